From an optimization exercise on the open Yosys and OpenROAD flow, aimed at small area; shortcuts taken in it are not production practice. In this exercise RTL edits were held to simulation tests only and were not proved equivalent to the original. Order is by start time. A run may have started before the one above it ended, and the first run may already hold edits. Not every run is shown, and edits may drop behaviour that the tests do not exercise. No driver is modelled on the clock port, so clocking that relies on it looks cheaper here than on a real chip.

===== run.sh =====
#!/bin/bash
# synth_recipe.tcl (not shown) runs the flow's synth.tcl, then flattens the netlist and writes it again
# the make line also repeats each setting of config.mk as NAME=value (left out here)
make -C /OpenROAD-flow-scripts/flow DESIGN_CONFIG=/design/flow/config.mk WORK_HOME=/design/flow/orfs CLKGATE_MAP_FILE= SYNTH_SCRIPT=/design/flow/synth_recipe.tcl finish

===== config.mk =====
export PLATFORM = sky130hd
export DESIGN_NAME = VGAController2
export DESIGN_NICKNAME = VGAController2
export VERILOG_FILES = /design/flow/design.v
export SDC_FILE = /design/flow/constraint.sdc
export NUM_CORES = 4
export LEC_CHECK = 0
export CAP_MARGIN = 20
export CORE_MARGIN = 2
export CORE_UTILIZATION = 40
export SLEW_MARGIN = 20

===== constraint.sdc =====
create_clock -name core_clock -period 10.0 [get_ports {CLK}]
set_input_delay 2.0000 -clock core_clock [delete_from_list [all_inputs] [get_ports {CLK}]]
set_output_delay 2.0000 -clock core_clock [all_outputs]
set_load 0.01 [all_outputs]

===== design.v =====
`timescale 1ns / 1ps
module VGAController2(CLK, KBCODE, HCOORD, VCOORD, KBSTROBE, CSEL, ARST_L);
input CLK, ARST_L, KBSTROBE;
input [7:0] KBCODE;
input [9:0] HCOORD;
input [9:0] VCOORD;
output [11:0] CSEL;
reg refresh;
reg refreshSlow;
reg [31:0] count_i;
reg [31:0] count2_i;
reg [11:0] CSEL;
reg [10:0] XPos;
reg [10:0] xspeed_i;
reg [10:0] YPos;
reg [10:0] yspeed_i;
reg [10:0] laserPos1X; 
reg [10:0] laserPos1Y;
reg [10:0] laserPos2X; 
reg [10:0] laserPos2Y; 
reg [10:0] laserPos3X; 
reg [10:0] laserPos3Y;  
wire col_S;
wire col_N;
wire col_W;
wire col_E;
wire floor;
reg laser1Wait;
reg laser2Wait;
reg laser3Wait;
reg moveright;
reg moveleft;
reg [6:0] jumpcount;
reg [6:0] laserCount;
reg jump;
reg [2:0] laser;
reg shield;
reg laserEN;
wire shieldCol;
wire col_Elaser1;
wire col_Elaser2;
wire col_Elaser3;
assign col_S = (YPos >= 471) ? 1'b1 : 1'b0;
assign col_N = (YPos <= 10) ? 1'b1 : 1'b0;
assign col_W = (XPos <= 10) ? 1'b1 : 1'b0;
assign col_E = (XPos >= 630) ? 1'b1 : 1'b0;
assign floor = (YPos >= 420) ? 1'b1 : 1'b0;
assign col_Elaser1 = (laserPos1X >= 630) ? 1'b1 : 1'b0;
assign col_Elaser2 = (laserPos2X >= 630) ? 1'b1 : 1'b0;
assign col_Elaser3 = (laserPos3X >= 630) ? 1'b1 : 1'b0;
always@(posedge CLK)
    begin
        if((HCOORD >= XPos) && (HCOORD < (XPos + 10))&&(VCOORD >= YPos)&&(VCOORD < (YPos + 2)))
            CSEL <= 12'h000;
        else if((HCOORD >= XPos + 2) && (HCOORD < (XPos + 10)) && (VCOORD >= YPos+2) && (VCOORD < (YPos + 4)))
            CSEL <= 12'hFA5;
        else if((HCOORD >= XPos) && (HCOORD < (XPos + 2)) && (VCOORD >= YPos+2) && (VCOORD < (YPos + 5)))
            CSEL <= 12'h000; 
        else if((HCOORD >= XPos + 2) && (HCOORD < (XPos + 6)) && (VCOORD >= YPos+4) && (VCOORD < (YPos + 5)))
             CSEL <= 12'hFA5;
        else if((HCOORD >= XPos + 6) && (HCOORD < (XPos + 7)) && (VCOORD >= YPos+4) && (VCOORD < (YPos + 5)))
             CSEL <= 12'hFFF; 
        else if((HCOORD >= XPos+7) && (HCOORD < (XPos + 8)) && (VCOORD >= YPos+4) && (VCOORD < (YPos + 5)))
                CSEL <= 12'h00F; 
        else if((HCOORD >= XPos + 8) && (HCOORD < (XPos + 10)) && (VCOORD >= YPos+4) && (VCOORD < (YPos + 5)))
                CSEL <= 12'hFA5;  
        else if((HCOORD >= XPos) && (HCOORD < (XPos + 10)) && (VCOORD >= YPos+5) && (VCOORD < (YPos + 8)))
                CSEL <= 12'hFA5;  
        else if((HCOORD >= XPos) && (HCOORD < (XPos + 6)) && (VCOORD >= YPos+9) && (VCOORD < (YPos + 10)))
                CSEL <= 12'hFA5;  
        else if((HCOORD >= XPos + 6) && (HCOORD < (XPos + 10)) && (VCOORD >= YPos+8) && (VCOORD < (YPos + 9)))
                CSEL <= 12'h000;
        else if((HCOORD >= XPos) && (HCOORD < (XPos + 10)) && (VCOORD >= YPos+8) && (VCOORD < (YPos + 10)))
                CSEL <= 12'hFA5; 
        else if((HCOORD >= XPos + 3) && (HCOORD < (XPos + 7)) && (VCOORD >= YPos+10) && (VCOORD < (YPos + 12)))
                CSEL <= 12'hFA5;  
        else if((HCOORD >= XPos + 1) && (HCOORD < (XPos + 10)) && (VCOORD >= YPos+12) && (VCOORD < (YPos + 14)))
                CSEL <= 12'h00F;          
        else if((HCOORD >= XPos + 1) && (HCOORD < (XPos + 4)) && (VCOORD >= YPos+14) && (VCOORD < (YPos + 16)))
                CSEL <= 12'h00F;  
        else if((HCOORD >= XPos + 1) && (HCOORD < (XPos + 10)) && (VCOORD >= YPos+16) && (VCOORD < (YPos + 23)))
                CSEL <= 12'h00F;
        else if((HCOORD >= XPos + 4) && (HCOORD < (XPos + 15)) && (VCOORD >= YPos+14) && (VCOORD < (YPos + 16)))
                CSEL <= 12'hFA5;
        else if((HCOORD >= XPos + 3) && (HCOORD < (XPos + 5)) && (VCOORD >= YPos+23) && (VCOORD < (YPos + 27)))
                CSEL <= 12'h000;  
        else if((HCOORD >= XPos + 6) && (HCOORD < (XPos + 8)) && (VCOORD >= YPos+23) && (VCOORD < (YPos + 27)))
                CSEL <= 12'h000;
        else if((HCOORD >= XPos + 13) && (HCOORD < (XPos + 22)) && (VCOORD >= YPos + 11) && (VCOORD < (YPos + 13)))
                CSEL <= 12'h000; 
        else if((HCOORD >= XPos + 13) && (HCOORD < (XPos + 15)) && (VCOORD >= YPos + 13) && (VCOORD < (YPos + 14)))
                CSEL <= 12'h000;
        else if((HCOORD >= XPos + 13) && (HCOORD < (XPos + 15)) && (VCOORD >= YPos + 16) && (VCOORD < (YPos + 17)))
                CSEL <= 12'h000; 
        else if((HCOORD >= laserPos1X) && (HCOORD < (laserPos1X + 7)) && (VCOORD >= laserPos1Y) && (VCOORD <(laserPos1Y + 2)))
                CSEL <= 12'hF00;
        else if((HCOORD >= laserPos2X) && (HCOORD < (laserPos2X + 7)) && (VCOORD >= laserPos2Y) && (VCOORD <(laserPos2Y + 2)))
                CSEL <= 12'hF00;   
        else if((HCOORD >= laserPos3X) && (HCOORD < (laserPos3X + 7)) && (VCOORD >= laserPos3Y) && (VCOORD <(laserPos3Y + 2)))
                CSEL <= 12'hF00; 
        else
            CSEL <= 12'hFFF;
    end
always@(posedge CLK or negedge ARST_L)
    begin
        if(ARST_L == 1'b0)
        begin
            jump <= 1'b1;
        end
        else if(jumpcount == 3)
        begin
            jump <= 1'b0;
        end
        else
        begin
            jump <= 1'b1;
        end
    end
always@(posedge CLK or negedge ARST_L)
    begin
        if(ARST_L == 1'b0)
        begin
            laserEN <= 1'b1;
        end
        else if(laserCount == 4)
        begin
            laserEN <= 1'b0;
        end
        else
        begin
            laserEN <= 1'b1;
        end
    end
always@(posedge CLK or negedge ARST_L)
    begin
        if(ARST_L == 1'b0)
        begin
            yspeed_i <= 0;
            xspeed_i <= 0;
            jumpcount <= 0;
            laserCount <= 0;
            moveleft <= 1'b0;
            moveright <= 1'b0;
            laser <= 3'd0;
            laser2Wait <= 1'b0;
            laser3Wait <= 1'b0;
        end
        else if((KBCODE == 8'h1D) && (KBSTROBE == 1'b1) && (col_N == 1'b0) && (col_S == 1'b0) && (col_W == 1'b0) && (col_E == 1'b0) && (jump == 1'b1))
            begin
                yspeed_i <= yspeed_i - 10;
                jumpcount <= jumpcount + 1;
            end
        else if((YPos <= 418)&&(refreshSlow == 1'b1)&& (KBSTROBE == 1'b0) )
            begin 
                yspeed_i <= yspeed_i + 1;
            end
        else if((YPos >= 419)&& (refreshSlow == 1'b1)&&(KBSTROBE == 1'b0))
            begin
                yspeed_i <= 0;
                jumpcount <= 0;
            end
        else if((col_Elaser1 == 1'b1) && (KBSTROBE == 1'b0))
            begin
                laserCount <= 0;
            end
        else if((KBCODE == 8'h23) && (KBSTROBE == 1'b1) && (moveleft == 1'b1 ))  
            begin
                xspeed_i <= 0;
                moveleft <= 1'b0;
            end
        else if((KBCODE == 8'h1C) && (KBSTROBE == 1'b1) && (moveright == 1'b1) )  
            begin
                xspeed_i <= 0;
                moveright <= 1'b0;
            end
        else if((KBCODE == 8'h23) && (KBSTROBE == 1'b1))  
            begin
                xspeed_i <= 3;
                moveright <= 1'b1;
            end
        else if((KBCODE == 8'h1C) && (KBSTROBE == 1'b1))  
            begin
                xspeed_i <= -3;
                moveleft <= 1'b1;
            end
        else if((KBCODE == 8'h29) && (KBSTROBE == 1'b1) && (laserCount == 0) && (laserEN == 1'b1))
            begin
                laser <= 1;
                laserCount <= laserCount + 1;
            end
        else if((KBCODE == 8'h29) && (KBSTROBE == 1'b1) && (laserCount == 1) && (laserEN ==1'b1))
            begin
                laserCount <= laserCount + 1;
                laser <= 2;
                laser2Wait <= 1'b1;
            end
        else if((KBCODE == 8'h29) && (KBSTROBE == 1'b1) && (laserCount == 2)&& (laserEN == 1'b1))
            begin
                laserCount <= laserCount + 1;
                laser <= 3;
                laser3Wait <= 1'b1;
            end 
        else if((refresh == 1'b1))
            begin
                laser <= 0;
            end
        else
        ;
    end        
always@(posedge CLK)
    begin 
        if(ARST_L == 1'b0)
        begin
            count_i <= 0;
            refresh <= 1'b0;
        end
        else if(count_i == 250000)
        begin
            count_i <= 0;
            refresh <= 1'b1;
        end
        else
        begin
            count_i <= count_i + 1;
            refresh <= 1'b0;
        end
    end
always @(posedge CLK or negedge ARST_L)
    begin
        if(ARST_L == 1'b0)
            begin
                laserPos1X <= 0;
                laserPos1Y <= 0; 
                laserPos2X <= 0;
                laserPos2Y <= 0;
                laserPos3X <= 0;
                laserPos3Y <= 0;
            end
        else if(laser == 1)
            begin
                laserPos1X <= (XPos + 22);  
                laserPos1Y <= (YPos + 11);
            end
        else if(laser == 2)
            begin
                laserPos2X <= (XPos + 22);  
                laserPos2Y <= (YPos + 11);
            end
        else if(laser == 3)
            begin
                laserPos3X <= (XPos + 22);  
                laserPos3Y <= (YPos + 11);
            end   
        else if((refresh == 1'b1)&&(col_Elaser1 == 1'b0)&&(col_Elaser2 == 1'b0) && (col_Elaser3 == 1'b0)) 
            begin
                laserPos1X <= laserPos1X + 5;
                laserPos1Y <= laserPos1Y;
                laserPos2X <= laserPos2X + 5;
                laserPos2Y <= laserPos2Y;
                laserPos3X <= laserPos3X + 5;
                laserPos3Y <= laserPos3Y;
            end
        else if((col_Elaser1 == 1'b1))
            begin
                laserPos1X <= 0;
                laserPos1Y <= 0;
            end     
        else if((col_Elaser2 == 1'b1))
            begin
                laserPos2X <= 0;
                laserPos2Y <= 0;
            end
        else if((col_Elaser3 == 1'b1))
            begin
                laserPos3X <= 0;
                laserPos3Y <= 0;       
            end   
        else 
            ;
     end       
always@(posedge CLK)
        begin
            if(ARST_L == 1'b0)
            begin
                count2_i <= 0;
                refreshSlow <= 1'b0;
            end
            else if(count2_i == 1000000)
            begin
                count2_i <= 0;
                refreshSlow <= 1'b1;
            end
            else
            begin
                count2_i <= count2_i + 1;
                refreshSlow <= 1'b0;
            end
        end          
always @(posedge CLK or negedge ARST_L)
    begin
        if(ARST_L == 1'b0)
        begin
            YPos <= 239;
            XPos <= 319;
        end
        else if((refresh == 1'b1) && (col_N == 0) && (col_S == 0) && (col_W == 0) && (col_E == 0) && (floor == 0))
        begin
            YPos <= YPos + yspeed_i;
            XPos <= XPos + xspeed_i;
        end
        else if((col_N == 1) && (refresh == 1'b1))
        begin
            YPos <= 11;
        end
        else if((col_S == 1) && (refresh == 1'b1))
        begin
            YPos <= 420;
        end
        else if((col_W == 1) && (refresh == 1'b1))
        begin
            XPos <= 11;
        end
        else if((col_E == 1) && (refresh == 1'b1))
        begin
            XPos <= 629;
        end
        else if((floor == 1) && (refresh == 1'b1))
        begin
            YPos <= 419;
        end
        else ;
    end
endmodule

==> results of run 1 <==
==> layout make-up <==
cell class / count / share of cell area, %
multi-input cells: 2374 / 70.4
flip-flops and latches: 193 / 18.4
well taps: 756 / 3.86
repair buffers: 69 / 2.55
inverters: 163 / 2.52
clock buffers: 18 / 1.79
clock inverters: 14 / 0.547
==> registers in the layout, summed over array words and instances, names as in the netlist, 2 cells and up <==
| signal | cells |
|---|---|
| count2_i | 32 |
| count_i | 32 |
| XPos | 11 |
| YPos | 11 |
| laserPos1X | 11 |
| laserPos1Y | 11 |
| laserPos2X | 11 |
| laserPos2Y | 11 |
| laserPos3X | 11 |
| laserPos3Y | 11 |
| yspeed_i | 11 |
| jumpcount | 7 |
| laserCount | 7 |
| CSEL | 5 |
| xspeed_i | 3 |
| laser | 2 |
==> logic make-up after synthesis <==
| family | count (synthesis) |
|---|---|
| AOI/OAI and AO/OA | 717 |
| adders and majority gates | 426 |
| buffers and inverters | 264 |
| xor gates and xnor gates | 289 |
| and+or+nand+nor | 932 |
| muxes | 10 |
| DFF | 193 |
==> per-layer routing <==
layer | global-route usage (%) | wire length [um] | share of wire (%)
met1 | 33.2 | 33700 | 45
met2 | 41.1 | 34000 | 46
met3 | 2.75 | 4340 | 5.8
met4 | 9.73 | 2520 | 3.4
met5 | 0 | 0 | 0
==> metrics by stage <==
step                      instances  setup slack, ps  hold WS (ps)  instance area (sq um)  util [%]
after floorplan                2831             5750           415                  22800         -
after global placement         3555             4220           441                  23900      42.4
after detailed placement       3555             4170           448                  23900      42.4
after CTS                      3587             4610           457                  24500      43.4
after global routing           3587             4260           489                  24500      43.4
final                          3587             4550           455                  24500      43.4
==> cells in the mapped netlist, types with 27 or more instances <==
library cell	count
a211oi_1	31
a21o_1	37
a21oi_1	166
buf_2	36
clkbuf_1	38
dfrtp_1	106
dfxtp_1	71
ha_1	424
inv_1	151
nand2_1	232
nand3_1	97
nand4_1	66
nor2_1	266
nor3_1	53
o211ai_1	29
o21a_1	27
o21ai_0	184
o22ai_1	32
xnor2_1	237
xor2_1	52
==> worst paths after layout <==
| kind | slack [ps] | endpoint | cells past startpoint |
|---|---|---|---|
| worst max-delay path | 4550 | CSEL[3] | 14 |
| worst min-delay path | 460 | laserEN | 1 |
| worst max register to register | 4550 | CSEL[3] | 14 |
| worst min register to register | 460 | laserEN | 1 |
| max in group asynchronous | 7170 | XPos[6] | 2 |
| min in group asynchronous | 1520 | YPos[10] | 1 |
==> impl_metrics.env, run 1 <==
export IMPL_crit_type="reg2reg"
export IMPL_hpwl_um=55100
export IMPL_synth_compound_area_share_pct=20.3
export IMPL_fin_crit_sh_pct=54.5
export IMPL_synth_top_cell_by_area="ha_1"
export IMPL_drt_wirelength_per_cell_um=20.8
export IMPL_synthXorXnorAreaFrac_pct=11.1
export IMPL_crit_required_ps=10390
export IMPL_holdCritStartpoint="laserCount[2]"
export IMPL_grt_ovfl_total=0
export IMPL_synth_avg_cell_area_sq_um=8.07
export IMPL_io_buffers=42
export IMPL_drtPass1Iterations=5
export IMPL_arrival_ps=5840
export IMPL_setup_viol=0
export IMPL_area_growth_syn_to_layout_pct=7.25
export IMPL_synth_area_mux_share_pct=0.455
export IMPL_syn_instance_count=2831
export IMPL_grtUsageTotal_pct=24.9
export IMPL_seq_area_frac_synth_pct=19.7
export IMPL_finalHoldViolations=0
export IMPL_coreArea_sq_um=56400
export IMPL_initial_core_util_pct=40.5
export IMPL_cts_hold_buf=0
export IMPL_synth_area_top_cells="ha_1, dfrtp_1, xnor2_1"
export IMPL_fin_skew_ps=16.9
export IMPL_synth_distinct_cells=102
export IMPL_synthArstFlopShare_pct=63.2
export IMPL_grt_pass1_vias=21000
export IMPL_reg2reg_from="YPos[3]"
export IMPL_syn_cell_area_sq_um=22800
export IMPL_grt_antenna_before_repair=0
export IMPL_critPathBufInv=1
export IMPL_max_slew_margin_pct=28.5
export IMPL_synth_edf_count=0
export IMPL_cts_buffers=17
export IMPL_layout_common_cells="ha_1, nor2_1, xnor2_1, nand2_1, o21ai_0"
export IMPL_ys_flop_type="dfrtp_1"
export IMPL_die_w_um=243
export IMPL_ys_seq_elements=193
export IMPL_start_kind="register"
export IMPL_grt_max_degree=69
export IMPL_crit_start="YPos[3]"
export IMPL_drc=0
export IMPL_synth_top_area_share_pct=23.2
export IMPL_final_nets=3275
export IMPL_period_minus_slack_ps=5450
export IMPL_rows=87
export IMPL_globalplace_congestion=0.965
export IMPL_setup_tns_final_ps=0
export IMPL_synth_top_family_by_area="adder cells"
export IMPL_drive_gt1_share_pct=4.77
export IMPL_h_tree_depth=4
export IMPL_max_clock_path_buffers=2
export IMPL_post_cts_resized=0
export IMPL_path_max_fanout=16
export IMPL_num_fill_cells=5777
export IMPL_ff_latch_area_sq_um=4490
export IMPL_die_area_sq_um=59000
export IMPL_tritoncts="done"
export IMPL_slowest_stage="dfstp_2"
export IMPL_end_kind="register"
export IMPL_cp_cell_sequence="inv_1 > ha_1 > a21oi_1 > and2_1 > nor2_1 > xnor2_1 > ha_1 > a2111oi_0 > o211ai_1 > o2111ai_1 > o32ai_1 > a21oi_1 > nand3b_1 > a311oi_1"
export IMPL_status="finished clean"
export IMPL_rsz0062_at_grt="no"
export IMPL_clock_root_buffer="clkbuf_16"
export IMPL_route_vias_total=21600
export IMPL_viasPerCell=6.02
export IMPL_drv_slew=0
export IMPL_final_common_cell="ha_1"
export IMPL_io_pins=43
export IMPL_die_h_um=243
export IMPL_maxCapViolations=0
export IMPL_antenna_cells=0
export IMPL_critPathTopFamily="compound AO/OA/AOI/OAI gates"
export IMPL_max_slew_worst_pin_slew_ps=1070
export IMPL_synth_simple_area_share_pct=20.2
export IMPL_clock_latency_ps=480
export IMPL_grt_pass1_wl_um=117000
export IMPL_initialDrtViolationCount=1679
export IMPL_synth_warning_count=1
export IMPL_multi_input_area_sq_um=17200
export IMPL_critPathMaxStageDelay_ps=850
export IMPL_cts_sinks=193
export IMPL_hold_path_class="reg2reg"
export IMPL_yosys_area_share_adder_pct=23.4
export IMPL_fmax_ghz=0.183
export IMPL_postCtsSetupRepairBufs=0
export IMPL_ant_nets=0
export IMPL_wl_um=74600
export IMPL_clk_pin_slew_ps=80
Power of run 1 is not shown: the default activity estimate is doubtful for this run.
==> run 2: changes to the inputs <==
==> design.v (replaced) <==
module VGAController2(CLK, KBCODE, HCOORD, VCOORD, KBSTROBE, CSEL, ARST_L);
input CLK, ARST_L, KBSTROBE;
input [7:0] KBCODE;
input [9:0] HCOORD;
input [9:0] VCOORD;
output [11:0] CSEL;
reg [17:0] count_i;
reg [19:0] count2_i;
reg refresh;
reg refreshSlow;
wire hit1 = count_i[17] & count_i[16] & count_i[15] & count_i[14] &
            count_i[12] & count_i[7] & count_i[4];                  
wire hit2 = count2_i[19] & count2_i[18] & count2_i[17] & count2_i[16] &
            count2_i[14] & count2_i[9] & count2_i[6];               
always @(posedge CLK) begin
    if (!ARST_L || hit1) count_i <= 18'd0;
    else                 count_i <= count_i + 18'd1;
    refresh <= ARST_L & hit1;
    if (!ARST_L || hit2) count2_i <= 20'd0;
    else                 count2_i <= count2_i + 20'd1;
    refreshSlow <= ARST_L & hit2;
end
reg [9:0]  XPos;
reg [10:0] YPos;
reg [10:0] yspeed_i;
reg        moveleft, moveright;
reg [6:0]  jumpcount;
reg        jump;
reg [1:0]  laserCount;
reg [1:0]  laser;
reg [9:0]  laserPos1X, laserPos2X, laserPos3X;
reg [10:0] laserPos1Y, laserPos2Y, laserPos3Y;
wire col_S = (YPos >= 11'd471);
wire col_N = (YPos <= 11'd10);
wire col_W = (XPos <= 10'd10);
wire col_E = (XPos >= 10'd630);
wire floor = (YPos >= 11'd420);
wire col_Elaser1 = (laserPos1X >= 10'd630);
wire col_Elaser2 = (laserPos2X >= 10'd630);
wire col_Elaser3 = (laserPos3X >= 10'd630);
wire kW  = KBSTROBE & (KBCODE == 8'h1D);
wire kD  = KBSTROBE & (KBCODE == 8'h23);
wire kA  = KBSTROBE & (KBCODE == 8'h1C);
wire kSp = KBSTROBE & (KBCODE == 8'h29);
wire p_jump = kW & ~col_N & ~col_S & ~col_W & ~col_E & jump;
wire p_grav = ~KBSTROBE & refreshSlow;
wire [10:0] ys_add = yspeed_i + (p_jump ? 11'h7F6 : 11'h001);
always @(posedge CLK or negedge ARST_L) begin
    if (!ARST_L) jump <= 1'b1;
    else         jump <= (jumpcount != 7'd3);
end
always @(posedge CLK or negedge ARST_L) begin
    if (!ARST_L) begin
        yspeed_i   <= 11'd0;
        jumpcount  <= 7'd0;
        laserCount <= 2'd0;
        moveleft   <= 1'b0;
        moveright  <= 1'b0;
        laser      <= 2'd0;
    end else if (p_jump) begin
        yspeed_i  <= ys_add;
        jumpcount <= jumpcount + 7'd1;
    end else if (p_grav) begin
        if (YPos <= 11'd418) yspeed_i <= ys_add;
        else begin
            yspeed_i  <= 11'd0;
            jumpcount <= 7'd0;
        end
    end else if (~KBSTROBE & col_Elaser1) begin
        laserCount <= 2'd0;
    end else if (kD & moveleft) begin
        moveleft <= 1'b0;
    end else if (kA & moveright) begin
        moveright <= 1'b0;
    end else if (kD) begin
        moveright <= 1'b1;
    end else if (kA) begin
        moveleft <= 1'b1;
    end else if (kSp & (laserCount != 2'd3)) begin
        laserCount <= laserCount + 2'd1;
        laser      <= laserCount + 2'd1;
    end else if (refresh) begin
        laser <= 2'd0;
    end
end
wire [9:0]  shotX = XPos + 10'd22;
wire [10:0] shotY = YPos + 11'd11;
always @(posedge CLK or negedge ARST_L) begin
    if (!ARST_L) begin
        laserPos1X <= 10'd0; laserPos1Y <= 11'd0;
        laserPos2X <= 10'd0; laserPos2Y <= 11'd0;
        laserPos3X <= 10'd0; laserPos3Y <= 11'd0;
    end else if (laser == 2'd1) begin
        laserPos1X <= shotX; laserPos1Y <= shotY;
    end else if (laser == 2'd2) begin
        laserPos2X <= shotX; laserPos2Y <= shotY;
    end else if (laser == 2'd3) begin
        laserPos3X <= shotX; laserPos3Y <= shotY;
    end else if (refresh & ~col_Elaser1 & ~col_Elaser2 & ~col_Elaser3) begin
        laserPos1X <= laserPos1X + 10'd5;
        laserPos2X <= laserPos2X + 10'd5;
        laserPos3X <= laserPos3X + 10'd5;
    end else if (col_Elaser1) begin
        laserPos1X <= 10'd0; laserPos1Y <= 11'd0;
    end else if (col_Elaser2) begin
        laserPos2X <= 10'd0; laserPos2Y <= 11'd0;
    end else if (col_Elaser3) begin
        laserPos3X <= 10'd0; laserPos3Y <= 11'd0;
    end
end
wire [9:0] xs = moveright ? 10'd3 : moveleft ? 10'h3FD : 10'd0;
always @(posedge CLK or negedge ARST_L) begin
    if (!ARST_L) begin
        YPos <= 11'd239;
        XPos <= 10'd319;
    end else if (refresh) begin
        if (col_N)      YPos <= 11'd11;
        else if (col_S) YPos <= 11'd420;
        else if (col_W) XPos <= 10'd11;
        else if (col_E) XPos <= 10'd629;
        else if (floor) YPos <= 11'd419;
        else begin
            YPos <= YPos + yspeed_i;
            XPos <= XPos + xs;
        end
    end
end
wire [10:0] dx = {1'b0, HCOORD} - {1'b0, XPos};
wire [11:0] dy = {2'b0, VCOORD} - {1'b0, YPos};
wire sx = (dx[10:5] == 6'd0);
wire sy = (dy[11:5] == 7'd0);
reg [3:0] spr;    
always @* begin
    spr = 4'b0000;
    if      (dx[4:0] < 10 && dy[4:0] < 2)                      spr = 4'b1000;
    else if (dx[4:0] >= 2 && dx[4:0] < 10 && dy[4:0] >= 2 && dy[4:0] < 4)  spr = 4'b1101;
    else if (dx[4:0] < 2 && dy[4:0] >= 2 && dy[4:0] < 5)       spr = 4'b1000;
    else if (dx[4:0] >= 2 && dx[4:0] < 6 && dy[4:0] == 4)      spr = 4'b1101;
    else if (dx[4:0] == 6 && dy[4:0] == 4)                     spr = 4'b1111;
    else if (dx[4:0] == 7 && dy[4:0] == 4)                     spr = 4'b1011;
    else if (dx[4:0] >= 8 && dx[4:0] < 10 && dy[4:0] == 4)     spr = 4'b1101;
    else if (dx[4:0] < 10 && dy[4:0] >= 5 && dy[4:0] < 8)      spr = 4'b1101;
    else if (dx[4:0] < 6 && dy[4:0] == 9)                      spr = 4'b1101;
    else if (dx[4:0] >= 6 && dx[4:0] < 10 && dy[4:0] == 8)     spr = 4'b1000;
    else if (dx[4:0] < 10 && dy[4:0] >= 8 && dy[4:0] < 10)     spr = 4'b1101;
    else if (dx[4:0] >= 3 && dx[4:0] < 7 && dy[4:0] >= 10 && dy[4:0] < 12) spr = 4'b1101;
    else if (dx[4:0] >= 1 && dx[4:0] < 10 && dy[4:0] >= 12 && dy[4:0] < 14) spr = 4'b1011;
    else if (dx[4:0] >= 1 && dx[4:0] < 4 && dy[4:0] >= 14 && dy[4:0] < 16)  spr = 4'b1011;
    else if (dx[4:0] >= 1 && dx[4:0] < 10 && dy[4:0] >= 16 && dy[4:0] < 23) spr = 4'b1011;
    else if (dx[4:0] >= 4 && dx[4:0] < 15 && dy[4:0] >= 14 && dy[4:0] < 16) spr = 4'b1101;
    else if (dx[4:0] >= 3 && dx[4:0] < 5 && dy[4:0] >= 23 && dy[4:0] < 27)  spr = 4'b1000;
    else if (dx[4:0] >= 6 && dx[4:0] < 8 && dy[4:0] >= 23 && dy[4:0] < 27)  spr = 4'b1000;
    else if (dx[4:0] >= 13 && dx[4:0] < 22 && dy[4:0] >= 11 && dy[4:0] < 13) spr = 4'b1000;
    else if (dx[4:0] >= 13 && dx[4:0] < 15 && dy[4:0] == 13)   spr = 4'b1000;
    else if (dx[4:0] >= 13 && dx[4:0] < 15 && dy[4:0] == 16)   spr = 4'b1000;
end
wire [10:0] lx1 = {1'b0, HCOORD} - {1'b0, laserPos1X};
wire [10:0] lx2 = {1'b0, HCOORD} - {1'b0, laserPos2X};
wire [10:0] lx3 = {1'b0, HCOORD} - {1'b0, laserPos3X};
wire [11:0] ly1 = {2'b0, VCOORD} - {1'b0, laserPos1Y};
wire [11:0] ly2 = {2'b0, VCOORD} - {1'b0, laserPos2Y};
wire [11:0] ly3 = {2'b0, VCOORD} - {1'b0, laserPos3Y};
wire l1 = (lx1[10:3] == 8'd0) & (lx1[2:0] != 3'd7) & (ly1[11:1] == 11'd0);
wire l2 = (lx2[10:3] == 8'd0) & (lx2[2:0] != 3'd7) & (ly2[11:1] == 11'd0);
wire l3 = (lx3[10:3] == 8'd0) & (lx3[2:0] != 3'd7) & (ly3[11:1] == 11'd0);
wire       sp = sx & sy & spr[3];
reg  [2:0] code;
always @(posedge CLK)
    code <= sp ? spr[2:0] : (l1 | l2 | l3) ? 3'b100 : 3'b111;
assign CSEL = {{4{code[2]}},
               code[2] & code[0], code[2] & code[1], code[2] & code[0], code[2] & code[1],
               code[1], code[0], code[1], code[0]};
endmodule
==> run 2 against run 1 <==
Net effect:
- still clean
- synthesized area is 45% lower
- global-route usage is 4.1 points lower
- worst setup slack better by 0.76 ps
- final cell count is 45% lower
- sequential cell count is 41 lower
- core utilization is 1.7 points higher
- synthesized cell count is 46% lower
- clock skew is 5.4 ps lower
- sequential share of layout area is 7.7 points higher
- worst hold slack better by 17 ps
- first-iteration DRC count is 63% lower
- clock-buffer cell count stayed put
- critical path type is now in2reg
- critical endpoint is now yspeed_i[10]
==> impl_metrics.env, run 2 <==
export IMPL_initial_core_util_pct=40.7
export IMPL_seq_area_frac_synth_pct=28.9
export IMPL_globalplace_congestion=0.897
export IMPL_synth_edf_count=0
export IMPL_reg2reg_depth=17
export IMPL_grt_ovfl_total=0
export IMPL_setup_viol=0
export IMPL_synth_commonest_cells="o21ai_0, nor2_1, ha_1, inv_1, nand2_1"
export IMPL_max_slew_margin_pct=33.5
export IMPL_fin_util_pct=45.1
export IMPL_synth_warning_count=1
export IMPL_crit_type="in2reg"
export IMPL_reg2reg_from="YPos[0]"
export IMPL_grt_max_degree=49
export IMPL_layout_common_cells="o21ai_0, nor2_1, inv_1, ha_1, nand2_1"
export IMPL_initialDrtViolationCount=625
export IMPL_final_nets=1712
export IMPL_top_register="count2_i"
export IMPL_maxCapViolations=0
export IMPL_path_max_fanout=10
export IMPL_fin_crit_sh_pct=54.5
export IMPL_drc=0
export IMPL_clock_root_buffer="clkbuf_16"
export IMPL_coreArea_sq_um=30700
export IMPL_synth_distinct_cells=92
export IMPL_synthArstFlopShare_pct=71.7
export IMPL_hold_path_class="reg2reg"
export IMPL_ant_nets=0
export IMPL_drtPass1Iterations=5
export IMPL_synth_top_area_share_pct=18.8
export IMPL_clk_pin_slew_ps=70
export IMPL_syn_instance_count=1526
export IMPL_rsz0062_at_grt="no"
export IMPL_drt_wirelength_per_cell_um=17.2
export IMPL_die_w_um=181
export IMPL_viasPerCell=5.72
export IMPL_hold_path_depth=1
export IMPL_area_growth_syn_to_layout_pct=10.9
export IMPL_synth_top_cell_by_area="dfrtp_1"
export IMPL_route_vias_total=11200
export IMPL_r2r_end="yspeed_i[10]"
export IMPL_synth_most_common_cell="o21ai_0"
export IMPL_period_minus_slack_ps=5450
export IMPL_io_pins=43
export IMPL_tritoncts="done"
export IMPL_h_tree_depth=4
export IMPL_cts_buffers=17
export IMPL_setup_tns_final_ps=0
export IMPL_grt_pass1_vias=10900
export IMPL_end_kind="register"
export IMPL_max_clock_path_buffers=2
export IMPL_clock_latency_ps=440
export IMPL_die_area_sq_um=32600
export IMPL_wl_um=33800
export IMPL_grt_pass1_wl_um=55000
export IMPL_fin_skew_ps=11.5
export IMPL_io_buffers=42
export IMPL_drv_slew=0
export IMPL_holdCritStartpoint="count2_i[0]"
export IMPL_final_common_cell="o21ai_0"
export IMPL_largest_reg_flops=20
export IMPL_rows=64
export IMPL_status="finished clean"
export IMPL_drive_gt1_share_pct=5.69
export IMPL_start_kind="primary input"
export IMPL_synth_avg_cell_area_sq_um=8.18
export IMPL_reg_top3="count2_i x20, count_i x18"
export IMPL_rrSetupSlack_ps=5240
export IMPL_hpwl_um=26400
export IMPL_grtUsageTotal_pct=20.8
export IMPL_syn_cell_area_sq_um=12500
export IMPL_post_cts_resized=0
export IMPL_holdPathEnd="count2_i[0]"
export IMPL_arrival_ps=5760
export IMPL_grt_antenna_before_repair=0
export IMPL_fmax_ghz=0.183
export IMPL_synth_area_top_cells="dfrtp_1, ha_1, dfxtp_1"
export IMPL_cts_sinks=152
export IMPL_finalHoldViolations=0
export IMPL_ys_seq_elements=152
export IMPL_ys_flop_type="dfrtp_1"
export IMPL_antenna_cells=0
export IMPL_postCtsSetupRepairBufs=0
export IMPL_cts_hold_buf=0
export IMPL_crit_required_ps=10310
export IMPL_die_h_um=181
export IMPL_max_slew_worst_pin_slew_ps=995
run 2: cell count changes after synthesis, sizes merged, moves of 47 or more:
cell   previous run  this run
ha              424       120
xnor2           237        63
nor2            269       134
nand2           232       114
a21oi           170        95
nand4            69        16
buf              63        16
run 2: worst max path at each step:
stage | start | endpoint | cells after the start
floorplan | KBCODE[1] | yspeed_i[10] | 15
global placement | KBCODE[1] | yspeed_i[10] | 15
detailed placement | KBCODE[1] | yspeed_i[10] | 15
CTS | KBCODE[1] | yspeed_i[10] | 15
global route | KBCODE[1] | yspeed_i[10] | 15
finish | KBCODE[1] | yspeed_i[10] | 15
run 2: logic make-up (layout without fill, tap and decap cells):
kind of cell / count (synthesis) / in the layout / synth area share (%)
compound gates: 452 / 452 / 23.1
mux: 9 / 9 / 0.742
xor+xnor: 107 / 107 / 7.57
buf+inv: 167 / 204 / 5.40
simple gates: 508 / 508 / 20.5
fa+ha+maj: 131 / 131 / 13.8
flops: 152 / 152 / 28.9
run 2: stage by stage:
| step | cell area (sq um) | hold slack (ps) | cells | setup slack, ps |
|---|---|---|---|---|
| 2_1_floorplan | 12500 | 426 | 1526 | 4920 |
| 3_3_place_gp | 13200 | 439 | 1927 | 4120 |
| 3_5_place_dp | 13200 | 454 | 1927 | 4090 |
| 4_1_cts | 13800 | 468 | 1959 | 4560 |
| 5_1_grt | 13800 | 490 | 1959 | 4170 |
| 6_report | 13800 | 472 | 1959 | 4550 |
run 2: metal layers:
metal / GRT usage [%] / wire length, um / share of wire, %
met3: 3.46 / 1620 / 4.8
met1: 26.8 / 15300 / 45
met5: 0 / 0 / 0
met4: 5.48 / 559 / 1.7
met2: 36.1 / 16300 / 48
run 2: area by class of cell:
| class | instances | area, sq um |
|---|---|---|
| clock buffers | 18 | 439 |
| multi-input cells | 1207 | 8210 |
| well taps | 396 | 495 |
| inverters | 123 | 462 |
| fillers | 3020 | 16800 |
| clock inverters | 14 | 155 |
| repair buffers | 49 | 470 |
| flip-flops and latches | 152 | 3610 |
run 2: critical path, stage by stage:
cell             delay, ps
clkdlybuf4s50_1        410
nand2b_1               170
nor3_1                 170
nand3_1                110
or4_1                  670
ha_1                   300
fa_1                   410
a21oi_1                220
o21bai_1               100
a21oi_1                220
o21ai_0                150
o41ai_1                500
nor2_1                  80
o21ai_1                130
o221ai_1               120
Power of run 2 is not shown: the default activity estimate is doubtful for this run.
==> run 3: changes to the inputs <==
==> design.v (replaced) <==
module VGAController2(CLK, KBCODE, HCOORD, VCOORD, KBSTROBE, CSEL, ARST_L);
input CLK, ARST_L, KBSTROBE;
input [7:0] KBCODE;
input [9:0] HCOORD;
input [9:0] VCOORD;
output [11:0] CSEL;
function [10:0] add11;
    input [10:0] a;
    input [10:0] b;
    input        cin;
    integer i;
    reg c;
    begin
        c = cin;
        for (i = 0; i < 11; i = i + 1) begin
            add11[i] = a[i] ^ b[i] ^ c;
            c = (a[i] & b[i]) | (c & (a[i] ^ b[i]));
        end
    end
endfunction
function [9:0] inc10;
    input [9:0] a;
    integer i;
    reg c;
    begin
        c = 1'b1;
        for (i = 0; i < 10; i = i + 1) begin
            inc10[i] = a[i] ^ c;
            c = a[i] & c;
        end
    end
endfunction
reg [17:0] count_i;
reg [19:0] count2_i;
reg refresh;
reg refreshSlow;
wire hit1 = (count_i  == 18'h150C9);
wire hit2 = (count2_i == 20'h1C4D6);
always @(posedge CLK or negedge ARST_L) begin
    if (!ARST_L) begin
        count_i     <= 18'h2A192;
        count2_i    <= 20'h389AD;
        refresh     <= 1'b0;
        refreshSlow <= 1'b0;
    end else begin
        count_i     <= {count_i[16:0],  ~(count_i[17]  ^ count_i[10]  ^ hit1)};
        count2_i    <= {count2_i[18:0], ~(count2_i[19] ^ count2_i[16] ^ hit2)};
        refresh     <= hit1;
        refreshSlow <= hit2;
    end
end
reg [9:0]  XP;
reg [10:0] YP;
reg [10:0] yspeed_i;
reg        moveleft, moveright;
reg [6:0]  jumpcount;
reg        jump;
reg [1:0]  laserCount;
reg [1:0]  laser;
reg [9:0]  laserPos1X, laserPos2X, laserPos3X;
reg [10:0] laserPos1Y, laserPos2Y, laserPos3Y;
wire ywrap = (YP <= 11'd10);                           
wire col_N = (YP >= 11'd11) & (YP <= 11'd21);          
wire col_S = (YP >= 11'd482) | ywrap;                  
wire floor = (YP >= 11'd431) | ywrap;                  
wire col_W = (XP <= 10'd32);                           
wire col_E = (XP >= 10'd652);                          
wire col_Elaser1 = (laserPos1X >= 10'd630);
wire col_Elaser2 = (laserPos2X >= 10'd630);
wire col_Elaser3 = (laserPos3X >= 10'd630);
wire kW  = KBSTROBE & (KBCODE == 8'h1D);
wire kD  = KBSTROBE & (KBCODE == 8'h23);
wire kA  = KBSTROBE & (KBCODE == 8'h1C);
wire kSp = KBSTROBE & (KBCODE == 8'h29);
wire p_jump = kW & ~col_N & ~col_S & ~col_W & ~col_E & jump;
wire p_grav = ~KBSTROBE & refreshSlow;
wire [10:0] ys_add = add11(yspeed_i, {{7{p_jump}}, 1'b0, p_jump, p_jump, ~p_jump}, 1'b0);
wire [6:0] jc_inc;
assign jc_inc[0] = ~jumpcount[0];
genvar g;
generate for (g = 1; g < 7; g = g + 1) begin : jci
    assign jc_inc[g] = jumpcount[g] ^ (&jumpcount[g-1:0]);
end endgenerate
always @(posedge CLK or negedge ARST_L) begin
    if (!ARST_L) jump <= 1'b1;
    else         jump <= (jumpcount != 7'd3);
end
always @(posedge CLK) begin
    if (!ARST_L) begin
        yspeed_i   <= 11'd0;
        jumpcount  <= 7'd0;
        laserCount <= 2'd0;
        moveleft   <= 1'b0;
        moveright  <= 1'b0;
        laser      <= 2'd0;
    end else if (p_jump) begin
        yspeed_i  <= ys_add;
        jumpcount <= jc_inc;
    end else if (p_grav) begin
        if (~floor & (YP != 11'd430)) yspeed_i <= ys_add;    
        else begin
            yspeed_i  <= 11'd0;
            jumpcount <= 7'd0;
        end
    end else if (~KBSTROBE & col_Elaser1) begin
        laserCount <= 2'd0;
    end else if (kD & moveleft) begin
        moveleft <= 1'b0;
    end else if (kA & moveright) begin
        moveright <= 1'b0;
    end else if (kD) begin
        moveright <= 1'b1;
    end else if (kA) begin
        moveleft <= 1'b1;
    end else if (kSp & (laserCount != 2'd3)) begin
        laserCount <= {laserCount[1] ^ laserCount[0], ~laserCount[0]};
        laser      <= {laserCount[1] ^ laserCount[0], ~laserCount[0]};
    end else if (refresh) begin
        laser <= 2'd0;
    end
end
function [9:0] plus5;
    input [9:0] a;
    reg [6:0] hi;
    begin
        hi = inc10({3'b000, a[9:3]}) ;
        plus5[0] = ~a[0];
        plus5[1] = a[1] ^ a[0];
        plus5[2] = ~(a[2] ^ (a[1] & a[0]));
        plus5[9:3] = (a[2] | (a[1] & a[0])) ? hi : a[9:3];
    end
endfunction
wire l_mv = refresh & ~col_Elaser1 & ~col_Elaser2 & ~col_Elaser3;
always @(posedge CLK) begin
    if (!ARST_L) begin
        laserPos1X <= 10'd0; laserPos1Y <= 11'd0;
        laserPos2X <= 10'd0; laserPos2Y <= 11'd0;
        laserPos3X <= 10'd0; laserPos3Y <= 11'd0;
    end else if (laser == 2'd1) begin
        laserPos1X <= XP; laserPos1Y <= YP;
    end else if (laser == 2'd2) begin
        laserPos2X <= XP; laserPos2Y <= YP;
    end else if (laser == 2'd3) begin
        laserPos3X <= XP; laserPos3Y <= YP;
    end else if (l_mv) begin
        laserPos1X <= plus5(laserPos1X);
        laserPos2X <= plus5(laserPos2X);
        laserPos3X <= plus5(laserPos3X);
    end else if (col_Elaser1) begin
        laserPos1X <= 10'd0; laserPos1Y <= 11'd0;
    end else if (col_Elaser2) begin
        laserPos2X <= 10'd0; laserPos2Y <= 11'd0;
    end else if (col_Elaser3) begin
        laserPos3X <= 10'd0; laserPos3Y <= 11'd0;
    end
end
wire [10:0] xp_add = add11({1'b0, XP}, {1'b0, {8{moveleft}}, moveright, moveright | moveleft}, 1'b0);
wire [10:0] yp_add = add11(YP, yspeed_i, 1'b0);
always @(posedge CLK or negedge ARST_L) begin
    if (!ARST_L) begin
        YP <= 11'd250;
        XP <= 10'd341;
    end else if (refresh) begin
        if (col_N)      YP <= 11'd22;
        else if (col_S) YP <= 11'd431;
        else if (col_W) XP <= 10'd33;
        else if (col_E) XP <= 10'd651;
        else if (floor) YP <= 11'd430;
        else begin
            YP <= yp_add;
            XP <= xp_add[9:0];
        end
    end
end
wire [10:0] slo  = add11({6'd0, HCOORD[4:0]}, {6'd0, ~XP[4:0]}, 1'b1);
wire [4:0]  ix   = slo[4:0];
wire        c5   = slo[5];
wire [4:0]  hh   = HCOORD[9:5];
wire [5:0]  hm;                       
assign hm[0] = 1'b1;
generate for (g = 1; g < 6; g = g + 1) begin : hmg
    assign hm[g] = &hh[g-1:0];
end endgenerate
wire [4:0]  xd   = XP[9:5] ^ hh;
wire        sx   = c5 ? ((xd == hm[4:0]) & ~hm[5]) : (xd == 5'd0);
wire [10:0] tlo  = add11({7'd0, VCOORD[3:0]}, {7'd0, ~YP[3:0]}, 1'b1);
wire        c4   = tlo[4];
wire [5:0]  vh   = VCOORD[9:4];
wire [6:0]  vp;                       
wire [6:0]  vm;                       
assign vp[0] = 1'b1;
assign vm[0] = 1'b1;
generate for (g = 1; g < 7; g = g + 1) begin : vmg
    assign vp[g] = &vh[g-1:0];
    assign vm[g] = ~|vh[g-1:0];
end endgenerate
wire [6:0]  yd   = YP[10:4] ^ {1'b0, vh};
wire        e0   = (yd == 7'd0);
wire        ep   = (yd == vp);
wire        em   = (yd == vm) & (|vh);
wire        sy   = (c4 ? (e0 | ep) : (em | e0)) & ~ywrap;
wire [4:0]  iy   = {c4 ? ep : e0, tlo[3:0]};
reg  [3:0] spr;    
always @* begin
    case ({iy, ix})
    10'd682: spr = 4'b1000;
    10'd683: spr = 4'b1000;
    10'd684: spr = 4'b1000;
    10'd685: spr = 4'b1000;
    10'd686: spr = 4'b1000;
    10'd687: spr = 4'b1000;
    10'd688: spr = 4'b1000;
    10'd689: spr = 4'b1000;
    10'd690: spr = 4'b1000;
    10'd691: spr = 4'b1000;
    10'd714: spr = 4'b1000;
    10'd715: spr = 4'b1000;
    10'd716: spr = 4'b1000;
    10'd717: spr = 4'b1000;
    10'd718: spr = 4'b1000;
    10'd719: spr = 4'b1000;
    10'd720: spr = 4'b1000;
    10'd721: spr = 4'b1000;
    10'd722: spr = 4'b1000;
    10'd723: spr = 4'b1000;
    10'd746: spr = 4'b1000;
    10'd747: spr = 4'b1000;
    10'd748: spr = 4'b1101;
    10'd749: spr = 4'b1101;
    10'd750: spr = 4'b1101;
    10'd751: spr = 4'b1101;
    10'd752: spr = 4'b1101;
    10'd753: spr = 4'b1101;
    10'd754: spr = 4'b1101;
    10'd755: spr = 4'b1101;
    10'd778: spr = 4'b1000;
    10'd779: spr = 4'b1000;
    10'd780: spr = 4'b1101;
    10'd781: spr = 4'b1101;
    10'd782: spr = 4'b1101;
    10'd783: spr = 4'b1101;
    10'd784: spr = 4'b1101;
    10'd785: spr = 4'b1101;
    10'd786: spr = 4'b1101;
    10'd787: spr = 4'b1101;
    10'd810: spr = 4'b1000;
    10'd811: spr = 4'b1000;
    10'd812: spr = 4'b1101;
    10'd813: spr = 4'b1101;
    10'd814: spr = 4'b1101;
    10'd815: spr = 4'b1101;
    10'd816: spr = 4'b1111;
    10'd817: spr = 4'b1011;
    10'd818: spr = 4'b1101;
    10'd819: spr = 4'b1101;
    10'd842: spr = 4'b1101;
    10'd843: spr = 4'b1101;
    10'd844: spr = 4'b1101;
    10'd845: spr = 4'b1101;
    10'd846: spr = 4'b1101;
    10'd847: spr = 4'b1101;
    10'd848: spr = 4'b1101;
    10'd849: spr = 4'b1101;
    10'd850: spr = 4'b1101;
    10'd851: spr = 4'b1101;
    10'd874: spr = 4'b1101;
    10'd875: spr = 4'b1101;
    10'd876: spr = 4'b1101;
    10'd877: spr = 4'b1101;
    10'd878: spr = 4'b1101;
    10'd879: spr = 4'b1101;
    10'd880: spr = 4'b1101;
    10'd881: spr = 4'b1101;
    10'd882: spr = 4'b1101;
    10'd883: spr = 4'b1101;
    10'd906: spr = 4'b1101;
    10'd907: spr = 4'b1101;
    10'd908: spr = 4'b1101;
    10'd909: spr = 4'b1101;
    10'd910: spr = 4'b1101;
    10'd911: spr = 4'b1101;
    10'd912: spr = 4'b1101;
    10'd913: spr = 4'b1101;
    10'd914: spr = 4'b1101;
    10'd915: spr = 4'b1101;
    10'd938: spr = 4'b1101;
    10'd939: spr = 4'b1101;
    10'd940: spr = 4'b1101;
    10'd941: spr = 4'b1101;
    10'd942: spr = 4'b1101;
    10'd943: spr = 4'b1101;
    10'd944: spr = 4'b1000;
    10'd945: spr = 4'b1000;
    10'd946: spr = 4'b1000;
    10'd947: spr = 4'b1000;
    10'd970: spr = 4'b1101;
    10'd971: spr = 4'b1101;
    10'd972: spr = 4'b1101;
    10'd973: spr = 4'b1101;
    10'd974: spr = 4'b1101;
    10'd975: spr = 4'b1101;
    10'd976: spr = 4'b1101;
    10'd977: spr = 4'b1101;
    10'd978: spr = 4'b1101;
    10'd979: spr = 4'b1101;
    10'd1005: spr = 4'b1101;
    10'd1006: spr = 4'b1101;
    10'd1007: spr = 4'b1101;
    10'd1008: spr = 4'b1101;
    10'd13: spr = 4'b1101;
    10'd14: spr = 4'b1101;
    10'd15: spr = 4'b1101;
    10'd16: spr = 4'b1101;
    10'd23: spr = 4'b1000;
    10'd24: spr = 4'b1000;
    10'd25: spr = 4'b1000;
    10'd26: spr = 4'b1000;
    10'd27: spr = 4'b1000;
    10'd28: spr = 4'b1000;
    10'd29: spr = 4'b1000;
    10'd30: spr = 4'b1000;
    10'd31: spr = 4'b1000;
    10'd43: spr = 4'b1011;
    10'd44: spr = 4'b1011;
    10'd45: spr = 4'b1011;
    10'd46: spr = 4'b1011;
    10'd47: spr = 4'b1011;
    10'd48: spr = 4'b1011;
    10'd49: spr = 4'b1011;
    10'd50: spr = 4'b1011;
    10'd51: spr = 4'b1011;
    10'd55: spr = 4'b1000;
    10'd56: spr = 4'b1000;
    10'd57: spr = 4'b1000;
    10'd58: spr = 4'b1000;
    10'd59: spr = 4'b1000;
    10'd60: spr = 4'b1000;
    10'd61: spr = 4'b1000;
    10'd62: spr = 4'b1000;
    10'd63: spr = 4'b1000;
    10'd75: spr = 4'b1011;
    10'd76: spr = 4'b1011;
    10'd77: spr = 4'b1011;
    10'd78: spr = 4'b1011;
    10'd79: spr = 4'b1011;
    10'd80: spr = 4'b1011;
    10'd81: spr = 4'b1011;
    10'd82: spr = 4'b1011;
    10'd83: spr = 4'b1011;
    10'd87: spr = 4'b1000;
    10'd88: spr = 4'b1000;
    10'd107: spr = 4'b1011;
    10'd108: spr = 4'b1011;
    10'd109: spr = 4'b1011;
    10'd110: spr = 4'b1101;
    10'd111: spr = 4'b1101;
    10'd112: spr = 4'b1101;
    10'd113: spr = 4'b1101;
    10'd114: spr = 4'b1101;
    10'd115: spr = 4'b1101;
    10'd116: spr = 4'b1101;
    10'd117: spr = 4'b1101;
    10'd118: spr = 4'b1101;
    10'd119: spr = 4'b1101;
    10'd120: spr = 4'b1101;
    10'd139: spr = 4'b1011;
    10'd140: spr = 4'b1011;
    10'd141: spr = 4'b1011;
    10'd142: spr = 4'b1101;
    10'd143: spr = 4'b1101;
    10'd144: spr = 4'b1101;
    10'd145: spr = 4'b1101;
    10'd146: spr = 4'b1101;
    10'd147: spr = 4'b1101;
    10'd148: spr = 4'b1101;
    10'd149: spr = 4'b1101;
    10'd150: spr = 4'b1101;
    10'd151: spr = 4'b1101;
    10'd152: spr = 4'b1101;
    10'd171: spr = 4'b1011;
    10'd172: spr = 4'b1011;
    10'd173: spr = 4'b1011;
    10'd174: spr = 4'b1011;
    10'd175: spr = 4'b1011;
    10'd176: spr = 4'b1011;
    10'd177: spr = 4'b1011;
    10'd178: spr = 4'b1011;
    10'd179: spr = 4'b1011;
    10'd183: spr = 4'b1000;
    10'd184: spr = 4'b1000;
    10'd203: spr = 4'b1011;
    10'd204: spr = 4'b1011;
    10'd205: spr = 4'b1011;
    10'd206: spr = 4'b1011;
    10'd207: spr = 4'b1011;
    10'd208: spr = 4'b1011;
    10'd209: spr = 4'b1011;
    10'd210: spr = 4'b1011;
    10'd211: spr = 4'b1011;
    10'd235: spr = 4'b1011;
    10'd236: spr = 4'b1011;
    10'd237: spr = 4'b1011;
    10'd238: spr = 4'b1011;
    10'd239: spr = 4'b1011;
    10'd240: spr = 4'b1011;
    10'd241: spr = 4'b1011;
    10'd242: spr = 4'b1011;
    10'd243: spr = 4'b1011;
    10'd267: spr = 4'b1011;
    10'd268: spr = 4'b1011;
    10'd269: spr = 4'b1011;
    10'd270: spr = 4'b1011;
    10'd271: spr = 4'b1011;
    10'd272: spr = 4'b1011;
    10'd273: spr = 4'b1011;
    10'd274: spr = 4'b1011;
    10'd275: spr = 4'b1011;
    10'd299: spr = 4'b1011;
    10'd300: spr = 4'b1011;
    10'd301: spr = 4'b1011;
    10'd302: spr = 4'b1011;
    10'd303: spr = 4'b1011;
    10'd304: spr = 4'b1011;
    10'd305: spr = 4'b1011;
    10'd306: spr = 4'b1011;
    10'd307: spr = 4'b1011;
    10'd331: spr = 4'b1011;
    10'd332: spr = 4'b1011;
    10'd333: spr = 4'b1011;
    10'd334: spr = 4'b1011;
    10'd335: spr = 4'b1011;
    10'd336: spr = 4'b1011;
    10'd337: spr = 4'b1011;
    10'd338: spr = 4'b1011;
    10'd339: spr = 4'b1011;
    10'd363: spr = 4'b1011;
    10'd364: spr = 4'b1011;
    10'd365: spr = 4'b1011;
    10'd366: spr = 4'b1011;
    10'd367: spr = 4'b1011;
    10'd368: spr = 4'b1011;
    10'd369: spr = 4'b1011;
    10'd370: spr = 4'b1011;
    10'd371: spr = 4'b1011;
    10'd397: spr = 4'b1000;
    10'd398: spr = 4'b1000;
    10'd400: spr = 4'b1000;
    10'd401: spr = 4'b1000;
    10'd429: spr = 4'b1000;
    10'd430: spr = 4'b1000;
    10'd432: spr = 4'b1000;
    10'd433: spr = 4'b1000;
    10'd461: spr = 4'b1000;
    10'd462: spr = 4'b1000;
    10'd464: spr = 4'b1000;
    10'd465: spr = 4'b1000;
    10'd493: spr = 4'b1000;
    10'd494: spr = 4'b1000;
    10'd496: spr = 4'b1000;
    10'd497: spr = 4'b1000;
    default: spr = 4'b0000;
    endcase
end
wire [6:0] ha  = HCOORD[9:3];
wire [6:0] ham;                        
assign ham[0] = 1'b1;
generate for (g = 1; g < 7; g = g + 1) begin : hag
    assign ham[g] = ~|ha[g-1:0];
end endgenerate
wire       hnz = |ha;
wire [2:0] hl  = HCOORD[2:0];
wire [9:0] vw  = {1'b0, VCOORD[9:1]};
wire [9:0] vwm;                        
assign vwm[0] = 1'b1;
generate for (g = 1; g < 10; g = g + 1) begin : vwg
    assign vwm[g] = ~|vw[g-1:0];
end endgenerate
wire       vnz = |vw;
wire       v0  = VCOORD[0];
function lhit;
    input [9:0]  lx;
    input [10:0] ly;
    input [6:0]  ha;
    input [6:0]  ham;
    input        hnz;
    input [2:0]  hl;
    input [9:0]  vw;
    input [9:0]  vwm;
    input        vnz;
    input        v0;
    reg [6:0] dxh;
    reg [9:0] dyh;
    reg hx, hy;
    begin
        dxh = ha ^ lx[9:3];
        hx  = ((dxh == 7'd0) & (hl >= lx[2:0]) & ~((hl == 3'd7) & (lx[2:0] == 3'd0))) |
              ((dxh == ham) & hnz & ({1'b0, lx[2:0]} >= {1'b0, hl} + 4'd2));
        dyh = vw ^ ly[10:1];
        hy  = ((dyh == 10'd0) & (v0 | ~ly[0])) |
              ((dyh == vwm) & vnz & ~v0 & ly[0]);
        lhit = hx & hy;
    end
endfunction
wire l1 = lhit(laserPos1X, laserPos1Y, ha, ham, hnz, hl, vw, vwm, vnz, v0);
wire l2 = lhit(laserPos2X, laserPos2Y, ha, ham, hnz, hl, vw, vwm, vnz, v0);
wire l3 = lhit(laserPos3X, laserPos3Y, ha, ham, hnz, hl, vw, vwm, vnz, v0);
wire       sp = sx & sy & spr[3];
reg  [2:0] code;
always @(posedge CLK)
    code <= sp ? spr[2:0] : (l1 | l2 | l3) ? 3'b100 : 3'b111;
assign CSEL = {{4{code[2]}},
               code[2] & code[0], code[2] & code[1], code[2] & code[0], code[2] & code[1],
               code[1], code[0], code[1], code[0]};
endmodule
==> run 3 against run 2 <==
Net effect:
- still clean on timing, DRC and antenna
- first-iteration DRC count is 22% higher
- cell area shrank 15%
- routed wire length is 19% lower
- worst setup slack lost 1100 ps
- critical path type unchanged
==> impl_metrics.env, run 3 <==
export IMPL_fin_crit_sh_pct=65.7
export IMPL_drtPass1Iterations=18
export IMPL_grt_max_degree=67
export IMPL_worst_slack_ps=3430
export IMPL_rsz0062_at_grt="no"
export IMPL_synth_distinct_cells=90
export IMPL_synthXorXnorAreaFrac_pct=5.98
export IMPL_clk_pin_slew_ps=70
export IMPL_ys_flop_type="dfxtp_1"
export IMPL_rows=59
export IMPL_max_slew_margin_pct=41.5
export IMPL_max_clock_path_buffers=2
export IMPL_synth_top_area_share_pct=16.9
export IMPL_maxCapViolations=0
export IMPL_syn_instance_count=1207
export IMPL_globalplace_congestion=0.891
export IMPL_synth_area_mux_share_pct=0.857
export IMPL_grt_ovfl_total=0
export IMPL_route_vias_total=9097
export IMPL_critPathBufInv=6
export IMPL_synth_compound_area_share_pct=22.6
export IMPL_cts_buffers=17
export IMPL_synth_top_family_by_area="compound AO/OA/AOI/OAI gates"
export IMPL_die_area_sq_um=28000
export IMPL_layout_common_cells="dfxtp_1, nor2_1, inv_1, nand2_1, ha_1"
export IMPL_stdcell_count=1543
export IMPL_tritoncts="done"
export IMPL_crit_required_ps=10350
export IMPL_area_growth_syn_to_layout_pct=10.9
export IMPL_die_w_um=167
export IMPL_synthArstFlopShare_pct=40.8
export IMPL_io_buffers=42
export IMPL_largest_reg_flops=20
export IMPL_seq_area_frac_synth_pct=31.8
export IMPL_arrival_ps=6920
export IMPL_ys_seq_elements=152
export IMPL_start_kind="primary input"
export IMPL_num_fill_cells=2565
export IMPL_synth_avg_cell_area_sq_um=8.84
export IMPL_drv_slew=0
export IMPL_reg_top3="count2_i x20, count_i x18"
export IMPL_hold_path_class="reg2reg"
export IMPL_synth_most_common_cell="dfxtp_1"
export IMPL_slowest_stage="clkdlybuf4s50_1"
export IMPL_fin_skew_ps=11.8
export IMPL_fmax_ghz=0.152
export IMPL_final_nets=1321
export IMPL_setup_tns_final_ps=0
export IMPL_cts_sinks=152
export IMPL_path_max_fanout=15
export IMPL_synth_commonest_cells="dfxtp_1, nor2_1, inv_1, nand2_1, ha_1"
export IMPL_viasPerCell=5.90
export IMPL_setup_viol=0
export IMPL_syn_cell_area_sq_um=10700
export IMPL_top_register="count2_i"
export IMPL_post_cts_resized=0
export IMPL_dp_cells=1510
export IMPL_drt_wirelength_per_cell_um=17.7
export IMPL_critPathTopFamily="adder cells"
export IMPL_synth_edf_count=0
export IMPL_h_tree_depth=4
export IMPL_period_minus_slack_ps=6570
export IMPL_synth_top_cell_by_area="dfxtp_1"
export IMPL_postCtsSetupRepairBufs=0
export IMPL_post_dp_cell_area_sq_um=11200
export IMPL_grtUsageTotal_pct=19.7
export IMPL_clock_root_buffer="clkbuf_16"
export IMPL_cp_cell_sequence="clkdlybuf4s50_1 > nand3b_1 > or4_1 > nor2_1 > o211ai_1 > buf_4 > ha_1 > inv_1 > fa_1 > inv_1 > fa_1 > ha_1 > inv_1 > fa_1 > fa_1 > fa_1 > inv_1 > fa_1 > fa_1 > fa_1 > mux2i_1 > nor2_1 > a211oi_1"
export IMPL_end_kind="register"
export IMPL_clock_latency_ps=430
export IMPL_finalHoldViolations=0
export IMPL_io_pins=43
export IMPL_grt_antenna_before_repair=0
export IMPL_dpl_worst_slack_ps=3000
export IMPL_critPathMaxStageDelay_ps=550
export IMPL_fin_area_sq_um=11800
export IMPL_ant_nets=0
export IMPL_grt_pass1_wl_um=44800
export IMPL_drive_gt1_share_pct=8.94
export IMPL_cts_hold_buf=0
export IMPL_antenna_cells=0
export IMPL_coreArea_sq_um=26100
export IMPL_synth_simple_area_share_pct=18.8
export IMPL_initialDrtViolationCount=760
export IMPL_crit_type="in2reg"
export IMPL_grt_pass1_vias=8514
export IMPL_final_common_cell="dfxtp_1"
export IMPL_path_common_cell="fa_1"
export IMPL_die_h_um=167
export IMPL_synth_warning_count=1
export IMPL_hpwl_um=19900
export IMPL_drc=0
export IMPL_wl_um=27400
export IMPL_synth_area_top_cells="dfxtp_1, dfrtp_1, ha_1"
export IMPL_yosys_area_share_adder_pct=13.4
export IMPL_max_slew_worst_pin_slew_ps=878
export IMPL_status="finished clean"
export IMPL_initial_core_util_pct=40.8
## run 3: worst reg2reg max path: stages, from the launching register on
cell and delay, ps:
dfrtp_1 570, or2_2 450, o21bai_1 210, a21oi_1 440, o211ai_1 170, buf_4 230
ha_1 200, inv_1 60, fa_1 150, inv_1 50, fa_1 360, ha_1 180
inv_1 60, fa_1 180, fa_1 190, fa_1 160, inv_1 50, fa_1 380
fa_1 390, fa_1 430, mux2i_1 170, nor2_1 50, a211oi_1 190
## run 3: through the flow
| step | util [%] | hold slack (ps) |
|---|---|---|
| final | 45.3 | 365 |
| after global routing | 45.3 | 370 |
| after detailed placement | 42.8 | 357 |
| after floorplan | - | 347 |
| after global placement | 42.8 | 353 |
| after CTS | 45.2 | 367 |
## run 3: layer usage
metal / GRT usage, % / wire, um / vias up
li1: - / - / 4375
met1: 28.9 / 13200 / 4430
met2: 30.6 / 12400 / 267
met3: 2.60 / 1430 / 25
met4: 4.95 / 290 / 0
met5: 0 / 0 / -
## run 3: path summary, 6_finish.rpt
check / depth (start not counted) / slack [ps] / to / start
hold / removal: 0 / 370 / count2_i[16] / count2_i[15]
min in group asynchronous: 1 / 1510 / count2_i[14] / ARST_L
setup reg to reg: 22 / 4610 / yspeed_i[10] / YP[9]
hold reg to reg: 0 / 370 / count2_i[16] / count2_i[15]
max in group asynchronous: 2 / 7590 / XP[4] / ARST_L
setup / recovery: 23 / 3430 / yspeed_i[10] / KBSTROBE
## run 3: final cells by class
cell class	instances	area (sq um)	area share [%]
multi-input combinational	886	6580	55.6
inverter	86	323	2.73
clock buffer	17	425	3.60
sequential	152	3390	28.7
clock inverter	15	200	1.69
tap	335	419	3.54
timing repair buffer	52	493	4.17
## run 3: cell families after synthesis
family          Yosys count
compound gates          335
fa+ha+maj                95
flops                   152
buf+inv                 169
simple gates            375
xor+xnor                 72
mux                       9
Power of run 3 is not shown: the default activity estimate is doubtful for this run.
==> run 4: changes to the inputs <==
--- a/design.v
+++ b/design.v
@@ -30,21 +30,27 @@
         end
     end
 endfunction
-reg [17:0] count_i;
-reg [19:0] count2_i;
+localparam [17:0] P1 = 18'h2AAAA;
+localparam [19:0] P2 = 20'hAAAAA;
+reg [17:0] c1;
+reg [19:0] c2;
 reg refresh;
 reg refreshSlow;
+wire [17:0] count_i  = c1 ^ P1;
+wire [19:0] count2_i = c2 ^ P2;
 wire hit1 = (count_i  == 18'h150C9);
 wire hit2 = (count2_i == 20'h1C4D6);
-always @(posedge CLK or negedge ARST_L) begin
+wire [17:0] count_n  = {count_i[16:0],  ~(count_i[17]  ^ count_i[10]  ^ hit1)};
+wire [19:0] count2_n = {count2_i[18:0], ~(count2_i[19] ^ count2_i[16] ^ hit2)};
+always @(posedge CLK) begin
     if (!ARST_L) begin
-        count_i     <= 18'h2A192;
-        count2_i    <= 20'h389AD;
+        c1          <= 18'h2A192 ^ P1;
+        c2          <= 20'h389AD ^ P2;
         refresh     <= 1'b0;
         refreshSlow <= 1'b0;
     end else begin
-        count_i     <= {count_i[16:0],  ~(count_i[17]  ^ count_i[10]  ^ hit1)};
-        count2_i    <= {count2_i[18:0], ~(count2_i[19] ^ count2_i[16] ^ hit2)};
+        c1          <= count_n  ^ P1;
+        c2          <= count2_n ^ P2;
         refresh     <= hit1;
         refreshSlow <= hit2;
     end
@@ -85,23 +91,25 @@
     if (!ARST_L) jump <= 1'b1;
     else         jump <= (jumpcount != 7'd3);
 end
+wire ys_up  = ~p_jump & p_grav & ~floor & (YP != 11'd430);    
+wire ys_clr = ~p_jump & p_grav & ~(~floor & (YP != 11'd430));
+always @(posedge CLK) begin
+    if (!ARST_L | ys_clr)  yspeed_i[10:1] <= 10'd0;
+    else if (p_jump | ys_up) yspeed_i[10:1] <= ys_add[10:1];
+    if (!ARST_L | ys_clr)  yspeed_i[0] <= 1'b0;
+    else if (ys_up)        yspeed_i[0] <= ~yspeed_i[0];
+end
+always @(posedge CLK) begin
+    if (!ARST_L | ys_clr)  jumpcount <= 7'd0;
+    else if (p_jump)       jumpcount <= jc_inc;
+end
 always @(posedge CLK) begin
     if (!ARST_L) begin
-        yspeed_i   <= 11'd0;
-        jumpcount  <= 7'd0;
         laserCount <= 2'd0;
         moveleft   <= 1'b0;
         moveright  <= 1'b0;
         laser      <= 2'd0;
-    end else if (p_jump) begin
-        yspeed_i  <= ys_add;
-        jumpcount <= jc_inc;
-    end else if (p_grav) begin
-        if (~floor & (YP != 11'd430)) yspeed_i <= ys_add;    
-        else begin
-            yspeed_i  <= 11'd0;
-            jumpcount <= 7'd0;
-        end
+    end else if (p_jump | p_grav) begin
     end else if (~KBSTROBE & col_Elaser1) begin
         laserCount <= 2'd0;
     end else if (kD & moveleft) begin
@@ -156,7 +164,7 @@
 end
 wire [10:0] xp_add = add11({1'b0, XP}, {1'b0, {8{moveleft}}, moveright, moveright | moveleft}, 1'b0);
 wire [10:0] yp_add = add11(YP, yspeed_i, 1'b0);
-always @(posedge CLK or negedge ARST_L) begin
+always @(posedge CLK) begin
     if (!ARST_L) begin
         YP <= 11'd250;
         XP <= 10'd341;
@@ -172,7 +180,7 @@
         end
     end
 end
-wire [10:0] slo  = add11({6'd0, HCOORD[4:0]}, {6'd0, ~XP[4:0]}, 1'b1);
+wire [10:0] slo  = add11({6'd0, HCOORD[4:0]}, {6'd0, ~XP[4:0]}, 1'b0);
 wire [4:0]  ix   = slo[4:0];
 wire        c5   = slo[5];
 wire [4:0]  hh   = HCOORD[9:5];
@@ -183,7 +191,7 @@
 end endgenerate
 wire [4:0]  xd   = XP[9:5] ^ hh;
 wire        sx   = c5 ? ((xd == hm[4:0]) & ~hm[5]) : (xd == 5'd0);
-wire [10:0] tlo  = add11({7'd0, VCOORD[3:0]}, {7'd0, ~YP[3:0]}, 1'b1);
+wire [10:0] tlo  = add11({7'd0, VCOORD[3:0]}, {7'd0, ~YP[3:0]}, 1'b0);
 wire        c4   = tlo[4];
 wire [5:0]  vh   = VCOORD[9:4];
 wire [6:0]  vp;                       
@@ -203,6 +211,17 @@
 reg  [3:0] spr;    
 always @* begin
     case ({iy, ix})
+    10'd649: spr = 4'b1000;
+    10'd650: spr = 4'b1000;
+    10'd651: spr = 4'b1000;
+    10'd652: spr = 4'b1000;
+    10'd653: spr = 4'b1000;
+    10'd654: spr = 4'b1000;
+    10'd655: spr = 4'b1000;
+    10'd656: spr = 4'b1000;
+    10'd657: spr = 4'b1000;
+    10'd658: spr = 4'b1000;
+    10'd681: spr = 4'b1000;
     10'd682: spr = 4'b1000;
     10'd683: spr = 4'b1000;
     10'd684: spr = 4'b1000;
@@ -212,19 +231,19 @@
     10'd688: spr = 4'b1000;
     10'd689: spr = 4'b1000;
     10'd690: spr = 4'b1000;
-    10'd691: spr = 4'b1000;
+    10'd713: spr = 4'b1000;
     10'd714: spr = 4'b1000;
-    10'd715: spr = 4'b1000;
-    10'd716: spr = 4'b1000;
-    10'd717: spr = 4'b1000;
-    10'd718: spr = 4'b1000;
-    10'd719: spr = 4'b1000;
-    10'd720: spr = 4'b1000;
-    10'd721: spr = 4'b1000;
-    10'd722: spr = 4'b1000;
-    10'd723: spr = 4'b1000;
+    10'd715: spr = 4'b1101;
+    10'd716: spr = 4'b1101;
+    10'd717: spr = 4'b1101;
+    10'd718: spr = 4'b1101;
+    10'd719: spr = 4'b1101;
+    10'd720: spr = 4'b1101;
+    10'd721: spr = 4'b1101;
+    10'd722: spr = 4'b1101;
+    10'd745: spr = 4'b1000;
     10'd746: spr = 4'b1000;
-    10'd747: spr = 4'b1000;
+    10'd747: spr = 4'b1101;
     10'd748: spr = 4'b1101;
     10'd749: spr = 4'b1101;
     10'd750: spr = 4'b1101;
@@ -232,27 +251,27 @@
     10'd752: spr = 4'b1101;
     10'd753: spr = 4'b1101;
     10'd754: spr = 4'b1101;
-    10'd755: spr = 4'b1101;
+    10'd777: spr = 4'b1000;
     10'd778: spr = 4'b1000;
-    10'd779: spr = 4'b1000;
+    10'd779: spr = 4'b1101;
     10'd780: spr = 4'b1101;
     10'd781: spr = 4'b1101;
     10'd782: spr = 4'b1101;
-    10'd783: spr = 4'b1101;
-    10'd784: spr = 4'b1101;
+    10'd783: spr = 4'b1111;
+    10'd784: spr = 4'b1011;
     10'd785: spr = 4'b1101;
     10'd786: spr = 4'b1101;
-    10'd787: spr = 4'b1101;
-    10'd810: spr = 4'b1000;
-    10'd811: spr = 4'b1000;
+    10'd809: spr = 4'b1101;
+    10'd810: spr = 4'b1101;
+    10'd811: spr = 4'b1101;
     10'd812: spr = 4'b1101;
     10'd813: spr = 4'b1101;
     10'd814: spr = 4'b1101;
     10'd815: spr = 4'b1101;
-    10'd816: spr = 4'b1111;
-    10'd817: spr = 4'b1011;
+    10'd816: spr = 4'b1101;
+    10'd817: spr = 4'b1101;
     10'd818: spr = 4'b1101;
-    10'd819: spr = 4'b1101;
+    10'd841: spr = 4'b1101;
     10'd842: spr = 4'b1101;
     10'd843: spr = 4'b1101;
     10'd844: spr = 4'b1101;
@@ -262,7 +281,7 @@
     10'd848: spr = 4'b1101;
     10'd849: spr = 4'b1101;
     10'd850: spr = 4'b1101;
-    10'd851: spr = 4'b1101;
+    10'd873: spr = 4'b1101;
     10'd874: spr = 4'b1101;
     10'd875: spr = 4'b1101;
     10'd876: spr = 4'b1101;
@@ -272,45 +291,53 @@
     10'd880: spr = 4'b1101;
     10'd881: spr = 4'b1101;
     10'd882: spr = 4'b1101;
-    10'd883: spr = 4'b1101;
+    10'd905: spr = 4'b1101;
     10'd906: spr = 4'b1101;
     10'd907: spr = 4'b1101;
     10'd908: spr = 4'b1101;
     10'd909: spr = 4'b1101;
     10'd910: spr = 4'b1101;
-    10'd911: spr = 4'b1101;
-    10'd912: spr = 4'b1101;
-    10'd913: spr = 4'b1101;
-    10'd914: spr = 4'b1101;
-    10'd915: spr = 4'b1101;
+    10'd911: spr = 4'b1000;
+    10'd912: spr = 4'b1000;
+    10'd913: spr = 4'b1000;
+    10'd914: spr = 4'b1000;
+    10'd937: spr = 4'b1101;
     10'd938: spr = 4'b1101;
     10'd939: spr = 4'b1101;
     10'd940: spr = 4'b1101;
     10'd941: spr = 4'b1101;
     10'd942: spr = 4'b1101;
     10'd943: spr = 4'b1101;
-    10'd944: spr = 4'b1000;
-    10'd945: spr = 4'b1000;
-    10'd946: spr = 4'b1000;
-    10'd947: spr = 4'b1000;
-    10'd970: spr = 4'b1101;
-    10'd971: spr = 4'b1101;
+    10'd944: spr = 4'b1101;
+    10'd945: spr = 4'b1101;
+    10'd946: spr = 4'b1101;
     10'd972: spr = 4'b1101;
     10'd973: spr = 4'b1101;
     10'd974: spr = 4'b1101;
     10'd975: spr = 4'b1101;
-    10'd976: spr = 4'b1101;
-    10'd977: spr = 4'b1101;
-    10'd978: spr = 4'b1101;
-    10'd979: spr = 4'b1101;
+    10'd1004: spr = 4'b1101;
     10'd1005: spr = 4'b1101;
     10'd1006: spr = 4'b1101;
     10'd1007: spr = 4'b1101;
-    10'd1008: spr = 4'b1101;
-    10'd13: spr = 4'b1101;
-    10'd14: spr = 4'b1101;
-    10'd15: spr = 4'b1101;
-    10'd16: spr = 4'b1101;
+    10'd1014: spr = 4'b1000;
+    10'd1015: spr = 4'b1000;
+    10'd1016: spr = 4'b1000;
+    10'd1017: spr = 4'b1000;
+    10'd1018: spr = 4'b1000;
+    10'd1019: spr = 4'b1000;
+    10'd1020: spr = 4'b1000;
+    10'd1021: spr = 4'b1000;
+    10'd1022: spr = 4'b1000;
+    10'd10: spr = 4'b1011;
+    10'd11: spr = 4'b1011;
+    10'd12: spr = 4'b1011;
+    10'd13: spr = 4'b1011;
+    10'd14: spr = 4'b1011;
+    10'd15: spr = 4'b1011;
+    10'd16: spr = 4'b1011;
+    10'd17: spr = 4'b1011;
+    10'd18: spr = 4'b1011;
+    10'd22: spr = 4'b1000;
     10'd23: spr = 4'b1000;
     10'd24: spr = 4'b1000;
     10'd25: spr = 4'b1000;
@@ -319,7 +346,7 @@
     10'd28: spr = 4'b1000;
     10'd29: spr = 4'b1000;
     10'd30: spr = 4'b1000;
-    10'd31: spr = 4'b1000;
+    10'd42: spr = 4'b1011;
     10'd43: spr = 4'b1011;
     10'd44: spr = 4'b1011;
     10'd45: spr = 4'b1011;
@@ -328,30 +355,26 @@
     10'd48: spr = 4'b1011;
     10'd49: spr = 4'b1011;
     10'd50: spr = 4'b1011;
-    10'd51: spr = 4'b1011;
+    10'd54: spr = 4'b1000;
     10'd55: spr = 4'b1000;
-    10'd56: spr = 4'b1000;
-    10'd57: spr = 4'b1000;
-    10'd58: spr = 4'b1000;
-    10'd59: spr = 4'b1000;
-    10'd60: spr = 4'b1000;
-    10'd61: spr = 4'b1000;
-    10'd62: spr = 4'b1000;
-    10'd63: spr = 4'b1000;
+    10'd74: spr = 4'b1011;
     10'd75: spr = 4'b1011;
     10'd76: spr = 4'b1011;
-    10'd77: spr = 4'b1011;
-    10'd78: spr = 4'b1011;
-    10'd79: spr = 4'b1011;
-    10'd80: spr = 4'b1011;
-    10'd81: spr = 4'b1011;
-    10'd82: spr = 4'b1011;
-    10'd83: spr = 4'b1011;
-    10'd87: spr = 4'b1000;
-    10'd88: spr = 4'b1000;
+    10'd77: spr = 4'b1101;
+    10'd78: spr = 4'b1101;
+    10'd79: spr = 4'b1101;
+    10'd80: spr = 4'b1101;
+    10'd81: spr = 4'b1101;
+    10'd82: spr = 4'b1101;
+    10'd83: spr = 4'b1101;
+    10'd84: spr = 4'b1101;
+    10'd85: spr = 4'b1101;
+    10'd86: spr = 4'b1101;
+    10'd87: spr = 4'b1101;
+    10'd106: spr = 4'b1011;
     10'd107: spr = 4'b1011;
     10'd108: spr = 4'b1011;
-    10'd109: spr = 4'b1011;
+    10'd109: spr = 4'b1101;
     10'd110: spr = 4'b1101;
     10'd111: spr = 4'b1101;
     10'd112: spr = 4'b1101;
@@ -362,21 +385,18 @@
     10'd117: spr = 4'b1101;
     10'd118: spr = 4'b1101;
     10'd119: spr = 4'b1101;
-    10'd120: spr = 4'b1101;
+    10'd138: spr = 4'b1011;
     10'd139: spr = 4'b1011;
     10'd140: spr = 4'b1011;
     10'd141: spr = 4'b1011;
-    10'd142: spr = 4'b1101;
-    10'd143: spr = 4'b1101;
-    10'd144: spr = 4'b1101;
-    10'd145: spr = 4'b1101;
-    10'd146: spr = 4'b1101;
-    10'd147: spr = 4'b1101;
-    10'd148: spr = 4'b1101;
-    10'd149: spr = 4'b1101;
-    10'd150: spr = 4'b1101;
-    10'd151: spr = 4'b1101;
-    10'd152: spr = 4'b1101;
+    10'd142: spr = 4'b1011;
+    10'd143: spr = 4'b1011;
+    10'd144: spr = 4'b1011;
+    10'd145: spr = 4'b1011;
+    10'd146: spr = 4'b1011;
+    10'd150: spr = 4'b1000;
+    10'd151: spr = 4'b1000;
+    10'd170: spr = 4'b1011;
     10'd171: spr = 4'b1011;
     10'd172: spr = 4'b1011;
     10'd173: spr = 4'b1011;
@@ -385,9 +405,7 @@
     10'd176: spr = 4'b1011;
     10'd177: spr = 4'b1011;
     10'd178: spr = 4'b1011;
-    10'd179: spr = 4'b1011;
-    10'd183: spr = 4'b1000;
-    10'd184: spr = 4'b1000;
+    10'd202: spr = 4'b1011;
     10'd203: spr = 4'b1011;
     10'd204: spr = 4'b1011;
     10'd205: spr = 4'b1011;
@@ -396,7 +414,7 @@
     10'd208: spr = 4'b1011;
     10'd209: spr = 4'b1011;
     10'd210: spr = 4'b1011;
-    10'd211: spr = 4'b1011;
+    10'd234: spr = 4'b1011;
     10'd235: spr = 4'b1011;
     10'd236: spr = 4'b1011;
     10'd237: spr = 4'b1011;
@@ -405,7 +423,7 @@
     10'd240: spr = 4'b1011;
     10'd241: spr = 4'b1011;
     10'd242: spr = 4'b1011;
-    10'd243: spr = 4'b1011;
+    10'd266: spr = 4'b1011;
     10'd267: spr = 4'b1011;
     10'd268: spr = 4'b1011;
     10'd269: spr = 4'b1011;
@@ -414,7 +432,7 @@
     10'd272: spr = 4'b1011;
     10'd273: spr = 4'b1011;
     10'd274: spr = 4'b1011;
-    10'd275: spr = 4'b1011;
+    10'd298: spr = 4'b1011;
     10'd299: spr = 4'b1011;
     10'd300: spr = 4'b1011;
     10'd301: spr = 4'b1011;
@@ -423,7 +441,7 @@
     10'd304: spr = 4'b1011;
     10'd305: spr = 4'b1011;
     10'd306: spr = 4'b1011;
-    10'd307: spr = 4'b1011;
+    10'd330: spr = 4'b1011;
     10'd331: spr = 4'b1011;
     10'd332: spr = 4'b1011;
     10'd333: spr = 4'b1011;
@@ -432,32 +450,22 @@
     10'd336: spr = 4'b1011;
     10'd337: spr = 4'b1011;
     10'd338: spr = 4'b1011;
-    10'd339: spr = 4'b1011;
-    10'd363: spr = 4'b1011;
-    10'd364: spr = 4'b1011;
-    10'd365: spr = 4'b1011;
-    10'd366: spr = 4'b1011;
-    10'd367: spr = 4'b1011;
-    10'd368: spr = 4'b1011;
-    10'd369: spr = 4'b1011;
-    10'd370: spr = 4'b1011;
-    10'd371: spr = 4'b1011;
+    10'd364: spr = 4'b1000;
+    10'd365: spr = 4'b1000;
+    10'd367: spr = 4'b1000;
+    10'd368: spr = 4'b1000;
+    10'd396: spr = 4'b1000;
     10'd397: spr = 4'b1000;
-    10'd398: spr = 4'b1000;
+    10'd399: spr = 4'b1000;
     10'd400: spr = 4'b1000;
-    10'd401: spr = 4'b1000;
+    10'd428: spr = 4'b1000;
     10'd429: spr = 4'b1000;
-    10'd430: spr = 4'b1000;
+    10'd431: spr = 4'b1000;
     10'd432: spr = 4'b1000;
-    10'd433: spr = 4'b1000;
+    10'd460: spr = 4'b1000;
     10'd461: spr = 4'b1000;
-    10'd462: spr = 4'b1000;
+    10'd463: spr = 4'b1000;
     10'd464: spr = 4'b1000;
-    10'd465: spr = 4'b1000;
-    10'd493: spr = 4'b1000;
-    10'd494: spr = 4'b1000;
-    10'd496: spr = 4'b1000;
-    10'd497: spr = 4'b1000;
     default: spr = 4'b0000;
     endcase
 end
==> flow/run.sh (new file) <==
#!/bin/bash
# Layout flow: the standard ORFS flow (standard.sh) with
#  - the same synthesis script (synth_recipe.tcl), except that
#    * adders are not pre-mapped to full/half-adder cells (ADDER_MAP_FILE
#      empty), so ABC sees all the logic, and
#    * the final technology mapping uses an area-oriented ABC script
#      (flow/abc_area.script: &deepsyn for two minutes, then amap);
#    registers are mapped exactly as in the standard synthesis;
#  - the smallest buffer cell for pass-through outputs and port buffers
#    (every port still gets its own buffer);
#  - clock tree synthesis without dummy loads, with clkbuf_8 only.
# Each tool's output goes to its own log in this folder (and ORFS's logs).
set -euo pipefail
HERE=$(pwd)
{
  cat <<TCL
proc abc {args} {
  set i [lsearch \$args -script]
  if { \$i >= 0 } { lset args [expr {\$i + 1}] $HERE/flow/abc_area.script }
  yosys abc {*}\$args
}
TCL
  cat synth_recipe.tcl
} > synth_area.tcl

ARGS=(SYNTH_SCRIPT=$HERE/synth_area.tcl
      ADDER_MAP_FILE=
      "MIN_BUF_CELL_AND_PORTS=sky130_fd_sc_hd__buf_1 A X"
      "BUFFER_PORTS_ARGS=-buffer_cell sky130_fd_sc_hd__buf_1"
      "CTS_ARGS=-sink_clustering_enable -repair_clock_nets -dont_use_dummy_load -buf_list {sky130_fd_sc_hd__clkbuf_8}")
bash standard.sh "${ARGS[@]}" synth > synth.log 2>&1
bash standard.sh "${ARGS[@]}" finish > layout.log 2>&1
==> flow/abc_area.script (new file) <==
strash
dc2
&get -n
&st
&deepsyn -T 120
&put
dch -f
amap
==> standard.sh (new file) <==
#!/bin/bash
# synth_recipe.tcl (not shown) runs the flow's synth.tcl, then flattens the netlist and writes it again
# the make line also repeats each setting of config.mk as NAME=value (left out here)
make -C /OpenROAD-flow-scripts/flow DESIGN_CONFIG=/design/flow/config.mk WORK_HOME=/design/flow/orfs CLKGATE_MAP_FILE= SYNTH_SCRIPT=/design/flow/synth_recipe.tcl "${@:-finish}"
--- a/config.mk
+++ b/config.mk
@@ -7,5 +7,5 @@
 export LEC_CHECK = 0
 export CAP_MARGIN = 20
 export CORE_MARGIN = 2
-export CORE_UTILIZATION = 40
+export CORE_UTILIZATION = 65
 export SLEW_MARGIN = 20
removed: run.sh
==> run 4 against run 3 <==
Net effect:
- cell area decreased by 27%
- clock-buffer cell count unchanged
- highest routed layer unchanged
- synthesized cell count decreased by 4.9%
==> impl_metrics.env, run 4 <==
export IMPL_hold_path_class="reg2reg"
export IMPL_max_slew_margin_pct=42.6
export IMPL_arrival_ps=5480
export IMPL_io_buffers=42
export IMPL_crit_required_ps=10340
export IMPL_initial_core_util_pct=66.7
export IMPL_clock_root_buffer="clkbuf_8"
export IMPL_holdPathEnd="c2[2]"
export IMPL_synth_warning_count=1
export IMPL_rsz0062_at_grt="no"
export IMPL_crit_type="in2reg"
export IMPL_final_nets=1238
export IMPL_drv_slew=0
export IMPL_largest_reg_flops=20
export IMPL_rows=40
export IMPL_grt_pass1_vias=7678
export IMPL_path_common_cell="o21ai_0"
export IMPL_finalHoldViolations=0
export IMPL_top_register="c2"
export IMPL_num_fill_cells=1072
export IMPL_syn_cell_area_sq_um=8040
export IMPL_route_vias_total=8768
export IMPL_grt_ovfl_total=0
export IMPL_tritoncts="done"
export IMPL_fin_crit_sh_pct=51.4
export IMPL_critPathMaxStageDelay_ps=430
export IMPL_postCtsSetupRepairBufs=0
export IMPL_synth_distinct_cells=49
export IMPL_synthArstFlopShare_pct=0.658
export IMPL_start_kind="primary input"
export IMPL_seq_area_frac_synth_pct=37.9
export IMPL_stdcell_count=1373
export IMPL_dp_cells=1356
export IMPL_ys_flop_type="dfxtp_1"
export IMPL_antenna_cells=0
export IMPL_post_cts_resized=0
export IMPL_slowest_stage="o21ai_0"
export IMPL_grt_pass1_wl_um=38100
export IMPL_cp_cell_sequence="buf_1 > clkinv_1 > o22ai_1 > clkinv_1 > nand2_1 > o21ai_0 > nand2_1 > o21ai_0 > o21ai_0 > clkinv_1 > nand4_1 > o21ai_0 > a2111oi_0 > a31oi_1 > nor3_1 > o21ai_0 > or3_1 > a21o_1"
export IMPL_clock_latency_ps=480
export IMPL_cts_hold_buf=0
export IMPL_initialDrtViolationCount=1109
export IMPL_fmax_ghz=0.195
export IMPL_ff_latch_area_sq_um=3050
export IMPL_hpwl_um=17700
export IMPL_die_area_sq_um=13300
export IMPL_path_max_fanout=6
export IMPL_clk_pin_slew_ps=100
export IMPL_synth_top_area_share_pct=37.6
export IMPL_reg2reg_from="YP[3]"
export IMPL_die_w_um=115
export IMPL_synth_area_top_cells="dfxtp_1, nor2_1, clkinv_1"
export IMPL_fin_skew_ps=28.2
export IMPL_cts_buffers=17
export IMPL_setup_viol=0
export IMPL_max_slew_worst_pin_slew_ps=858
export IMPL_area_growth_syn_to_layout_pct=7.62
export IMPL_viasPerCell=6.39
export IMPL_drtPass1Iterations=7
export IMPL_status="finished clean"
export IMPL_drc=0
export IMPL_syn_instance_count=1148
export IMPL_layout_common_cells="nor2_1, clkinv_1, dfxtp_1, nand2_1, o21ai_0"
export IMPL_r2r_end="XP[9]"
export IMPL_hold_path_depth=1
export IMPL_holdCritStartpoint="c2[1]"
export IMPL_synth_commonest_cells="nor2_1, clkinv_1, dfxtp_1, nand2_1, o21ai_0"
export IMPL_coreArea_sq_um=12100
export IMPL_cts_sinks=152
export IMPL_reg2reg_depth=17
export IMPL_grt_antenna_before_repair=0
export IMPL_h_tree_depth=4
export IMPL_max_clock_path_buffers=2
export IMPL_end_kind="register"
export IMPL_drive_gt1_share_pct=1.91
export IMPL_final_common_cell="nor2_1"
export IMPL_die_h_um=115
export IMPL_grtUsageTotal_pct=36.5
export IMPL_synth_most_common_cell="nor2_1"
export IMPL_rrSetupSlack_ps=5770
export IMPL_io_pins=43
export IMPL_synth_edf_count=0
export IMPL_ys_seq_elements=152
export IMPL_grt_max_degree=42
export IMPL_hold_slack_ps=371
export IMPL_globalplace_congestion=1.04
export IMPL_reg_top3="c2 x20, c1 x18"
export IMPL_wl_um=23700
export IMPL_ant_nets=0
export IMPL_synth_avg_cell_area_sq_um=7.01
export IMPL_setup_tns_final_ps=0
export IMPL_drt_wirelength_per_cell_um=17.2
export IMPL_synth_top_cell_by_area="dfxtp_1"
export IMPL_multi_input_area_sq_um=4330
export IMPL_maxCapViolations=0
export IMPL_period_minus_slack_ps=5140
[run 4: worst max path at each step]
stage                    from  endpoint  slack [ps]  cells after the start
floorplan           HCOORD[1]   code[2]        5190                     17
global placement    HCOORD[1]   code[2]        4530                     18
detailed placement  HCOORD[1]   code[2]        4470                     18
CTS                 HCOORD[1]   code[2]        4930                     18
global route        HCOORD[1]   code[1]        4310                     18
finish              HCOORD[1]   code[2]        4860                     18
[run 4: through the flow]
stage	utilization (%)	area [sq um]	worst slack [ps]
2_1_floorplan	-	8040	5190
3_3_place_gp	69.8	8420	4530
3_5_place_dp	69.8	8420	4470
4_1_cts	71.8	8660	4930
5_1_grt	71.8	8660	4310
6_report	71.8	8660	4860
[run 4: kinds of logic (layout without fill, tap and decap cells)]
logic type             count (synthesis)  in the layout  share of synthesized area, %
AOI/OAI and AO/OA                    372            372                          30.0
and+or+nand+nor                      447            447                          23.8
DFF                                  152            152                          37.9
buffers and inverters                177            234                          8.26
[run 4: routing by layer]
metal | track usage (%) | part of all wire, %
met1 | 48.5 | 42
met2 | 57.1 | 45
met3 | 8.17 | 9.9
met4 | 16.4 | 3.5
met5 | 0 | 0
[run 4: area by class of cell]
type | count | share of cell area (%)
Clock buffer | 17 | 2.70
Inverter | 170 | 7.37
Multi-Input combinational cell | 819 | 50.0
Sequential cell | 152 | 35.2
Tap cell | 168 | 2.43
Timing Repair Buffer | 47 | 2.25
[run 4: critical path, delay by kind of cell]
kind | cells | cell delay, ps
buf+inv | 4 | 790
simple gates | 5 | 900
compound gates | 9 | 1790
Power of run 4 is not shown: the default activity estimate is doubtful for this run.
==> run 5: changes to the inputs <==
==> flow/run.sh (replaced) <==
#!/bin/bash
# Layout flow: the standard ORFS flow (standard.sh) with
#  - the same synthesis script (synth_recipe.tcl), except that
#    * adders are not pre-mapped to full/half-adder cells (ADDER_MAP_FILE
#      empty), so ABC sees all the logic, and
#    * the final technology mapping uses area-oriented ABC scripts
#      (flow/abc.script.in: &deepsyn, then amap or &nf); three such
#      syntheses run side by side (different seeds / mappers) and the one
#      with the smallest cell area is laid out;
#    registers are mapped exactly as in the standard synthesis;
#  - the smallest buffer cell for pass-through outputs and port buffers
#    (every port still gets its own buffer);
#  - clock tree synthesis without dummy loads, with clkbuf_8 only.
# Each tool's output goes to its own log in this folder (and ORFS's logs).
set -euo pipefail
HERE=$(pwd)

ARGS=(ADDER_MAP_FILE=
      "MIN_BUF_CELL_AND_PORTS=sky130_fd_sc_hd__buf_1 A X"
      "BUFFER_PORTS_ARGS=-buffer_cell sky130_fd_sc_hd__buf_1"
      "CTS_ARGS=-sink_clustering_enable -repair_clock_nets -dont_use_dummy_load -buf_list {sky130_fd_sc_hd__clkbuf_8}")

run_synth() {  # $1 = name, $2 = seed, $3 = mapper
  local n=$1
  sed -e "s/@SEED@/$2/" -e "s/@MAP@/$3/" flow/abc.script.in > abc_$n.script
  {
    cat <<TCL
proc abc {args} {
  set i [lsearch \$args -script]
  if { \$i >= 0 } { lset args [expr {\$i + 1}] $HERE/abc_$n.script }
  yosys abc {*}\$args
}
TCL
    cat synth_recipe.tcl
  } > synth_$n.tcl
  sed -E "s#WORK_HOME=[^ ]*/orfs #WORK_HOME=$HERE/syn_$n #" standard.sh > standard_$n.sh
  grep -q "WORK_HOME=$HERE/syn_$n " standard_$n.sh
  bash standard_$n.sh "${ARGS[@]}" SYNTH_SCRIPT=$HERE/synth_$n.tcl synth > synth_$n.log 2>&1
}

run_synth a 1 amap &
run_synth b 2 amap &
run_synth c 3 "\&nf -a" &
wait

best=""; best_area=""
for n in a b c; do
  rpt=syn_$n/reports/sky130hd/VGAController2/base/synth_stat.txt
  [[ -f $rpt ]] || continue
  a=$(awk '/Chip area for module/ {print $NF}' $rpt | tail -1)
  echo "synthesis $n: $a" >> synth_choice.log
  if [[ -z $best ]] || awk "BEGIN{exit !($a < $best_area)}"; then best=$n; best_area=$a; fi
done
echo "chosen: $best ($best_area)" >> synth_choice.log
mkdir -p orfs
cp -a syn_$best/. orfs/
bash standard.sh "${ARGS[@]}" SYNTH_SCRIPT=$HERE/synth_$best.tcl finish > layout.log 2>&1
==> flow/abc.script.in (new file) <==
strash
dc2
&get -n
&st
&deepsyn -T 100 -S @SEED@
&put
dch -f
@MAP@
--- a/config.mk
+++ b/config.mk
@@ -7,5 +7,5 @@
 export LEC_CHECK = 0
 export CAP_MARGIN = 20
 export CORE_MARGIN = 2
-export CORE_UTILIZATION = 65
+export CORE_UTILIZATION = 50
 export SLEW_MARGIN = 20
removed: flow/abc_area.script
==> run 5 against run 4 <==
Net effect:
- the flow now stops in synthesis (1_2_yosys)
==> impl_metrics.env, run 5 <==
export IMPL_tool_error="ERROR: Found 2373 problems in 'check -assert'."
export IMPL_synth_warning_count=1
export IMPL_lastStage="synthesis (1_2_yosys)"
export IMPL_status="aborted with a tool error"
==> run 6: changes to the inputs <==
--- a/design.v
+++ b/design.v
@@ -81,15 +81,11 @@
 wire p_jump = kW & ~col_N & ~col_S & ~col_W & ~col_E & jump;
 wire p_grav = ~KBSTROBE & refreshSlow;
 wire [10:0] ys_add = add11(yspeed_i, {{7{p_jump}}, 1'b0, p_jump, p_jump, ~p_jump}, 1'b0);
-wire [6:0] jc_inc;
-assign jc_inc[0] = ~jumpcount[0];
+wire [6:0] jc_inc = {jumpcount[5:0], jumpcount[6] ^ jumpcount[5] ^ (jumpcount[5:0] == 6'd0)};
 genvar g;
-generate for (g = 1; g < 7; g = g + 1) begin : jci
-    assign jc_inc[g] = jumpcount[g] ^ (&jumpcount[g-1:0]);
-end endgenerate
 always @(posedge CLK or negedge ARST_L) begin
     if (!ARST_L) jump <= 1'b1;
-    else         jump <= (jumpcount != 7'd3);
+    else         jump <= (jumpcount != 7'd4);    
 end
 wire ys_up  = ~p_jump & p_grav & ~floor & (YP != 11'd430);    
 wire ys_clr = ~p_jump & p_grav & ~(~floor & (YP != 11'd430));
@@ -258,7 +254,7 @@
     10'd781: spr = 4'b1101;
     10'd782: spr = 4'b1101;
     10'd783: spr = 4'b1111;
-    10'd784: spr = 4'b1011;
+    10'd784: spr = 4'b1010;
     10'd785: spr = 4'b1101;
     10'd786: spr = 4'b1101;
     10'd809: spr = 4'b1101;
@@ -328,15 +324,15 @@
     10'd1020: spr = 4'b1000;
     10'd1021: spr = 4'b1000;
     10'd1022: spr = 4'b1000;
-    10'd10: spr = 4'b1011;
-    10'd11: spr = 4'b1011;
-    10'd12: spr = 4'b1011;
-    10'd13: spr = 4'b1011;
-    10'd14: spr = 4'b1011;
-    10'd15: spr = 4'b1011;
-    10'd16: spr = 4'b1011;
-    10'd17: spr = 4'b1011;
-    10'd18: spr = 4'b1011;
+    10'd10: spr = 4'b1010;
+    10'd11: spr = 4'b1010;
+    10'd12: spr = 4'b1010;
+    10'd13: spr = 4'b1010;
+    10'd14: spr = 4'b1010;
+    10'd15: spr = 4'b1010;
+    10'd16: spr = 4'b1010;
+    10'd17: spr = 4'b1010;
+    10'd18: spr = 4'b1010;
     10'd22: spr = 4'b1000;
     10'd23: spr = 4'b1000;
     10'd24: spr = 4'b1000;
@@ -346,20 +342,20 @@
     10'd28: spr = 4'b1000;
     10'd29: spr = 4'b1000;
     10'd30: spr = 4'b1000;
-    10'd42: spr = 4'b1011;
-    10'd43: spr = 4'b1011;
-    10'd44: spr = 4'b1011;
-    10'd45: spr = 4'b1011;
-    10'd46: spr = 4'b1011;
-    10'd47: spr = 4'b1011;
-    10'd48: spr = 4'b1011;
-    10'd49: spr = 4'b1011;
-    10'd50: spr = 4'b1011;
+    10'd42: spr = 4'b1010;
+    10'd43: spr = 4'b1010;
+    10'd44: spr = 4'b1010;
+    10'd45: spr = 4'b1010;
+    10'd46: spr = 4'b1010;
+    10'd47: spr = 4'b1010;
+    10'd48: spr = 4'b1010;
+    10'd49: spr = 4'b1010;
+    10'd50: spr = 4'b1010;
     10'd54: spr = 4'b1000;
     10'd55: spr = 4'b1000;
-    10'd74: spr = 4'b1011;
-    10'd75: spr = 4'b1011;
-    10'd76: spr = 4'b1011;
+    10'd74: spr = 4'b1010;
+    10'd75: spr = 4'b1010;
+    10'd76: spr = 4'b1010;
     10'd77: spr = 4'b1101;
     10'd78: spr = 4'b1101;
     10'd79: spr = 4'b1101;
@@ -371,9 +367,9 @@
     10'd85: spr = 4'b1101;
     10'd86: spr = 4'b1101;
     10'd87: spr = 4'b1101;
-    10'd106: spr = 4'b1011;
-    10'd107: spr = 4'b1011;
-    10'd108: spr = 4'b1011;
+    10'd106: spr = 4'b1010;
+    10'd107: spr = 4'b1010;
+    10'd108: spr = 4'b1010;
     10'd109: spr = 4'b1101;
     10'd110: spr = 4'b1101;
     10'd111: spr = 4'b1101;
@@ -385,71 +381,71 @@
     10'd117: spr = 4'b1101;
     10'd118: spr = 4'b1101;
     10'd119: spr = 4'b1101;
-    10'd138: spr = 4'b1011;
-    10'd139: spr = 4'b1011;
-    10'd140: spr = 4'b1011;
-    10'd141: spr = 4'b1011;
-    10'd142: spr = 4'b1011;
-    10'd143: spr = 4'b1011;
-    10'd144: spr = 4'b1011;
-    10'd145: spr = 4'b1011;
-    10'd146: spr = 4'b1011;
+    10'd138: spr = 4'b1010;
+    10'd139: spr = 4'b1010;
+    10'd140: spr = 4'b1010;
+    10'd141: spr = 4'b1010;
+    10'd142: spr = 4'b1010;
+    10'd143: spr = 4'b1010;
+    10'd144: spr = 4'b1010;
+    10'd145: spr = 4'b1010;
+    10'd146: spr = 4'b1010;
     10'd150: spr = 4'b1000;
     10'd151: spr = 4'b1000;
-    10'd170: spr = 4'b1011;
-    10'd171: spr = 4'b1011;
-    10'd172: spr = 4'b1011;
-    10'd173: spr = 4'b1011;
-    10'd174: spr = 4'b1011;
-    10'd175: spr = 4'b1011;
-    10'd176: spr = 4'b1011;
-    10'd177: spr = 4'b1011;
-    10'd178: spr = 4'b1011;
-    10'd202: spr = 4'b1011;
-    10'd203: spr = 4'b1011;
-    10'd204: spr = 4'b1011;
-    10'd205: spr = 4'b1011;
-    10'd206: spr = 4'b1011;
-    10'd207: spr = 4'b1011;
-    10'd208: spr = 4'b1011;
-    10'd209: spr = 4'b1011;
-    10'd210: spr = 4'b1011;
-    10'd234: spr = 4'b1011;
-    10'd235: spr = 4'b1011;
-    10'd236: spr = 4'b1011;
-    10'd237: spr = 4'b1011;
-    10'd238: spr = 4'b1011;
-    10'd239: spr = 4'b1011;
-    10'd240: spr = 4'b1011;
-    10'd241: spr = 4'b1011;
-    10'd242: spr = 4'b1011;
-    10'd266: spr = 4'b1011;
-    10'd267: spr = 4'b1011;
-    10'd268: spr = 4'b1011;
-    10'd269: spr = 4'b1011;
-    10'd270: spr = 4'b1011;
-    10'd271: spr = 4'b1011;
-    10'd272: spr = 4'b1011;
-    10'd273: spr = 4'b1011;
-    10'd274: spr = 4'b1011;
-    10'd298: spr = 4'b1011;
-    10'd299: spr = 4'b1011;
-    10'd300: spr = 4'b1011;
-    10'd301: spr = 4'b1011;
-    10'd302: spr = 4'b1011;
-    10'd303: spr = 4'b1011;
-    10'd304: spr = 4'b1011;
-    10'd305: spr = 4'b1011;
-    10'd306: spr = 4'b1011;
-    10'd330: spr = 4'b1011;
-    10'd331: spr = 4'b1011;
-    10'd332: spr = 4'b1011;
-    10'd333: spr = 4'b1011;
-    10'd334: spr = 4'b1011;
-    10'd335: spr = 4'b1011;
-    10'd336: spr = 4'b1011;
-    10'd337: spr = 4'b1011;
-    10'd338: spr = 4'b1011;
+    10'd170: spr = 4'b1010;
+    10'd171: spr = 4'b1010;
+    10'd172: spr = 4'b1010;
+    10'd173: spr = 4'b1010;
+    10'd174: spr = 4'b1010;
+    10'd175: spr = 4'b1010;
+    10'd176: spr = 4'b1010;
+    10'd177: spr = 4'b1010;
+    10'd178: spr = 4'b1010;
+    10'd202: spr = 4'b1010;
+    10'd203: spr = 4'b1010;
+    10'd204: spr = 4'b1010;
+    10'd205: spr = 4'b1010;
+    10'd206: spr = 4'b1010;
+    10'd207: spr = 4'b1010;
+    10'd208: spr = 4'b1010;
+    10'd209: spr = 4'b1010;
+    10'd210: spr = 4'b1010;
+    10'd234: spr = 4'b1010;
+    10'd235: spr = 4'b1010;
+    10'd236: spr = 4'b1010;
+    10'd237: spr = 4'b1010;
+    10'd238: spr = 4'b1010;
+    10'd239: spr = 4'b1010;
+    10'd240: spr = 4'b1010;
+    10'd241: spr = 4'b1010;
+    10'd242: spr = 4'b1010;
+    10'd266: spr = 4'b1010;
+    10'd267: spr = 4'b1010;
+    10'd268: spr = 4'b1010;
+    10'd269: spr = 4'b1010;
+    10'd270: spr = 4'b1010;
+    10'd271: spr = 4'b1010;
+    10'd272: spr = 4'b1010;
+    10'd273: spr = 4'b1010;
+    10'd274: spr = 4'b1010;
+    10'd298: spr = 4'b1010;
+    10'd299: spr = 4'b1010;
+    10'd300: spr = 4'b1010;
+    10'd301: spr = 4'b1010;
+    10'd302: spr = 4'b1010;
+    10'd303: spr = 4'b1010;
+    10'd304: spr = 4'b1010;
+    10'd305: spr = 4'b1010;
+    10'd306: spr = 4'b1010;
+    10'd330: spr = 4'b1010;
+    10'd331: spr = 4'b1010;
+    10'd332: spr = 4'b1010;
+    10'd333: spr = 4'b1010;
+    10'd334: spr = 4'b1010;
+    10'd335: spr = 4'b1010;
+    10'd336: spr = 4'b1010;
+    10'd337: spr = 4'b1010;
+    10'd338: spr = 4'b1010;
     10'd364: spr = 4'b1000;
     10'd365: spr = 4'b1000;
     10'd367: spr = 4'b1000;
@@ -518,5 +514,5 @@
     code <= sp ? spr[2:0] : (l1 | l2 | l3) ? 3'b100 : 3'b111;
 assign CSEL = {{4{code[2]}},
                code[2] & code[0], code[2] & code[1], code[2] & code[0], code[2] & code[1],
-               code[1], code[0], code[1], code[0]};
+               code[1], code[1] | code[0], code[1], code[1] | code[0]};
 endmodule
--- a/flow/run.sh
+++ b/flow/run.sh
@@ -22,7 +22,7 @@
 
 run_synth() {  # $1 = name, $2 = seed, $3 = mapper
   local n=$1
-  sed -e "s/@SEED@/$2/" -e "s/@MAP@/$3/" flow/abc.script.in > abc_$n.script
+  sed -e "s/@SEED@/$2/" -e "s/@MAP@/$3/" flow/abc.script.in | tr '|' '\n' > abc_$n.script
   {
     cat <<TCL
 proc abc {args} {
@@ -38,15 +38,15 @@
   bash standard_$n.sh "${ARGS[@]}" SYNTH_SCRIPT=$HERE/synth_$n.tcl synth > synth_$n.log 2>&1
 }
 
-run_synth a 1 amap &
-run_synth b 2 amap &
-run_synth c 3 "\&nf -a" &
+run_synth a 1 "\&put|dch -f|amap" &
+run_synth b 2 "\&put|dch -f|amap" &
+run_synth c 3 "\&dch -f|\&nf -a|\&put" &
 wait
 
 best=""; best_area=""
 for n in a b c; do
   rpt=syn_$n/reports/sky130hd/VGAController2/base/synth_stat.txt
-  [[ -f $rpt ]] || continue
+  [[ -f $rpt && -f syn_$n/results/sky130hd/VGAController2/base/1_synth.odb ]] || continue
   a=$(awk '/Chip area for module/ {print $NF}' $rpt | tail -1)
   echo "synthesis $n: $a" >> synth_choice.log
   if [[ -z $best ]] || awk "BEGIN{exit !($a < $best_area)}"; then best=$n; best_area=$a; fi
==> flow/abc.script.in (replaced) <==
strash
dc2
&get -n
&st
&deepsyn -T 100 -S @SEED@
@MAP@
==> run 6 against run 5 <==
Net effect:
- the run now finishes clean
==> impl_metrics.env, run 6 <==
export IMPL_end_kind="register"
export IMPL_synth_edf_count=0
export IMPL_synth_warning_count=1
export IMPL_drtPass1Iterations=5
export IMPL_wl_um=24800
export IMPL_largest_reg_flops=20
export IMPL_rsz0062_at_grt="no"
export IMPL_clk_pin_slew_ps=80
export IMPL_ys_flop_type="dfxtp_1"
export IMPL_fin_skew_ps=42.0
export IMPL_top_register="c2"
export IMPL_post_dp_cell_area_sq_um=8460
export IMPL_grt_ovfl_total=0
export IMPL_die_area_sq_um=17100
export IMPL_grt_pass1_vias=7409
export IMPL_final_common_cell="nor2_1"
export IMPL_grtUsageTotal_pct=29.2
export IMPL_reg_top3="c2 x20, c1 x18"
export IMPL_cp_cell_sequence="buf_1 > clkinv_1 > nor2_1 > clkinv_1 > o22ai_1 > nand2_1 > o21ai_0 > nand2_1 > o21ai_0 > nor2_1 > a21oi_1 > nor3_1 > a31oi_1 > clkinv_1 > a31oi_1 > a21oi_1 > o21ai_0 > nor2b_1 > nor2_1"
export IMPL_critPathMaxStageDelay_ps=300
export IMPL_synth_top_family_by_area="compound AO/OA/AOI/OAI gates"
export IMPL_reg2reg_from="YP[3]"
export IMPL_route_vias_total=8460
export IMPL_syn_instance_count=1128
export IMPL_crit_cells=19
export IMPL_h_tree_depth=4
export IMPL_crit_type="in2reg"
export IMPL_synthArstFlopShare_pct=0.658
export IMPL_rows=46
export IMPL_synth_area_mux_share_pct=0
export IMPL_layout_common_cells="nor2_1, clkinv_1, dfxtp_1, o22ai_1, o21ai_0"
export IMPL_initial_core_util_pct=50.9
export IMPL_tritoncts="done"
export IMPL_seq_area_frac_synth_pct=38.0
export IMPL_multi_input_area_sq_um=4290
export IMPL_crit_start="HCOORD[0]"
export IMPL_cts_buffers=17
export IMPL_ff_latch_area_sq_um=3050
export IMPL_globalplace_congestion=1.04
export IMPL_clock_root_buffer="clkbuf_8"
export IMPL_drv_slew=0
export IMPL_yosys_area_share_adder_pct=0
export IMPL_synth_most_common_cell="nor2_1"
export IMPL_grt_max_degree=40
export IMPL_drt_wirelength_per_cell_um=17.7
export IMPL_period_minus_slack_ps=4670
export IMPL_drc=0
export IMPL_antenna_cells=0
export IMPL_cts_hold_buf=0
export IMPL_cts_sinks=152
export IMPL_syn_cell_area_sq_um=8020
export IMPL_max_slew_margin_pct=25.7
export IMPL_coreArea_sq_um=15800
export IMPL_finalHoldViolations=0
export IMPL_ant_nets=0
export IMPL_arrival_ps=4980
export IMPL_die_h_um=131
export IMPL_synth_distinct_cells=49
export IMPL_critPathBufInv=4
export IMPL_hold_path_depth=1
export IMPL_grt_antenna_before_repair=0
export IMPL_area_growth_syn_to_layout_pct=8.39
export IMPL_synth_compound_area_share_pct=30.6
export IMPL_status="finished clean"
export IMPL_post_cts_resized=0
export IMPL_fin_crit_sh_pct=46.7
export IMPL_synth_top_area_share_pct=37.7
export IMPL_synth_area_top_cells="dfxtp_1, nor2_1, clkinv_1"
export IMPL_synthXorXnorAreaFrac_pct=0
export IMPL_fin_util_pct=55.1
export IMPL_clock_latency_ps=460
export IMPL_setup_tns_final_ps=0
export IMPL_hold_slack_ps=381
export IMPL_drive_gt1_share_pct=2.03
export IMPL_postCtsSetupRepairBufs=0
export IMPL_hold_path_class="reg2reg"
export IMPL_maxCapViolations=0
export IMPL_reg2reg_depth=17
export IMPL_viasPerCell=6.04
export IMPL_path_max_fanout=7
export IMPL_num_fill_cells=1659
export IMPL_max_slew_worst_pin_slew_ps=1110
export IMPL_initialDrtViolationCount=756
export IMPL_io_pins=43
export IMPL_critPathTopFamily="compound AO/OA/AOI/OAI gates"
export IMPL_synth_avg_cell_area_sq_um=7.11
export IMPL_final_nets=1217
export IMPL_start_kind="primary input"
export IMPL_fmax_ghz=0.214
export IMPL_fin_area_sq_um=8690
export IMPL_setup_viol=0
export IMPL_synth_simple_area_share_pct=22.9
export IMPL_synth_top_cell_by_area="dfxtp_1"
export IMPL_io_buffers=42
export IMPL_max_clock_path_buffers=2
export IMPL_grt_pass1_wl_um=38400
export IMPL_hpwl_um=18700
export IMPL_holdCritStartpoint="c2[18]"
export IMPL_crit_required_ps=10310
export IMPL_slowest_stage="a31oi_1"
export IMPL_ys_seq_elements=152
export IMPL_die_w_um=131
export IMPL_synth_commonest_cells="nor2_1, clkinv_1, dfxtp_1, o22ai_1, o21ai_0"
==> run 6: metal layers <==
layer / track usage [%] / vias up / share of wire (%)
met2: 47.3 / 328 / 45
li1: - / 4198 / -
met4: 8.01 / 0 / 1.9
met1: 40.5 / 3894 / 46
met5: 0 / - / 0
met3: 4.93 / 40 / 6.4
==> run 6: through the flow <==
stage / instances / setup slack [ps]
after detailed placement: 1383 / 4990
after floorplan: 1128 / 5680
final: 1400 / 5330
after global routing: 1400 / 5000
after global placement: 1383 / 5090
after CTS: 1400 / 5440
==> run 6: cells by family after synthesis <==
logic type / after synthesis
compound gates: 375
simple gates: 419
buf+inv: 182
flops: 152
==> run 6: worst paths after layout <==
| path | end | slack, ps |
|---|---|---|
| min in group asynchronous | jump | 1890 |
| min reg2reg | c2[19] | 380 |
| min | c2[19] | 380 |
| max | code[0] | 5330 |
| max reg2reg | yspeed_i[10] | 6100 |
| max in group asynchronous | jump | 8080 |
==> run 6: area by class of cell <==
| cell class | count | area share (%) |
|---|---|---|
| sequential | 152 | 35.1 |
| tap | 216 | 3.11 |
| multi-input combinational | 794 | 49.3 |
| clock buffer | 17 | 2.69 |
| inverter | 173 | 7.47 |
| timing repair buffer | 48 | 2.33 |
==> run 6: worst register-to-register path: stages (launching register included) <==
cell and delay (ps):
dfxtp_1 510, clkinv_1 420, o21ai_0 330, nor2_1 110, nor3_1 210, o21ai_0 160
or2_0 320, nor4_1 230, buf_4 190, o21ai_0 140, nor2_1 160, nand2_1 110
nor2_1 150, nand2_1 120, o22ai_1 240, o221ai_1 200, a21oi_1 170, nor2_1 50
Power of run 6 is not shown: the default activity estimate is doubtful for this run.
==> run 7: changes to the inputs <==
==> flow/run.sh (replaced) <==
#!/bin/bash
# Layout flow: the standard ORFS flow (standard.sh) with
#  - the same synthesis script (synth_recipe.tcl), except that
#    * adders are not pre-mapped to full/half-adder cells (ADDER_MAP_FILE
#      empty), so ABC sees all the logic, and
#    * the final technology mapping uses area-oriented ABC scripts
#      (flow/abc.script.in: &deepsyn, then two rounds of choice-based area
#      mapping with amap); five such syntheses run side by side (different
#      seeds and amap options) and the one with the smallest cell area is
#      laid out;
#    registers are mapped exactly as in the standard synthesis;
#  - the smallest buffer cell for pass-through outputs and port buffers
#    (every port still gets its own buffer);
#  - clock tree synthesis without dummy loads, with clkbuf_4 buffers; after
#    it, each clock buffer whose flip-flop clock pins would see a slew over
#    85 ps is upsized to clkbuf_8 (flow/clock_buffers.tcl);
#  - buffers from synthesis removed at floorplan (REMOVE_ABC_BUFFERS).
# Each tool's output goes to its own log in this folder (and ORFS's logs).
set -euo pipefail
HERE=$(pwd)

ARGS=(ADDER_MAP_FILE=
      "MIN_BUF_CELL_AND_PORTS=sky130_fd_sc_hd__buf_1 A X"
      "BUFFER_PORTS_ARGS=-buffer_cell sky130_fd_sc_hd__buf_1"
      "CTS_ARGS=-sink_clustering_enable -repair_clock_nets -dont_use_dummy_load -buf_list {sky130_fd_sc_hd__clkbuf_4}"
      POST_CTS_TCL=$HERE/flow/clock_buffers.tcl
      REMOVE_ABC_BUFFERS=1)
export CLK_SLEW_TARGET=0.085

run_synth() {  # $1 = name, $2 = seed, $3 = extra amap option
  local n=$1
  sed -e "s/@SEED@/$2/" -e "s/@M@/$3/" flow/abc.script.in > abc_$n.script
  {
    cat <<TCL
proc abc {args} {
  set i [lsearch \$args -script]
  if { \$i >= 0 } { lset args [expr {\$i + 1}] $HERE/abc_$n.script }
  yosys abc {*}\$args
}
TCL
    cat synth_recipe.tcl
  } > synth_$n.tcl
  sed -E "s#WORK_HOME=[^ ]*/orfs #WORK_HOME=$HERE/syn_$n #" standard.sh > standard_$n.sh
  grep -q "WORK_HOME=$HERE/syn_$n " standard_$n.sh
  bash standard_$n.sh "${ARGS[@]}" SYNTH_SCRIPT=$HERE/synth_$n.tcl synth > synth_$n.log 2>&1
}

run_synth a 1 "" &
run_synth b 2 "" &
run_synth c 1 "-m" &
run_synth d 2 "-m" &
run_synth e 3 "-m" &
wait

best=""; best_area=""
for n in a b c d e; do
  rpt=syn_$n/reports/sky130hd/VGAController2/base/synth_stat.txt
  [[ -f $rpt && -f syn_$n/results/sky130hd/VGAController2/base/1_synth.odb ]] || continue
  a=$(awk '/Chip area for module/ {print $NF}' $rpt | tail -1)
  echo "synthesis $n: $a" >> synth_choice.log
  if [[ -z $best ]] || awk "BEGIN{exit !($a < $best_area)}"; then best=$n; best_area=$a; fi
done
echo "chosen: $best ($best_area)" >> synth_choice.log
mkdir -p orfs
cp -a syn_$best/. orfs/
bash standard.sh "${ARGS[@]}" SYNTH_SCRIPT=$HERE/synth_$best.tcl finish > layout.log 2>&1
==> flow/abc.script.in (replaced) <==
strash
dc2
&get -n
&st
&deepsyn -T 120 -S @SEED@
&put
dch -f
amap -F 20 -A 20 -C 5000 @M@
strash
dch -f
amap -F 20 -A 20 -C 5000 @M@
==> flow/clock_buffers.tcl (new file) <==
# Upsize the clock-tree buffers whose flip-flop clock pins see a high slew.
estimate_parasitics -placement
set lib_big [get_lib_cells sky130_fd_sc_hd__clkbuf_8]
set changed 0
foreach inst [get_cells -hierarchical *] {
  set m [get_property $inst ref_name]
  if { $m ne "sky130_fd_sc_hd__clkbuf_4" } { continue }
  set out [get_pins -of_objects $inst -filter "direction == output"]
  set net [get_nets -of_objects $out]
  set worst 0
  foreach p [get_pins -of_objects $net -filter "direction == input"] {
    set s [get_property $p slew_max]
    if { $s > $worst } { set worst $s }
  }
  if { $worst > $::env(CLK_SLEW_TARGET) } {
    replace_cell $inst $lib_big
    incr changed
  }
}
puts "clock buffers upsized: $changed"
if { $changed > 0 } {
  detailed_placement
  estimate_parasitics -placement
}
==> run 7 against run 6 <==
Net effect:
- worst hold slack got worse by 15 ps
- die area fell by 0.60%
- sequential share of layout area rose by 0.27 points
- fmax fell by 3.1%
- sequential cell count did not move
- critical path depth fell by 3
- clock-buffer cell count did not move
- largest cell class unchanged
==> impl_metrics.env, run 7 <==
export IMPL_syn_instance_count=1098
export IMPL_synth_distinct_cells=51
export IMPL_r2r_end="yspeed_i[10]"
export IMPL_finalHoldViolations=0
export IMPL_drv_slew=0
export IMPL_fin_util_pct=54.9
export IMPL_fmax_ghz=0.207
export IMPL_crit_type="in2reg"
export IMPL_die_h_um=130
export IMPL_drive_gt1_share_pct=1.99
export IMPL_period_minus_slack_ps=4820
export IMPL_hpwl_um=19300
export IMPL_fin_crit_sh_pct=48.2
export IMPL_rsz0062_at_grt="no"
export IMPL_initialDrtViolationCount=939
export IMPL_largest_reg_flops=20
export IMPL_io_pins=43
export IMPL_drtPass1Iterations=5
export IMPL_grt_pass1_wl_um=39900
export IMPL_cp_endpoint="code[1]"
export IMPL_arrival_ps=5200
export IMPL_grt_max_degree=37
export IMPL_layout_common_cells="clkinv_1, nor2_1, dfxtp_1, o22ai_1, o21ai_0"
export IMPL_grt_antenna_before_repair=1
export IMPL_clock_latency_ps=460
export IMPL_synth_top_cell_by_area="dfxtp_1"
export IMPL_ys_flop_type="dfxtp_1"
export IMPL_die_area_sq_um=17000
export IMPL_setup_viol=0
export IMPL_critPathMaxStageDelay_ps=460
export IMPL_drt_wirelength_per_cell_um=18.6
export IMPL_grtUsageTotal_pct=30.5
export IMPL_path_max_fanout=6
export IMPL_synth_area_top_cells="dfxtp_1, o22ai_1, clkinv_1"
export IMPL_die_w_um=130
export IMPL_synth_avg_cell_area_sq_um=7.26
export IMPL_viasPerCell=6.23
export IMPL_status="finished clean"
export IMPL_hold_path_class="reg2reg"
export IMPL_synth_top_area_share_pct=37.9
export IMPL_drc=0
export IMPL_final_nets=1186
export IMPL_syn_cell_area_sq_um=7970
export IMPL_ys_seq_elements=152
export IMPL_max_slew_margin_pct=25.1
export IMPL_io_buffers=42
export IMPL_reg2reg_from="YP[3]"
export IMPL_cp_cell_sequence="buf_1 > clkinv_1 > nor2_1 > nand2_1 > o21a_1 > o21ai_0 > nor2_1 > a21oi_1 > a21oi_1 > a2111oi_0 > o21ai_0 > a22oi_1 > nor2_1 > nor4_1 > a31oi_1 > a21oi_1"
export IMPL_coreArea_sq_um=15700
export IMPL_final_common_cell="clkinv_1"
export IMPL_multi_input_area_sq_um=4270
export IMPL_ff_latch_area_sq_um=3050
export IMPL_wl_um=25500
export IMPL_setup_tns_final_ps=0
export IMPL_globalplace_congestion=1.00
export IMPL_area_growth_syn_to_layout_pct=8.23
export IMPL_max_slew_worst_pin_slew_ps=1120
export IMPL_synth_most_common_cell="clkinv_1"
export IMPL_crit_start="HCOORD[0]"
export IMPL_synth_warning_count=1
export IMPL_reg2reg_depth=15
export IMPL_crit_required_ps=10380
export IMPL_synth_edf_count=0
export IMPL_maxCapViolations=0
export IMPL_end_kind="register"
export IMPL_clk_pin_slew_ps=100
export IMPL_rows=46
export IMPL_slowest_stage="o21ai_0"
export IMPL_rrSetupSlack_ps=6040
export IMPL_route_vias_total=8537
export IMPL_fin_skew_ps=31.8
export IMPL_start_kind="primary input"
export IMPL_initial_core_util_pct=50.7
export IMPL_cts_sinks=152
export IMPL_seq_area_frac_synth_pct=38.3
export IMPL_tritoncts="done"
export IMPL_synth_commonest_cells="clkinv_1, nor2_1, dfxtp_1, o22ai_1, o21ai_0"
export IMPL_reg_top3="c2 x20, c1 x18"
export IMPL_ant_nets=0
export IMPL_grt_pass1_vias=7528
export IMPL_num_fill_cells=1572
export IMPL_synthArstFlopShare_pct=0.658
export IMPL_grt_ovfl_total=0
export IMPL_top_register="c2"
-- run 7: cell types whose count changed in the layout (fill, tap and decap cells not counted), sizes merged, moves of 4 or more --
cell	change
clkinv	-8
o221ai	-4
o32ai	-8
nor2	-61
a22oi	+4
a21oi	+7
a221oi	-4
or3	-7
a21o	+5
o21ai	+26
a222oi	+8
o22ai	+28
-- run 7: through the flow --
step | hold slack (ps) | instances | setup slack [ps] | cell area (sq um)
detailed placement | 368 | 1352 | 4770 | 8400
global route | 375 | 1370 | 4860 | 8630
global placement | 363 | 1352 | 4910 | 8400
floorplan | 352 | 1089 | 5540 | 7940
finish | 365 | 1370 | 5180 | 8630
-- run 7: logic make-up after synthesis --
kind of cell,after synthesis,share of synthesized area (%)
and+or+nand+nor,339,18.7
DFF,152,38.3
AOI/OAI and AO/OA,433,34.9
buffers and inverters,174,8.19
-- run 7: final cells by class --
| cell class | instances | share of cell area, % |
|---|---|---|
| Multi-Input combinational cell | 772 | 49.5 |
| Sequential cell | 152 | 35.3 |
| Inverter | 165 | 7.18 |
| Tap cell | 216 | 3.13 |
| Clock buffer | 17 | 2.57 |
| Timing Repair Buffer | 47 | 2.26 |
| Antenna cell | 1 | 0.0290 |
-- run 7: metal layers --
metal | global-route usage [%] | routed length, um
met5 | 0 | 0
met4 | 13.3 | 968
met3 | 7.42 | 1980
met2 | 46.5 | 11200
met1 | 41.2 | 11400
-- run 7: critical path: cells and delay by family --
kind	cells	cell delay, ps
AO/OA/AOI/OAI	9	1870
buffers and inverters	2	460
AND/OR/NAND/NOR	5	860
-- run 7: worst min-delay path by stage --
stage	to	cells after the start	slack [ps]	startpoint
after detailed placement	c2[1]	1	370	c2[0]
after floorplan	c2[13]	1	350	c2[12]
after global routing	c1[3]	1	370	c1[2]
final	c2[1]	1	370	c2[0]
after global placement	c1[8]	1	360	c1[7]
Power of run 7 is not shown: the default activity estimate is doubtful for this run.
==> run 8: changes to the inputs <==
--- a/flow/run.sh
+++ b/flow/run.sh
@@ -4,10 +4,9 @@
 #    * adders are not pre-mapped to full/half-adder cells (ADDER_MAP_FILE
 #      empty), so ABC sees all the logic, and
 #    * the final technology mapping uses area-oriented ABC scripts
-#      (flow/abc.script.in: &deepsyn, then two rounds of choice-based area
-#      mapping with amap); five such syntheses run side by side (different
-#      seeds and amap options) and the one with the smallest cell area is
-#      laid out;
+#      (flow/abc.script.in: &deepsyn, then amap or &nf); three such
+#      syntheses run side by side (different seeds / mappers) and the one
+#      with the smallest cell area is laid out;
 #    registers are mapped exactly as in the standard synthesis;
 #  - the smallest buffer cell for pass-through outputs and port buffers
 #    (every port still gets its own buffer);
@@ -27,9 +26,9 @@
       REMOVE_ABC_BUFFERS=1)
 export CLK_SLEW_TARGET=0.085
 
-run_synth() {  # $1 = name, $2 = seed, $3 = extra amap option
+run_synth() {  # $1 = name, $2 = seed, $3 = mapper
   local n=$1
-  sed -e "s/@SEED@/$2/" -e "s/@M@/$3/" flow/abc.script.in > abc_$n.script
+  sed -e "s/@SEED@/$2/" -e "s/@MAP@/$3/" flow/abc.script.in | tr '|' '\n' > abc_$n.script
   {
     cat <<TCL
 proc abc {args} {
@@ -45,15 +44,13 @@
   bash standard_$n.sh "${ARGS[@]}" SYNTH_SCRIPT=$HERE/synth_$n.tcl synth > synth_$n.log 2>&1
 }
 
-run_synth a 1 "" &
-run_synth b 2 "" &
-run_synth c 1 "-m" &
-run_synth d 2 "-m" &
-run_synth e 3 "-m" &
+run_synth a 1 "\&put|dch -f|amap" &
+run_synth b 2 "\&put|dch -f|amap" &
+run_synth c 3 "\&dch -f|\&nf -a|\&put" &
 wait
 
 best=""; best_area=""
-for n in a b c d e; do
+for n in a b c; do
   rpt=syn_$n/reports/sky130hd/VGAController2/base/synth_stat.txt
   [[ -f $rpt && -f syn_$n/results/sky130hd/VGAController2/base/1_synth.odb ]] || continue
   a=$(awk '/Chip area for module/ {print $NF}' $rpt | tail -1)
==> flow/abc.script.in (replaced) <==
strash
dc2
&get -n
&st
&deepsyn -T 100 -S @SEED@
@MAP@
==> run 8 against run 7 <==
Net effect:
- sequential share of layout area down 0.28 points
- routed wire length down 4.3%
- cell area up 0.80%
- clock skew up 1.0 ps
- synthesized area up 0.97%
- non-clock buffer count unchanged
- register-to-register slack worse by 350 ps
- die area up 0.94%
- synthesized cell count up 4.5%
- still clean on timing, DRC and antenna
==> impl_metrics.env, run 8 <==
export IMPL_status="finished clean"
export IMPL_hpwl_um=18300
export IMPL_syn_cell_area_sq_um=8050
export IMPL_synth_commonest_cells="nor2_1, clkinv_1, dfxtp_1, nand2_1, o21ai_0"
export IMPL_path_max_fanout=9
export IMPL_fin_crit_sh_pct=47.5
export IMPL_synth_edf_count=0
export IMPL_max_slew_margin_pct=23.0
export IMPL_grt_pass1_wl_um=38600
export IMPL_period_minus_slack_ps=4750
export IMPL_seq_area_frac_synth_pct=37.9
export IMPL_grt_max_degree=45
export IMPL_end_kind="register"
export IMPL_top_register="c2"
export IMPL_io_buffers=42
export IMPL_die_w_um=131
export IMPL_reg_top3="c2 x20, c1 x18"
export IMPL_synth_top_cell_by_area="dfxtp_1"
export IMPL_wl_um=24500
export IMPL_die_h_um=131
export IMPL_setup_tns_final_ps=0
export IMPL_drc=0
export IMPL_grt_ovfl_total=0
export IMPL_clk_pin_slew_ps=100
export IMPL_synth_distinct_cells=46
export IMPL_cp_cell_sequence="buf_1 > clkinv_1 > o22ai_1 > clkinv_1 > nand2_1 > o21ai_0 > nand2_1 > o21ai_0 > o21ai_0 > clkinv_1 > a221oi_1 > nor3_1 > nor4_1 > o21ai_0 > nor3_1 > clkinv_1"
export IMPL_drtPass1Iterations=6
export IMPL_viasPerCell=5.99
export IMPL_rows=46
export IMPL_final_common_cell="nor2_1"
export IMPL_slowest_stage="o21ai_0"
export IMPL_synth_most_common_cell="nor2_1"
export IMPL_grtUsageTotal_pct=29.1
export IMPL_globalplace_congestion=0.973
export IMPL_route_vias_total=8492
export IMPL_critPathBufInv=5
export IMPL_synth_warning_count=1
export IMPL_io_pins=43
export IMPL_largest_reg_flops=20
export IMPL_worst_slack_ps=5250
export IMPL_synth_top_area_share_pct=37.6
export IMPL_finalHoldViolations=0
export IMPL_area_growth_syn_to_layout_pct=8.04
export IMPL_synth_avg_cell_area_sq_um=7.02
export IMPL_hold_path_class="reg2reg"
export IMPL_crit_required_ps=10320
export IMPL_fin_skew_ps=32.8
export IMPL_coreArea_sq_um=15800
export IMPL_synthArstFlopShare_pct=0.658
export IMPL_drive_gt1_share_pct=1.91
export IMPL_die_area_sq_um=17100
export IMPL_layout_common_cells="nor2_1, clkinv_1, dfxtp_1, nand2_1, o21ai_0"
export IMPL_ys_seq_elements=152
export IMPL_critPathTopFamily="compound AO/OA/AOI/OAI gates"
export IMPL_grt_pass1_vias=7573
export IMPL_clock_latency_ps=450
export IMPL_cts_sinks=152
export IMPL_final_nets=1235
export IMPL_arrival_ps=5070
export IMPL_initialDrtViolationCount=871
export IMPL_drt_wirelength_per_cell_um=17.2
export IMPL_initial_core_util_pct=50.8
export IMPL_crit_type="in2reg"
export IMPL_dpl_worst_slack_ps=4850
export IMPL_start_kind="primary input"
export IMPL_grt_antenna_before_repair=0
export IMPL_antenna_cells=0
export IMPL_max_slew_worst_pin_slew_ps=1150
export IMPL_critPathMaxStageDelay_ps=390
export IMPL_setup_viol=0
export IMPL_ys_flop_type="dfxtp_1"
export IMPL_ant_nets=0
export IMPL_synth_area_top_cells="dfxtp_1, nor2_1, clkinv_1"
export IMPL_maxCapViolations=0
export IMPL_rsz0062_at_grt="no"
export IMPL_fmax_ghz=0.210
export IMPL_syn_instance_count=1147
export IMPL_drv_slew=0
export IMPL_tritoncts="done"
==> run 8: cell types whose count changed after synthesis, sizes merged, moves of 6 or more <==
cell,previous run,this run
a222oi,9,1
clkinv,165,175
nor2,156,239
o21ai,105,83
a211oi,8,15
a21o,6,0
nor3,40,51
or3,3,11
o22ai,112,69
a21oi,72,58
o32ai,12,22
nand2,80,88
==> run 8: cell type report <==
cell class / instances / area (sq um)
Clock buffer: 17 / 215
Sequential cell: 152 / 3050
Multi-Input combinational cell: 811 / 4310
Timing Repair Buffer: 47 / 195
Tap cell: 216 / 270
Inverter: 175 / 657
Fill cell: 1589 / 7130
==> run 8: logic make-up (layout without fill, tap and decap cells) <==
group | Yosys count | after routing | share of synthesized area (%)
AND/OR/NAND/NOR | 448 | 448 | 23.9
AO/OA/AOI/OAI | 363 | 363 | 29.6
buffers and inverters | 184 | 239 | 8.58
flip-flops | 152 | 152 | 37.9
==> run 8: stage by stage <==
stage	area, sq um	hold slack, ps	util (%)	cells
after floorplan	8010	352	-	1138
after detailed placement	8480	365	53.6	1401
after global placement	8480	359	53.6	1401
final	8690	367	54.9	1418
after global routing	8690	390	54.9	1418
==> run 8: routing by layer <==
| metal | up-vias | GRT usage (%) | wire [um] |
|---|---|---|---|
| met3 | 46 | 4.60 | 1760 |
| met2 | 332 | 46.7 | 10800 |
| met1 | 3876 | 40.5 | 11300 |
| li1 | 4238 | - | - |
| met4 | 0 | 8.95 | 622 |
| met5 | - | 0 | 0 |
==> run 8: worst register-to-register path: stages, from the launching register on <==
cell and delay [ps]:
dfxtp_1 530, clkinv_1 390, o21ai_0 300, nor2_1 140
nor3_1 240, o21ai_0 180, a21oi_1 280, clkinv_1 150
a211oi_1 740, clkinv_1 290, or3_1 450, or3_1 340
nand3_1 90, o211ai_1 80
==> run 8: final timing paths <==
check,from,to,slack [ps],depth (start not counted)
max reg2reg,YP[3],XP[7],5690,13
min in group asynchronous,ARST_L,jump,1880,2
max,VCOORD[1],code[2],5250,16
min reg2reg,c2[1],c2[2],370,1
min,c2[1],c2[2],370,1
max in group asynchronous,ARST_L,jump,8100,2
Power of run 8 is not shown: the default activity estimate is doubtful for this run.
==> run 9: changes to the inputs <==
--- a/design.v
+++ b/design.v
@@ -83,10 +83,8 @@
 wire [10:0] ys_add = add11(yspeed_i, {{7{p_jump}}, 1'b0, p_jump, p_jump, ~p_jump}, 1'b0);
 wire [6:0] jc_inc = {jumpcount[5:0], jumpcount[6] ^ jumpcount[5] ^ (jumpcount[5:0] == 6'd0)};
 genvar g;
-always @(posedge CLK or negedge ARST_L) begin
-    if (!ARST_L) jump <= 1'b1;
-    else         jump <= (jumpcount != 7'd4);    
-end
+always @(posedge CLK)
+    jump <= ~ARST_L | (jumpcount != 7'd4);       
 wire ys_up  = ~p_jump & p_grav & ~floor & (YP != 11'd430);    
 wire ys_clr = ~p_jump & p_grav & ~(~floor & (YP != 11'd430));
 always @(posedge CLK) begin
--- a/flow/run.sh
+++ b/flow/run.sh
@@ -4,15 +4,16 @@
 #    * adders are not pre-mapped to full/half-adder cells (ADDER_MAP_FILE
 #      empty), so ABC sees all the logic, and
 #    * the final technology mapping uses area-oriented ABC scripts
-#      (flow/abc.script.in: &deepsyn, then amap or &nf); three such
-#      syntheses run side by side (different seeds / mappers) and the one
-#      with the smallest cell area is laid out;
+#      (flow/abc.script.in: &deepsyn, then two rounds of choice-based area
+#      mapping with amap); seven such syntheses run side by side (different
+#      seeds and amap options) and the one with the smallest cell area is
+#      laid out;
 #    registers are mapped exactly as in the standard synthesis;
 #  - the smallest buffer cell for pass-through outputs and port buffers
 #    (every port still gets its own buffer);
 #  - clock tree synthesis without dummy loads, with clkbuf_4 buffers; after
 #    it, each clock buffer whose flip-flop clock pins would see a slew over
-#    85 ps is upsized to clkbuf_8 (flow/clock_buffers.tcl);
+#    90 ps is upsized to clkbuf_8 (flow/clock_buffers.tcl);
 #  - buffers from synthesis removed at floorplan (REMOVE_ABC_BUFFERS).
 # Each tool's output goes to its own log in this folder (and ORFS's logs).
 set -euo pipefail
@@ -24,11 +25,11 @@
       "CTS_ARGS=-sink_clustering_enable -repair_clock_nets -dont_use_dummy_load -buf_list {sky130_fd_sc_hd__clkbuf_4}"
       POST_CTS_TCL=$HERE/flow/clock_buffers.tcl
       REMOVE_ABC_BUFFERS=1)
-export CLK_SLEW_TARGET=0.085
+export CLK_SLEW_TARGET=0.09
 
-run_synth() {  # $1 = name, $2 = seed, $3 = mapper
+run_synth() {  # $1 = name, $2 = seed, $3 = extra amap option
   local n=$1
-  sed -e "s/@SEED@/$2/" -e "s/@MAP@/$3/" flow/abc.script.in | tr '|' '\n' > abc_$n.script
+  sed -e "s/@SEED@/$2/" -e "s/@M@/$3/" flow/abc.script.in > abc_$n.script
   {
     cat <<TCL
 proc abc {args} {
@@ -44,13 +45,17 @@
   bash standard_$n.sh "${ARGS[@]}" SYNTH_SCRIPT=$HERE/synth_$n.tcl synth > synth_$n.log 2>&1
 }
 
-run_synth a 1 "\&put|dch -f|amap" &
-run_synth b 2 "\&put|dch -f|amap" &
-run_synth c 3 "\&dch -f|\&nf -a|\&put" &
+run_synth a 1 "" &
+run_synth b 2 "" &
+run_synth c 3 "" &
+run_synth d 1 "-m" &
+run_synth e 2 "-m" &
+run_synth f 3 "-m" &
+run_synth g 4 "-m" &
 wait
 
 best=""; best_area=""
-for n in a b c; do
+for n in a b c d e f g; do
   rpt=syn_$n/reports/sky130hd/VGAController2/base/synth_stat.txt
   [[ -f $rpt && -f syn_$n/results/sky130hd/VGAController2/base/1_synth.odb ]] || continue
   a=$(awk '/Chip area for module/ {print $NF}' $rpt | tail -1)
==> flow/abc.script.in (replaced) <==
strash
dc2
&get -n
&st
&deepsyn -T 150 -S @SEED@
&put
dch -f
amap -F 20 -A 20 -C 5000 @M@
strash
dch -f
amap -F 20 -A 20 -C 5000 @M@
--- a/config.mk
+++ b/config.mk
@@ -5,7 +5,8 @@
 export SDC_FILE = /design/flow/constraint.sdc
 export NUM_CORES = 4
 export LEC_CHECK = 0
-export CAP_MARGIN = 20
+export CAP_MARGIN = 10
 export CORE_MARGIN = 2
 export CORE_UTILIZATION = 50
-export SLEW_MARGIN = 20
+export GPL_TIMING_DRIVEN = 0
+export SLEW_MARGIN = 10
==> run 9 against run 8 <==
Net effect:
- die area is 1.5% lower
- fmax shrank 20%
- sequential cell count did not move
- sequential share of layout area increased by 0.43 points
- final cell count fell by 3.9%
- core utilization decreased by 0.18 points
- worst hold slack improved by 3.0 ps
- synthesized area shrank 1.6%
==> impl_metrics.env, run 9 <==
export IMPL_status="finished clean"
export IMPL_grt_max_degree=31
export IMPL_finalHoldViolations=0
export IMPL_cp_cell_sequence="buf_1 > clkinv_1 > o22ai_1 > clkinv_1 > nand2_1 > o21a_1 > nor2_1 > a21oi_1 > nor2_1 > a21oi_1 > o21ai_0 > nand2_1 > o21ai_0 > o31a_1 > or4_1 > o22a_1 > nor4_1 > mux2_1"
export IMPL_final_nets=1180
export IMPL_max_slew_worst_pin_slew_ps=1180
export IMPL_clk_pin_slew_ps=100
export IMPL_grt_pass1_vias=7397
export IMPL_maxCapViolations=0
export IMPL_crit_type="in2reg"
export IMPL_initial_core_util_pct=50.6
export IMPL_fin_skew_ps=28.0
export IMPL_end_kind="register"
export IMPL_synth_distinct_cells=48
export IMPL_largest_reg_flops=20
export IMPL_synth_top_area_share_pct=38.4
export IMPL_num_fill_cells=1586
export IMPL_rrSetupSlack_ps=5140
export IMPL_grt_antenna_before_repair=0
export IMPL_path_max_fanout=10
export IMPL_die_area_sq_um=16900
export IMPL_ant_nets=0
export IMPL_dpl_worst_slack_ps=3750
export IMPL_drv_slew=0
export IMPL_layout_common_cells="clkinv_1, nor2_1, dfxtp_1, o22ai_1, o21ai_0"
export IMPL_grt_ovfl_total=0
export IMPL_crit_required_ps=10330
export IMPL_drc=0
export IMPL_worst_slack_ps=4030
export IMPL_wl_um=24300
export IMPL_syn_cell_area_sq_um=7920
export IMPL_io_buffers=42
export IMPL_tritoncts="done"
export IMPL_ys_seq_elements=152
export IMPL_viasPerCell=6.12
export IMPL_critPathTopFamily="compound AO/OA/AOI/OAI gates"
export IMPL_setup_tns_final_ps=0
export IMPL_slowest_stage="nor4_1"
export IMPL_setup_viol=0
export IMPL_period_minus_slack_ps=5970
export IMPL_max_slew_margin_pct=21.1
export IMPL_die_h_um=130
export IMPL_synth_warning_count=1
export IMPL_ys_flop_type="dfxtp_1"
export IMPL_start_kind="primary input"
export IMPL_synth_top_cell_by_area="dfxtp_1"
export IMPL_top_register="c2"
export IMPL_fin_crit_sh_pct=59.7
export IMPL_fin_util_pct=54.8
export IMPL_drt_wirelength_per_cell_um=17.9
export IMPL_grtUsageTotal_pct=29.6
export IMPL_synthArstFlopShare_pct=0
export IMPL_route_vias_total=8339
export IMPL_die_w_um=130
export IMPL_globalplace_congestion=0.945
export IMPL_synth_commonest_cells="clkinv_1, nor2_1, dfxtp_1, o22ai_1, o21ai_0"
export IMPL_hold_path_class="reg2reg"
export IMPL_arrival_ps=6300
export IMPL_coreArea_sq_um=15700
export IMPL_clock_latency_ps=450
export IMPL_rsz0062_at_grt="no"
export IMPL_critPathBufInv=3
export IMPL_drtPass1Iterations=6
export IMPL_fmax_ghz=0.167
export IMPL_antenna_cells=0
export IMPL_io_pins=43
export IMPL_grt_pass1_wl_um=38900
export IMPL_drive_gt1_share_pct=1.92
export IMPL_hpwl_um=18200
export IMPL_synth_area_top_cells="dfxtp_1, o22ai_1, clkinv_1"
export IMPL_seq_area_frac_synth_pct=38.4
export IMPL_cts_sinks=152
export IMPL_initialDrtViolationCount=694
export IMPL_critPathMaxStageDelay_ps=620
export IMPL_syn_instance_count=1093
export IMPL_reg_top3="c2 x20, c1 x18"
export IMPL_area_growth_syn_to_layout_pct=8.23
export IMPL_synth_edf_count=0
export IMPL_synth_avg_cell_area_sq_um=7.25
export IMPL_rows=46
## run 9: path summary, 6_finish.rpt
check / depth (start not counted) / endpoint / from
worst max-delay path: 18 / code[1] / HCOORD[1]
worst min-delay path: 1 / c2[9] / c2[8]
worst max register to register: 19 / laserPos2X[9] / laserPos1X[1]
worst min register to register: 1 / c2[9] / c2[8]
## run 9: cell type report
cell class / instances / area [sq um] / share of cell area (%)
Multi-Input combinational cell: 768 / 4230 / 49.3
Inverter: 164 / 616 / 7.18
Timing Repair Buffer: 46 / 206 / 2.41
Sequential cell: 152 / 3040 / 35.5
Tap cell: 216 / 270 / 3.15
Clock buffer: 17 / 209 / 2.44
## run 9: metal layers
metal  up-vias  wire length (um)  global-route usage [%]  share of wire [%]
met2       319             10300                    44.7                 42
met1      3797             11300                    40.4                 46
met5         -                 0                       0                  0
met4         0               795                    10.2                3.3
met3        63              2030                    8.69                8.3
li1       4160                 -                       -                  -
## run 9: cells by family after synthesis
kind of cell / after synthesis / synth area share, %
muxes: 1 / 0.142
buffers and inverters: 173 / 8.20
DFF: 152 / 38.4
and+or+nand+nor: 336 / 18.6
AOI/OAI and AO/OA: 430 / 34.5
xor gates and xnor gates: 1 / 0.111
## run 9: through the flow
stage | instances | cell area, sq um | hold WS, ps
global route | 1363 | 8570 | 382
finish | 1363 | 8570 | 370
floorplan | 1084 | 7890 | 352
detailed placement | 1345 | 8360 | 364
global placement | 1342 | 8310 | 364
Power of run 9 is not shown: the default activity estimate is doubtful for this run.
==> run 10: changes to the inputs <==
==> flow/abc.script.in (replaced) <==
strash
dc2
&get -n
&st
&deepsyn -T 200 -S @SEED@
&put
dch -f
amap -F 20 -A 20 -C 5000 @M@
strash
dch -f
amap -F 20 -A 20 -C 5000 @M@
--- a/config.mk
+++ b/config.mk
@@ -7,6 +7,6 @@
 export LEC_CHECK = 0
 export CAP_MARGIN = 10
 export CORE_MARGIN = 2
-export CORE_UTILIZATION = 50
+export CORE_UTILIZATION = 58
 export GPL_TIMING_DRIVEN = 0
 export SLEW_MARGIN = 10
==> run 10 against run 9 <==
Net effect:
- cell area decreased by 0.53%
- non-clock buffer count shrank 1
- clock skew is 1.5 ps higher
==> impl_metrics.env, run 10 <==
export IMPL_status="finished clean"
export IMPL_crit_type="in2reg"
export IMPL_io_pins=43
export IMPL_grt_pass1_wl_um=37300
export IMPL_initialDrtViolationCount=911
export IMPL_fin_crit_sh_pct=53.3
export IMPL_synth_simple_area_share_pct=17.2
export IMPL_synthArstFlopShare_pct=0
export IMPL_clk_pin_slew_ps=100
export IMPL_drc=0
export IMPL_crit_required_ps=10330
export IMPL_area_growth_syn_to_layout_pct=7.59
export IMPL_ys_seq_elements=152
export IMPL_final_nets=1174
export IMPL_syn_cell_area_sq_um=7930
export IMPL_reg_top3="c2 x20, c1 x18"
export IMPL_io_buffers=42
export IMPL_fin_skew_ps=29.5
export IMPL_synth_edf_count=0
export IMPL_globalplace_congestion=1.02
export IMPL_arrival_ps=5660
export IMPL_grt_antenna_before_repair=0
export IMPL_drt_wirelength_per_cell_um=17.7
export IMPL_wl_um=23400
export IMPL_die_area_sq_um=14600
export IMPL_syn_instance_count=1088
export IMPL_hold_path_class="reg2reg"
export IMPL_synth_warning_count=1
export IMPL_synth_distinct_cells=48
export IMPL_hpwl_um=17400
export IMPL_finalHoldViolations=0
export IMPL_die_h_um=121
export IMPL_synth_compound_area_share_pct=35.9
export IMPL_viasPerCell=6.45
export IMPL_grt_pass1_vias=7658
export IMPL_cts_sinks=152
export IMPL_fmax_ghz=0.187
export IMPL_grt_max_degree=44
export IMPL_synth_commonest_cells="clkinv_1, dfxtp_1, nor2_1, o22ai_1, o21ai_0"
export IMPL_synth_most_common_cell="clkinv_1"
export IMPL_tritoncts="done"
export IMPL_coreArea_sq_um=13300
export IMPL_largest_reg_flops=20
export IMPL_layout_common_cells="clkinv_1, dfxtp_1, nor2_1, o22ai_1, o21ai_0"
export IMPL_seq_area_frac_synth_pct=38.4
export IMPL_yosys_area_share_adder_pct=0
export IMPL_maxCapViolations=0
export IMPL_route_vias_total=8495
export IMPL_drive_gt1_share_pct=1.93
export IMPL_final_common_cell="clkinv_1"
export IMPL_post_dp_cell_area_sq_um=8300
export IMPL_synthXorXnorAreaFrac_pct=0
export IMPL_synth_avg_cell_area_sq_um=7.28
export IMPL_ant_nets=0
export IMPL_synth_area_mux_share_pct=0
export IMPL_synth_area_top_cells="dfxtp_1, o22ai_1, clkinv_1"
export IMPL_drv_slew=0
export IMPL_fin_area_sq_um=8530
export IMPL_ys_flop_type="dfxtp_1"
export IMPL_path_max_fanout=7
export IMPL_synth_top_cell_by_area="dfxtp_1"
export IMPL_grt_ovfl_total=0
export IMPL_clock_latency_ps=460
export IMPL_initial_core_util_pct=59.6
export IMPL_max_slew_margin_pct=35.1
export IMPL_top_register="c2"
export IMPL_synth_top_family_by_area="compound AO/OA/AOI/OAI gates"
export IMPL_synth_top_area_share_pct=38.4
export IMPL_antenna_cells=0
export IMPL_rsz0062_at_grt="no"
export IMPL_start_kind="primary input"
export IMPL_die_w_um=121
export IMPL_end_kind="register"
export IMPL_period_minus_slack_ps=5330
export IMPL_drtPass1Iterations=6
export IMPL_grtUsageTotal_pct=32.3
export IMPL_rows=42
export IMPL_setup_viol=0
export IMPL_setup_tns_final_ps=0
export IMPL_max_slew_worst_pin_slew_ps=970
-- run 10: worst paths after layout --
check                 from       endpoint  slack, ps  depth (start not counted)
max              HCOORD[1]        code[0]       4670                         18
min                  c2[1]          c2[2]        360                          1
max reg2reg  laserPos1X[1]  laserPos1X[8]       5490                         20
min reg2reg          c2[1]          c2[2]        360                          1
-- run 10: area by class of cell --
class	instances	area [sq um]
Timing Repair Buffer	45	209
Fill cell	1259	4770
Sequential cell	152	3040
Multi-Input combinational cell	758	4220
Clock buffer	17	203
Tap cell	176	220
Inverter	169	634
-- run 10: cells by family (layout without fill, tap and decap cells) --
logic type,after synthesis,count (layout)
AND/OR/NAND/NOR,310,310
flip-flops,152,152
buffers and inverters,178,231
AO/OA/AOI/OAI,448,448
-- run 10: through the flow --
step	utilization (%)	std cells	setup slack (ps)	hold slack, ps
finish	64.1	1317	4670	361
global route	64.1	1317	4300	365
detailed placement	62.4	1299	4420	369
global placement	62.2	1297	3910	358
floorplan	-	1079	5360	352
-- run 10: critical path, cell delays in order --
cell and delay [ps]:
buf_1 310, clkinv_1 340, o22ai_1 300, clkinv_1 110, nand2_1 90, o21a_1 140, nor2_1 50, a21oi_1 200
clkinv_1 160, or2_0 240, o21ai_0 340, clkinv_1 130, or4_1 410, o311ai_0 100, o2111ai_1 220, clkinv_1 100
o311ai_0 210, nor2b_1 210
-- run 10: per-layer routing --
metal / vias to the layer above / routed length, um / track usage (%)
met3: 62 / 1920 / 7.00
met1: 3869 / 10300 / 43.7
met2: 409 / 10300 / 50.2
met4: 0 / 829 / 12.7
li1: 4155 / - / -
met5: - / 0 / 0
Power of run 10 is not shown: the default activity estimate is doubtful for this run.

[port drivers added, routing unchanged]
Ports are ideal in the flow. The routed layouts listed here were re-timed in OpenROAD. Step 1, drivers: a clkbuf_16 drives CLK and a buf_2 each remaining input, both assumed. Step 2 times the ports against the registers' clock, not the clock port: input delays grow and output delays shrink by t, the midpoint of the rising clock arrivals with the driver on. Slacks: no drivers / after step 1 / after step 2; pairs: no drivers / after step 1.
run | shift t [ns] | slack for setup (ns) | worst setup path after step 2 | worst slew at a driven data input, ns | cell pins on the clock port's net
run 1 | 0.530 | 4.545 / 4.545 / 4.103 | input to register | 0.04 | 1
run 2 | 0.485 | 4.546 / 4.573 / 4.088 | input to register | 0.04 | 1
run 3 | 0.475 | 3.426 / 3.451 / 2.976 | input to register | 0.03 | 1
run 4 | 0.497 | 4.862 / 4.874 / 4.377 | input to register | 0.03 | 1
run 6 | 0.476 | 5.329 / 5.344 / 4.868 | input to register | 0.04 | 1
run 7 | 0.485 | 5.179 / 5.196 / 4.711 | input to register | 0.07 | 1
run 8 | 0.479 | 5.247 / 5.260 / 4.782 | input to register | 0.06 | 1
run 9 | 0.479 | 4.030 / 4.046 / 3.568 | input to register | 0.03 | 1
run 10 | 0.482 | 4.666 / 4.682 / 4.200 | input to register | 0.03 | 1
After both steps setup and hold are still met in every run listed. The setup slack of run 4, which loses most, moves by +0.012 ns with the drivers and by -0.485 ns with both steps.
